What follows belongs to an exercise in optimizing a design on an open flow for a short achievable clock period and few clock cycles; a production flow would make more cautious choices. At most, simulation tests tie the RTL to the original design; equivalence was not proved. Runs are listed by start time; runs that overlapped did not see each other's results, and the first one shown may already differ from the original design. Not every run is shown, and edits may drop behaviour that the tests do not exercise. Function not checked in runs 4 to 6, 8, 9, 12 to 15, 17 to 20, 24 and 25: the RTL went through the layout flow alone.

### flow/config.mk
export PLATFORM = sky130hd
export DESIGN_NAME = overture
export DESIGN_NICKNAME = overture
export VERILOG_FILES = /design/flow/design.v
export SDC_FILE = /design/flow/constraint.sdc
export NUM_CORES = 4
export LEC_CHECK = 0
export CAP_MARGIN = 20
export CORE_MARGIN = 2
export CORE_UTILIZATION = 40
export SLEW_MARGIN = 20
### flow/constraint.sdc
create_clock -name core_clock -period 7.2 [get_ports {clk_i}]
set_input_delay 1.4400 -clock core_clock [delete_from_list [all_inputs] [get_ports {clk_i}]]
set_output_delay 1.4400 -clock core_clock [all_outputs]
set_load 0.01 [all_outputs]
### flow/design.v
module fetch (
    input  wire       clk_i,
    input  wire       reset_i,
    input  wire       perform_jump_i,
    input  wire [7:0] jump_address_i,
    input  wire       halt_i,
    input  wire [7:0] memory_data_i,
    output wire [7:0] memory_address_o,
    output wire [7:0] fetched_instruction_o
);
    reg [7:0] program_counter_reg;
    always @(posedge clk_i) begin
        if (reset_i)
            program_counter_reg <= 8'd0;
        else if (halt_i)
            program_counter_reg <= program_counter_reg;
        else if (perform_jump_i)
            program_counter_reg <= jump_address_i;
        else
            program_counter_reg <= program_counter_reg + 8'd1;
    end
    assign memory_address_o      = program_counter_reg;
    assign fetched_instruction_o = memory_data_i;
endmodule
module decode (
    input  wire [7:0] fetched_instruction_i,
    output wire [1:0] instruction_type_o,
    output reg  [2:0] alu_op_o,
    output reg  [2:0] jump_condition_o,
    output reg  [2:0] src_reg_o,
    output reg  [2:0] dst_reg_o,
    output reg  [5:0] immediate_value_o,
    output reg        halt_o
);
    assign instruction_type_o = fetched_instruction_i[7:6];
    always @(*) begin
        src_reg_o         = 3'b000;
        dst_reg_o         = 3'b000;
        alu_op_o          = 3'b000;
        jump_condition_o  = 3'b000;
        immediate_value_o = 6'b000000;
        halt_o            = 1'b0;
        case (fetched_instruction_i[7:6])
            2'b00: begin  
                dst_reg_o         = 3'd0;
                immediate_value_o = fetched_instruction_i[5:0];
            end
            2'b01: begin  
                if (fetched_instruction_i[5:3] != 3'b000) begin
                    halt_o = 1'b1;
                end else begin
                    src_reg_o = 3'd2;
                    dst_reg_o = 3'd3;
                    alu_op_o  = fetched_instruction_i[2:0];
                end
            end
            2'b10: begin  
                src_reg_o = fetched_instruction_i[5:3];
                dst_reg_o = fetched_instruction_i[2:0];
            end
            default: begin  
                if (fetched_instruction_i[5:3] != 3'b000) begin
                    halt_o = 1'b1;
                end else begin
                    src_reg_o        = 3'd3;
                    jump_condition_o = fetched_instruction_i[2:0];
                end
            end
        endcase
    end
endmodule
module alu (
    input  wire [2:0] alu_op_i,
    input  wire [7:0] operand_a_i,
    input  wire [7:0] operand_b_i,
    output reg  [7:0] result_o
);
    always @(*) begin
        case (alu_op_i)
            3'b000:  result_o = operand_a_i | operand_b_i;
            3'b001:  result_o = ~(operand_a_i & operand_b_i);
            3'b010:  result_o = ~(operand_a_i | operand_b_i);
            3'b011:  result_o = operand_a_i & operand_b_i;
            3'b100:  result_o = operand_a_i + operand_b_i;
            3'b101:  result_o = operand_a_i - operand_b_i;
            3'b110:  result_o = operand_a_i ^ operand_b_i;
            default: result_o = 8'h00;
        endcase
    end
endmodule
module barrel_shifter (
    input  wire [7:0] input_vector_i,
    input  wire [3:0] shift_amount_i,
    output wire [7:0] output_vector_o
);
    wire       shift_direction_left = ~shift_amount_i[3];
    wire [3:0] shift_amount_abs     = shift_amount_i[3] ? (4'd0 - shift_amount_i) : shift_amount_i;
    wire [7:0] input_vector_reversed;
    wire [7:0] output_vector_reversed;
    wire [7:0] stage0;
    wire [7:0] stage1;
    wire [7:0] stage2;
    wire [7:0] stage3;
    genvar i;
    generate
        for (i = 0; i < 8; i = i + 1) begin : g_reverse
            assign input_vector_reversed[7 - i]  = input_vector_i[i];
            assign output_vector_reversed[7 - i] = stage3[i];
        end
    endgenerate
    assign stage0 = shift_direction_left ? input_vector_reversed : input_vector_i;
    assign stage1 = shift_amount_abs[0] ? {1'b0, stage0[7:1]}    : stage0;
    assign stage2 = shift_amount_abs[1] ? {2'b00, stage1[7:2]}   : stage1;
    assign stage3 = shift_amount_abs[2] ? {4'b0000, stage2[7:4]} : stage2;
    assign output_vector_o = shift_direction_left ? output_vector_reversed : stage3;
endmodule
module condition (
    input  wire [2:0] condition_op_i,
    input  wire [7:0] operand_i,
    output reg        result_o
);
    wire is_zero     = (operand_i == 8'd0);
    wire is_negative = operand_i[7];
    always @(*) begin
        case (condition_op_i)
            3'b000:  result_o = 1'b0;
            3'b001:  result_o = is_zero;
            3'b010:  result_o = is_negative;
            3'b011:  result_o = is_negative | is_zero;
            3'b100:  result_o = 1'b1;
            3'b101:  result_o = ~is_zero;
            3'b110:  result_o = ~is_negative;
            default: result_o = ~is_negative & ~is_zero;
        endcase
    end
endmodule
module execute (
    input  wire [1:0] instruction_type_i,
    input  wire [2:0] alu_op_i,
    input  wire [2:0] jump_condition_i,
    input  wire [2:0] dst_reg_i,
    input  wire [7:0] alu_operand_a_i,
    input  wire [7:0] source_register_i,
    input  wire [5:0] immediate_value_i,
    output wire [1:0] instruction_type_o,
    output wire [2:0] dst_reg_o,
    output reg  [7:0] result_data_o,
    output wire       condition_result_o
);
    wire [7:0] logic_alu_result;
    wire [7:0] barrel_shift_result;
    wire [7:0] alu_result;
    assign dst_reg_o          = dst_reg_i;
    assign instruction_type_o = instruction_type_i;
    assign alu_result = (alu_op_i != 3'b111) ? logic_alu_result : barrel_shift_result;
    always @(*) begin
        case (instruction_type_i)
            2'b00:   result_data_o = {2'b00, immediate_value_i};
            2'b01:   result_data_o = alu_result;
            default: result_data_o = source_register_i;
        endcase
    end
    alu ALU_INST (
        .alu_op_i    (alu_op_i),
        .operand_a_i (alu_operand_a_i),
        .operand_b_i (source_register_i),
        .result_o    (logic_alu_result)
    );
    barrel_shifter BARREL_SHIFTER_INST (
        .input_vector_i  (alu_operand_a_i),
        .shift_amount_i  (source_register_i[3:0]),
        .output_vector_o (barrel_shift_result)
    );
    condition JMP_CONDITION_CHECK_INST (
        .condition_op_i (jump_condition_i),
        .operand_i      (source_register_i),
        .result_o       (condition_result_o)
    );
endmodule
module registers (
    input  wire       clk_i,
    input  wire       reset_i,
    input  wire [2:0] write_address_i,
    input  wire [7:0] write_data_i,
    input  wire       write_enable_i,
    input  wire [2:0] read_address_i,
    output wire [7:0] read_data_o,
    output wire [7:0] jump_address_o,
    output wire [7:0] alu_operand_a_o,
    output wire [7:0] io_address_o
);
    reg [7:0] register_file [0:6];
    assign read_data_o     = (read_address_i == 3'b111) ? 8'h00 : register_file[read_address_i];
    assign jump_address_o  = register_file[0];
    assign alu_operand_a_o = register_file[1];
    assign io_address_o    = register_file[6];
    integer k;
    always @(posedge clk_i) begin
        if (reset_i) begin
            for (k = 0; k < 7; k = k + 1)
                register_file[k] <= 8'h00;
        end else if (write_enable_i && write_address_i < 3'd7) begin
            register_file[write_address_i] <= write_data_i;
        end
    end
endmodule
module write_back (
    input  wire [1:0] instruction_type_i,
    input  wire [2:0] dst_reg_i,
    input  wire [7:0] result_data_i,
    output wire [7:0] register_data_o,
    output reg        registers_write_enable_o,
    output wire [2:0] registers_write_address_o,
    output wire [7:0] io_data_o,
    output reg        io_data_write_enable_o
);
    assign register_data_o           = result_data_i;
    assign registers_write_address_o = dst_reg_i;
    assign io_data_o                 = result_data_i;
    always @(*) begin
        registers_write_enable_o = 1'b0;
        io_data_write_enable_o   = 1'b0;
        case (instruction_type_i)
            2'b00, 2'b01: registers_write_enable_o = 1'b1;
            2'b10: begin
                if (dst_reg_i == 3'b111)
                    io_data_write_enable_o = 1'b1;
                else
                    registers_write_enable_o = 1'b1;
            end
            default: ;
        endcase
    end
endmodule
module overture (
    input  wire       clk_i,
    input  wire       reset_i,
    input  wire [7:0] memory_data_i,
    output wire [7:0] memory_address_o,
    output wire [7:0] io_address_o,
    input  wire [7:0] io_data_read_i,
    output wire [7:0] io_data_write_o,
    output wire       io_data_write_enable_o,
    output wire       io_data_read_enable_o,
    output wire       cpu_halted_o
);
    wire       perform_jump_EX_FE;
    wire [7:0] jump_address_RF_FE;
    wire       cpu_halt_DE_FE;
    wire [7:0] fetched_instruction_FE_DE;
    wire [1:0] instruction_type_DE_EX;
    wire [1:0] instruction_type_EX_WB;
    wire [5:0] immediate_value_DE_EX;
    wire [2:0] alu_op_DE_EX;
    wire [2:0] jump_condition_DE_EX;
    wire [2:0] src_reg_addr_DE_RF;
    wire [2:0] dst_reg_addr_DE_EX;
    wire [2:0] dst_reg_addr_EX_WB;
    wire [7:0] result_data_EX_WB;
    wire [7:0] alu_operand_a_RF_EX;
    wire [7:0] source_register_EX;
    wire [7:0] read_register_RF_EX;
    wire       register_write_enable_WB_RF;
    wire [2:0] write_address_WB_RF;
    wire [7:0] write_data_WB_RF;
    reg cpu_halted_reg;
    assign cpu_halted_o = cpu_halted_reg;
    always @(posedge clk_i) begin
        if (reset_i)
            cpu_halted_reg <= 1'b0;
        else
            cpu_halted_reg <= cpu_halt_DE_FE;
    end
    fetch FETCH_UNIT (
        .clk_i                 (clk_i),
        .reset_i               (reset_i),
        .perform_jump_i        (perform_jump_EX_FE),
        .jump_address_i        (jump_address_RF_FE),
        .halt_i                (cpu_halt_DE_FE),
        .memory_data_i         (memory_data_i),
        .memory_address_o      (memory_address_o),
        .fetched_instruction_o (fetched_instruction_FE_DE)
    );
    decode DECODE_UNIT (
        .fetched_instruction_i (fetched_instruction_FE_DE),
        .instruction_type_o    (instruction_type_DE_EX),
        .alu_op_o              (alu_op_DE_EX),
        .jump_condition_o      (jump_condition_DE_EX),
        .src_reg_o             (src_reg_addr_DE_RF),
        .dst_reg_o             (dst_reg_addr_DE_EX),
        .immediate_value_o     (immediate_value_DE_EX),
        .halt_o                (cpu_halt_DE_FE)
    );
    assign source_register_EX    = (src_reg_addr_DE_RF == 3'b111) ? io_data_read_i : read_register_RF_EX;
    assign io_data_read_enable_o = (src_reg_addr_DE_RF == 3'b111);
    execute EXECUTE_UNIT (
        .instruction_type_i (instruction_type_DE_EX),
        .alu_op_i           (alu_op_DE_EX),
        .jump_condition_i   (jump_condition_DE_EX),
        .dst_reg_i          (dst_reg_addr_DE_EX),
        .alu_operand_a_i    (alu_operand_a_RF_EX),
        .source_register_i  (source_register_EX),
        .immediate_value_i  (immediate_value_DE_EX),
        .instruction_type_o (instruction_type_EX_WB),
        .dst_reg_o          (dst_reg_addr_EX_WB),
        .result_data_o      (result_data_EX_WB),
        .condition_result_o (perform_jump_EX_FE)
    );
    registers REGISTER_FILE (
        .clk_i           (clk_i),
        .reset_i         (reset_i),
        .write_address_i (write_address_WB_RF),
        .write_data_i    (write_data_WB_RF),
        .write_enable_i  (register_write_enable_WB_RF),
        .read_address_i  (src_reg_addr_DE_RF),
        .read_data_o     (read_register_RF_EX),
        .jump_address_o  (jump_address_RF_FE),
        .alu_operand_a_o (alu_operand_a_RF_EX),
        .io_address_o    (io_address_o)
    );
    write_back WRITE_BACK_UNIT (
        .instruction_type_i        (instruction_type_EX_WB),
        .dst_reg_i                 (dst_reg_addr_EX_WB),
        .result_data_i             (result_data_EX_WB),
        .register_data_o           (write_data_WB_RF),
        .registers_write_enable_o  (register_write_enable_WB_RF),
        .registers_write_address_o (write_address_WB_RF),
        .io_data_o                 (io_data_write_o),
        .io_data_write_enable_o    (io_data_write_enable_o)
    );
endmodule
### flow/run.sh
#!/bin/bash
# synth_recipe.tcl (not shown) runs the flow's synth.tcl, then flattens the netlist and writes it again
# the make line also repeats each setting of config.mk as NAME=value (left out here)
make -C /OpenROAD-flow-scripts/flow DESIGN_CONFIG=/design/flow/config.mk WORK_HOME=/design/flow/orfs CLKGATE_MAP_FILE= SYNTH_SCRIPT=/design/flow/synth_recipe.tcl finish
==> results of run 1 <==
per-stage QoR:
| stage | TNS [ns] | utilization | hold WS, ns |
|---|---|---|---|
| 4_1_cts | -0.0446 | 0.533 | 0.517 |
| 5_1_grt | -0.0346 | 0.547 | 0.564 |
| 6_report | 0 | 0.547 | 0.518 |
| 2_1_floorplan | 0 | - | 0.503 |
| 3_3_place_gp | -2.95 | 0.507 | 0.495 |
| 3_5_place_dp | -3.44 | 0.507 | 0.508 |
worst max-delay path: cells and delay by family:
family,cells,cell delay (ns)
multiplexers,2,0.38
adder cells (fa/ha/maj),3,0.79
buffers and inverters,6,0.74
AND/OR/NAND/NOR,5,0.66
AO/OA/AOI/OAI,6,1.26
XOR/XNOR,2,0.34
layout make-up:
type | count | share of cell area
Timing Repair Buffer | 187 | 0.192
Tap cell | 184 | 0.0291
Sequential cell | 65 | 0.225
Clock buffer | 9 | 0.0284
Multi-Input combinational cell | 531 | 0.500
Clock inverter | 7 | 0.00901
Inverter | 34 | 0.0161
layer usage:
metal	global-route usage	wire [microns]	vias to the layer above
met5	0	0	-
li1	-	-	2875
met1	0.385	9670	3063
met4	0.118	975	0
met3	0.0351	1420	67
met2	0.486	11100	296
worst max path at each step:
stage                      from            endpoint  cells after the start
2_1_floorplan  memory_data_i[6]  io_data_write_o[6]                     25
3_3_place_gp   memory_data_i[7]  io_data_write_o[6]                     21
3_5_place_dp   memory_data_i[7]  io_data_write_o[7]                     21
4_1_cts        memory_data_i[5]  io_data_write_o[7]                     22
5_1_grt        memory_data_i[6]  io_data_write_o[7]                     24
6_report       memory_data_i[6]  io_data_write_o[7]                     24
synth_stat cells (4+ instances only):
cell / count / area, sq um
a211oi_1: 7 / 52.6
a21boi_0: 11 / 82.6
a21boi_1: 5 / 37.5
a21oi_1: 40 / 200
a22oi_1: 9 / 67.6
a31oi_1: 9 / 56.3
and2_1: 7 / 43.8
and3_1: 11 / 68.8
buf_1: 6 / 22.5
buf_2: 16 / 80.1
clkbuf_1: 19 / 71.3
dfxtp_1: 17 / 340
edfxtp_1: 48 / 1440
ha_1: 30 / 375
inv_1: 33 / 124
mux2_2: 6 / 67.6
mux2i_1: 27 / 270
nand2_1: 56 / 210
nand2b_1: 14 / 87.6
nand3_1: 15 / 75.1
nand4_1: 5 / 31.3
nor2_1: 64 / 240
nor2b_1: 5 / 31.3
nor3_1: 28 / 140
o2111ai_1: 4 / 35.0
o211ai_1: 11 / 82.6
o21a_1: 4 / 30.0
o21ai_0: 18 / 90.1
o221ai_1: 10 / 87.6
o22a_1: 4 / 35.0
o22ai_1: 16 / 100
o32ai_1: 6 / 52.6
or3_1: 8 / 50.1
xnor2_1: 11 / 96.3
cells by family after synthesis:
family,count (synthesis),synth area share
multiplexers,34,0.0596
AND/OR/NAND/NOR,232,0.198
AO/OA/AOI/OAI,219,0.290
XOR/XNOR,15,0.0246
adder cells (fa/ha/maj),31,0.0671
flip-flops,65,0.302
buffers and inverters,80,0.0588
timing repair:
action	in CTS	in global routing
gates cloned	0	0
setup endpoints to repair	8	8
pin swaps	12	19
hold buffers	0	0
setup buffers	2	10
gates resized for setup	27	43
==> results.json, run 1 <==
{
  "placed_area_sq_um": 7340,
  "cp_data_required_time_ns": 5.76,
  "crit_fanout": 6,
  "syn_avg_cell_area_sq_um": 8.72,
  "dp_slack_ns": -0.757,
  "whs_endpoint": "FETCH_UNIT.program_counter_reg[0]$_SDFFE_PP0N_",
  "remaining_drc_errors": 0,
  "die-area_sq_um": 15700,
  "first_iter_violations": 741,
  "io_buffers": 44,
  "period_minus_slack_ns": 7.07,
  "r2r_slack_ns": 2.67,
  "hold_class": "reg -> reg",
  "ctsRootBufferMaster": "clkbuf_16",
  "cts_sinks": 65,
  "largest_reg_flops": 56,
  "vias": 6301,
  "layout.nets": 877,
  "cts_tree": "yes",
  "die_height_microns": 125,
  "clk_latency_ns": 0.33,
  "crit_chain": "clkbuf_2 > inv_2 > ha_4 > clkbuf_4 > and2_2 > buf_4 > mux2i_4 > mux2i_4 > a21oi_4 > ha_4 > nor2_2 > a21oi_2 > inv_1 > ha_1 > nor2b_2 > o2111ai_2 > nand3_2 > o41a_1 > xnor3_1 > xnor2_1 > o221ai_1 > o211ai_2 > nand2_1 > buf_2",
  "cp-start-kind": "input port",
  "setup_slack_ns": 0.128,
  "min-delay-start": "FETCH_UNIT.program_counter_reg[0]$_SDFFE_PP0N_",
  "final-setup-viol-count": 0,
  "slew_headroom": 0.361,
  "clk_pin_slew_worst_paths_ns": 0.06,
  "layout_commonest_cell": "buf_4",
  "nFillCells": 1342,
  "wl_per_cell_microns": 22.8,
  "dp_hpwl_microns": 17900,
  "ys_async_sr_fraction": 0,
  "worstMarginPinSlew_ns": 0.951,
  "antenna_found_initial": 0,
  "io_pins": 45,
  "layout.cells.non_filler": 1017,
  "cts-htree-levels": 3,
  "netlist_area_sq_um": 5900,
  "drv_slew": 0,
  "fin_area_sq_um": 7920,
  "finalHoldViolCount": 0,
  "first_pass_iters": 5,
  "mostFrequentLayoutCells": "buf_4 (137), nor2_1 (60), nand2_1 (54), edfxtp_1 (48), a21oi_1 (38)",
  "ys_ff_latch": 65,
  "area_growth_pct": 34.3,
  "syn_nets": 725,
  "core_area_sq_um": 14500,
  "cts-buffers-inserted": 9,
  "r2r_end": "REGISTER_FILE.register_file[0][7]$_SDFFCE_PN0P_",
  "syn_inst": 676,
  "critPathSlowestCell": "o41a_1",
  "drive_gt1_frac": 0.281,
  "clockBufferDepth": 2,
  "n_antenna_cell": 0,
  "place_inst": 989,
  "sequential_cell_area_sq_um": 1780,
  "ys.flop_type": "edfxtp_1",
  "r2r-start": "REGISTER_FILE.register_file[1][1]$_SDFFCE_PN0P_",
  "cap_viol_max_count": 0,
  "yosys.cell_types.count": 94,
  "multi_input_area_sq_um": 3960,
  "wirelength_microns": 23200,
  "cpPeakStageDelay_ns": 0.39,
  "reg2reg_depth": 19,
  "synth-edff-count": 48,
  "yosysSeqAreaShare": 0.302,
  "viasPerCell": 6.20,
  "fp.dieW_microns": 125,
  "worstSetupEndpointType": "output pin",
  "postRouteAntennaNets": 0,
  "grt_max_degree": 27,
  "critPathKind": "in -> out",
  "start_util": 0.407,
  "track_usage": 0.291,
  "max_clock_freq_mhz": 141,
  "hold-path-cell-count": 2,
  "grt_pass1_vias": 6099,
  "overflow": 0,
  "place_congestion": 0.946,
  "grt_pass1_wl_microns": 35500,
  "finalCritPeriodShare": 0.982,
  "rows": 44,
  "status": "timing/DRC/antenna clean",
  "arrival_ns": 5.63,
  "yosys_warnings": 8,
  "fin_skew_ns": 0.00471
}
Testbench counts, summed over its fixed seeds: cycles 58,323.
Power of run 1 is not shown: the default activity estimate is doubtful for this run.
==> run 2: changes to the inputs <==
==> flow/design.v (replaced) <==
module overture (
    input  wire       clk_i,
    input  wire       reset_i,
    input  wire [7:0] memory_data_i,
    output wire [7:0] memory_address_o,
    output wire [7:0] io_address_o,
    input  wire [7:0] io_data_read_i,
    output wire [7:0] io_data_write_o,
    output wire       io_data_write_enable_o,
    output wire       io_data_read_enable_o,
    output wire       cpu_halted_o
);
    reg [7:0] pc;
    reg [7:0] r0, r1, r2, r3, r4, r5, r6;
    reg       halted;
    reg [6:0] e_wen;       
    reg       e_alu;       
    reg       e_sel_imm;   
    reg       e_sel_io;    
    reg [2:0] e_op;
    reg [5:0] e_imm;
    reg [7:0] op_a;        
    reg [7:0] op_b;        
    reg       re_q;
    reg       we_q;
    reg       bf_phase;    
    reg [7:0] alu_out;
    wire [3:0] sh_amt = op_b[3:0];
    wire [2:0] sh_right = 3'd0 - sh_amt[2:0];
    always @(*) begin
        case (e_op)
            3'b000:  alu_out = op_a | op_b;
            3'b001:  alu_out = ~(op_a & op_b);
            3'b010:  alu_out = ~(op_a | op_b);
            3'b011:  alu_out = op_a & op_b;
            3'b100:  alu_out = op_a + op_b;
            3'b101:  alu_out = op_a - op_b;
            3'b110:  alu_out = op_a ^ op_b;
            default: alu_out = sh_amt[3] ? (op_a >> sh_right) : (op_a << sh_amt[2:0]);
        endcase
    end
    wire [7:0] e_val_fast = e_sel_imm ? {2'b00, e_imm} :
                            e_sel_io  ? io_data_read_i : op_b;
    wire [7:0] e_val      = e_alu ? alu_out : e_val_fast;
    wire [7:0] n0 = e_wen[0] ? e_val : r0;
    wire [7:0] n1 = e_wen[1] ? e_val : r1;
    wire [7:0] n2 = e_wen[2] ? e_val : r2;
    wire [7:0] n3 = e_wen[3] ? e_val : r3;
    wire [7:0] n4 = e_wen[4] ? e_val : r4;
    wire [7:0] n5 = e_wen[5] ? e_val : r5;
    wire [7:0] n6 = e_wen[6] ? e_val : r6;
    wire [7:0] n0_fast = e_wen[0] ? e_val_fast : r0;
    wire [7:0] n3_fast = e_wen[3] ? e_val_fast : r3;
    wire [7:0] ins    = memory_data_i;
    wire [1:0] ty     = ins[7:6];
    wire [2:0] src    = ins[5:3];
    wire [2:0] dst    = ins[2:0];
    wire       bad    = (ty[0] == 1'b1) && (src != 3'b000);
    wire       is_ldi = (ty == 2'b00);
    wire       is_alu = (ty == 2'b01) && !bad;
    wire       is_cp  = (ty == 2'b10);
    wire       is_jmp = (ty == 2'b11) && !bad;
    wire       is_rd  = is_cp && (src == 3'b111);
    wire       is_wr  = is_cp && (dst == 3'b111);
    wire       is_bf  = is_rd && is_wr;
    wire       zero = (n3_fast == 8'd0);
    wire       neg  = n3_fast[7];
    reg        cond;
    always @(*) begin
        case (dst)
            3'b000:  cond = 1'b0;
            3'b001:  cond = zero;
            3'b010:  cond = neg;
            3'b011:  cond = neg | zero;
            3'b100:  cond = 1'b1;
            3'b101:  cond = ~zero;
            3'b110:  cond = ~neg;
            default: cond = ~neg & ~zero;
        endcase
    end
    wire jstall  = is_jmp && e_alu && (dst[1:0] != 2'b00);
    wire issue   = !halted && !bad && !jstall;
    wire bf_rd   = is_bf && !bf_phase;
    wire advance = issue && !bf_rd;
    reg [7:0] src_val;
    always @(*) begin
        case (is_alu ? 3'd2 : src)
            3'd0:    src_val = n0;
            3'd1:    src_val = n1;
            3'd2:    src_val = n2;
            3'd3:    src_val = n3;
            3'd4:    src_val = n4;
            3'd5:    src_val = n5;
            3'd6:    src_val = n6;
            default: src_val = io_data_read_i;    
        endcase
    end
    reg [6:0] wen;
    always @(*) begin
        wen = 7'd0;
        if (is_ldi) wen[0] = 1'b1;
        if (is_alu) wen[3] = 1'b1;
        if (is_cp && dst != 3'b111) wen[dst] = 1'b1;
    end
    always @(posedge clk_i) begin
        if (reset_i) begin
            pc        <= 8'd0;
            halted    <= 1'b0;
            r0 <= 8'd0; r1 <= 8'd0; r2 <= 8'd0; r3 <= 8'd0;
            r4 <= 8'd0; r5 <= 8'd0; r6 <= 8'd0;
            e_wen     <= 7'd0;
            e_alu     <= 1'b0;
            e_sel_imm <= 1'b0;
            e_sel_io  <= 1'b0;
            e_op      <= 3'd0;
            e_imm     <= 6'd0;
            op_a      <= 8'd0;
            op_b      <= 8'd0;
            re_q      <= 1'b0;
            we_q      <= 1'b0;
            bf_phase  <= 1'b0;
        end else begin
            r0 <= n0; r1 <= n1; r2 <= n2; r3 <= n3;
            r4 <= n4; r5 <= n5; r6 <= n6;
            if (!halted && bad)
                halted <= 1'b1;
            if (advance)
                pc <= (is_jmp && cond) ? n0_fast : pc + 8'd1;
            e_wen     <= issue ? wen : 7'd0;
            e_alu     <= issue && is_alu;
            e_sel_imm <= is_ldi;
            e_sel_io  <= is_rd;
            e_op      <= dst;
            e_imm     <= ins[5:0];
            op_a      <= n1;
            op_b      <= src_val;
            re_q      <= issue && is_rd && !(is_bf && bf_phase);
            we_q      <= issue && is_wr && !bf_rd;
            bf_phase  <= issue && bf_rd;
        end
    end
    assign memory_address_o       = pc;
    assign io_address_o           = r6;
    assign io_data_write_o        = op_b;
    assign io_data_write_enable_o = we_q;
    assign io_data_read_enable_o  = re_q;
    assign cpu_halted_o           = halted;
endmodule
==> results.json, run 2 <==
{
  "status": "timing/DRC/antenna clean",
  "cp-start-kind": "flop",
  "viasPerCell": 6.23,
  "finalHoldViolCount": 0,
  "hold_class": "reg -> reg",
  "track_usage": 0.249,
  "ys_async_sr_fraction": 0,
  "ctsRootBufferMaster": "clkbuf_16",
  "clockBufferDepth": 2,
  "yosys.cell_types.count": 78,
  "syn_inst": 767,
  "first_iter_violations": 641,
  "grt_max_degree": 83,
  "fp.dieW_microns": 130,
  "whs_ns": 0.455,
  "setup-tns-final_ns": 0,
  "nFillCells": 1550,
  "first_pass_iters": 8,
  "cts_resized": 0,
  "critPathKind": "reg -> reg",
  "grt_pass1_wl_microns": 32100,
  "r2r-start": "e_imm[2]$_SDFF_PP0_",
  "cts_sinks": 92,
  "syn_avg_cell_area_sq_um": 8.25,
  "layout_commonest_cell": "nor2_1",
  "antenna_found_initial": 0,
  "finalCritPeriodShare": 0.636,
  "die-area_sq_um": 16800,
  "mostFrequentLayoutCells": "nor2_1 (106), dfxtp_1 (91), a211oi_1 (59), nand2_1 (44), clkdlybuf4s50_1 (43)",
  "syn_nets": 819,
  "drive_gt1_frac": 0.0736,
  "postCtsHoldBufs": 0,
  "vias": 6137,
  "startpoint": "e_imm[2]$_SDFF_PP0_",
  "postCtsSetupBuffers": 0,
  "max_clock_freq_mhz": 218,
  "cts-buffers-inserted": 9,
  "placed_area_sq_um": 6820,
  "slew_headroom": 0.299,
  "grt_setup_unrepaired": "false",
  "io_pins": 45,
  "yosysMostFrequentCell": "nor2_1",
  "ys.flop_type": "dfxtp_1",
  "period_minus_slack_ns": 4.58,
  "clk_latency_ns": 0.35,
  "overflow": 0,
  "wirelength_microns": 20900,
  "core_area_sq_um": 15300,
  "wl_per_cell_microns": 21.2,
  "final-setup-viol-count": 0,
  "synth_commonest_cells": "nor2_1 (106), dfxtp_1 (92), a211oi_1 (59)",
  "die_height_microns": 130,
  "synth.area.top_cells": "dfxtp_1 (29%), a211oi_1 (7.0%), ha_1 (6.5%)",
  "drv_slew": 0,
  "yosysSeqAreaShare": 0.291,
  "crit_fanout": 20,
  "rows": 45,
  "start_util": 0.413,
  "min-delay-start": "bf_phase$_SDFF_PP0_",
  "yosys_warnings": 1,
  "cts_tree": "yes",
  "grt_pass1_vias": 5649,
  "place_congestion": 0.915,
  "netlist_area_sq_um": 6330,
  "n_antenna_cell": 0,
  "fin_area_sq_um": 7150,
  "layout.nets": 821,
  "fin_skew_ns": 0.00737,
  "cp_data_required_time_ns": 7.39,
  "remaining_drc_errors": 0,
  "yosysTopAreaCell": "dfxtp_1",
  "synth-edff-count": 0,
  "postRouteAntennaNets": 0,
  "cap_viol_max_count": 0,
  "worstSetupEndpointType": "flop",
  "cts-htree-levels": 3,
  "clk_pin_slew_worst_paths_ns": 0.06,
  "dp_hpwl_microns": 14800,
  "ys_ff_latch": 92,
  "worstMarginPinSlew_ns": 1.05,
  "yosys.area.top_type_share": 0.291,
  "io_buffers": 44,
  "arrival_ns": 4.77,
  "area_growth_pct": 13.0
}
run 2: cell types whose count changed after synthesis, sizes merged, moves of 17 or more:
cell / delta
dfxtp: +75
edfxtp: -48
clkbuf: +17
a211oi: +52
nor2: +41
run 2: kinds of logic after synthesis:
logic type / count (synthesis) / synth area share
and+or+nand+nor: 267 / 0.208
AOI/OAI and AO/OA: 221 / 0.251
buffers and inverters: 93 / 0.0625
DFF: 92 / 0.291
muxes: 47 / 0.0980
adders and majority gates: 34 / 0.0684
xor gates and xnor gates: 13 / 0.0210
run 2: metal layers:
metal  track usage  part of all wire  up-vias
li1              -                 -     2860
met1         0.360              0.47     2929
met4        0.0955             0.038        0
met2         0.366              0.42      295
met3        0.0463             0.076       53
met5             0                 0        -
run 2: worst paths after layout:
kind / depth (start not counted) / to / slack, ns
worst max-delay path: 14 / op_b[5]$_SDFF_PP0_ / 2.62
worst min-delay path: 1 / bf_phase$_SDFF_PP0_ / 0.46
worst max register to register: 14 / op_b[5]$_SDFF_PP0_ / 2.62
worst min register to register: 1 / bf_phase$_SDFF_PP0_ / 0.46
run 2: area by class of cell:
| class | count | area (sq um) | area share |
|---|---|---|---|
| tap | 211 | 264 | 0.0369 |
| multi-input combinational | 582 | 4100 | 0.573 |
| inverter | 33 | 124 | 0.0173 |
| clock buffer | 11 | 253 | 0.0353 |
| timing repair buffer | 51 | 488 | 0.0682 |
| sequential | 92 | 1840 | 0.258 |
| clock inverter | 5 | 83.8 | 0.0117 |
run 2: through the flow:
step                 util  cells  setup slack [ns]
finish              0.467    985              2.62
global route        0.467    985              2.25
CTS                 0.467    985              2.68
detailed placement  0.445    969              2.56
global placement    0.445    969              2.77
floorplan               -    767              3.30
run 2: critical path, stage by stage, from the launching register on:
cell	delay [ns]
dfxtp_1	0.72
nor2b_1	0.69
nand2_1	0.24
nor2_1	0.14
a21o_1	0.15
inv_1	0.06
ha_1	0.27
nor2b_4	0.13
o2111a_1	0.26
or4_1	0.49
a31o_1	0.27
a31oi_4	0.32
a211oi_1	0.13
a2111oi_1	0.39
a311oi_1	0.14
Testbench counts for the RTL of run 2, summed over its fixed seeds: cycles 58,570.
Power of run 2 is not shown: the default activity estimate is doubtful for this run.
==> run 3: changes to the inputs <==
--- a/flow/config.mk
+++ b/flow/config.mk
@@ -5,7 +5,9 @@
 export SDC_FILE = /design/flow/constraint.sdc
 export NUM_CORES = 4
 export LEC_CHECK = 0
+export ABC_CLOCK_PERIOD_IN_PS = 2000
 export CAP_MARGIN = 20
 export CORE_MARGIN = 2
 export CORE_UTILIZATION = 40
+export SETUP_SLACK_MARGIN = 5
 export SLEW_MARGIN = 20
==> results.json, run 3 <==
{
  "layout_commonest_cell": "nor2_1",
  "postRouteAntennaNets": 0,
  "die-area_sq_um": 16800,
  "slew_headroom": 0.266,
  "fin_skew_ns": 0.00809,
  "ys_async_sr_fraction": 0,
  "hold_class": "reg -> reg",
  "route.met3.wl_microns": 2230,
  "critPathKind": "reg -> reg",
  "mostFrequentLayoutCells": "nor2_1 (96), buf_4 (79), dfxtp_1 (63), buf_6 (54), nand2_1 (40)",
  "first_iter_violations": 770,
  "wl_met1_microns": 10200,
  "synth-edff-count": 0,
  "synth_commonest_cells": "nor2_1 (106), dfxtp_1 (92), a211oi_1 (59)",
  "crit_fanout": 7,
  "grt_pass1_vias": 6421,
  "io_pins": 45,
  "worstSetupEndpointType": "flop",
  "vias": 6812,
  "ys.flop_type": "dfxtp_1",
  "clk_latency_ns": 0.35,
  "cp_data_required_time_ns": 7.41,
  "cts_tree": "yes",
  "syn_inst": 767,
  "overflow": 0,
  "grt_max_degree": 84,
  "ctsRootBufferMaster": "clkbuf_16",
  "io_buffers": 44,
  "cpPeakStageDelay_ns": 0.40,
  "max_clock_freq_mhz": 304,
  "yosys_warnings": 1,
  "layout.nets": 934,
  "finalCritPeriodShare": 0.457,
  "first_pass_iters": 6,
  "cp-start-kind": "flop",
  "grt_pass1_wl_microns": 37100,
  "clk_pin_slew_worst_paths_ns": 0.07,
  "path_buf_inv": 3,
  "status": "timing/DRC/antenna clean",
  "crit_chain": "clkinvlp_4 > ha_4 > a21o_1 > inv_2 > ha_4 > nor2b_4 > o2111a_1 > or4_1 > a31o_1 > a31oi_4 > buf_6 > a21oi_4 > o21bai_1 > a311oi_1",
  "die_height_microns": 130,
  "area_growth_pct": 44.7,
  "whs_ns": 0.445,
  "cap_viol_max_count": 0,
  "top_layer_used": "met4",
  "place_congestion": 0.913,
  "worstMarginPinSlew_ns": 1.10,
  "yosys.cell_types.count": 78,
  "wl_met2_microns": 11000,
  "synth.area.top_cells": "dfxtp_1 (29%), a211oi_1 (7.0%), ha_1 (6.5%)",
  "dp_hpwl_microns": 15000,
  "cp_top_family": "compound AO/OA/AOI/OAI gates",
  "netlist_area_sq_um": 6330,
  "fp.dieW_microns": 130,
  "wl_per_cell_microns": 22.3,
  "period_minus_slack_ns": 3.29,
  "viasPerCell": 6.20,
  "remaining_drc_errors": 0,
  "cts_sinks": 92,
  "yosysSeqAreaShare": 0.291,
  "wirelength_microns": 24400,
  "clockBufferDepth": 2,
  "cts-htree-levels": 3,
  "final-setup-viol-count": 0,
  "arrival_ns": 3.50,
  "drive_gt1_frac": 0.404,
  "finalHoldViolCount": 0,
  "start_util": 0.413,
  "drv_slew": 0,
  "syn_nets": 819,
  "yosys.area.top_type_share": 0.291,
  "setup-tns-final_ns": 0,
  "ys_ff_latch": 92,
  "antenna_found_initial": 0,
  "grt_setup_unrepaired": "true",
  "yosysMostFrequentCell": "nor2_1",
  "core_area_sq_um": 15300,
  "cts-buffers-inserted": 9,
  "critPathSlowestCell": "or4_1",
  "yosysTopAreaCell": "dfxtp_1",
  "cpMostUsedCell": "ha_4",
  "track_usage": 0.288,
  "syn_avg_cell_area_sq_um": 8.25,
  "rows": 45
}
-- run 3: layer usage --
metal,GRT usage,vias to the layer above
met5,0,-
met4,0.130,0
met3,0.0668,76
met2,0.434,378
met1,0.393,3280
li1,-,3078
-- run 3: timing repair --
action	CTS	global route
endpoints found under the setup margin	117	110
setup buffers	90	19
pin swaps	58	39
cloned	3	1
hold buffers	0	0
resized for setup	358	56
-- run 3: area by class of cell --
cell class / count / area, sq um
Clock inverter: 4 / 28.8
Multi-Input combinational cell: 583 / 4970
Tap cell: 211 / 264
Inverter: 33 / 139
Clock buffer: 11 / 233
Timing Repair Buffer: 162 / 1600
Fill cell: 1343 / 6160
Sequential cell: 92 / 1920
Antenna cell: 1 / 2.50
Timing Repair inverter: 1 / 7.51
-- run 3: final timing paths --
kind	from	to	slack [ns]	depth (start not counted)
worst min register to register	bf_phase$_SDFF_PP0_	bf_phase$_SDFF_PP0_	0.44	1
worst min-delay path	bf_phase$_SDFF_PP0_	bf_phase$_SDFF_PP0_	0.44	1
worst max-delay path	op_b[1]$_SDFF_PP0_	op_b[5]$_SDFF_PP0_	3.91	14
worst max register to register	op_b[1]$_SDFF_PP0_	op_b[5]$_SDFF_PP0_	3.91	14
-- run 3: through the flow --
stage          instances  worst slack [ns]  utilization  cell area, sq um
3_3_place_gp         969              2.76        0.459              7030
4_1_cts             1077              3.90        0.570              8730
6_report            1098              3.91        0.598              9160
5_1_grt             1097              3.81        0.598              9160
3_5_place_dp         969              2.61        0.459              7030
2_1_floorplan        767              3.70            -              6670
-- run 3: cell families (layout without fill, tap and decap cells) --
logic type	count (synthesis)	after routing	synth area share
adder cells (fa/ha/maj)	34	34	0.0684
XOR/XNOR	13	13	0.0210
flip-flops	92	92	0.291
other	0	1	0
buffers and inverters	93	211	0.0625
AND/OR/NAND/NOR	267	267	0.208
multiplexers	47	47	0.0980
AO/OA/AOI/OAI	221	222	0.251
Power of run 3 is not shown: the default activity estimate is doubtful for this run.
==> run 4: changes to the inputs <==
--- a/flow/design.v
+++ b/flow/design.v
@@ -24,6 +24,8 @@
     reg       re_q;
     reg       we_q;
     reg       bf_phase;    
+    reg [7:0] io_addr_q;   
+    reg [7:0] io_wdata_q;  
     reg [7:0] alu_out;
     wire [3:0] sh_amt = op_b[3:0];
     wire [2:0] sh_right = 3'd0 - sh_amt[2:0];
@@ -41,15 +43,14 @@
     end
     wire [7:0] e_val_fast = e_sel_imm ? {2'b00, e_imm} :
                             e_sel_io  ? io_data_read_i : op_b;
-    wire [7:0] e_val      = e_alu ? alu_out : e_val_fast;
-    wire [7:0] n0 = e_wen[0] ? e_val : r0;
-    wire [7:0] n1 = e_wen[1] ? e_val : r1;
-    wire [7:0] n2 = e_wen[2] ? e_val : r2;
-    wire [7:0] n3 = e_wen[3] ? e_val : r3;
-    wire [7:0] n4 = e_wen[4] ? e_val : r4;
-    wire [7:0] n5 = e_wen[5] ? e_val : r5;
-    wire [7:0] n6 = e_wen[6] ? e_val : r6;
-    wire [7:0] n0_fast = e_wen[0] ? e_val_fast : r0;
+    wire [7:0] n0 = e_wen[0] ? e_val_fast : r0;
+    wire [7:0] n1 = e_wen[1] ? e_val_fast : r1;
+    wire [7:0] n2 = e_wen[2] ? e_val_fast : r2;
+    wire [7:0] n3 = e_alu ? alu_out : e_wen[3] ? e_val_fast : r3;
+    wire [7:0] n4 = e_wen[4] ? e_val_fast : r4;
+    wire [7:0] n5 = e_wen[5] ? e_val_fast : r5;
+    wire [7:0] n6 = e_wen[6] ? e_val_fast : r6;
+    wire [7:0] n0_fast = n0;
     wire [7:0] n3_fast = e_wen[3] ? e_val_fast : r3;
     wire [7:0] ins    = memory_data_i;
     wire [1:0] ty     = ins[7:6];
@@ -82,19 +83,21 @@
     wire issue   = !halted && !bad && !jstall;
     wire bf_rd   = is_bf && !bf_phase;
     wire advance = issue && !bf_rd;
-    reg [7:0] src_val;
+    wire [2:0] sel = is_alu ? 3'd2 : src;
+    reg  [7:0] src_fast;
     always @(*) begin
-        case (is_alu ? 3'd2 : src)
-            3'd0:    src_val = n0;
-            3'd1:    src_val = n1;
-            3'd2:    src_val = n2;
-            3'd3:    src_val = n3;
-            3'd4:    src_val = n4;
-            3'd5:    src_val = n5;
-            3'd6:    src_val = n6;
-            default: src_val = io_data_read_i;    
+        case (sel)
+            3'd0:    src_fast = n0_fast;
+            3'd1:    src_fast = n1;
+            3'd2:    src_fast = n2;
+            3'd3:    src_fast = n3_fast;
+            3'd4:    src_fast = n4;
+            3'd5:    src_fast = n5;
+            3'd6:    src_fast = n6;
+            default: src_fast = io_data_read_i;    
         endcase
     end
+    wire [7:0] src_val = (e_alu && sel == 3'd3) ? alu_out : src_fast;
     reg [6:0] wen;
     always @(*) begin
         wen = 7'd0;
@@ -119,6 +122,8 @@
             re_q      <= 1'b0;
             we_q      <= 1'b0;
             bf_phase  <= 1'b0;
+            io_addr_q <= 8'd0;
+            io_wdata_q <= 8'd0;
         end else begin
             r0 <= n0; r1 <= n1; r2 <= n2; r3 <= n3;
             r4 <= n4; r5 <= n5; r6 <= n6;
@@ -137,11 +142,15 @@
             re_q      <= issue && is_rd && !(is_bf && bf_phase);
             we_q      <= issue && is_wr && !bf_rd;
             bf_phase  <= issue && bf_rd;
+            if (is_rd || is_wr)
+                io_addr_q <= n6;
+            if (is_wr)
+                io_wdata_q <= src_val;
         end
     end
     assign memory_address_o       = pc;
-    assign io_address_o           = r6;
-    assign io_data_write_o        = op_b;
+    assign io_address_o           = io_addr_q;
+    assign io_data_write_o        = io_wdata_q;
     assign io_data_write_enable_o = we_q;
     assign io_data_read_enable_o  = re_q;
     assign cpu_halted_o           = halted;
==> results.json, run 4 <==
{
  "status": "timing/DRC/antenna clean",
  "worstSetupEndpointType": "flop",
  "grt_pass1_wl_microns": 35100,
  "yosys.cell_types.count": 75,
  "clockBufferDepth": 2,
  "ys_ff_latch": 108,
  "fp.dieW_microns": 132,
  "netlist_area_sq_um": 6590,
  "io_pins": 45,
  "placed_area_sq_um": 7310,
  "crit_fanout": 6,
  "grt_max_degree": 61,
  "antenna_found_initial": 0,
  "n_antenna_cell": 0,
  "drive_gt1_frac": 0.396,
  "ys_async_sr_fraction": 0,
  "wirelength_microns": 24000,
  "cp-start-kind": "input port",
  "top_layer_used": "met4",
  "vias": 6732,
  "yosysTopAreaCell": "dfxtp_1",
  "layout_commonest_cell": "nor2_1",
  "ys.flop_type": "dfxtp_1",
  "final-setup-viol-count": 0,
  "first_pass_iters": 5,
  "synth-edff-count": 0,
  "cts_tree": "yes",
  "finalHoldViolCount": 0,
  "die-area_sq_um": 17500,
  "syn_inst": 782,
  "clk_pin_slew_worst_paths_ns": 0.07,
  "finalCritPeriodShare": 0.441,
  "slew_headroom": 0.407,
  "syn_nets": 834,
  "dp_hpwl_microns": 14300,
  "rows": 46,
  "worstMarginPinSlew_ns": 0.888,
  "arrival_ns": 3.42,
  "synth.area.top_cells": "dfxtp_1 (33%), mux2i_1 (13%), nor2_1 (6.4%)",
  "yosys.area.top_type_share": 0.328,
  "max_clock_freq_mhz": 315,
  "hold_class": "reg -> reg",
  "cts-htree-levels": 3,
  "ctsRootBufferMaster": "clkbuf_16",
  "cap_viol_max_count": 0,
  "track_usage": 0.256,
  "postRouteAntennaNets": 0,
  "first_iter_violations": 556,
  "yosysSeqAreaShare": 0.328,
  "fin_area_sq_um": 9620,
  "wl_met2_microns": 11500,
  "cts_sinks": 108,
  "start_util": 0.412,
  "viasPerCell": 6.05,
  "yosysMostFrequentCell": "nor2_1",
  "die_height_microns": 132,
  "clk_latency_ns": 0.36,
  "synth_commonest_cells": "nor2_1 (112), dfxtp_1 (108), mux2i_1 (83)",
  "syn_avg_cell_area_sq_um": 8.43,
  "layout.nets": 944,
  "yosys_warnings": 1,
  "place_congestion": 0.894,
  "core_area_sq_um": 16000,
  "wl_met1_microns": 9870,
  "route.met3.wl_microns": 1610,
  "grt_pass1_vias": 6203,
  "remaining_drc_errors": 0,
  "cts-buffers-inserted": 9,
  "fin_skew_ns": 0.0114,
  "wl_per_cell_microns": 21.6,
  "mostFrequentLayoutCells": "nor2_1 (104), dfxtp_1 (74), buf_4 (72), mux2i_1 (53), buf_6 (48)",
  "period_minus_slack_ns": 3.18,
  "setup-tns-final_ns": 0,
  "overflow": 0,
  "drv_slew": 0,
  "cp_data_required_time_ns": 7.44,
  "grt_setup_unrepaired": "true",
  "critPathKind": "in -> reg",
  "io_buffers": 44,
  "area_growth_pct": 46.0
}
==> run 4: cell type report <==
type | instances | area, sq um
timing repair buffer | 150 | 1610
inverter | 33 | 158
fill | 1345 | 6380
multi-input combinational | 590 | 5090
clock buffer | 12 | 236
tap | 216 | 270
sequential | 108 | 2230
clock inverter | 4 | 26.3
==> run 4: worst paths after layout <==
path	from	to	slack, ns	cells past startpoint
max	io_data_read_i[5]	pc[1]$_SDFFE_PP0P_	4.02	10
min	io_wdata_q[6]$_SDFFE_PP0P_	io_wdata_q[6]$_SDFFE_PP0P_	0.48	2
max reg2reg	e_imm[2]$_SDFF_PP0_	io_wdata_q[5]$_SDFFE_PP0P_	4.32	15
min reg2reg	io_wdata_q[6]$_SDFFE_PP0P_	io_wdata_q[6]$_SDFFE_PP0P_	0.48	2
==> run 4: cells by family (layout without fill, tap and decap cells) <==
logic type               after synthesis  count (layout)  share of synthesized area
AND/OR/NAND/NOR                      261             262                      0.189
flip-flops                           108             108                      0.328
adder cells (fa/ha/maj)               34              34                     0.0657
AO/OA/AOI/OAI                        189             191                      0.195
buffers and inverters                 87             199                     0.0558
multiplexers                          94              94                      0.155
XOR/XNOR                               9               9                     0.0120
==> run 4: what timing repair did <==
action                                  in CTS  in global routing
gates resized for setup                    363                127
buffers inserted                            56                 40
pin swaps                                   40                 50
hold buffers                                 0                  0
cloned                                       5                  2
endpoints found under the setup margin     135                123
==> run 4: critical path, stage by stage <==
cell and delay, ns:
buf_8 0.10, mux2i_4 0.16, o21ai_4 0.10, nor4_2 0.33, nand2_2 0.11, o311ai_4 0.30, buf_12 0.17, o211ai_4 0.14
and4bb_1 0.25, a311o_1 0.30
==> run 4: routing by layer <==
layer / up-vias / GRT usage
li1: 3086 / -
met1: 3263 / 0.335
met2: 307 / 0.425
met3: 76 / 0.0323
met4: 0 / 0.108
met5: - / 0
==> run 4: through the flow <==
stage	instances	hold slack [ns]	util	worst slack [ns]
floorplan	782	0.427	-	4.03
global placement	994	0.466	0.457	2.78
detailed placement	994	0.475	0.457	2.59
CTS	1071	0.487	0.544	4.00
global route	1113	0.503	0.601	3.97
finish	1113	0.480	0.601	4.02
Power of run 4 is not shown: the default activity estimate is doubtful for this run.
==> run 5: changes to the inputs <==
==> flow/design.v (replaced) <==
module overture (
    input  wire       clk_i,
    input  wire       reset_i,
    input  wire [7:0] memory_data_i,
    output wire [7:0] memory_address_o,
    output wire [7:0] io_address_o,
    input  wire [7:0] io_data_read_i,
    output wire [7:0] io_data_write_o,
    output wire       io_data_write_enable_o,
    output wire       io_data_read_enable_o,
    output wire       cpu_halted_o
);
    reg [7:0] pc;
    reg [7:0] r0, r1, r2, r3, r4, r5, r6;
    reg       halted;
    reg [6:0] e_wen;       
    reg       e_alu;       
    reg       e_io;        
    reg [7:0] e_val;       
    reg       e_add;       
    reg       e_sub;
    reg       e_shl;
    reg       e_shr;
    reg       e_log;
    reg [2:0] e_op;
    reg [7:0] op_a;        
    reg [7:0] op_b;        
    reg [2:0] sh_n;        
    reg       re_q;
    reg       we_q;
    reg       bf_phase;    
    reg [7:0] io_addr_q;   
    reg [7:0] io_wdata_q;  
    reg [7:0] log_out;
    always @(*) begin
        case (e_op[2:0])
            3'b000:  log_out = op_a | op_b;
            3'b001:  log_out = ~(op_a & op_b);
            3'b010:  log_out = ~(op_a | op_b);
            3'b011:  log_out = op_a & op_b;
            default: log_out = op_a ^ op_b;
        endcase
    end
    wire [7:0] sum     = op_a + (op_b ^ {8{e_sub}}) + {7'd0, e_sub};
    wire [7:0] shl_out = op_a << sh_n;
    wire [7:0] shr_out = op_a >> sh_n;
    wire [7:0] alu_out = ({8{e_add | e_sub}} & sum) |
                         ({8{e_shl}} & shl_out) |
                         ({8{e_shr}} & shr_out) |
                         ({8{e_log}} & log_out);
    wire [7:0] e_wval = e_io ? io_data_read_i : e_val;
    wire [7:0] n0 = e_wen[0] ? e_wval : r0;
    wire [7:0] n1 = e_wen[1] ? e_wval : r1;
    wire [7:0] n2 = e_wen[2] ? e_wval : r2;
    wire [7:0] n3 = e_alu ? alu_out : e_wen[3] ? e_wval : r3;
    wire [7:0] n4 = e_wen[4] ? e_wval : r4;
    wire [7:0] n5 = e_wen[5] ? e_wval : r5;
    wire [7:0] n6 = e_wen[6] ? e_wval : r6;
    wire [7:0] m0 = e_wen[0] ? e_val : r0;
    wire [7:0] m1 = e_wen[1] ? e_val : r1;
    wire [7:0] m2 = e_wen[2] ? e_val : r2;
    wire [7:0] m3 = e_wen[3] ? e_val : r3;
    wire [7:0] m4 = e_wen[4] ? e_val : r4;
    wire [7:0] m5 = e_wen[5] ? e_val : r5;
    wire [7:0] m6 = e_wen[6] ? e_val : r6;
    wire [7:0] ins    = memory_data_i;
    wire [1:0] ty     = ins[7:6];
    wire [2:0] src    = ins[5:3];
    wire [2:0] dst    = ins[2:0];
    wire       bad    = (ty[0] == 1'b1) && (src != 3'b000);
    wire       is_ldi = (ty == 2'b00);
    wire       is_alu = (ty == 2'b01);             
    wire       is_cp  = (ty == 2'b10);
    wire       is_jmp = (ty == 2'b11);             
    wire       is_rd  = is_cp && (src == 3'b111);
    wire       is_wr  = is_cp && (dst == 3'b111);
    wire       is_bf  = is_rd && is_wr;
    wire       zero = (m3 == 8'd0);
    wire       neg  = m3[7];
    reg        cond;
    always @(*) begin
        case (dst)
            3'b000:  cond = 1'b0;
            3'b001:  cond = zero;
            3'b010:  cond = neg;
            3'b011:  cond = neg | zero;
            3'b100:  cond = 1'b1;
            3'b101:  cond = ~zero;
            3'b110:  cond = ~neg;
            default: cond = ~neg & ~zero;
        endcase
    end
    wire e_r3_late = e_alu | (e_io & e_wen[3]);
    wire jstall  = is_jmp && e_r3_late && (dst[1:0] != 2'b00);
    wire bf_rd   = is_bf && !bf_phase;
    wire issue   = !halted && !bad && !jstall;
    wire hold    = halted || bad || jstall || bf_rd;
    wire [2:0] sel = is_alu ? 3'd2 : src;
    reg  [7:0] src_m;
    reg        src_e;    
    always @(*) begin
        case (sel)
            3'd0:    begin src_m = m0; src_e = e_wen[0]; end
            3'd1:    begin src_m = m1; src_e = e_wen[1]; end
            3'd2:    begin src_m = m2; src_e = e_wen[2]; end
            3'd3:    begin src_m = m3; src_e = e_wen[3]; end
            3'd4:    begin src_m = m4; src_e = e_wen[4]; end
            3'd5:    begin src_m = m5; src_e = e_wen[5]; end
            3'd6:    begin src_m = m6; src_e = e_wen[6]; end
            default: begin src_m = m0; src_e = 1'b1;     end  
        endcase
    end
    wire fwd_io  = e_io && src_e;
    wire fwd_alu = e_alu && (sel == 3'd3);
    wire [7:0] src_val = fwd_io ? io_data_read_i : fwd_alu ? alu_out : src_m;
    reg [6:0] wen;
    always @(*) begin
        wen = 7'd0;
        if (is_ldi) wen[0] = 1'b1;
        if (is_alu) wen[3] = 1'b1;
        if (is_cp && dst != 3'b111) wen[dst] = 1'b1;
    end
    wire [3:0] amt = n2[3:0];
    wire [2:0] amt_neg = 3'd0 - amt[2:0];
    always @(posedge clk_i) begin
        if (reset_i) begin
            pc        <= 8'd0;
            halted    <= 1'b0;
            r0 <= 8'd0; r1 <= 8'd0; r2 <= 8'd0; r3 <= 8'd0;
            r4 <= 8'd0; r5 <= 8'd0; r6 <= 8'd0;
            e_wen     <= 7'd0;
            e_alu     <= 1'b0;
            e_io      <= 1'b0;
            re_q      <= 1'b0;
            we_q      <= 1'b0;
            bf_phase  <= 1'b0;
        end else begin
            r0 <= n0; r1 <= n1; r2 <= n2; r3 <= n3;
            r4 <= n4; r5 <= n5; r6 <= n6;
            if (bad)
                halted <= 1'b1;
            if (!hold)
                pc <= (is_jmp && cond) ? n0 : pc + 8'd1;
            e_wen     <= issue ? wen : 7'd0;
            e_alu     <= issue && is_alu;
            e_io      <= issue && is_rd;
            re_q      <= issue && is_rd && !(is_bf && bf_phase);
            we_q      <= issue && is_wr && !bf_rd;
            bf_phase  <= issue && bf_rd;
        end
        e_val     <= is_ldi ? {2'b00, ins[5:0]} : src_val;
        e_op      <= dst;
        e_add     <= dst == 3'b100;
        e_sub     <= dst == 3'b101;
        e_shl     <= dst == 3'b111 && !amt[3];
        e_shr     <= dst == 3'b111 && amt[3];
        e_log     <= dst[2] == 1'b0 || dst == 3'b110;
        sh_n      <= amt[3] ? amt_neg : amt[2:0];
        op_a      <= n1;
        op_b      <= n2;
        if (is_rd || is_wr)
            io_addr_q <= n6;
        if (is_wr)
            io_wdata_q <= src_val;
    end
    assign memory_address_o       = pc;
    assign io_address_o           = io_addr_q;
    assign io_data_write_o        = io_wdata_q;
    assign io_data_write_enable_o = we_q;
    assign io_data_read_enable_o  = re_q;
    assign cpu_halted_o           = halted;
endmodule
==> results.json, run 5 <==
{
  "status": "timing/DRC/antenna clean",
  "critPathKind": "in -> reg",
  "cts-htree-levels": 4,
  "clockBufferDepth": 2,
  "grt_pass1_vias": 6189,
  "postRouteAntennaNets": 0,
  "sequential_cell_area_sq_um": 2750,
  "io_buffers": 44,
  "clk_pin_slew_worst_paths_ns": 0.06,
  "fin_skew_ns": 0.0129,
  "cap_viol_max_count": 0,
  "critPathSlowestCell": "a222oi_1",
  "area_growth_pct": 38.1,
  "fp.dieW_microns": 137,
  "core_area_sq_um": 17300,
  "first_pass_iters": 6,
  "slew_headroom": 0.422,
  "crit_chain": "buf_8 > and2b_4 > nor4b_4 > buf_4 > buf_6 > a222oi_1 > nand3_1 > o211ai_1 > a31oi_1 > mux2_4",
  "yosys.area.top_type_share": 0.314,
  "vias": 6512,
  "r2r_slack_ns": 4.59,
  "syn_avg_cell_area_sq_um": 9.20,
  "hold_class": "reg -> reg",
  "track_usage": 0.261,
  "multi_input_area_sq_um": 4810,
  "cts_sinks": 127,
  "ys.flop_type": "dfxtp_1",
  "ys_ff_latch": 127,
  "cpPeakStageDelay_ns": 0.42,
  "drv_slew": 0,
  "io_pins": 45,
  "cp_top_family": "compound AO/OA/AOI/OAI gates",
  "reg2reg_depth": 8,
  "start_util": 0.409,
  "drive_gt1_frac": 0.351,
  "wirelength_microns": 24200,
  "place_congestion": 0.925,
  "whs_endpoint": "r5[0]$_SDFFE_PP0P_",
  "finalCritPeriodShare": 0.435,
  "mostFrequentLayoutCells": "nor2_1 (95), dfxtp_1 (92), buf_4 (68), a21oi_1 (50)",
  "synth.area.top_cells": "dfxtp_1 (31%), edfxtp_1 (6.8%), ha_1 (5.8%)",
  "arrival_ns": 3.44,
  "cp_data_required_time_ns": 7.51,
  "setup-tns-final_ns": 0,
  "path_buf_inv": 3,
  "fin_area_sq_um": 9760,
  "die_height_microns": 137,
  "overflow": 0,
  "yosys_warnings": 1,
  "dp_hpwl_microns": 16100,
  "final-setup-viol-count": 0,
  "cts-buffers-inserted": 17,
  "cp-start-kind": "input port",
  "grt_setup_unrepaired": "true",
  "die-area_sq_um": 18700,
  "antenna_found_initial": 1,
  "ctsRootBufferMaster": "clkbuf_16",
  "layout.nets": 927,
  "syn_nets": 820,
  "grt_max_degree": 72,
  "worstMarginPinSlew_ns": 0.866,
  "grt_pass1_wl_microns": 36000,
  "first_iter_violations": 624,
  "period_minus_slack_ns": 3.13,
  "r2r_end": "e_val[1]$_DFF_P_",
  "nFillCells": 1534,
  "rows": 48,
  "synth-edff-count": 16,
  "yosys.cell_types.count": 78,
  "postCtsHoldBufs": 0,
  "crit_fanout": 6,
  "min-delay-start": "r5[0]$_SDFFE_PP0P_",
  "wl_per_cell_microns": 21.7,
  "cts_tree": "yes",
  "yosysMostFrequentCell": "dfxtp_1",
  "hold-path-cell-count": 2,
  "yosysTopAreaCell": "dfxtp_1",
  "max_clock_freq_mhz": 319,
  "ys_async_sr_fraction": 0,
  "synth_commonest_cells": "dfxtp_1 (111), nor2_1 (103), a21oi_1 (57)",
  "clk_latency_ns": 0.43,
  "syn_inst": 768,
  "layout_commonest_cell": "nor2_1",
  "placed_area_sq_um": 7920,
  "finalHoldViolCount": 0,
  "r2r-start": "e_wen[5]$_SDFF_PP0_",
  "whs_ns": 0.484,
  "viasPerCell": 5.85,
  "yosysSeqAreaShare": 0.382,
  "remaining_drc_errors": 0,
  "worstSetupEndpointType": "flop",
  "netlist_area_sq_um": 7070
}
==> run 5: cell types whose count changed in the layout (fill, tap and decap cells not counted), moves of 17 or more <==
cell | previous run | this run
buf_6 | 48 | 24
a21oi_1 | 32 | 50
mux2i_1 | 53 | 23
nor2b_1 | 10 | 27
a211oi_1 | 9 | 30
dfxtp_1 | 74 | 92
==> run 5: kinds of logic (layout without fill, tap and decap cells) <==
logic type	count (synthesis)	in the layout	share of synthesized area
compound gates	195	196	0.192
xor+xnor	23	23	0.0285
fa+ha+maj	34	34	0.0613
buf+inv	77	196	0.0462
flops	127	127	0.382
mux	62	62	0.110
other cells	0	1	0
simple gates	250	250	0.180
==> run 5: worst max-delay path by stage <==
stage | startpoint | endpoint | slack (ns) | depth (start not counted)
4_1_cts | memory_data_i[7] | e_val[1]$_DFF_P_ | 4.13 | 10
3_3_place_gp | memory_data_i[4] | e_val[5]$_DFF_P_ | 2.96 | 8
5_1_grt | memory_data_i[7] | e_val[1]$_DFF_P_ | 4.05 | 10
2_1_floorplan | memory_data_i[7] | io_wdata_q[7]$_DFFE_PP_ | 4.04 | 9
6_report | memory_data_i[7] | e_val[1]$_DFF_P_ | 4.07 | 10
3_5_place_dp | memory_data_i[4] | e_val[6]$_SDFF_PP0_ | 2.89 | 8
==> run 5: area by class of cell <==
cell class	instances	share of cell area
Antenna cell	1	0.000256
Timing Repair Buffer	134	0.124
Sequential cell	127	0.281
Inverter	30	0.0146
Clock buffer	19	0.0444
Clock inverter	13	0.0131
Multi-Input combinational cell	565	0.493
Tap cell	225	0.0288
==> run 5: per-layer routing <==
layer  part of all wire  vias up  global-route usage  wire length [microns]
met5                  0        -                   0                      0
met3              0.076       32              0.0656                   1830
met4              0.020        0              0.0813                    480
li1                   -     3021                   -                      -
met1               0.45     3198               0.362                  10900
met2               0.46      261               0.398                  11000
==> run 5: worst reg2reg max path, cell delays in order (launching register included) <==
cell      delay, ns
dfxtp_1        0.84
nor4b_4        0.13
buf_4          0.19
buf_6          0.11
a222oi_1       0.42
nand3_1        0.24
o211ai_1       0.17
a31oi_1        0.13
mux2_4         0.28
==> run 5: timing repair <==
item,CTS,global route
pin swaps,35,42
setup buffers,58,28
endpoints found under the hold margin,0,0
endpoints found under the setup margin,168,84
cloned,1,0
gates resized for setup,263,68
==> run 5: stage by stage <==
| step | setup slack [ns] | util | std cells |
|---|---|---|---|
| final | 4.07 | 0.564 | 1114 |
| after global routing | 4.05 | 0.564 | 1113 |
| after CTS | 4.13 | 0.535 | 1085 |
| after detailed placement | 2.89 | 0.458 | 994 |
| after global placement | 2.96 | 0.457 | 994 |
| after floorplan | 4.04 | - | 768 |
Power of run 5 is not shown: the default activity estimate is doubtful for this run.
==> run 6: changes to the inputs <==
--- a/flow/config.mk
+++ b/flow/config.mk
@@ -8,6 +8,6 @@
 export ABC_CLOCK_PERIOD_IN_PS = 2000
 export CAP_MARGIN = 20
 export CORE_MARGIN = 2
-export CORE_UTILIZATION = 40
+export CORE_UTILIZATION = 65
 export SETUP_SLACK_MARGIN = 5
 export SLEW_MARGIN = 20
==> results.json, run 6 <==
{
  "status": "timing/DRC/antenna clean",
  "worstMarginPinSlew_ns": 0.951,
  "layout.nets": 952,
  "area_growth_pct": 41.8,
  "cp_data_required_time_ns": 7.64,
  "fp.dieW_microns": 108,
  "antenna_found_initial": 2,
  "vias": 8120,
  "cp-start-kind": "input port",
  "period_minus_slack_ns": 3.32,
  "grt_setup_unrepaired": "true",
  "max_clock_freq_mhz": 301,
  "core_area_sq_um": 10700,
  "io_pins": 45,
  "netlist_area_sq_um": 7070,
  "grt_max_degree": 72,
  "ys.flop_type": "dfxtp_1",
  "track_usage": 0.422,
  "grt_pass1_wl_microns": 36700,
  "worstSetupEndpointType": "flop",
  "ctsRootBufferMaster": "clkbuf_8",
  "syn_inst": 768,
  "ys_async_sr_fraction": 0,
  "crit_fanout": 6,
  "io_buffers": 44,
  "yosysTopAreaCell": "dfxtp_1",
  "die-area_sq_um": 11700,
  "critPathSlowestCell": "a222oi_1",
  "arrival_ns": 3.77,
  "ys_ff_latch": 127,
  "viasPerCell": 7.71,
  "clk_latency_ns": 0.57,
  "rows": 38,
  "fin_area_sq_um": 10000,
  "syn_avg_cell_area_sq_um": 9.20,
  "synth_commonest_cells": "dfxtp_1 (111), nor2_1 (103), a21oi_1 (57)",
  "yosys.cell_types.count": 78,
  "final-setup-viol-count": 0,
  "cap_viol_max_count": 0,
  "critPathKind": "in -> reg",
  "clockBufferDepth": 2,
  "placed_area_sq_um": 7800,
  "drive_gt1_frac": 0.372,
  "finalCritPeriodShare": 0.462,
  "wirelength_microns": 33000,
  "clk_pin_slew_worst_paths_ns": 0.06,
  "start_util": 0.658,
  "die_height_microns": 108,
  "cpPeakStageDelay_ns": 0.50,
  "cts-htree-levels": 4,
  "cts-buffers-inserted": 17,
  "cts_sinks": 127,
  "yosys.area.top_type_share": 0.314,
  "crit_chain": "buf_12 > and2b_4 > buf_6 > nor4b_4 > buf_4 > a222oi_1 > nand3_1 > o211ai_1 > a31oi_1 > mux2_4",
  "n_antenna_cell": 0,
  "drv_slew": 0,
  "cts_tree": "yes",
  "finalHoldViolCount": 0,
  "synth-edff-count": 16,
  "wl_per_cell_microns": 31.3,
  "first_iter_violations": 1674,
  "setup-tns-final_ns": 0,
  "mostFrequentLayoutCells": "nor2_1 (95), dfxtp_1 (92), buf_4 (92), a21oi_1 (47), nand2_1 (30)",
  "synth.area.top_cells": "dfxtp_1 (31%), edfxtp_1 (6.8%), ha_1 (5.8%)",
  "overflow": 0,
  "grt_pass1_vias": 6616,
  "fin_skew_ns": 0.0285,
  "layout_commonest_cell": "nor2_1",
  "first_pass_iters": 20,
  "syn_nets": 820,
  "yosysMostFrequentCell": "dfxtp_1",
  "path_buf_inv": 3,
  "postRouteAntennaNets": 0,
  "remaining_drc_errors": 0,
  "yosysSeqAreaShare": 0.382,
  "hold_class": "reg -> reg",
  "cp_top_family": "compound AO/OA/AOI/OAI gates",
  "place_congestion": 0.997,
  "slew_headroom": 0.365,
  "yosys_warnings": 1,
  "dp_hpwl_microns": 14700
}
run 6: cell counts after synthesis:
No cell type changed its count.
run 6: final timing paths:
path,end,from,depth (start not counted),slack (ns)
max reg2reg,e_val[0]$_DFF_P_,e_wen[6]$_SDFF_PP0_,7,4.26
min,r5[2]$_SDFFE_PP0P_,r5[2]$_SDFFE_PP0P_,2,0.51
min reg2reg,r5[2]$_SDFFE_PP0P_,r5[2]$_SDFFE_PP0P_,2,0.51
max,e_val[4]$_DFF_P_,memory_data_i[7],10,3.88
run 6: layout make-up:
cell class / instances / area (sq um)
clock inverter: 8 / 124
inverter: 30 / 143
timing repair buffer: 157 / 1410
tap: 140 / 175
multi-input combinational: 567 / 4930
fill: 320 / 719
sequential: 127 / 2740
clock buffer: 24 / 502
run 6: cell families (layout without fill, tap and decap cells):
| group | count (synthesis) | in the layout | synth area share |
|---|---|---|---|
| xor+xnor | 23 | 23 | 0.0285 |
| simple gates | 250 | 251 | 0.180 |
| flops | 127 | 127 | 0.382 |
| fa+ha+maj | 34 | 34 | 0.0613 |
| buf+inv | 77 | 219 | 0.0462 |
| compound gates | 195 | 197 | 0.192 |
| mux | 62 | 62 | 0.110 |
run 6: what timing repair did:
| action | 4_1_cts | 5_1_grt |
|---|---|---|
| gates cloned | 3 | 0 |
| setup buffers | 59 | 51 |
| pin swaps | 41 | 55 |
| setup endpoints to repair | 157 | 69 |
| hold buffers | 0 | 0 |
| resized for setup | 256 | 87 |
run 6: per-layer routing:
metal	global-route usage	vias up	share of wire
li1	-	3068	-
met1	0.520	3682	0.32
met2	0.655	961	0.41
met3	0.147	405	0.16
met4	0.220	4	0.10
met5	0	-	0.00058
run 6: metrics by stage:
step	cells	setup slack (ns)	hold WS (ns)	utilization
CTS	1002	4.31	0.492	0.855
finish	1053	3.88	0.506	0.933
global route	1053	3.88	0.521	0.933
floorplan	768	4.04	0.450	-
global placement	907	3.01	0.474	0.725
detailed placement	908	2.91	0.482	0.726
run 6: worst register-to-register path, cell delays in order, from the launching register on:
cell,delay [ns]
dfxtp_1,0.80
nand4bb_1,0.36
nor2_4,0.11
a222oi_1,0.61
nand3_1,0.29
o211ai_1,0.21
a31oi_2,0.14
mux2_4,0.29
Power of run 6 is not shown: the default activity estimate is doubtful for this run.
==> run 7: changes to the inputs <==
--- a/flow/design.v
+++ b/flow/design.v
@@ -17,6 +17,8 @@
     reg       e_alu;       
     reg       e_io;        
     reg [7:0] e_val;       
+    reg       e_ldi;       
+    reg [5:0] e_imm;
     reg       e_add;       
     reg       e_sub;
     reg       e_shl;
@@ -48,7 +50,8 @@
                          ({8{e_shl}} & shl_out) |
                          ({8{e_shr}} & shr_out) |
                          ({8{e_log}} & log_out);
-    wire [7:0] e_wval = e_io ? io_data_read_i : e_val;
+    wire [7:0] e_fval = e_ldi ? {2'b00, e_imm} : e_val;
+    wire [7:0] e_wval = e_io ? io_data_read_i : e_fval;
     wire [7:0] n0 = e_wen[0] ? e_wval : r0;
     wire [7:0] n1 = e_wen[1] ? e_wval : r1;
     wire [7:0] n2 = e_wen[2] ? e_wval : r2;
@@ -56,13 +59,13 @@
     wire [7:0] n4 = e_wen[4] ? e_wval : r4;
     wire [7:0] n5 = e_wen[5] ? e_wval : r5;
     wire [7:0] n6 = e_wen[6] ? e_wval : r6;
-    wire [7:0] m0 = e_wen[0] ? e_val : r0;
-    wire [7:0] m1 = e_wen[1] ? e_val : r1;
-    wire [7:0] m2 = e_wen[2] ? e_val : r2;
-    wire [7:0] m3 = e_wen[3] ? e_val : r3;
-    wire [7:0] m4 = e_wen[4] ? e_val : r4;
-    wire [7:0] m5 = e_wen[5] ? e_val : r5;
-    wire [7:0] m6 = e_wen[6] ? e_val : r6;
+    wire [7:0] m0 = e_wen[0] ? e_fval : r0;
+    wire [7:0] m1 = e_wen[1] ? e_fval : r1;
+    wire [7:0] m2 = e_wen[2] ? e_fval : r2;
+    wire [7:0] m3 = e_wen[3] ? e_fval : r3;
+    wire [7:0] m4 = e_wen[4] ? e_fval : r4;
+    wire [7:0] m5 = e_wen[5] ? e_fval : r5;
+    wire [7:0] m6 = e_wen[6] ? e_fval : r6;
     wire [7:0] ins    = memory_data_i;
     wire [1:0] ty     = ins[7:6];
     wire [2:0] src    = ins[5:3];
@@ -95,7 +98,7 @@
     wire bf_rd   = is_bf && !bf_phase;
     wire issue   = !halted && !bad && !jstall;
     wire hold    = halted || bad || jstall || bf_rd;
-    wire [2:0] sel = is_alu ? 3'd2 : src;
+    wire [2:0] sel = src;
     reg  [7:0] src_m;
     reg        src_e;    
     always @(*) begin
@@ -148,7 +151,9 @@
             we_q      <= issue && is_wr && !bf_rd;
             bf_phase  <= issue && bf_rd;
         end
-        e_val     <= is_ldi ? {2'b00, ins[5:0]} : src_val;
+        e_val     <= src_val;
+        e_ldi     <= is_ldi;
+        e_imm     <= ins[5:0];
         e_op      <= dst;
         e_add     <= dst == 3'b100;
         e_sub     <= dst == 3'b101;
@@ -158,10 +163,8 @@
         sh_n      <= amt[3] ? amt_neg : amt[2:0];
         op_a      <= n1;
         op_b      <= n2;
-        if (is_rd || is_wr)
-            io_addr_q <= n6;
-        if (is_wr)
-            io_wdata_q <= src_val;
+        io_addr_q <= n6;
+        io_wdata_q <= src_val;
     end
     assign memory_address_o       = pc;
     assign io_address_o           = io_addr_q;
--- a/flow/config.mk
+++ b/flow/config.mk
@@ -8,6 +8,6 @@
 export ABC_CLOCK_PERIOD_IN_PS = 2000
 export CAP_MARGIN = 20
 export CORE_MARGIN = 2
-export CORE_UTILIZATION = 65
+export CORE_UTILIZATION = 40
 export SETUP_SLACK_MARGIN = 5
 export SLEW_MARGIN = 20
==> results.json, run 7 <==
{
  "viasPerCell": 5.98,
  "vias": 7066,
  "cts-htree-levels": 4,
  "yosysSeqAreaShare": 0.356,
  "fin_skew_ns": 0.00538,
  "syn_nets": 850,
  "synth_commonest_cells": "dfxtp_1 (123), nor2_1 (85), nand2_1 (51)",
  "first_iter_violations": 688,
  "place_congestion": 0.944,
  "cts-buffers-inserted": 17,
  "syn_avg_cell_area_sq_um": 8.66,
  "max_clock_freq_mhz": 326,
  "layout.nets": 995,
  "crit_fanout": 4,
  "dp_hpwl_microns": 15600,
  "die-area_sq_um": 18400,
  "mostFrequentLayoutCells": "dfxtp_1 (92), buf_4 (84), nor2_1 (75), nor2b_1 (46), nand2_1 (44)",
  "top_layer_used": "met4",
  "yosys_warnings": 1,
  "period_minus_slack_ns": 3.06,
  "synth-edff-count": 0,
  "overflow": 0,
  "status": "timing/DRC/antenna clean",
  "worstMarginPinSlew_ns": 0.872,
  "rows": 48,
  "layout_commonest_cell": "dfxtp_1",
  "ys_ff_latch": 123,
  "ys.flop_type": "dfxtp_1",
  "hold-path-cell-count": 2,
  "slew_headroom": 0.418,
  "yosys.area.top_type_share": 0.356,
  "finalHoldViolCount": 0,
  "worstSetupEndpointType": "flop",
  "area_growth_pct": 49.8,
  "yosys.cell_types.count": 66,
  "wl_met2_microns": 12700,
  "netlist_area_sq_um": 6920,
  "wirelength_microns": 26800,
  "critPathKind": "in -> reg",
  "hold_class": "reg -> reg",
  "grt_pass1_vias": 6733,
  "yosysMostFrequentCell": "dfxtp_1",
  "first_pass_iters": 6,
  "cts_tree": "yes",
  "start_util": 0.404,
  "track_usage": 0.287,
  "drive_gt1_frac": 0.393,
  "clockBufferDepth": 2,
  "nFillCells": 1358,
  "clk_latency_ns": 0.42,
  "final-setup-viol-count": 0,
  "arrival_ns": 3.40,
  "clk_pin_slew_worst_paths_ns": 0.06,
  "ys_async_sr_fraction": 0,
  "drv_slew": 0,
  "postRouteAntennaNets": 0,
  "grt_setup_unrepaired": "true",
  "grt_max_degree": 36,
  "io_pins": 45,
  "reg2reg_depth": 7,
  "cp-start-kind": "input port",
  "core_area_sq_um": 17100,
  "cp_data_required_time_ns": 7.54,
  "io_buffers": 44,
  "multi_input_area_sq_um": 4970,
  "ctsRootBufferMaster": "clkbuf_16",
  "die_height_microns": 136,
  "finalCritPeriodShare": 0.425,
  "syn_inst": 799,
  "synth.area.top_cells": "dfxtp_1 (36%), ha_1 (5.8%), mux2i_1 (5.2%)",
  "antenna_found_initial": 0,
  "setup-tns-final_ns": 0,
  "n_antenna_cell": 0,
  "sequential_cell_area_sq_um": 2530,
  "cts_sinks": 123,
  "fp.dieW_microns": 136,
  "grt_pass1_wl_microns": 39200,
  "route.met3.wl_microns": 1630,
  "yosysTopAreaCell": "dfxtp_1",
  "wl_per_cell_microns": 22.6,
  "wl_met1_microns": 10700,
  "remaining_drc_errors": 0,
  "cap_viol_max_count": 0
}
run 7: changes by cell type after synthesis, sizes merged, moves of 6 or more:
cell	delta
edfxtp	-16
dfxtp	+12
o21ai	+9
nand4	-6
inv	+13
clkbuf	+6
a21oi	-14
nor2b	+19
nor2	-18
a211oi	-13
nand2	+17
run 7: layout make-up:
class / instances / area share
multi-input cells: 587 / 0.479
flip-flops and latches: 123 / 0.244
repair buffers: 172 / 0.177
clock buffers: 22 / 0.0457
well taps: 225 / 0.0272
inverters: 43 / 0.0182
clock inverters: 10 / 0.00893
run 7: cells by family after synthesis:
group           synth area share
compound gates             0.182
xor+xnor                  0.0266
fa+ha+maj                 0.0608
buf+inv                   0.0504
flops                      0.356
mux                        0.123
simple gates               0.202
run 7: through the flow:
| stage | cells | hold slack (ns) | area (sq um) | util | worst slack (ns) |
|---|---|---|---|---|---|
| 3_3_place_gp | 1028 | 0.465 | 7780 | 0.455 | 3.11 |
| 2_1_floorplan | 799 | 0.425 | 7300 | - | 3.99 |
| 4_1_cts | 1150 | 0.483 | 9810 | 0.573 | 4.19 |
| 3_5_place_dp | 1028 | 0.473 | 7780 | 0.455 | 2.95 |
| 5_1_grt | 1182 | 0.492 | 10400 | 0.606 | 4.12 |
| 6_report | 1182 | 0.487 | 10400 | 0.606 | 4.14 |
run 7: final timing paths:
path                 startpoint                  to  slack (ns)
max reg2reg       e_ldi$_DFF_P_  pc[4]$_SDFFE_PP0N_        4.46
min          r5[6]$_SDFFE_PP0P_  r5[6]$_SDFFE_PP0P_        0.49
min reg2reg  r5[6]$_SDFFE_PP0P_  r5[6]$_SDFFE_PP0P_        0.49
max            memory_data_i[1]  pc[5]$_SDFFE_PP0N_        4.14
run 7: layer usage:
metal / GRT usage / vias to the layer above
li1: - / 3148
met3: 0.0494 / 124
met2: 0.491 / 393
met5: 0 / -
met1: 0.346 / 3401
met4: 0.147 / 0
run 7: repair_timing:
action,4_1_cts,5_1_grt
cloned,12,0
setup endpoints to repair,128,57
setup buffers,78,32
resized for setup,322,80
endpoints found under the hold margin,0,0
pin swaps,60,52
hold buffers,0,0
run 7: worst max-delay path, cell delays in order:
cell	delay, ns
buf_12	0.11
inv_12	0.03
ha_4	0.17
ha_4	0.16
nor3_4	0.17
buf_6	0.15
nand3_4	0.08
a211oi_4	0.43
nor3_4	0.09
or3_1	0.38
a31oi_1	0.17
Testbench counts for the RTL of run 7, summed over its fixed seeds: cycles 58,708.
Power of run 7 is not shown: the default activity estimate is doubtful for this run.
==> run 8: changes to the inputs <==
==> flow/design.v (replaced) <==
module overture (
    input  wire       clk_i,
    input  wire       reset_i,
    input  wire [7:0] memory_data_i,
    output wire [7:0] memory_address_o,
    output wire [7:0] io_address_o,
    input  wire [7:0] io_data_read_i,
    output wire [7:0] io_data_write_o,
    output wire       io_data_write_enable_o,
    output wire       io_data_read_enable_o,
    output wire       cpu_halted_o
);
    reg         halted;
    reg [7:0]   r0, r1, r2, r3, r4, r5, r6;
    reg [7:0]   s0, s1;        
    reg [1:0]   s_n;           
    reg [7:0]   q;             
    reg [255:0] qh;            
    reg [7:0]   m;             
    reg [8:0]   h;             
    reg         bf_phase;      
    reg [255:0] cv;            
    reg [2047:0] cd;           
    reg [6:0]   e_w0;          
    reg [6:0]   e_w1;          
    reg [6:0]   e_wio;         
    reg [6:0]   e_walu;        
    reg [7:0]   ev0, ev1;
    reg [2:0]   e_op;
    reg [7:0]   op_a, op_b;
    reg         re_q, we_q;
    reg [7:0]   io_addr_q, io_wdata_q;
    wire [2:0] sh_r = 3'd0 - op_b[2:0];
    reg  [7:0] alu_out;
    always @(*) begin
        case (e_op)
            3'b000:  alu_out = op_a | op_b;
            3'b001:  alu_out = ~(op_a & op_b);
            3'b010:  alu_out = ~(op_a | op_b);
            3'b011:  alu_out = op_a & op_b;
            3'b100:  alu_out = op_a + op_b;
            3'b101:  alu_out = op_a - op_b;
            3'b110:  alu_out = op_a ^ op_b;
            default: alu_out = op_b[3] ? (op_a >> sh_r) : (op_a << op_b[2:0]);
        endcase
    end
    wire [7:0] rr [0:6];
    assign rr[0] = r0; assign rr[1] = r1; assign rr[2] = r2; assign rr[3] = r3;
    assign rr[4] = r4; assign rr[5] = r5; assign rr[6] = r6;
    wire [7:0] mm [0:7];
    wire [7:0] nn [0:6];
    wire [7:0] late;
    genvar g;
    generate
        for (g = 0; g < 7; g = g + 1) begin : g_next
            assign mm[g] = e_w1[g] ? ev1 : e_w0[g] ? ev0 : rr[g];
            assign nn[g] = e_walu[g] ? alu_out : e_wio[g] ? io_data_read_i : mm[g];
            assign late[g] = e_walu[g] | e_wio[g];
        end
    endgenerate
    assign mm[7] = 8'd0;
    assign late[7] = 1'b0;
    function [7:0] val;
        input [2:0] x;
        begin
            if (x != 3'd7 && e_walu[x])     val = alu_out;
            else if (x != 3'd7 && e_wio[x]) val = io_data_read_i;
            else                            val = mm[x];
        end
    endfunction
    function cond;
        input [2:0] cc;
        input [7:0] v;
        reg z, n;
        begin
            z = (v == 8'd0);
            n = v[7];
            case (cc)
                3'b000:  cond = 1'b0;
                3'b001:  cond = z;
                3'b010:  cond = n;
                3'b011:  cond = n | z;
                3'b100:  cond = 1'b1;
                3'b101:  cond = ~z;
                3'b110:  cond = ~n;
                default: cond = ~n & ~z;
            endcase
        end
    endfunction
    wire [1:0] ty0 = s0[7:6], ty1 = s1[7:6];
    wire [2:0] sr0 = s0[5:3], sr1 = s1[5:3];
    wire [2:0] ds0 = s0[2:0], ds1 = s1[2:0];
    wire bad0 = ty0[0] && sr0 != 3'd0;
    wire bad1 = ty1[0] && sr1 != 3'd0;
    wire ldi0 = ty0 == 2'b00, ldi1 = ty1 == 2'b00;
    wire alu0 = ty0 == 2'b01 && !bad0, alu1 = ty1 == 2'b01 && !bad1;
    wire cp0  = ty0 == 2'b10, cp1 = ty1 == 2'b10;
    wire jmp0 = ty0 == 2'b11 && !bad0, jmp1 = ty1 == 2'b11 && !bad1;
    wire rd0  = cp0 && sr0 == 3'd7, rd1 = cp1 && sr1 == 3'd7;
    wire wr0  = cp0 && ds0 == 3'd7, wr1 = cp1 && ds1 == 3'd7;
    wire io0  = rd0 || wr0, io1 = rd1 || wr1;
    wire bf0  = rd0 && wr0, bf1 = rd1 && wr1;
    wire cj0  = jmp0 && ds0 != 3'd0;     
    wire cj1  = jmp1 && ds1 != 3'd0;
    reg [6:0] w0, w1, rdm1;
    always @(*) begin
        w0 = 7'd0; w1 = 7'd0; rdm1 = 7'd0;
        if (ldi0) w0[0] = 1'b1;
        if (alu0) w0[3] = 1'b1;
        if (cp0 && ds0 != 3'd7) w0[ds0] = 1'b1;
        if (ldi1) w1[0] = 1'b1;
        if (alu1) w1[3] = 1'b1;
        if (cp1 && ds1 != 3'd7) w1[ds1] = 1'b1;
        if (alu1) begin rdm1[1] = 1'b1; rdm1[2] = 1'b1; end
        if (cp1 && sr1 != 3'd7) rdm1[sr1] = 1'b1;
        if (io1) rdm1[6] = 1'b1;
        if (cj1) begin rdm1[0] = 1'b1; rdm1[3] = 1'b1; end
    end
    wire [7:0] v0   = ldi0 ? {2'b00, s0[5:0]} : val(sr0);
    wire [7:0] v0e  = ldi0 ? {2'b00, s0[5:0]} : mm[sr0];    
    wire       v0_late = !ldi0 && late[sr0];
    function [7:0] val1;       
        input [2:0] x;
        begin
            if (x != 3'd7 && w0[x]) val1 = v0;
            else                    val1 = val(x);
        end
    endfunction
    wire [7:0] v1 = ldi1 ? {2'b00, s1[5:0]} : val1(sr1);
    wire head   = (s_n != 2'd0) && !halted;
    wire stall0 = cj0 && (late[3] || late[0]);
    wire go0    = head && !bad0 && !stall0;           
    wire bf_rd  = bf0 && !bf_phase;                    
    wire k0     = go0 && !bf_rd;                       
    wire tk0    = k0 && jmp0 && cond(ds0, mm[3]);
    wire [7:0] r3a = w0[3] ? v0e : mm[3];
    wire [7:0] r0a = w0[0] ? v0e : mm[0];
    wire r3a_late = w0[3] ? (alu0 || rd0 || v0_late) : late[3];
    wire r0a_late = w0[0] ? (rd0 || v0_late) : late[0];
    wire pair_ok = (s_n == 2'd2) && !tk0 && !bad1 && !bf0 && !bf1 &&
                   !(io0 && io1) &&
                   !(rd0 && (rdm1[ds0] && ds0 != 3'd7)) &&
                   !(alu0 && rdm1[3] && !(cp1 && !wr1)) &&
                   !(cj1 && (r3a_late || r0a_late));
    wire k1     = k0 && pair_ok;
    wire tk1    = k1 && jmp1 && cond(ds1, r3a);
    wire taken  = tk0 || tk1;
    wire [7:0] tgt = tk0 ? mm[0] : r0a;
    wire [1:0] k = {1'b0, k0} + {1'b0, k1};
    reg [6:0] nw0, nw1, nwio, nwalu;
    always @(*) begin
        nw0 = 7'd0; nw1 = 7'd0; nwio = 7'd0; nwalu = 7'd0;
        if (k0) begin
            if (ldi0) nw0[0] = 1'b1;
            if (alu0) nwalu[3] = 1'b1;
            if (cp0 && ds0 != 3'd7) begin
                if (rd0) nwio[ds0] = 1'b1;
                else     nw0[ds0]  = 1'b1;
            end
        end
        if (k1) begin
            nw0 = nw0 & ~w1; nwio = nwio & ~w1; nwalu = nwalu & ~w1;
            if (ldi1) nw1[0] = 1'b1;
            if (alu1) nwalu[3] = 1'b1;
            if (cp1 && ds1 != 3'd7) begin
                if (rd1)                    nwio[ds1]  = 1'b1;
                else if (alu0 && sr1 == 3'd3) nwalu[ds1] = 1'b1;
                else                        nw1[ds1]   = 1'b1;
            end
        end
    end
    wire alu_sel1 = k1 && alu1;
    reg [7:0] c0, c1;
    reg       cv0, cv1, cv2;
    integer i;
    always @(*) begin
        c0 = 8'd0; c1 = 8'd0; cv0 = 1'b0; cv1 = 1'b0; cv2 = 1'b0;
        for (i = 0; i < 256; i = i + 1) begin
            c0  = c0  | ({8{qh[i]}} & cd[8*i +: 8]);
            c1  = c1  | ({8{qh[i]}} & cd[8*((i+1)%256) +: 8]);
            cv0 = cv0 | (qh[i] & cv[i]);
            cv1 = cv1 | (qh[i] & cv[(i+1)%256]);
            cv2 = cv2 | (qh[i] & cv[(i+2)%256]);
        end
    end
    wire [7:0] q1 = q + 8'd1;
    wire [7:0] q2 = q + 8'd2;
    wire av0 = cv0 || (m == q);
    wire av1 = cv1 || (m == q1);
    wire [7:0] b0 = cv0 ? c0 : memory_data_i;
    wire [7:0] b1 = cv1 ? c1 : memory_data_i;
    wire nav0 = cv0 || (m == q);
    wire nav1 = cv1 || (m == q1);
    wire nav2 = cv2 || (m == q2);
    wire [1:0] rem = s_n - k;
    reg  [1:0] fill;
    reg  [7:0] ns0, ns1;
    always @(*) begin
        ns0 = s0; ns1 = s1; fill = 2'd0;
        case (rem)
            2'd0: begin
                if (av0) begin
                    ns0 = b0; fill = 2'd1;
                    if (av1) begin ns1 = b1; fill = 2'd2; end
                end
            end
            2'd1: begin
                if (s_n == 2'd2) ns0 = s1;
                if (av0) begin ns1 = b0; fill = 2'd1; end
            end
            default: ;
        endcase
    end
    wire [7:0] qn  = taken ? tgt : q + {6'd0, fill};
    wire       qn_av = (fill == 2'd0) ? nav0 : (fill == 2'd1) ? nav1 : nav2;
    wire [8:0] hp  = h;
    reg  [7:0] mn;
    always @(*) begin
        if (taken)
            mn = ({1'b0, tgt} >= h || h[8]) ? tgt : h[7:0];
        else if (!qn_av)
            mn = qn;
        else
            mn = h[8] ? m : h[7:0];
    end
    wire [8:0] hn = ({1'b0, mn} >= h) ? {1'b0, mn} + 9'd1 : h;
    reg [255:0] qhn;
    always @(*) begin
        if (taken)
            qhn = 256'd1 << tgt;
        else case (fill)
            2'd1:    qhn = {qh[254:0], qh[255]};
            2'd2:    qhn = {qh[253:0], qh[255:254]};
            default: qhn = qh;
        endcase
    end
    always @(posedge clk_i) begin
        if (reset_i) begin
            halted   <= 1'b0;
            r0 <= 8'd0; r1 <= 8'd0; r2 <= 8'd0; r3 <= 8'd0;
            r4 <= 8'd0; r5 <= 8'd0; r6 <= 8'd0;
            s_n      <= 2'd0;
            q        <= 8'd0;
            qh       <= 256'd1;
            m        <= 8'd0;
            h        <= 9'd1;
            bf_phase <= 1'b0;
            cv       <= 256'd0;
            e_w0     <= 7'd0;
            e_w1     <= 7'd0;
            e_wio    <= 7'd0;
            e_walu   <= 7'd0;
            re_q     <= 1'b0;
            we_q     <= 1'b0;
        end else begin
            r0 <= nn[0]; r1 <= nn[1]; r2 <= nn[2]; r3 <= nn[3];
            r4 <= nn[4]; r5 <= nn[5]; r6 <= nn[6];
            if (head && bad0)
                halted <= 1'b1;
            s_n      <= taken ? 2'd0 : rem + fill;
            q        <= qn;
            qh       <= qhn;
            m        <= mn;
            h        <= hn;
            bf_phase <= go0 && bf_rd;
            cv[m]    <= 1'b1;
            e_w0     <= nw0;
            e_w1     <= nw1;
            e_wio    <= nwio;
            e_walu   <= nwalu;
            re_q     <= (go0 && rd0 && !(bf0 && bf_phase)) || (k1 && rd1);
            we_q     <= (go0 && wr0 && !bf_rd) || (k1 && wr1);
        end
        s0 <= ns0;
        s1 <= ns1;
        cd[8*m +: 8] <= memory_data_i;
        ev0 <= v0;
        ev1 <= v1;
        e_op <= alu_sel1 ? ds1 : ds0;
        op_a <= alu_sel1 ? val1(3'd1) : val(3'd1);
        op_b <= alu_sel1 ? val1(3'd2) : val(3'd2);
        io_addr_q <= (k1 && io1) ? val1(3'd6) : val(3'd6);
        io_wdata_q <= (bf0 && bf_phase) ? io_data_read_i : (k1 && io1) ? v1 : v0;
    end
    assign memory_address_o       = m;
    assign io_address_o           = io_addr_q;
    assign io_data_write_o        = io_wdata_q;
    assign io_data_write_enable_o = we_q;
    assign io_data_read_enable_o  = re_q;
    assign cpu_halted_o           = halted;
endmodule
==> results.json, run 8 <==
{
  "yosys.area.top_type_share": 0.421,
  "synth.area.top_cells": "dfxtp_1 (42%), mux2_2 (16%), a22o_1 (6.1%)",
  "syn_inst": 13200,
  "overflow": 4897,
  "grt_pass1_wl_microns": 2140000,
  "haltStage": "global routing",
  "yosys.cell_types.count": 95,
  "io_pins": 45,
  "synth-edff-count": 16,
  "status": "aborted with a tool error",
  "error_line": "[ERROR GRT-0116] Global routing finished with congestion. Check the congestion regions in the DRC Viewer.",
  "ctsRootBufferMaster": "clkbuf_16",
  "rows": 209,
  "place_congestion": 1.37,
  "fp.dieW_microns": 574,
  "cts-htree-levels": 5,
  "syn_avg_cell_area_sq_um": 9.80,
  "grt_pass1_vias": 177000,
  "place_inst": 17600,
  "yosysMostFrequentCell": "dfxtp_1",
  "clockBufferDepth": 4,
  "ys_async_sr_fraction": 0,
  "cts_sinks": 2742,
  "start_util": 0.401,
  "die_height_microns": 574,
  "yosys_warnings": 1,
  "track_usage": 0.945,
  "yosysTopAreaCell": "dfxtp_1",
  "ys_ff_latch": 2742,
  "syn_nets": 13300,
  "postCtsHoldBufs": 0,
  "netlist_area_sq_um": 130000,
  "grt_max_degree": 163,
  "ys.flop_type": "dfxtp_1",
  "cts-buffers-inserted": 319,
  "synth_commonest_cells": "dfxtp_1 (2726), mux2_2 (1877), clkbuf_1 (986)",
  "dp_hpwl_microns": 1020000,
  "yosysSeqAreaShare": 0.424,
  "io_buffers": 44
}
## run 8: cell count changes after synthesis, sizes merged, moves of 753 or more
cell / delta
nor2: +834
mux2: +1860
a221oi: +882
a22o: +906
nand2: +753
dfxtp: +2603
clkbuf: +951
## run 8: cells by family after synthesis
kind of cell,share of synthesized area
AO/OA/AOI/OAI,0.242
AND/OR/NAND/NOR,0.101
flip-flops,0.424
multiplexers,0.182
buffers and inverters,0.0395
adder cells (fa/ha/maj),0.00754
XOR/XNOR,0.00391
## run 8: how the worst max path moves through the flow
| stage | from | depth (start not counted) | slack [ns] | endpoint |
|---|---|---|---|---|
| after floorplan | s0[1]$_DFFE_PP_ | 40 | 0.37 | h[1]$_SDFFE_PP0P_ |
| after global placement | e_w0[3]$_SDFF_PP0_ | 36 | -1.22 | h[7]$_SDFFE_PP0P_ |
| after detailed placement | e_w0[3]$_SDFF_PP0_ | 34 | -0.60 | h[7]$_SDFFE_PP0P_ |
| after CTS | e_w0[3]$_SDFF_PP0_ | 37 | -0.44 | h[1]$_SDFFE_PP0P_ |
## run 8: routing by layer
metal	global-route usage	overflow
met1	0.945	793
met2	0.994	1870
met3	0.913	875
met4	0.927	1247
met5	0.791	112
## run 8: metrics by stage
step	setup slack [ns]	area [sq um]
after floorplan	0.373	132000
after global placement	-1.22	143000
after detailed placement	-0.599	144000
after CTS	-0.445	157000
## run 8: timing repair
| item | 4_1_cts |
|---|---|
| buffers inserted | 83 |
| pin swaps | 45 |
| gates cloned | 55 |
| endpoints found under the setup margin | 2783 |
| gates resized for setup | 155 |
==> run 9: changes to the inputs <==
==> flow/design.v (replaced) <==
module overture (
    input  wire       clk_i,
    input  wire       reset_i,
    input  wire [7:0] memory_data_i,
    output wire [7:0] memory_address_o,
    output wire [7:0] io_address_o,
    input  wire [7:0] io_data_read_i,
    output wire [7:0] io_data_write_o,
    output wire       io_data_write_enable_o,
    output wire       io_data_read_enable_o,
    output wire       cpu_halted_o
);
    reg         halted;
    reg [7:0]   r0, r1, r2, r3, r4, r5, r6;
    reg [7:0]   s0, s1;        
    reg [23:0]  s0d, s1d;      
    reg [1:0]   s_n;           
    reg [7:0]   q;             
    reg [63:0]  x0h, x1h;      
    reg [7:0]   m;             
    reg [8:0]   h;             
    reg         bf_phase;      
    reg [63:0]  cv0b, cv1b;    
    reg [63:0]  ct0b, ct1b;    
    reg [511:0] cd0b, cd1b;    
    reg [6:0]   e_w0;          
    reg [6:0]   e_w1;          
    reg [6:0]   e_wio;         
    reg [6:0]   e_walu;        
    reg [7:0]   ev0, ev1;
    reg [2:0]   e_op;
    reg [7:0]   op_a, op_b;
    reg         re_q, we_q;
    reg [7:0]   io_addr_q, io_wdata_q;
    wire [2:0] sh_r = 3'd0 - op_b[2:0];
    reg  [7:0] alu_out;
    always @(*) begin
        case (e_op)
            3'b000:  alu_out = op_a | op_b;
            3'b001:  alu_out = ~(op_a & op_b);
            3'b010:  alu_out = ~(op_a | op_b);
            3'b011:  alu_out = op_a & op_b;
            3'b100:  alu_out = op_a + op_b;
            3'b101:  alu_out = op_a - op_b;
            3'b110:  alu_out = op_a ^ op_b;
            default: alu_out = op_b[3] ? (op_a >> sh_r) : (op_a << op_b[2:0]);
        endcase
    end
    wire [7:0] rr [0:6];
    assign rr[0] = r0; assign rr[1] = r1; assign rr[2] = r2; assign rr[3] = r3;
    assign rr[4] = r4; assign rr[5] = r5; assign rr[6] = r6;
    wire [7:0] mm [0:7];
    wire [7:0] nn [0:6];
    wire [7:0] late;
    genvar g;
    generate
        for (g = 0; g < 7; g = g + 1) begin : g_next
            assign mm[g] = e_w1[g] ? ev1 : e_w0[g] ? ev0 : rr[g];
            assign nn[g] = e_walu[g] ? alu_out : e_wio[g] ? io_data_read_i : mm[g];
            assign late[g] = e_walu[g] | e_wio[g];
        end
    endgenerate
    assign mm[7] = 8'd0;
    assign late[7] = 1'b0;
    function [7:0] val;
        input [2:0] x;
        begin
            if (x != 3'd7 && e_walu[x])     val = alu_out;
            else if (x != 3'd7 && e_wio[x]) val = io_data_read_i;
            else                            val = mm[x];
        end
    endfunction
    function condf;
        input [2:0] cc;
        input z, n;
        begin
            case (cc)
                3'b000:  condf = 1'b0;
                3'b001:  condf = z;
                3'b010:  condf = n;
                3'b011:  condf = n | z;
                3'b100:  condf = 1'b1;
                3'b101:  condf = ~z;
                3'b110:  condf = ~n;
                default: condf = ~n & ~z;
            endcase
        end
    endfunction
    function [23:0] dec;
        input [7:0] b;
        reg [1:0] ty;
        reg [2:0] sr, ds;
        reg bad, ldi, alu, cp, jmp, rd, wr, cj;
        reg [6:0] w, r;
        begin
            ty = b[7:6]; sr = b[5:3]; ds = b[2:0];
            bad = ty[0] && sr != 3'd0;
            ldi = ty == 2'b00;
            alu = ty == 2'b01 && !bad;
            cp  = ty == 2'b10;
            jmp = ty == 2'b11 && !bad;
            rd  = cp && sr == 3'd7;
            wr  = cp && ds == 3'd7;
            cj  = jmp && ds != 3'd0;
            w = 7'd0; r = 7'd0;
            if (ldi) w[0] = 1'b1;
            if (alu) w[3] = 1'b1;
            if (cp && ds != 3'd7) w[ds] = 1'b1;
            if (alu) begin r[1] = 1'b1; r[2] = 1'b1; end
            if (cp && sr != 3'd7) r[sr] = 1'b1;
            if (rd || wr) r[6] = 1'b1;
            if (cj) begin r[0] = 1'b1; r[3] = 1'b1; end
            dec = {r, w, cj, rd && wr, rd || wr, wr, rd, jmp, cp, alu, ldi, bad};
        end
    endfunction
    wire [1:0] ty0 = s0[7:6], ty1 = s1[7:6];
    wire [2:0] sr0 = s0[5:3], sr1 = s1[5:3];
    wire [2:0] ds0 = s0[2:0], ds1 = s1[2:0];
    wire bad0 = s0d[0],  bad1 = s1d[0];
    wire ldi0 = s0d[1],  ldi1 = s1d[1];
    wire alu0 = s0d[2],  alu1 = s1d[2];
    wire cp0  = s0d[3],  cp1  = s1d[3];
    wire jmp0 = s0d[4],  jmp1 = s1d[4];
    wire rd0  = s0d[5],  rd1  = s1d[5];
    wire wr0  = s0d[6],  wr1  = s1d[6];
    wire io0  = s0d[7],  io1  = s1d[7];
    wire bf0  = s0d[8],  bf1  = s1d[8];
    wire cj0  = s0d[9],  cj1  = s1d[9];       
    wire [6:0] w0   = s0d[16:10];               
    wire [6:0] w1   = s1d[16:10];
    wire [6:0] rdm1 = s1d[23:17];               
    wire [7:0] v0   = ldi0 ? {2'b00, s0[5:0]} : val(sr0);
    wire [7:0] v0e  = ldi0 ? {2'b00, s0[5:0]} : mm[sr0];    
    wire       v0_late = !ldi0 && late[sr0];
    function [7:0] val1;       
        input [2:0] x;
        begin
            if (x != 3'd7 && w0[x]) val1 = v0;
            else                    val1 = val(x);
        end
    endfunction
    wire [7:0] v1 = ldi1 ? {2'b00, s1[5:0]} : val1(sr1);
    wire head   = (s_n != 2'd0) && !halted;
    wire stall0 = cj0 && (late[3] || late[0]);
    wire go0    = head && !bad0 && !stall0;           
    wire bf_rd  = bf0 && !bf_phase;                    
    wire k0     = go0 && !bf_rd;                       
    wire zev0 = ev0 == 8'd0, zev1 = ev1 == 8'd0;
    wire [7:0] mz;
    generate
        for (g = 0; g < 7; g = g + 1) begin : g_zero
            assign mz[g] = e_w1[g] ? zev1 : e_w0[g] ? zev0 : (rr[g] == 8'd0);
        end
    endgenerate
    assign mz[7] = 1'b1;
    wire tk0    = k0 && jmp0 && condf(ds0, mz[3], mm[3][7]);
    wire r3z = w0[3] ? mz[sr0] : mz[3];
    wire r3n = w0[3] ? mm[sr0][7] : mm[3][7];
    wire r3a_late = w0[3] ? (alu0 || rd0 || v0_late) : late[3];
    wire r0a_late = w0[0] ? !ldi0 : late[0];
    wire pair_ok = (s_n == 2'd2) && !tk0 && !bad1 && !bf0 && !bf1 &&
                   !(io0 && io1) &&
                   !(rd0 && (rdm1[ds0] && ds0 != 3'd7)) &&
                   !(alu0 && rdm1[3] && !(cp1 && !wr1)) &&
                   !(cj1 && (r3a_late || r0a_late));
    wire k1     = k0 && pair_ok;
    wire tk1    = k1 && jmp1 && condf(ds1, r3z, r3n);
    wire taken  = tk0 || tk1;
    wire [7:0] tgt = w0[0] ? {2'b00, s0[5:0]} : mm[0];
    reg [6:0] nw0, nw1, nwio, nwalu;
    always @(*) begin
        nw0 = 7'd0; nw1 = 7'd0; nwio = 7'd0; nwalu = 7'd0;
        if (k0) begin
            if (ldi0) nw0[0] = 1'b1;
            if (alu0) nwalu[3] = 1'b1;
            if (cp0 && ds0 != 3'd7) begin
                if (rd0) nwio[ds0] = 1'b1;
                else     nw0[ds0]  = 1'b1;
            end
        end
        if (k1) begin
            nw0 = nw0 & ~w1; nwio = nwio & ~w1; nwalu = nwalu & ~w1;
            if (ldi1) nw1[0] = 1'b1;
            if (alu1) nwalu[3] = 1'b1;
            if (cp1 && ds1 != 3'd7) begin
                if (rd1)                    nwio[ds1]  = 1'b1;
                else if (alu0 && sr1 == 3'd3) nwalu[ds1] = 1'b1;
                else                        nw1[ds1]   = 1'b1;
            end
        end
    end
    wire alu_sel1 = k1 && alu1;
    reg [7:0] d0r, d1r;
    reg       v0r, v1r, t0r, t1r;
    integer i;
    always @(*) begin
        d0r = 8'd0; d1r = 8'd0; v0r = 1'b0; v1r = 1'b0; t0r = 1'b0; t1r = 1'b0;
        for (i = 0; i < 64; i = i + 1) begin
            d0r = d0r | ({8{x0h[i]}} & cd0b[8*i +: 8]);
            d1r = d1r | ({8{x1h[i]}} & cd1b[8*i +: 8]);
            v0r = v0r | (x0h[i] & cv0b[i]);
            v1r = v1r | (x1h[i] & cv1b[i]);
            t0r = t0r | (x0h[i] & ct0b[i]);
            t1r = t1r | (x1h[i] & ct1b[i]);
        end
    end
    wire [7:0] q1 = q + 8'd1;
    wire [7:0] q2 = q + 8'd2;
    wire h0 = v0r && (t0r == (q[0] ? q1[7] : q[7]));
    wire h1 = v1r && (t1r == q[7]);
    wire cv0 = q[0] ? h1 : h0;
    wire cv1 = q[0] ? h0 : h1;
    wire [7:0] c0 = q[0] ? d1r : d0r;
    wire [7:0] c1 = q[0] ? d0r : d1r;
    wire av0 = cv0 || (m == q);
    wire av1 = cv1 || (m == q1);
    wire [7:0] b0 = cv0 ? c0 : memory_data_i;
    wire [7:0] b1 = cv1 ? c1 : memory_data_i;
    wire [23:0] md = dec(memory_data_i);
    wire [23:0] bd0 = cv0 ? dec(c0) : md;
    wire [23:0] bd1 = cv1 ? dec(c1) : md;
    wire left2 = (s_n == 2'd2) && !k0;
    wire left1 = ((s_n == 2'd1) && !k0) || ((s_n == 2'd2) && k0 && !k1);
    wire left0 = !left2 && !left1;
    wire f1 = av0 && !left2;            
    wire f2 = av0 && av1 && left0;      
    wire [1:0] fill = {f2, f1 && !f2};
    reg  [7:0] ns0, ns1;
    reg  [23:0] nsd0, nsd1;
    reg  [1:0] nsn;
    always @(*) begin
        ns0 = s0; ns1 = s1; nsd0 = s0d; nsd1 = s1d;
        if (left0) begin
            ns0 = b0; ns1 = b1; nsd0 = bd0; nsd1 = bd1;
            nsn = {f2, f1 && !f2};
        end else if (left1) begin
            if (s_n == 2'd2) begin ns0 = s1; nsd0 = s1d; end
            ns1 = b0; nsd1 = bd0;
            nsn = f1 ? 2'd2 : 2'd1;
        end else
            nsn = 2'd2;
        if (taken) nsn = 2'd0;
    end
    wire [7:0] qn = taken ? tgt : f2 ? q2 : f1 ? q1 : q;
    wire       m_ge = !h[8] && m >= h[7:0];
    wire [8:0] he = m_ge ? {1'b0, m} + 9'd1 : h;
    wire [8:0] he1 = he + 9'd1;
    wire       pf = !taken && av0 && av1 && !he[8];
    wire [7:0] mn = taken ? tgt : !av0 ? q : !av1 ? q1 : he[8] ? m : he[7:0];
    wire [8:0] hn = pf ? he1 : he;
    reg [63:0] x0n, x1n;
    always @(*) begin
        if (taken) begin
            x1n = 64'd1 << tgt[6:1];
            x0n = tgt[0] ? {x1n[62:0], x1n[63]} : x1n;
        end else begin
            x0n = x0h; x1n = x1h;
            if (f2 || (f1 && !q[0])) x0n = {x0h[62:0], x0h[63]};
            if (f2 || (f1 &&  q[0])) x1n = {x1h[62:0], x1h[63]};
        end
    end
    always @(posedge clk_i) begin
        if (reset_i) begin
            halted   <= 1'b0;
            r0 <= 8'd0; r1 <= 8'd0; r2 <= 8'd0; r3 <= 8'd0;
            r4 <= 8'd0; r5 <= 8'd0; r6 <= 8'd0;
            s_n      <= 2'd0;
            q        <= 8'd0;
            x0h      <= 64'd1;
            x1h      <= 64'd1;
            m        <= 8'd0;
            h        <= 9'd1;
            bf_phase <= 1'b0;
            cv0b     <= 64'd0;
            cv1b     <= 64'd0;
            e_w0     <= 7'd0;
            e_w1     <= 7'd0;
            e_wio    <= 7'd0;
            e_walu   <= 7'd0;
            re_q     <= 1'b0;
            we_q     <= 1'b0;
        end else begin
            r0 <= nn[0]; r1 <= nn[1]; r2 <= nn[2]; r3 <= nn[3];
            r4 <= nn[4]; r5 <= nn[5]; r6 <= nn[6];
            if (head && bad0)
                halted <= 1'b1;
            s_n      <= nsn;
            q        <= qn;
            x0h      <= x0n;
            x1h      <= x1n;
            m        <= mn;
            h        <= hn;
            bf_phase <= go0 && bf_rd;
            if (m[0]) cv1b[m[6:1]] <= 1'b1;
            else      cv0b[m[6:1]] <= 1'b1;
            e_w0     <= nw0;
            e_w1     <= nw1;
            e_wio    <= nwio;
            e_walu   <= nwalu;
            re_q     <= (go0 && rd0 && !(bf0 && bf_phase)) || (k1 && rd1);
            we_q     <= (go0 && wr0 && !bf_rd) || (k1 && wr1);
        end
        s0 <= ns0;
        s1 <= ns1;
        s0d <= nsd0;
        s1d <= nsd1;
        if (m[0]) begin
            cd1b[8*m[6:1] +: 8] <= memory_data_i;
            ct1b[m[6:1]] <= m[7];
        end else begin
            cd0b[8*m[6:1] +: 8] <= memory_data_i;
            ct0b[m[6:1]] <= m[7];
        end
        ev0 <= v0;
        ev1 <= v1;
        e_op <= alu_sel1 ? ds1 : ds0;
        op_a <= alu_sel1 ? val1(3'd1) : val(3'd1);
        op_b <= alu_sel1 ? val1(3'd2) : val(3'd2);
        io_addr_q <= (k1 && io1) ? val1(3'd6) : val(3'd6);
        io_wdata_q <= (bf0 && bf_phase) ? io_data_read_i : (k1 && io1) ? v1 : v0;
    end
    assign memory_address_o       = m;
    assign io_address_o           = io_addr_q;
    assign io_data_write_o        = io_wdata_q;
    assign io_data_write_enable_o = we_q;
    assign io_data_read_enable_o  = re_q;
    assign cpu_halted_o           = halted;
endmodule
--- a/flow/config.mk
+++ b/flow/config.mk
@@ -8,6 +8,6 @@
 export ABC_CLOCK_PERIOD_IN_PS = 2000
 export CAP_MARGIN = 20
 export CORE_MARGIN = 2
-export CORE_UTILIZATION = 40
+export CORE_UTILIZATION = 50
 export SETUP_SLACK_MARGIN = 5
 export SLEW_MARGIN = 20
==> results.json, run 9 <==
{
  "placed_area_sq_um": 87000,
  "syn_nets": 7858,
  "status": "aborted with a tool error",
  "ys.flop_type": "edfxtp_1",
  "fp.dieW_microns": 413,
  "grt_max_degree": 105,
  "die_height_microns": 413,
  "netlist_area_sq_um": 83600,
  "cts-buffers-inserted": 182,
  "cts_sinks": 1627,
  "clockBufferDepth": 3,
  "yosysSeqAreaShare": 0.534,
  "syn_inst": 7757,
  "place_inst": 9699,
  "io_pins": 45,
  "synth_commonest_cells": "nand2_1 (1498), edfxtp_1 (1205), mux2_2 (665)",
  "ys_ff_latch": 1627,
  "synth.area.top_cells": "edfxtp_1 (43%), dfxtp_1 (10%), mux2_2 (9.0%)",
  "yosysMostFrequentCell": "nand2_1",
  "ctsRootBufferMaster": "clkbuf_16",
  "haltStage": "global routing",
  "syn_avg_cell_area_sq_um": 10.8,
  "overflow": 10,
  "cts-htree-levels": 4,
  "io_buffers": 44,
  "yosys.area.top_type_share": 0.433,
  "ys_async_sr_fraction": 0,
  "track_usage": 0.661,
  "dp_hpwl_microns": 303000,
  "yosys_warnings": 1,
  "postCtsHoldBufs": 0,
  "error_line": "[ERROR GRT-0232] Routing congestion too high. Check the congestion heatmap in the GUI.",
  "yosysTopAreaCell": "edfxtp_1",
  "yosys.cell_types.count": 101,
  "rows": 150,
  "start_util": 0.502,
  "place_congestion": 1.12,
  "synth-edff-count": 1205
}
==> run 9: kinds of logic after synthesis <==
group | share of synthesized area
adders and majority gates | 0.0125
and+or+nand+nor | 0.126
buffers and inverters | 0.0367
xor gates and xnor gates | 0.00459
muxes | 0.127
AOI/OAI and AO/OA | 0.160
DFF | 0.534
==> run 9: what timing repair did <==
action                                  4_1_cts
gates resized for setup                    2950
setup buffers                               767
endpoints found under the setup margin     2461
cloned                                      110
pin swaps                                   655
==> run 9: worst max path at each step <==
stage / endpoint / slack, ns / from
floorplan: h[5]$_SDFF_PP0_ / -1.22 / m[0]$_SDFFE_PP0P_
global placement: io_wdata_q[4]$_DFF_P_ / 1.62 / e_op[2]$_DFF_P_
detailed placement: io_wdata_q[6]$_DFF_P_ / 1.96 / e_op[2]$_DFF_P_
CTS: s1d[7]$_DFFE_PP_ / 3.41 / x1h[62]$_SDFFE_PP0P_
==> run 9: stage by stage <==
stage               TNS (ns)  hold slack [ns]  worst slack, ns   util
CTS                        0            0.471             3.41  0.679
detailed placement         0            0.454             1.96  0.522
global placement           0            0.448             1.62  0.522
floorplan             -17.66            0.437            -1.22      -
==> run 9: layer usage <==
layer | GRT usage | GRT overflow
met1 | 0.722 | 0
met2 | 0.811 | 5
met3 | 0.496 | 0
met4 | 0.543 | 5
met5 | 0.263 | 0
==> run 10: changes to the inputs <==
==> flow/design.v (replaced) <==
module overture (
    input  wire       clk_i,
    input  wire       reset_i,
    input  wire [7:0] memory_data_i,
    output wire [7:0] memory_address_o,
    output wire [7:0] io_address_o,
    input  wire [7:0] io_data_read_i,
    output wire [7:0] io_data_write_o,
    output wire       io_data_write_enable_o,
    output wire       io_data_read_enable_o,
    output wire       cpu_halted_o
);
    reg [7:0] pc;
    reg [7:0] r0, r1, r2, r3, r4, r5, r6;
    reg       halted;
    reg [7:0] ir;          
    reg       ir_v;
    reg [6:0] e_wen;       
    reg       e_alu;       
    reg       e_io;        
    reg [7:0] e_val;       
    reg       e_ldi;       
    reg [5:0] e_imm;
    reg       e_add;       
    reg       e_sub;
    reg       e_shl;
    reg       e_shr;
    reg       e_log;
    reg [2:0] e_op;
    reg [7:0] op_a;        
    reg [7:0] op_b;        
    reg [2:0] sh_n;        
    reg       re_q;
    reg       we_q;
    reg       bf_phase;    
    reg [7:0] io_addr_q;   
    reg [7:0] io_wdata_q;  
    reg [7:0] log_out;
    always @(*) begin
        case (e_op[2:0])
            3'b000:  log_out = op_a | op_b;
            3'b001:  log_out = ~(op_a & op_b);
            3'b010:  log_out = ~(op_a | op_b);
            3'b011:  log_out = op_a & op_b;
            default: log_out = op_a ^ op_b;
        endcase
    end
    wire [7:0] sum     = op_a + (op_b ^ {8{e_sub}}) + {7'd0, e_sub};
    wire [7:0] shl_out = op_a << sh_n;
    wire [7:0] shr_out = op_a >> sh_n;
    wire [7:0] alu_out = ({8{e_add | e_sub}} & sum) |
                         ({8{e_shl}} & shl_out) |
                         ({8{e_shr}} & shr_out) |
                         ({8{e_log}} & log_out);
    wire [7:0] e_fval = e_ldi ? {2'b00, e_imm} : e_val;
    wire [7:0] e_wval = e_io ? io_data_read_i : e_fval;
    wire [7:0] n0 = e_wen[0] ? e_wval : r0;
    wire [7:0] n1 = e_wen[1] ? e_wval : r1;
    wire [7:0] n2 = e_wen[2] ? e_wval : r2;
    wire [7:0] n3 = e_alu ? alu_out : e_wen[3] ? e_wval : r3;
    wire [7:0] n4 = e_wen[4] ? e_wval : r4;
    wire [7:0] n5 = e_wen[5] ? e_wval : r5;
    wire [7:0] n6 = e_wen[6] ? e_wval : r6;
    wire [7:0] m0 = e_wen[0] ? e_fval : r0;
    wire [7:0] m1 = e_wen[1] ? e_fval : r1;
    wire [7:0] m2 = e_wen[2] ? e_fval : r2;
    wire [7:0] m3 = e_wen[3] ? e_fval : r3;
    wire [7:0] m4 = e_wen[4] ? e_fval : r4;
    wire [7:0] m5 = e_wen[5] ? e_fval : r5;
    wire [7:0] m6 = e_wen[6] ? e_fval : r6;
    wire [7:0] ins    = ir;
    wire [1:0] ty     = ins[7:6];
    wire [2:0] src    = ins[5:3];
    wire [2:0] dst    = ins[2:0];
    wire       bad    = ir_v && (ty[0] == 1'b1) && (src != 3'b000);
    wire       is_ldi = (ty == 2'b00);
    wire       is_alu = (ty == 2'b01);             
    wire       is_cp  = (ty == 2'b10);
    wire       is_jmp = (ty == 2'b11);             
    wire       is_rd  = is_cp && (src == 3'b111);
    wire       is_wr  = is_cp && (dst == 3'b111);
    wire       is_bf  = is_rd && is_wr;
    wire       zero = (m3 == 8'd0);
    wire       neg  = m3[7];
    reg        cond;
    always @(*) begin
        case (dst)
            3'b000:  cond = 1'b0;
            3'b001:  cond = zero;
            3'b010:  cond = neg;
            3'b011:  cond = neg | zero;
            3'b100:  cond = 1'b1;
            3'b101:  cond = ~zero;
            3'b110:  cond = ~neg;
            default: cond = ~neg & ~zero;
        endcase
    end
    wire e_r3_late = e_alu | (e_io & e_wen[3]);
    wire jstall  = is_jmp && e_r3_late && (dst[1:0] != 2'b00);
    wire bf_rd   = is_bf && !bf_phase;
    wire issue   = ir_v && !halted && !bad && !jstall;
    wire hold    = halted || bad || (ir_v && (jstall || bf_rd));
    wire [2:0] sel = src;
    reg  [7:0] src_m;
    reg        src_e;    
    always @(*) begin
        case (sel)
            3'd0:    begin src_m = m0; src_e = e_wen[0]; end
            3'd1:    begin src_m = m1; src_e = e_wen[1]; end
            3'd2:    begin src_m = m2; src_e = e_wen[2]; end
            3'd3:    begin src_m = m3; src_e = e_wen[3]; end
            3'd4:    begin src_m = m4; src_e = e_wen[4]; end
            3'd5:    begin src_m = m5; src_e = e_wen[5]; end
            3'd6:    begin src_m = m6; src_e = e_wen[6]; end
            default: begin src_m = m0; src_e = 1'b1;     end  
        endcase
    end
    wire fwd_io  = e_io && src_e;
    wire fwd_alu = e_alu && (sel == 3'd3);
    wire [7:0] src_val = fwd_io ? io_data_read_i : fwd_alu ? alu_out : src_m;
    reg [6:0] wen;
    always @(*) begin
        wen = 7'd0;
        if (is_ldi) wen[0] = 1'b1;
        if (is_alu) wen[3] = 1'b1;
        if (is_cp && dst != 3'b111) wen[dst] = 1'b1;
    end
    wire [3:0] amt = n2[3:0];
    wire [2:0] amt_neg = 3'd0 - amt[2:0];
    always @(posedge clk_i) begin
        if (reset_i) begin
            pc        <= 8'd0;
            halted    <= 1'b0;
            ir_v      <= 1'b0;
            r0 <= 8'd0; r1 <= 8'd0; r2 <= 8'd0; r3 <= 8'd0;
            r4 <= 8'd0; r5 <= 8'd0; r6 <= 8'd0;
            e_wen     <= 7'd0;
            e_alu     <= 1'b0;
            e_io      <= 1'b0;
            re_q      <= 1'b0;
            we_q      <= 1'b0;
            bf_phase  <= 1'b0;
        end else begin
            r0 <= n0; r1 <= n1; r2 <= n2; r3 <= n3;
            r4 <= n4; r5 <= n5; r6 <= n6;
            if (bad)
                halted <= 1'b1;
            if (!hold) begin
                if (ir_v && is_jmp && cond) begin
                    pc   <= n0;
                    ir_v <= 1'b0;      
                end else begin
                    pc   <= pc + 8'd1;
                    ir   <= memory_data_i;
                    ir_v <= 1'b1;
                end
            end
            e_wen     <= issue ? wen : 7'd0;
            e_alu     <= issue && is_alu;
            e_io      <= issue && is_rd;
            re_q      <= issue && is_rd && !(is_bf && bf_phase);
            we_q      <= issue && is_wr && !bf_rd;
            bf_phase  <= issue && bf_rd;
        end
        e_val     <= src_val;
        e_ldi     <= is_ldi;
        e_imm     <= ins[5:0];
        e_op      <= dst;
        e_add     <= dst == 3'b100;
        e_sub     <= dst == 3'b101;
        e_shl     <= dst == 3'b111 && !amt[3];
        e_shr     <= dst == 3'b111 && amt[3];
        e_log     <= dst[2] == 1'b0 || dst == 3'b110;
        sh_n      <= amt[3] ? amt_neg : amt[2:0];
        op_a      <= n1;
        op_b      <= n2;
        io_addr_q <= n6;
        io_wdata_q <= src_val;
    end
    assign memory_address_o       = pc;
    assign io_address_o           = io_addr_q;
    assign io_data_write_o        = io_wdata_q;
    assign io_data_write_enable_o = we_q;
    assign io_data_read_enable_o  = re_q;
    assign cpu_halted_o           = halted;
endmodule
--- a/flow/config.mk
+++ b/flow/config.mk
@@ -8,6 +8,6 @@
 export ABC_CLOCK_PERIOD_IN_PS = 2000
 export CAP_MARGIN = 20
 export CORE_MARGIN = 2
-export CORE_UTILIZATION = 50
+export CORE_UTILIZATION = 40
 export SETUP_SLACK_MARGIN = 5
 export SLEW_MARGIN = 20
==> results.json, run 10 <==
{
  "layout.nets": 978,
  "vias": 6637,
  "layout.cells.non_filler": 1169,
  "yosys.area.top_type_share": 0.342,
  "hold_class": "reg -> reg",
  "synthXorXnorAreaFrac": 0.0241,
  "yosysTopAreaCell": "dfxtp_1",
  "syn_nets": 857,
  "wl_per_cell_microns": 19.9,
  "io_pins": 45,
  "min-delay-start": "r4[6]$_SDFFE_PP0P_",
  "r2r-start": "ir[1]$_DFFE_PP_",
  "synth-edff-count": 8,
  "cp_data_required_time_ns": 7.50,
  "grt_setup_unrepaired": "true",
  "yosysSeqAreaShare": 0.375,
  "final-setup-viol-count": 0,
  "clk_pin_slew_worst_paths_ns": 0.06,
  "postRouteAntennaNets": 0,
  "core_area_sq_um": 17900,
  "finalCritPeriodShare": 0.349,
  "syn_inst": 807,
  "synth_commonest_cells": "dfxtp_1 (124), nor2_1 (75), nand2_1 (49)",
  "critPathKind": "reg -> reg",
  "cts-htree-levels": 4,
  "reg2reg_depth": 10,
  "place_inst": 1038,
  "grt_pass1_wl_microns": 35200,
  "area_growth_pct": 37.2,
  "viasPerCell": 5.68,
  "postCtsHoldBufs": 0,
  "dp_hpwl_microns": 14700,
  "setup-tns-final_ns": 0,
  "top_layer_used": "met4",
  "ys_ff_latch": 132,
  "remaining_drc_errors": 0,
  "first_pass_iters": 8,
  "clk_latency_ns": 0.43,
  "place_congestion": 0.909,
  "synth_top_family_by_area": "simple AND/OR/NAND/NOR gates",
  "track_usage": 0.233,
  "wirelength_microns": 23300,
  "clockBufferDepth": 2,
  "critPathSlowestCell": "edfxtp_1",
  "grt_max_degree": 29,
  "muxShareOfSynthArea": 0.118,
  "overflow": 0,
  "cpPeakStageDelay_ns": 0.45,
  "r2r_slack_ns": 4.69,
  "wl_met2_microns": 11100,
  "syn_avg_cell_area_sq_um": 9.01,
  "worstMarginPinSlew_ns": 0.552,
  "synth_compound_area_frac": 0.178,
  "first_iter_violations": 613,
  "drive_gt1_frac": 0.359,
  "die-area_sq_um": 19300,
  "status": "timing/DRC/antenna clean",
  "layout_commonest_cell": "dfxtp_1",
  "mostFrequentLayoutCells": "dfxtp_1 (84), buf_4 (81), nor2_1 (68), nand2_1 (46)",
  "crit_chain": "buf_4 > ha_4 > o21bai_1 > a22oi_1 > a311oi_2 > o32a_1 > and2_4 > buf_6 > mux2i_1 > a311o_1",
  "worstSetupEndpointType": "flop",
  "crit_fanout": 5,
  "cp-start-kind": "flop",
  "yosysMostFrequentCell": "dfxtp_1",
  "final_util": 0.557,
  "synthAdderAreaFrac": 0.0561,
  "cap_viol_max_count": 0,
  "ctsRootBufferMaster": "clkbuf_16",
  "route.met3.wl_microns": 1560,
  "rows": 49,
  "wl_met1_microns": 9940,
  "cts_sinks": 132,
  "ys_async_sr_fraction": 0,
  "netlist_area_sq_um": 7270,
  "r2r_end": "pc[6]$_SDFFE_PP0N_",
  "die_height_microns": 139,
  "drv_slew": 0,
  "arrival_ns": 2.81,
  "synth_simple_gate_area_frac": 0.195,
  "antenna_found_initial": 0,
  "yosys_warnings": 1,
  "slew_headroom": 0.632,
  "whs_endpoint": "r4[6]$_SDFFE_PP0P_",
  "start_util": 0.406,
  "fp.dieW_microns": 139,
  "period_minus_slack_ns": 2.51,
  "cts-buffers-inserted": 17,
  "finalHoldViolCount": 0,
  "max_clock_freq_mhz": 398,
  "grt_pass1_vias": 6109,
  "n_antenna_cell": 0,
  "synth.area.top_cells": "dfxtp_1 (34%), ha_1 (5.3%), mux2_2 (5.1%)",
  "cts_tree": "yes",
  "ys.flop_type": "dfxtp_1",
  "io_buffers": 44,
  "yosys.cell_types.count": 78,
  "hold-path-cell-count": 2,
  "fin_skew_ns": 0.0146
}
==> run 10: what timing repair did <==
action | in CTS | in global routing
buffers inserted | 68 | 27
pin swaps | 38 | 38
endpoints found under the setup margin | 123 | 64
cloned | 2 | 3
resized for setup | 255 | 68
==> run 10: how the worst max path moves through the flow <==
stage                      start                 end  slack (ns)  cells past startpoint
3_3_place_gp             reset_i  pc[3]$_SDFFE_PP0N_        4.02                      6
6_report         ir[1]$_DFFE_PP_  pc[6]$_SDFFE_PP0N_        4.69                     10
3_5_place_dp             reset_i  pc[3]$_SDFFE_PP0N_        4.04                      6
2_1_floorplan  io_data_read_i[0]     sh_n[1]$_DFF_P_        4.80                      5
4_1_cts          sh_n[0]$_DFF_P_    e_val[6]$_DFF_P_        4.79                     10
5_1_grt            e_sub$_DFF_P_    e_val[6]$_DFF_P_        4.54                     10
==> run 10: logic make-up after synthesis <==
| group | Yosys count |
|---|---|
| and+or+nand+nor | 269 |
| AOI/OAI and AO/OA | 190 |
| DFF | 132 |
| buffers and inverters | 91 |
| muxes | 73 |
| adders and majority gates | 32 |
| xor gates and xnor gates | 20 |
==> run 10: final cells by class <==
class	instances	area, sq um
Fill cell	1599	7930
Multi-Input combinational cell	587	4780
Sequential cell	132	2810
Timing Repair Buffer	147	1380
Clock buffer	26	499
Tap cell	229	287
Inverter	43	176
Clock inverter	5	50.0
==> run 10: critical path: cells and delay by family, from the launching register on <==
family          cells  cell delay [ns]
simple gates        1             0.22
mux                 1             0.07
flops               1             0.45
fa+ha+maj           1             0.17
compound gates      5             1.17
buf+inv             2             0.31
==> run 10: through the flow <==
stage	hold WS (ns)	worst slack, ns	cell area (sq um)
finish	0.481	4.69	9970
global route	0.489	4.54	9970
CTS	0.482	4.79	9420
detailed placement	0.460	4.04	7920
global placement	0.465	4.02	7920
floorplan	0.365	4.80	7440
==> run 10: metal layers <==
metal  GRT usage  vias to the layer above
li1            -                     3156
met1       0.311                     3156
met2       0.377                      277
met3      0.0439                       48
met4      0.0872                        0
met5           0                        -
Testbench counts for the RTL of run 10, summed over its fixed seeds: cycles 60,843.
Power of run 10 is not shown: the default activity estimate is doubtful for this run.
==> run 11: changes to the inputs <==
--- a/flow/design.v
+++ b/flow/design.v
@@ -26,32 +26,22 @@
     reg       e_shl;
     reg       e_shr;
     reg       e_log;
-    reg [2:0] e_op;
     reg [7:0] op_a;        
-    reg [7:0] op_b;        
+    reg [7:0] op_bx;       
+    reg [7:0] log_q;       
     reg [2:0] sh_n;        
     reg       re_q;
     reg       we_q;
     reg       bf_phase;    
     reg [7:0] io_addr_q;   
     reg [7:0] io_wdata_q;  
-    reg [7:0] log_out;
-    always @(*) begin
-        case (e_op[2:0])
-            3'b000:  log_out = op_a | op_b;
-            3'b001:  log_out = ~(op_a & op_b);
-            3'b010:  log_out = ~(op_a | op_b);
-            3'b011:  log_out = op_a & op_b;
-            default: log_out = op_a ^ op_b;
-        endcase
-    end
-    wire [7:0] sum     = op_a + (op_b ^ {8{e_sub}}) + {7'd0, e_sub};
+    wire [7:0] sum     = op_a + op_bx + {7'd0, e_sub};
     wire [7:0] shl_out = op_a << sh_n;
     wire [7:0] shr_out = op_a >> sh_n;
     wire [7:0] alu_out = ({8{e_add | e_sub}} & sum) |
                          ({8{e_shl}} & shl_out) |
                          ({8{e_shr}} & shr_out) |
-                         ({8{e_log}} & log_out);
+                         ({8{e_log}} & log_q);
     wire [7:0] e_fval = e_ldi ? {2'b00, e_imm} : e_val;
     wire [7:0] e_wval = e_io ? io_data_read_i : e_fval;
     wire [7:0] n0 = e_wen[0] ? e_wval : r0;
@@ -165,7 +155,6 @@
         e_val     <= src_val;
         e_ldi     <= is_ldi;
         e_imm     <= ins[5:0];
-        e_op      <= dst;
         e_add     <= dst == 3'b100;
         e_sub     <= dst == 3'b101;
         e_shl     <= dst == 3'b111 && !amt[3];
@@ -173,7 +162,14 @@
         e_log     <= dst[2] == 1'b0 || dst == 3'b110;
         sh_n      <= amt[3] ? amt_neg : amt[2:0];
         op_a      <= n1;
-        op_b      <= n2;
+        op_bx     <= n2 ^ {8{dst == 3'b101}};
+        case (dst)
+            3'b000:  log_q <= n1 | n2;
+            3'b001:  log_q <= ~(n1 & n2);
+            3'b010:  log_q <= ~(n1 | n2);
+            3'b011:  log_q <= n1 & n2;
+            default: log_q <= n1 ^ n2;
+        endcase
         io_addr_q <= n6;
         io_wdata_q <= src_val;
     end
==> results.json, run 11 <==
{
  "period_minus_slack_ns": 2.41,
  "start_util": 0.409,
  "grt_setup_unrepaired": "true",
  "critPathKind": "reg -> reg",
  "clk_pin_slew_worst_paths_ns": 0.06,
  "core_area_sq_um": 18000,
  "die_height_microns": 139,
  "r2r_slack_ns": 4.79,
  "grt_pass1_vias": 6458,
  "cp-start-kind": "flop",
  "postRouteAntennaNets": 0,
  "viasPerCell": 5.78,
  "layout.nets": 1000,
  "yosysMostFrequentCell": "dfxtp_1",
  "fin_skew_ns": 0.0102,
  "hold_class": "reg -> reg",
  "place_congestion": 0.928,
  "yosys.cell_types.count": 77,
  "cap_viol_max_count": 0,
  "syn_inst": 825,
  "postCtsHoldBufs": 0,
  "clockBufferDepth": 2,
  "yosys_warnings": 1,
  "finalHoldViolCount": 0,
  "dp_slack_ns": 3.98,
  "synth-edff-count": 8,
  "syn_nets": 875,
  "arrival_ns": 2.76,
  "cp_data_required_time_ns": 7.54,
  "netlist_area_sq_um": 7340,
  "wl_per_cell_microns": 20.6,
  "nFillCells": 1541,
  "ys_ff_latch": 141,
  "remaining_drc_errors": 0,
  "synth_commonest_cells": "dfxtp_1 (133), nor2_1 (91), a21oi_1 (53)",
  "setup_slack_ns": 4.79,
  "first_iter_violations": 607,
  "synth.area.top_cells": "dfxtp_1 (36%), mux2i_1 (5.7%), ha_1 (5.1%)",
  "rows": 49,
  "cts-buffers-inserted": 17,
  "first_pass_iters": 5,
  "place_inst": 1057,
  "yosysSeqAreaShare": 0.395,
  "fp.dieW_microns": 139,
  "wirelength_microns": 24500,
  "drv_slew": 0,
  "track_usage": 0.246,
  "ctsRootBufferMaster": "clkbuf_16",
  "cts_tree": "yes",
  "dp_hpwl_microns": 15600,
  "final_util": 0.577,
  "layout.cells.non_filler": 1193,
  "yosys.area.top_type_share": 0.363,
  "multi_input_area_sq_um": 4770,
  "status": "timing/DRC/antenna clean",
  "syn_avg_cell_area_sq_um": 8.90,
  "cts-htree-levels": 4,
  "clk_latency_ns": 0.43,
  "slew_headroom": 0.460,
  "worstMarginPinSlew_ns": 0.808,
  "io_pins": 45,
  "yosysTopAreaCell": "dfxtp_1",
  "antenna_found_initial": 1,
  "vias": 6897,
  "cts_sinks": 141,
  "area_growth_pct": 41.1,
  "max_clock_freq_mhz": 415,
  "overflow": 0,
  "mostFrequentLayoutCells": "dfxtp_1 (98), nor2_1 (83), buf_4 (79), nand2_1 (45), buf_6 (43)",
  "final-setup-viol-count": 0,
  "finalCritPeriodShare": 0.335,
  "grt_max_degree": 33,
  "die-area_sq_um": 19500,
  "crit_fanout": 6,
  "drive_gt1_frac": 0.371,
  "worstSetupEndpointType": "flop",
  "ys_async_sr_fraction": 0,
  "layout_commonest_cell": "dfxtp_1",
  "ys.flop_type": "dfxtp_1",
  "setup-tns-final_ns": 0,
  "grt_pass1_wl_microns": 36800,
  "sequential_cell_area_sq_um": 2980,
  "io_buffers": 44
}
## run 11: changes by cell type in the layout (fill, tap and decap cells not counted), sizes merged, moves of 6 or more
cell,change
mux2,-9
buf,+11
o21a,+10
nor3,-11
nor2,+16
dfxtp,+9
and2,-18
mux2i,+9
a221oi,-6
## run 11: kinds of logic (layout without fill, tap and decap cells)
kind of cell / Yosys count / count (layout) / synth area share
flops: 141 / 141 / 0.395
compound gates: 212 / 212 / 0.195
other cells: 0 / 1 / 0
buf+inv: 88 / 226 / 0.0491
xor+xnor: 15 / 15 / 0.0179
fa+ha+maj: 32 / 32 / 0.0566
mux: 68 / 68 / 0.100
simple gates: 269 / 269 / 0.186
## run 11: cell type report
class | count | area share
Antenna cell | 1 | 0.000241
Clock buffer | 22 | 0.0468
Clock inverter | 10 | 0.0109
Inverter | 41 | 0.0155
Multi-Input combinational cell | 596 | 0.460
Sequential cell | 141 | 0.287
Tap cell | 229 | 0.0277
Timing Repair Buffer | 153 | 0.151
## run 11: metal layers
| metal | global-route usage | part of all wire | routed length [microns] |
|---|---|---|---|
| met2 | 0.367 | 0.44 | 10800 |
| met3 | 0.0743 | 0.097 | 2370 |
| met4 | 0.0665 | 0.018 | 451 |
| met1 | 0.345 | 0.44 | 10900 |
| met5 | 0 | 0 | 0 |
## run 11: worst max-delay path, cell delays in order, from the launching register on
cell and delay (ns):
edfxtp_1 0.48, ha_4 0.23, nor2b_4 0.12, or4_4 0.53, o2111a_2 0.16, o21ai_4 0.21, nand2_4 0.12, or3_1 0.32
a31oi_1 0.14
## run 11: path summary, 6_finish.rpt
kind                                         start            endpoint  cells after the start
worst min-delay path            r5[6]$_SDFFE_PP0P_  r5[6]$_SDFFE_PP0P_                      2
worst max-delay path               ir[0]$_DFFE_PP_  pc[0]$_SDFFE_PP0N_                      8
worst min register to register  r5[6]$_SDFFE_PP0P_  r5[6]$_SDFFE_PP0P_                      2
worst max register to register     ir[0]$_DFFE_PP_  pc[0]$_SDFFE_PP0N_                      8
## run 11: what timing repair did
action	CTS	global route
endpoints found under the setup margin	123	78
pin swaps	41	51
gates cloned	3	1
resized for setup	283	69
buffers inserted	71	28
## run 11: through the flow
step	hold WS, ns	cell area (sq um)
3_3_place_gp	0.461	8170
4_1_cts	0.487	9850
5_1_grt	0.507	10400
6_report	0.489	10400
3_5_place_dp	0.468	8170
2_1_floorplan	0.343	7650
Testbench counts for the RTL of run 11, summed over its fixed seeds: cycles 60,843.
Power of run 11 is not shown: the default activity estimate is doubtful for this run.
==> run 12: changes to the inputs <==
--- a/flow/design.v
+++ b/flow/design.v
@@ -19,6 +19,8 @@
     reg       e_alu;       
     reg       e_io;        
     reg [7:0] e_val;       
+    reg       e_valz;      
+    reg       e_valz_ok;   
     reg       e_ldi;       
     reg [5:0] e_imm;
     reg       e_add;       
@@ -70,7 +72,7 @@
     wire       is_rd  = is_cp && (src == 3'b111);
     wire       is_wr  = is_cp && (dst == 3'b111);
     wire       is_bf  = is_rd && is_wr;
-    wire       zero = (m3 == 8'd0);
+    wire       zero = e_wen[3] ? (e_ldi ? (e_imm == 6'd0) : e_valz) : (r3 == 8'd0);
     wire       neg  = m3[7];
     reg        cond;
     always @(*) begin
@@ -85,7 +87,7 @@
             default: cond = ~neg & ~zero;
         endcase
     end
-    wire e_r3_late = e_alu | (e_io & e_wen[3]);
+    wire e_r3_late = e_alu | (e_wen[3] & (e_io | (!e_ldi & !e_valz_ok)));
     wire jstall  = is_jmp && e_r3_late && (dst[1:0] != 2'b00);
     wire bf_rd   = is_bf && !bf_phase;
     wire issue   = ir_v && !halted && !bad && !jstall;
@@ -153,6 +155,8 @@
             bf_phase  <= issue && bf_rd;
         end
         e_val     <= src_val;
+        e_valz    <= fwd_io ? (io_data_read_i == 8'd0) : (src_m == 8'd0);
+        e_valz_ok <= !fwd_alu;
         e_ldi     <= is_ldi;
         e_imm     <= ins[5:0];
         e_add     <= dst == 3'b100;
==> results.json, run 12 <==
{
  "core_area_sq_um": 18800,
  "final_util": 0.582,
  "ctsRootBufferMaster": "clkbuf_16",
  "r2r_end": "e_val[5]$_DFF_P_",
  "critical_path.endpoint": "e_val[5]$_DFF_P_",
  "ys.flop_type": "dfxtp_1",
  "worstSetupEndpointType": "flop",
  "syn_avg_cell_area_sq_um": 9.29,
  "drv_slew": 0,
  "place_congestion": 0.907,
  "grt_pass1_vias": 6798,
  "layout.nets": 1022,
  "status": "timing/DRC/antenna clean",
  "ys_async_sr_fraction": 0,
  "hold-path-cell-count": 2,
  "clk_latency_ns": 0.43,
  "synth_compound_area_frac": 0.205,
  "muxShareOfSynthArea": 0.0988,
  "cts-htree-levels": 4,
  "placed_area_sq_um": 8410,
  "die-area_sq_um": 20300,
  "cts_tree": "yes",
  "track_usage": 0.255,
  "wirelength_microns": 25500,
  "synthXorXnorAreaFrac": 0.0183,
  "postCtsHoldBufs": 0,
  "netlist_area_sq_um": 7660,
  "first_pass_iters": 5,
  "synth_simple_gate_area_frac": 0.183,
  "start_util": 0.408,
  "slew_headroom": 0.478,
  "yosysSeqAreaShare": 0.384,
  "yosys_warnings": 1,
  "crit_fanout": 4,
  "syn_inst": 825,
  "r2r-start": "ir[4]$_DFFE_PP_",
  "arrival_ns": 2.82,
  "synth_top_family_by_area": "compound AO/OA/AOI/OAI gates",
  "final-setup-viol-count": 0,
  "max_clock_freq_mhz": 405,
  "critPathKind": "reg -> reg",
  "yosysTopAreaCell": "dfxtp_1",
  "fin_area_sq_um": 10900,
  "first_iter_violations": 505,
  "startpoint": "ir[4]$_DFFE_PP_",
  "postRouteAntennaNets": 0,
  "io_pins": 45,
  "syn_nets": 875,
  "setup-tns-final_ns": 0,
  "wl_per_cell_microns": 21.0,
  "layout_commonest_cell": "dfxtp_1",
  "ys_ff_latch": 143,
  "io_buffers": 44,
  "mostFrequentLayoutCells": "dfxtp_1 (108), buf_4 (105), nor2_1 (76), nand2_1 (44), buf_6 (40)",
  "grt_pass1_wl_microns": 38900,
  "drive_gt1_frac": 0.412,
  "finalCritPeriodShare": 0.343,
  "finalHoldViolCount": 0,
  "rows": 50,
  "cap_viol_max_count": 0,
  "remaining_drc_errors": 0,
  "yosys.cell_types.count": 93,
  "period_minus_slack_ns": 2.47,
  "grt_max_degree": 40,
  "clk_pin_slew_worst_paths_ns": 0.06,
  "dp_hpwl_microns": 15100,
  "synth-edff-count": 8,
  "synth_commonest_cells": "dfxtp_1 (135), nor2_1 (89), nand2_1 (51)",
  "hold_class": "reg -> reg",
  "yosys.area.top_type_share": 0.353,
  "synth.area.top_cells": "dfxtp_1 (35%), mux2i_1 (5.1%), ha_1 (4.9%)",
  "r2r_slack_ns": 4.73,
  "vias": 7076,
  "clockBufferDepth": 2,
  "cts_sinks": 143,
  "cts-buffers-inserted": 17,
  "die_height_microns": 142,
  "n_antenna_cell": 0,
  "grt_setup_unrepaired": "true",
  "fp.dieW_microns": 142,
  "overflow": 0,
  "reg2reg_depth": 11,
  "viasPerCell": 5.81,
  "fin_skew_ns": 0.00808,
  "worstMarginPinSlew_ns": 0.782,
  "yosysMostFrequentCell": "dfxtp_1",
  "cp-start-kind": "flop",
  "antenna_found_initial": 0,
  "cp_data_required_time_ns": 7.55,
  "synthAdderAreaFrac": 0.0542,
  "area_growth_pct": 42.6
}
## run 12: area by class of cell
| class | count | area (sq um) |
|---|---|---|
| multi-input cells | 593 | 5160 |
| inverters | 38 | 150 |
| clock buffers | 19 | 443 |
| clock inverters | 12 | 143 |
| repair buffers | 179 | 1730 |
| fillers | 1550 | 7840 |
| flip-flops and latches | 143 | 3010 |
| well taps | 234 | 293 |
## run 12: how the worst min path moves through the flow
| stage | to | slack (ns) | start |
|---|---|---|---|
| final | r5[6]$_SDFFE_PP0P_ | 0.49 | r5[6]$_SDFFE_PP0P_ |
| after global routing | re_q$_SDFF_PP0_ | 0.50 | bf_phase$_SDFF_PP0_ |
| after CTS | re_q$_SDFF_PP0_ | 0.49 | bf_phase$_SDFF_PP0_ |
| after detailed placement | e_imm[1]$_DFF_P_ | 0.46 | ir[1]$_DFFE_PP_ |
| after global placement | e_imm[1]$_DFF_P_ | 0.46 | ir[1]$_DFFE_PP_ |
| after floorplan | e_imm[5]$_DFF_P_ | 0.35 | ir[5]$_DFFE_PP_ |
## run 12: critical path, stage by stage (launching register included)
cell	delay (ns)
edfxtp_1	0.44
buf_6	0.18
buf_12	0.13
buf_16	0.12
nand2b_4	0.15
o221ai_4	0.21
a22oi_2	0.09
buf_4	0.15
nor3b_2	0.14
or3_1	0.34
mux2_2	0.31
o21ai_2	0.14
## run 12: kinds of logic (layout without fill, tap and decap cells)
kind of cell,count (synthesis),in the layout
simple gates,267,267
compound gates,210,213
flops,143,143
buf+inv,92,248
mux,65,65
fa+ha+maj,32,32
xor+xnor,16,16
## run 12: per-layer routing
layer | vias up | global-route usage | share of wire
met1 | 3401 | 0.338 | 0.43
met4 | 0 | 0.0995 | 0.037
li1 | 3299 | - | -
met5 | - | 0 | 0
met3 | 78 | 0.0562 | 0.069
met2 | 298 | 0.406 | 0.46
## run 12: timing repair
| action | CTS | global route |
|---|---|---|
| gates cloned | 11 | 0 |
| pin swaps | 70 | 38 |
| setup endpoints to repair | 140 | 75 |
| buffers inserted | 94 | 25 |
| resized for setup | 341 | 34 |
## run 12: stage by stage
stage          setup slack (ns)  hold slack (ns)  cells
2_1_floorplan              4.56            0.349    825
3_3_place_gp               3.86            0.457   1057
3_5_place_dp               3.81            0.459   1057
4_1_cts                    4.79            0.489   1193
5_1_grt                    4.68            0.496   1218
6_report                   4.73            0.490   1218
Power of run 12 is not shown: the default activity estimate is doubtful for this run.
==> run 13: changes to the inputs <==
--- a/flow/config.mk
+++ b/flow/config.mk
@@ -9,5 +9,7 @@
 export CAP_MARGIN = 20
 export CORE_MARGIN = 2
 export CORE_UTILIZATION = 40
+export CTS_CLUSTER_DIAMETER = 300
+export CTS_CLUSTER_SIZE = 100
 export SETUP_SLACK_MARGIN = 5
 export SLEW_MARGIN = 20
==> results.json, run 13 <==
{
  "status": "timing/DRC/antenna clean",
  "layout.nets": 1022,
  "finalCritPeriodShare": 0.343,
  "crit_fanout": 4,
  "grt_pass1_wl_microns": 38900,
  "clockBufferDepth": 2,
  "clk_latency_ns": 0.43,
  "cpPeakStageDelay_ns": 0.44,
  "max_clock_freq_mhz": 405,
  "ys.flop_type": "dfxtp_1",
  "track_usage": 0.255,
  "synth_simple_gate_area_frac": 0.183,
  "syn_nets": 875,
  "vias": 7076,
  "layout_commonest_cell": "dfxtp_1",
  "slew_headroom": 0.478,
  "cts-htree-levels": 4,
  "fin_skew_ns": 0.00808,
  "first_pass_iters": 5,
  "yosysTopAreaCell": "dfxtp_1",
  "worstMarginPinSlew_ns": 0.782,
  "cp_top_family": "simple AND/OR/NAND/NOR gates",
  "viasPerCell": 5.81,
  "cp-start-kind": "flop",
  "nFillCells": 1550,
  "ys_async_sr_fraction": 0,
  "yosys_warnings": 1,
  "layout.cells.non_filler": 1218,
  "first_iter_violations": 505,
  "cts-buffers-inserted": 17,
  "hold_class": "reg -> reg",
  "yosys.area.top_type_share": 0.353,
  "antenna_found_initial": 0,
  "finalHoldViolCount": 0,
  "grt-busiest-layer": "met2",
  "place_inst": 1057,
  "clk_pin_slew_worst_paths_ns": 0.06,
  "synth-edff-count": 8,
  "yosysSeqAreaShare": 0.384,
  "whs_endpoint": "r5[6]$_SDFFE_PP0P_",
  "syn_inst": 825,
  "ctsRootBufferMaster": "clkbuf_16",
  "setup-tns-final_ns": 0,
  "syn_avg_cell_area_sq_um": 9.29,
  "synthXorXnorAreaFrac": 0.0183,
  "drive_gt1_frac": 0.412,
  "grt_max_degree": 40,
  "met1_usage": 0.338,
  "synthAdderAreaFrac": 0.0542,
  "area_growth_pct": 42.6,
  "postCtsHoldBufs": 0,
  "die_height_microns": 142,
  "critPathSlowestCell": "edfxtp_1",
  "cp_data_required_time_ns": 7.55,
  "wirelength_microns": 25500,
  "cts_sinks": 143,
  "drv_slew": 0,
  "period_minus_slack_ns": 2.47,
  "netlist_area_sq_um": 7660,
  "mostFrequentLayoutCells": "dfxtp_1 (108), buf_4 (105), nor2_1 (76), nand2_1 (44), buf_6 (40)",
  "n_antenna_cell": 0,
  "remaining_drc_errors": 0,
  "core_area_sq_um": 18800,
  "grt_setup_unrepaired": "true",
  "reg2reg_depth": 11,
  "wl_per_cell_microns": 21.0,
  "synth.area.top_cells": "dfxtp_1 (35%), mux2i_1 (5.1%), ha_1 (4.9%)",
  "grtUsageMet2": 0.406,
  "hold-path-cell-count": 2,
  "cap_viol_max_count": 0,
  "final-setup-viol-count": 0,
  "synth_commonest_cells": "dfxtp_1 (135), nor2_1 (89), nand2_1 (51)",
  "critPathKind": "reg -> reg",
  "min-delay-start": "r5[6]$_SDFFE_PP0P_",
  "io_buffers": 44,
  "crit_chain": "buf_6 > buf_12 > buf_16 > nand2b_4 > o221ai_4 > a22oi_2 > buf_4 > nor3b_2 > or3_1 > mux2_2 > o21ai_2",
  "io_pins": 45,
  "yosysMostFrequentCell": "dfxtp_1",
  "grt_pass1_vias": 6798,
  "r2r-start": "ir[4]$_DFFE_PP_",
  "arrival_ns": 2.82,
  "fp.dieW_microns": 142,
  "worstSetupEndpointType": "flop",
  "place_congestion": 0.907,
  "muxShareOfSynthArea": 0.0988,
  "overflow": 0,
  "synth_compound_area_frac": 0.205,
  "grt.met3_usage": 0.0562,
  "dp_hpwl_microns": 15100,
  "path_buf_inv": 4,
  "start_util": 0.408,
  "die-area_sq_um": 20300,
  "cts_tree": "yes",
  "postRouteAntennaNets": 0,
  "r2r_slack_ns": 4.73,
  "r2r_end": "e_val[5]$_DFF_P_",
  "rows": 50,
  "synth_top_family_by_area": "compound AO/OA/AOI/OAI gates",
  "ys_ff_latch": 143,
  "yosys.cell_types.count": 93
}
[run 13: cell counts in the layout (fill, tap and decap cells not counted)]
No cell type changed its count.
[run 13: worst register-to-register path, cell delays in order (launching register included)]
cell and delay, ns:
edfxtp_1 0.44, buf_6 0.18, buf_12 0.13, buf_16 0.12, nand2b_4 0.15, o221ai_4 0.21
a22oi_2 0.09, buf_4 0.15, nor3b_2 0.14, or3_1 0.34, mux2_2 0.31, o21ai_2 0.14
[run 13: kinds of logic (layout without fill, tap and decap cells)]
logic type | count (synthesis) | count (layout)
simple gates | 267 | 267
compound gates | 210 | 213
flops | 143 | 143
buf+inv | 92 | 248
mux | 65 | 65
fa+ha+maj | 32 | 32
xor+xnor | 16 | 16
[run 13: cell type report]
| type | instances | area, sq um | share of cell area |
|---|---|---|---|
| inverters | 38 | 150 | 0.0137 |
| clock buffers | 19 | 443 | 0.0405 |
| flip-flops and latches | 143 | 3010 | 0.275 |
| clock inverters | 12 | 143 | 0.0131 |
| repair buffers | 179 | 1730 | 0.158 |
| multi-input cells | 593 | 5160 | 0.472 |
| well taps | 234 | 293 | 0.0268 |
[run 13: layer usage]
layer  part of all wire  vias up
met4              0.037        0
met5                  0        -
met2               0.46      298
met3              0.069       78
met1               0.43     3401
li1                   -     3299
[run 13: what timing repair did]
action                     4_1_cts  5_1_grt
gates resized for setup        341       34
cloned                          11        0
pin swaps                       70       38
setup buffers                   94       25
setup endpoints to repair      140       75
[run 13: how the worst max path moves through the flow]
stage          slack [ns]              start          endpoint  cells past startpoint
5_1_grt              4.68      e_sub$_DFF_P_  e_val[7]$_DFF_P_                      9
2_1_floorplan        4.56  io_data_read_i[3]  log_q[3]$_DFF_P_                      6
3_5_place_dp         3.81  io_data_read_i[4]  log_q[4]$_DFF_P_                      7
6_report             4.73    ir[4]$_DFFE_PP_  e_val[5]$_DFF_P_                     11
4_1_cts              4.79      e_sub$_DFF_P_  e_val[7]$_DFF_P_                      9
3_3_place_gp         3.86  io_data_read_i[4]  log_q[4]$_DFF_P_                      7
[run 13: per-stage QoR]
stage	setup WS, ns	hold WS (ns)	cell area, sq um	utilization
global route	4.68	0.496	10900	0.582
detailed placement	3.81	0.459	8410	0.448
finish	4.73	0.490	10900	0.582
CTS	4.79	0.489	10600	0.563
floorplan	4.56	0.349	7990	-
global placement	3.86	0.457	8410	0.448
Power of run 13 is not shown: the default activity estimate is doubtful for this run.
==> run 14: changes to the inputs <==
--- a/flow/design.v
+++ b/flow/design.v
@@ -15,6 +15,8 @@
     reg       halted;
     reg [7:0] ir;          
     reg       ir_v;
+    reg       ir_pred;     
+    reg [7:0] ir_pc1;      
     reg [6:0] e_wen;       
     reg       e_alu;       
     reg       e_io;        
@@ -91,6 +93,9 @@
     wire jstall  = is_jmp && e_r3_late && (dst[1:0] != 2'b00);
     wire bf_rd   = is_bf && !bf_phase;
     wire issue   = ir_v && !halted && !bad && !jstall;
+    wire pred     = memory_data_i[7:2] == 6'b110001 && !(ir_v && is_cp && dst == 3'd0);
+    wire [7:0] pred_tgt = (ir_v && is_ldi) ? {2'b00, ir[5:0]} : n0;
+    wire mispredict = ir_v && is_jmp && (cond != ir_pred);
     wire hold    = halted || bad || (ir_v && (jstall || bf_rd));
     wire [2:0] sel = src;
     reg  [7:0] src_m;
@@ -138,13 +143,15 @@
             if (bad)
                 halted <= 1'b1;
             if (!hold) begin
-                if (ir_v && is_jmp && cond) begin
-                    pc   <= n0;
+                if (mispredict) begin
+                    pc   <= cond ? n0 : ir_pc1;
                     ir_v <= 1'b0;      
                 end else begin
-                    pc   <= pc + 8'd1;
-                    ir   <= memory_data_i;
-                    ir_v <= 1'b1;
+                    pc      <= pred ? pred_tgt : pc + 8'd1;
+                    ir      <= memory_data_i;
+                    ir_v    <= 1'b1;
+                    ir_pred <= pred;
+                    ir_pc1  <= pc + 8'd1;
                 end
             end
             e_wen     <= issue ? wen : 7'd0;
--- a/flow/config.mk
+++ b/flow/config.mk
@@ -9,7 +9,5 @@
 export CAP_MARGIN = 20
 export CORE_MARGIN = 2
 export CORE_UTILIZATION = 40
-export CTS_CLUSTER_DIAMETER = 300
-export CTS_CLUSTER_SIZE = 100
 export SETUP_SLACK_MARGIN = 5
 export SLEW_MARGIN = 20
==> results.json, run 14 <==
{
  "cp_data_required_time_ns": 7.58,
  "cts-htree-levels": 4,
  "period_minus_slack_ns": 2.94,
  "cp-start-kind": "input port",
  "yosys_warnings": 1,
  "cts_tree": "yes",
  "synth-edff-count": 17,
  "clockBufferDepth": 2,
  "fin_skew_ns": 0.0121,
  "syn_nets": 935,
  "first_pass_iters": 7,
  "layout_commonest_cell": "dfxtp_1",
  "grt_pass1_wl_microns": 40700,
  "yosysMostFrequentCell": "dfxtp_1",
  "netlist_area_sq_um": 8050,
  "finalHoldViolCount": 0,
  "cpPeakStageDelay_ns": 0.52,
  "n_antenna_cell": 0,
  "overflow": 0,
  "setup_slack_ns": 4.26,
  "ys.flop_type": "dfxtp_1",
  "io_buffers": 44,
  "yosysTopAreaCell": "dfxtp_1",
  "finalCritPeriodShare": 0.408,
  "grt_setup_unrepaired": "true",
  "wirelength_microns": 27100,
  "postRouteAntennaNets": 0,
  "yosys.cell_types.count": 82,
  "yosys.area.top_type_share": 0.336,
  "io_pins": 45,
  "wl_per_cell_microns": 21.0,
  "start_util": 0.411,
  "critPathSlowestCell": "or4b_4",
  "cts-buffers-inserted": 17,
  "place_congestion": 0.908,
  "rows": 51,
  "core_area_sq_um": 19600,
  "ys_async_sr_fraction": 0,
  "syn_avg_cell_area_sq_um": 9.09,
  "track_usage": 0.246,
  "worstMarginPinSlew_ns": 0.772,
  "fp.dieW_microns": 146,
  "crit_fanout": 3,
  "grt_max_degree": 33,
  "syn_inst": 885,
  "setup-tns-final_ns": 0,
  "synth_commonest_cells": "dfxtp_1 (135), nor2_1 (97), a21oi_1 (60)",
  "die-area_sq_um": 21300,
  "synth.area.top_cells": "dfxtp_1 (34%), edfxtp_1 (6.3%), mux2i_1 (6.1%)",
  "slew_headroom": 0.485,
  "drv_slew": 0,
  "area_growth_pct": 42.8,
  "drive_gt1_frac": 0.396,
  "worstSetupEndpointType": "flop",
  "clk_latency_ns": 0.43,
  "clk_pin_slew_worst_paths_ns": 0.07,
  "yosysSeqAreaShare": 0.399,
  "mostFrequentLayoutCells": "dfxtp_1 (107), nor2_1 (91), buf_4 (91), nand2_1 (44), buf_6 (42)",
  "cts_sinks": 152,
  "ctsRootBufferMaster": "clkbuf_16",
  "arrival_ns": 3.32,
  "dp_slack_ns": 3.29,
  "hold_class": "reg -> reg",
  "remaining_drc_errors": 0,
  "antenna_found_initial": 0,
  "first_iter_violations": 651,
  "final-setup-viol-count": 0,
  "die_height_microns": 146,
  "grt_pass1_vias": 7176,
  "vias": 7452,
  "ys_ff_latch": 152,
  "cap_viol_max_count": 0,
  "max_clock_freq_mhz": 340,
  "critPathKind": "in -> reg",
  "dp_hpwl_microns": 16800,
  "crit_chain": "buf_6 > or4b_4 > a311o_2 > a211oi_2 > a21oi_4 > mux2_4 > a22oi_2 > a22o_1",
  "viasPerCell": 5.78,
  "layout.nets": 1062,
  "status": "timing/DRC/antenna clean"
}
## run 14: cell types whose count changed after synthesis, moves of 9 or more
cell      before  now
a21oi_1       46   60
clkbuf_1      26   40
a211oi_1      19   30
and2_1         1   12
mux2i_1       39   49
edfxtp_1       8   17
## run 14: layout make-up
type | count | area (sq um)
Clock buffer | 21 | 460
Clock inverter | 10 | 143
Fill cell | 1653 | 8100
Inverter | 43 | 214
Multi-Input combinational cell | 634 | 5490
Sequential cell | 152 | 3270
Tap cell | 265 | 332
Timing Repair Buffer | 164 | 1580
## run 14: per-stage QoR
| stage | hold slack [ns] | cells | utilization | area [sq um] |
|---|---|---|---|---|
| after floorplan | 0.393 | 885 | - | 8330 |
| after global placement | 0.458 | 1147 | 0.456 | 8920 |
| after detailed placement | 0.463 | 1147 | 0.456 | 8920 |
| after CTS | 0.476 | 1259 | 0.553 | 10800 |
| after global routing | 0.510 | 1289 | 0.586 | 11500 |
| final | 0.477 | 1289 | 0.586 | 11500 |
## run 14: worst paths after layout
| check | startpoint | end | slack [ns] | depth (start not counted) |
|---|---|---|---|---|
| max | memory_data_i[4] | pc[5]$_SDFFE_PP0N_ | 4.26 | 8 |
| min | bf_phase$_SDFF_PP0_ | bf_phase$_SDFF_PP0_ | 0.48 | 1 |
| max reg2reg | ir[1]$_DFFE_PP_ | pc[2]$_SDFFE_PP0N_ | 4.29 | 11 |
| min reg2reg | bf_phase$_SDFF_PP0_ | bf_phase$_SDFF_PP0_ | 0.48 | 1 |
## run 14: critical path: cells and delay by family
kind / cells / cell delay, ns
multiplexers: 1 / 0.27
AO/OA/AOI/OAI: 5 / 1.00
AND/OR/NAND/NOR: 1 / 0.52
buffers and inverters: 1 / 0.09
## run 14: cells by family (layout without fill, tap and decap cells)
kind of cell,count (synthesis),in the layout,synth area share
AO/OA/AOI/OAI,228,228,0.199
XOR/XNOR,20,20,0.0227
adder cells (fa/ha/maj),32,32,0.0516
buffers and inverters,100,238,0.0491
flip-flops,152,152,0.399
multiplexers,71,71,0.0973
AND/OR/NAND/NOR,282,283,0.181
## run 14: what timing repair did
item,4_1_cts,5_1_grt
setup endpoints to repair,152,85
hold buffers,0,0
pin swaps,70,65
gates cloned,4,0
setup buffers,77,30
resized for setup,348,84
## run 14: layer usage
layer / up-vias / routed length [microns] / track usage
li1: 3484 / - / -
met2: 302 / 12700 / 0.387
met4: 0 / 717 / 0.0936
met5: - / 0 / 0
met1: 3614 / 11600 / 0.324
met3: 52 / 2010 / 0.0643
Power of run 14 is not shown: the default activity estimate is doubtful for this run.
==> run 15: changes to the inputs <==
--- a/flow/design.v
+++ b/flow/design.v
@@ -17,6 +17,7 @@
     reg       ir_v;
     reg       ir_pred;     
     reg [7:0] ir_pc1;      
+    reg [7:0] ir_srch;     
     reg [6:0] e_wen;       
     reg       e_alu;       
     reg       e_io;        
@@ -97,23 +98,13 @@
     wire [7:0] pred_tgt = (ir_v && is_ldi) ? {2'b00, ir[5:0]} : n0;
     wire mispredict = ir_v && is_jmp && (cond != ir_pred);
     wire hold    = halted || bad || (ir_v && (jstall || bf_rd));
-    wire [2:0] sel = src;
-    reg  [7:0] src_m;
-    reg        src_e;    
-    always @(*) begin
-        case (sel)
-            3'd0:    begin src_m = m0; src_e = e_wen[0]; end
-            3'd1:    begin src_m = m1; src_e = e_wen[1]; end
-            3'd2:    begin src_m = m2; src_e = e_wen[2]; end
-            3'd3:    begin src_m = m3; src_e = e_wen[3]; end
-            3'd4:    begin src_m = m4; src_e = e_wen[4]; end
-            3'd5:    begin src_m = m5; src_e = e_wen[5]; end
-            3'd6:    begin src_m = m6; src_e = e_wen[6]; end
-            default: begin src_m = m0; src_e = 1'b1;     end  
-        endcase
-    end
+    wire [7:0] src_m = ({8{ir_srch[0]}} & m0) | ({8{ir_srch[1]}} & m1) |
+                       ({8{ir_srch[2]}} & m2) | ({8{ir_srch[3]}} & m3) |
+                       ({8{ir_srch[4]}} & m4) | ({8{ir_srch[5]}} & m5) |
+                       ({8{ir_srch[6]}} & m6);
+    wire       src_e = |(ir_srch & {1'b1, e_wen});   
     wire fwd_io  = e_io && src_e;
-    wire fwd_alu = e_alu && (sel == 3'd3);
+    wire fwd_alu = e_alu && ir_srch[3];
     wire [7:0] src_val = fwd_io ? io_data_read_i : fwd_alu ? alu_out : src_m;
     reg [6:0] wen;
     always @(*) begin
@@ -149,6 +140,7 @@
                 end else begin
                     pc      <= pred ? pred_tgt : pc + 8'd1;
                     ir      <= memory_data_i;
+                    ir_srch <= 8'd1 << memory_data_i[5:3];
                     ir_v    <= 1'b1;
                     ir_pred <= pred;
                     ir_pc1  <= pc + 8'd1;
==> results.json, run 15 <==
{
  "antenna_found_initial": 0,
  "min-delay-start": "r5[7]$_SDFFE_PP0P_",
  "cp_data_required_time_ns": 7.36,
  "wirelength_microns": 26300,
  "yosys.cell_types.count": 68,
  "ys.flop_type": "dfxtp_1",
  "viasPerCell": 5.66,
  "r2r_end": "ir_srch[3]$_SDFFCE_PP0P_",
  "period_minus_slack_ns": 2.65,
  "synthAdderAreaFrac": 0.0537,
  "yosysMostFrequentCell": "dfxtp_1",
  "yosysSeqAreaShare": 0.433,
  "cts_tree": "yes",
  "io_pins": 45,
  "clockBufferDepth": 2,
  "vias": 7149,
  "die-area_sq_um": 21100,
  "clk_pin_slew_worst_paths_ns": 0.07,
  "syn_nets": 886,
  "cpMostUsedCell": "buf_6",
  "postRouteAntennaNets": 0,
  "cp-start-kind": "flop",
  "ys_async_sr_fraction": 0,
  "io_buffers": 44,
  "reg2reg_depth": 10,
  "synthXorXnorAreaFrac": 0.0220,
  "wl_met2_microns": 12300,
  "crit_chain": "buf_6 > ha_4 > or3_4 > a21oi_4 > a2111oi_4 > a32o_2 > a211oi_4 > buf_6 > buf_4 > and2_4",
  "synth_top_family_by_area": "compound AO/OA/AOI/OAI gates",
  "synth.area.top_cells": "dfxtp_1 (34%), edfxtp_1 (9.4%), ha_1 (4.9%)",
  "critPathSlowestCell": "edfxtp_1",
  "arrival_ns": 2.80,
  "dp_hpwl_microns": 16500,
  "area_growth_pct": 41.3,
  "drive_gt1_frac": 0.403,
  "wl_per_cell_microns": 20.8,
  "syn_inst": 835,
  "core_area_sq_um": 19500,
  "top_layer_used": "met4",
  "synth_compound_area_frac": 0.183,
  "r2r_slack_ns": 4.55,
  "route.met3.wl_microns": 1420,
  "postCtsHoldBufs": 0,
  "setup_slack_ns": 4.55,
  "r2r-start": "ir[0]$_DFFE_PP_",
  "fin_skew_ns": 0.0207,
  "clk_latency_ns": 0.44,
  "yosysTopAreaCell": "dfxtp_1",
  "dp_slack_ns": 3.37,
  "final-setup-viol-count": 0,
  "cts-htree-levels": 4,
  "slew_headroom": 0.496,
  "muxShareOfSynthArea": 0.0981,
  "first_pass_iters": 5,
  "wl_met1_microns": 11700,
  "ctsRootBufferMaster": "clkbuf_16",
  "cts-buffers-inserted": 17,
  "drv_slew": 0,
  "synth_simple_gate_area_frac": 0.165,
  "layout.nets": 1035,
  "overflow": 0,
  "remaining_drc_errors": 0,
  "grt_max_degree": 31,
  "critPathKind": "reg -> reg",
  "start_util": 0.408,
  "grt_setup_unrepaired": "true",
  "n_antenna_cell": 0,
  "crit_fanout": 6,
  "cpPeakStageDelay_ns": 0.45,
  "first_iter_violations": 602,
  "synth_commonest_cells": "dfxtp_1 (135), nor2_1 (87), a21oi_1 (62), nor2b_1 (62), nand2_1 (41)",
  "synth-edff-count": 25,
  "rows": 51,
  "grt_pass1_vias": 6827,
  "mostFrequentLayoutCells": "buf_4 (107), dfxtp_1 (105), nor2_1 (78), nor2b_1 (56), nand2_1 (40)",
  "cap_viol_max_count": 0,
  "grt_pass1_wl_microns": 40100,
  "place_congestion": 0.878,
  "whs_endpoint": "r5[7]$_SDFFE_PP0P_",
  "fp.dieW_microns": 145,
  "worstMarginPinSlew_ns": 0.752,
  "finalHoldViolCount": 0,
  "finalCritPeriodShare": 0.368,
  "ys_ff_latch": 160,
  "die_height_microns": 145,
  "syn_avg_cell_area_sq_um": 9.55,
  "hold_class": "reg -> reg",
  "yosys.area.top_type_share": 0.339,
  "layout_commonest_cell": "buf_4",
  "worstSetupEndpointType": "flop",
  "status": "timing/DRC/antenna clean",
  "setup-tns-final_ns": 0,
  "max_clock_freq_mhz": 378,
  "cts_sinks": 160,
  "netlist_area_sq_um": 7970,
  "track_usage": 0.249,
  "yosys_warnings": 1,
  "hold-path-cell-count": 2
}
## run 15: changes by cell type after synthesis, sizes merged, moves of 8 or more
cell | before | now
o2111ai | 10 | 1
nand2 | 50 | 41
o21a | 18 | 0
nor2b | 29 | 62
a22oi | 4 | 17
buf | 17 | 8
mux2i | 49 | 32
a211oi | 30 | 21
nor2 | 97 | 87
edfxtp | 17 | 25
nor3b | 15 | 5
## run 15: logic make-up (layout without fill, tap and decap cells)
logic type	count (synthesis)	after routing
AO/OA/AOI/OAI	208	209
XOR/XNOR	20	20
adder cells (fa/ha/maj)	33	33
AND/OR/NAND/NOR	262	265
multiplexers	63	63
flip-flops	160	160
buffers and inverters	89	247
## run 15: routing by layer
layer	global-route usage	vias to the layer above
met5	0	-
met4	0.103	0
met3	0.0487	53
met2	0.390	256
met1	0.338	3491
li1	-	3349
## run 15: stage by stage
step / utilization / hold WS [ns] / instance area (sq um) / instances
floorplan: - / 0.375 / 8350 / 835
global placement: 0.457 / 0.469 / 8920 / 1100
detailed placement: 0.457 / 0.470 / 8920 / 1100
CTS: 0.554 / 0.487 / 10800 / 1239
global route: 0.577 / 0.517 / 11300 / 1262
finish: 0.577 / 0.487 / 11300 / 1262
## run 15: worst max-delay path by stage
stage,from,to,slack [ns]
floorplan,ir[0]$_DFFE_PP_,ir[0]$_DFFE_PP_,4.58
global placement,ir[0]$_DFFE_PP_,ir_srch[1]$_SDFFCE_PP0P_,3.46
detailed placement,ir[0]$_DFFE_PP_,ir_srch[4]$_SDFFCE_PN0P_,3.37
CTS,ir[0]$_DFFE_PP_,pc[7]$_SDFFE_PP0N_,4.56
global route,ir[0]$_DFFE_PP_,pc[1]$_SDFFE_PP0N_,4.47
finish,ir[0]$_DFFE_PP_,ir_srch[3]$_SDFFCE_PP0P_,4.55
## run 15: cell type report
| class | instances | area [sq um] |
|---|---|---|
| clock buffers | 17 | 425 |
| flip-flops and latches | 160 | 3520 |
| repair buffers | 173 | 1570 |
| multi-input cells | 590 | 5090 |
| inverters | 42 | 158 |
| fillers | 1706 | 8260 |
| well taps | 265 | 332 |
| clock inverters | 15 | 169 |
## run 15: critical path: cells and delay by family (launching register included)
| family | cells | cell delay [ns] |
|---|---|---|
| AOI/OAI and AO/OA | 4 | 0.74 |
| adders and majority gates | 1 | 0.15 |
| buffers and inverters | 3 | 0.44 |
| DFF | 1 | 0.45 |
| and+or+nand+nor | 2 | 0.57 |
## run 15: what timing repair did
| action | 4_1_cts | 5_1_grt |
|---|---|---|
| gates cloned | 6 | 1 |
| resized for setup | 317 | 72 |
| pin swaps | 54 | 61 |
| buffers inserted | 101 | 22 |
| setup endpoints to repair | 161 | 88 |
Power of run 15 is not shown: the default activity estimate is doubtful for this run.
==> run 16: changes to the inputs <==
--- a/flow/design.v
+++ b/flow/design.v
@@ -18,6 +18,10 @@
     reg       ir_pred;     
     reg [7:0] ir_pc1;      
     reg [7:0] ir_srch;     
+    reg       ir_bad;      
+    reg       ir_r3;       
+    reg [2:0] ir_jt;       
+    reg [2:0] ir_jm;       
     reg [6:0] e_wen;       
     reg       e_alu;       
     reg       e_io;        
@@ -67,7 +71,7 @@
     wire [1:0] ty     = ins[7:6];
     wire [2:0] src    = ins[5:3];
     wire [2:0] dst    = ins[2:0];
-    wire       bad    = ir_v && (ty[0] == 1'b1) && (src != 3'b000);
+    wire       bad    = ir_v && ir_bad;
     wire       is_ldi = (ty == 2'b00);
     wire       is_alu = (ty == 2'b01);             
     wire       is_cp  = (ty == 2'b10);
@@ -77,26 +81,21 @@
     wire       is_bf  = is_rd && is_wr;
     wire       zero = e_wen[3] ? (e_ldi ? (e_imm == 6'd0) : e_valz) : (r3 == 8'd0);
     wire       neg  = m3[7];
-    reg        cond;
-    always @(*) begin
-        case (dst)
-            3'b000:  cond = 1'b0;
-            3'b001:  cond = zero;
-            3'b010:  cond = neg;
-            3'b011:  cond = neg | zero;
-            3'b100:  cond = 1'b1;
-            3'b101:  cond = ~zero;
-            3'b110:  cond = ~neg;
-            default: cond = ~neg & ~zero;
-        endcase
-    end
+    wire cond = zero ? ir_jt[0] : neg ? ir_jt[1] : ir_jt[2];
     wire e_r3_late = e_alu | (e_wen[3] & (e_io | (!e_ldi & !e_valz_ok)));
-    wire jstall  = is_jmp && e_r3_late && (dst[1:0] != 2'b00);
+    wire jstall  = ir_r3 && e_r3_late;
     wire bf_rd   = is_bf && !bf_phase;
     wire issue   = ir_v && !halted && !bad && !jstall;
     wire pred     = memory_data_i[7:2] == 6'b110001 && !(ir_v && is_cp && dst == 3'd0);
     wire [7:0] pred_tgt = (ir_v && is_ldi) ? {2'b00, ir[5:0]} : n0;
-    wire mispredict = ir_v && is_jmp && (cond != ir_pred);
+    wire       f_bad = memory_data_i[6] && memory_data_i[5:3] != 3'd0;
+    wire       f_jmp = memory_data_i[7:3] == 5'b11000;
+    wire [2:0] f_cc  = memory_data_i[2:0];
+    wire [2:0] f_jt  = {3{f_jmp}} & {
+        f_cc == 3'b100 || f_cc == 3'b101 || f_cc == 3'b110 || f_cc == 3'b111,    
+        f_cc == 3'b010 || f_cc == 3'b011 || f_cc == 3'b100 || f_cc == 3'b101,    
+        f_cc == 3'b001 || f_cc == 3'b011 || f_cc == 3'b100 || f_cc == 3'b110};   
+    wire mispredict = ir_v && (zero ? ir_jm[0] : neg ? ir_jm[1] : ir_jm[2]);
     wire hold    = halted || bad || (ir_v && (jstall || bf_rd));
     wire [7:0] src_m = ({8{ir_srch[0]}} & m0) | ({8{ir_srch[1]}} & m1) |
                        ({8{ir_srch[2]}} & m2) | ({8{ir_srch[3]}} & m3) |
@@ -141,6 +140,10 @@
                     pc      <= pred ? pred_tgt : pc + 8'd1;
                     ir      <= memory_data_i;
                     ir_srch <= 8'd1 << memory_data_i[5:3];
+                    ir_bad  <= f_bad;
+                    ir_r3   <= f_jmp && memory_data_i[1:0] != 2'b00;
+                    ir_jt   <= f_jt;
+                    ir_jm   <= f_jt ^ {3{pred}};
                     ir_v    <= 1'b1;
                     ir_pred <= pred;
                     ir_pc1  <= pc + 8'd1;
==> results.json, run 16 <==
{
  "clk_pin_slew_worst_paths_ns": 0.08,
  "yosys_warnings": 1,
  "clockBufferDepth": 2,
  "yosysMostFrequentCell": "dfxtp_1",
  "grt.met3_usage": 0.0531,
  "grt_setup_unrepaired": "true",
  "ctsRootBufferMaster": "clkbuf_16",
  "hold_class": "reg -> reg",
  "ys_ff_latch": 167,
  "netlist_area_sq_um": 8230,
  "wirelength_microns": 27200,
  "mostFrequentLayoutCells": "buf_4 (110), dfxtp_1 (100), nor2_1 (78), nand2_1 (55), nor2b_1 (54)",
  "place_inst": 1146,
  "syn_avg_cell_area_sq_um": 9.45,
  "reg2reg_depth": 6,
  "finalHoldViolCount": 0,
  "wl_per_cell_microns": 20.7,
  "layout.cells.non_filler": 1311,
  "place_congestion": 0.916,
  "grt_max_degree": 32,
  "dp_hpwl_microns": 17000,
  "die-area_sq_um": 21700,
  "critical_path.endpoint": "e_valz$_DFF_P_",
  "layout_commonest_cell": "buf_4",
  "io_buffers": 44,
  "arrival_ns": 2.82,
  "layout.nets": 1079,
  "vias": 7563,
  "track_usage": 0.245,
  "final-setup-viol-count": 0,
  "syn_nets": 922,
  "startpoint": "ir_srch[1]$_SDFFCE_PP0P_",
  "drive_gt1_frac": 0.382,
  "ys_async_sr_fraction": 0,
  "worstMarginPinSlew_ns": 0.743,
  "yosys.cell_types.count": 62,
  "overflow": 0,
  "grt_pass1_wl_microns": 40800,
  "syn_inst": 871,
  "fp.dieW_microns": 147,
  "synth.area.top_cells": "dfxtp_1 (33%), edfxtp_1 (12%), ha_1 (4.7%)",
  "max_clock_freq_mhz": 407,
  "setup-tns-final_ns": 0,
  "critPathKind": "reg -> reg",
  "crit_fanout": 8,
  "worstSetupEndpointType": "flop",
  "drv_slew": 0,
  "grtUsageMet2": 0.396,
  "cp-start-kind": "flop",
  "remaining_drc_errors": 0,
  "r2r_slack_ns": 4.74,
  "die_height_microns": 147,
  "cts_sinks": 167,
  "yosys.area.top_type_share": 0.329,
  "slew_headroom": 0.504,
  "postCtsHoldBufs": 0,
  "cts-buffers-inserted": 17,
  "viasPerCell": 5.77,
  "finalCritPeriodShare": 0.341,
  "synth_commonest_cells": "dfxtp_1 (135), nor2_1 (86), nand2_1 (60)",
  "period_minus_slack_ns": 2.46,
  "first_pass_iters": 5,
  "fin_skew_ns": 0.0182,
  "status": "timing/DRC/antenna clean",
  "cp_data_required_time_ns": 7.56,
  "r2r_end": "e_valz$_DFF_P_",
  "ys.flop_type": "dfxtp_1",
  "io_pins": 45,
  "area_growth_pct": 41.9,
  "n_antenna_cell": 0,
  "start_util": 0.407,
  "cap_viol_max_count": 0,
  "cts-htree-levels": 4,
  "yosysSeqAreaShare": 0.445,
  "grt-busiest-layer": "met2",
  "synth-edff-count": 32,
  "clk_latency_ns": 0.44,
  "postRouteAntennaNets": 0,
  "grt_pass1_vias": 7146,
  "yosysTopAreaCell": "dfxtp_1",
  "r2r-start": "ir_srch[1]$_SDFFCE_PP0P_",
  "antenna_found_initial": 0,
  "core_area_sq_um": 20200,
  "first_iter_violations": 732,
  "cts_tree": "yes",
  "met1_usage": 0.323,
  "rows": 52
}
run 16: changes by cell type in the layout (fill, tap and decap cells not counted), moves of 6 or more:
| cell | change |
|---|---|
| mux2_2 | -7 |
| buf_12 | +8 |
| a211o_1 | +8 |
| a22o_1 | -7 |
| a21oi_2 | -6 |
| nand3_1 | +6 |
| nand2_1 | +15 |
| edfxtp_1 | +7 |
run 16: how the worst min path moves through the flow:
stage                     from                to  slack (ns)  depth (start not counted)
5_1_grt        ir[4]$_DFFE_PP_  e_imm[4]$_DFF_P_        0.45                          0
2_1_floorplan  ir[5]$_DFFE_PP_  e_imm[5]$_DFF_P_        0.36                          0
3_3_place_gp   ir[4]$_DFFE_PP_  e_imm[4]$_DFF_P_        0.39                          0
6_report       ir[4]$_DFFE_PP_  e_imm[4]$_DFF_P_        0.44                          0
3_5_place_dp   ir[4]$_DFFE_PP_  e_imm[4]$_DFF_P_        0.40                          0
4_1_cts        ir[4]$_DFFE_PP_  e_imm[4]$_DFF_P_        0.41                          0
run 16: area by class of cell:
type | instances | area (sq um)
clock buffer | 17 | 425
clock inverter | 15 | 165
fill | 1694 | 8560
inverter | 41 | 166
multi-input combinational | 622 | 5140
sequential | 167 | 3740
tap | 270 | 338
timing repair buffer | 179 | 1700
run 16: critical path: stages (launching register included):
cell	delay, ns
edfxtp_1	0.60
nor2b_1	0.25
a22oi_1	0.15
o2111ai_1	0.17
a2111o_1	0.44
or4_4	0.53
o31ai_4	0.23
run 16: metrics by stage:
stage	hold slack (ns)	setup WS, ns	area, sq um	utilization
2_1_floorplan	0.364	4.45	8620	-
3_3_place_gp	0.392	3.76	9220	0.456
3_5_place_dp	0.396	3.81	9220	0.456
4_1_cts	0.412	4.77	11100	0.549
5_1_grt	0.450	4.67	11700	0.577
6_report	0.442	4.74	11700	0.577
run 16: metal layers:
layer  share of wire  vias to the layer above
met1            0.42                     3636
met4           0.038                        0
met5               0                        -
li1                -                     3505
met2            0.46                      351
met3           0.076                       71
run 16: cell families after synthesis:
| family | count (synthesis) | synth area share |
|---|---|---|
| xor+xnor | 20 | 0.0213 |
| mux | 55 | 0.0760 |
| flops | 167 | 0.445 |
| compound gates | 222 | 0.189 |
| simple gates | 289 | 0.178 |
| buf+inv | 85 | 0.0389 |
| fa+ha+maj | 33 | 0.0520 |
run 16: repair_timing:
item / 4_1_cts / 5_1_grt
gates cloned: 6 / 0
endpoints found under the setup margin: 166 / 88
resized for setup: 325 / 83
hold endpoints to repair: 0 / 0
setup buffers: 97 / 30
pin swaps: 53 / 64
Testbench counts for the RTL of run 16, summed over its fixed seeds: cycles 59,732.
Power of run 16 is not shown: the default activity estimate is doubtful for this run.
==> run 17: changes to the inputs <==
--- a/flow/design.v
+++ b/flow/design.v
@@ -67,6 +67,11 @@
     wire [7:0] m4 = e_wen[4] ? e_fval : r4;
     wire [7:0] m5 = e_wen[5] ? e_fval : r5;
     wire [7:0] m6 = e_wen[6] ? e_fval : r6;
+    wire       zf = e_fval == 8'd0;
+    wire [6:0] mzv = {e_wen[6] ? zf : r6 == 8'd0, e_wen[5] ? zf : r5 == 8'd0,
+                      e_wen[4] ? zf : r4 == 8'd0, e_wen[3] ? zf : r3 == 8'd0,
+                      e_wen[2] ? zf : r2 == 8'd0, e_wen[1] ? zf : r1 == 8'd0,
+                      e_wen[0] ? zf : r0 == 8'd0};
     wire [7:0] ins    = ir;
     wire [1:0] ty     = ins[7:6];
     wire [2:0] src    = ins[5:3];
@@ -97,6 +102,8 @@
         f_cc == 3'b001 || f_cc == 3'b011 || f_cc == 3'b100 || f_cc == 3'b110};   
     wire mispredict = ir_v && (zero ? ir_jm[0] : neg ? ir_jm[1] : ir_jm[2]);
     wire hold    = halted || bad || (ir_v && (jstall || bf_rd));
+    wire [7:0] pc_seq  = hold ? pc : mispredict ? (cond ? n0 : ir_pc1) : pc + 8'd1;
+    wire [7:0] pc_next = (pred && !hold && !mispredict) ? pred_tgt : pc_seq;
     wire [7:0] src_m = ({8{ir_srch[0]}} & m0) | ({8{ir_srch[1]}} & m1) |
                        ({8{ir_srch[2]}} & m2) | ({8{ir_srch[3]}} & m3) |
                        ({8{ir_srch[4]}} & m4) | ({8{ir_srch[5]}} & m5) |
@@ -132,12 +139,11 @@
             r4 <= n4; r5 <= n5; r6 <= n6;
             if (bad)
                 halted <= 1'b1;
+            pc <= pc_next;
             if (!hold) begin
                 if (mispredict) begin
-                    pc   <= cond ? n0 : ir_pc1;
                     ir_v <= 1'b0;      
                 end else begin
-                    pc      <= pred ? pred_tgt : pc + 8'd1;
                     ir      <= memory_data_i;
                     ir_srch <= 8'd1 << memory_data_i[5:3];
                     ir_bad  <= f_bad;
@@ -157,7 +163,7 @@
             bf_phase  <= issue && bf_rd;
         end
         e_val     <= src_val;
-        e_valz    <= fwd_io ? (io_data_read_i == 8'd0) : (src_m == 8'd0);
+        e_valz    <= fwd_io ? (io_data_read_i == 8'd0) : (ir_srch[6:0] & mzv) != 7'd0;
         e_valz_ok <= !fwd_alu;
         e_ldi     <= is_ldi;
         e_imm     <= ins[5:0];
==> results.json, run 17 <==
{
  "yosys.area.top_type_share": 0.321,
  "place_congestion": 0.944,
  "status": "timing/DRC/antenna clean",
  "clockBufferDepth": 2,
  "worstMarginPinSlew_ns": 0.842,
  "worstSetupEndpointType": "flop",
  "arrival_ns": 2.88,
  "multi_input_area_sq_um": 5140,
  "cts-htree-levels": 4,
  "synth.area.top_cells": "dfxtp_1 (32%), edfxtp_1 (11%), mux2i_1 (8.8%)",
  "synth-edff-count": 32,
  "placed_area_sq_um": 9200,
  "ys.flop_type": "dfxtp_1",
  "period_minus_slack_ns": 2.57,
  "yosysMostFrequentCell": "dfxtp_1",
  "layout.nets": 1041,
  "cap_viol_max_count": 0,
  "wl_per_cell_microns": 21.1,
  "core_area_sq_um": 20800,
  "slew_headroom": 0.434,
  "whs_endpoint": "e_imm[3]$_DFF_P_",
  "fin_skew_ns": 0.00876,
  "syn_avg_cell_area_sq_um": 9.68,
  "mostFrequentLayoutCells": "nor2_1 (102), dfxtp_1 (100), buf_4 (87), mux2i_1 (54), nand2_1 (35)",
  "wirelength_microns": 27000,
  "cts_sinks": 167,
  "r2r-start": "e_sub$_DFF_P_",
  "path_buf_inv": 1,
  "setup-tns-final_ns": 0,
  "yosysSeqAreaShare": 0.435,
  "ctsRootBufferMaster": "clkbuf_16",
  "min-delay-start": "ir[3]$_DFFE_PP_",
  "cp_top_family": "simple AND/OR/NAND/NOR gates",
  "nFillCells": 1810,
  "crit_fanout": 6,
  "fin_area_sq_um": 11500,
  "cts-buffers-inserted": 17,
  "antenna_found_initial": 0,
  "area_growth_pct": 36.3,
  "syn_nets": 922,
  "finalCritPeriodShare": 0.357,
  "io_pins": 45,
  "first_pass_iters": 7,
  "critPathKind": "in -> reg",
  "ys_async_sr_fraction": 0,
  "cp-start-kind": "input port",
  "max_clock_freq_mhz": 389,
  "syn_inst": 871,
  "hold_class": "reg -> reg",
  "netlist_area_sq_um": 8430,
  "dp_hpwl_microns": 17800,
  "grt_max_degree": 38,
  "yosys_warnings": 1,
  "fp.dieW_microns": 149,
  "clk_latency_ns": 0.43,
  "critPathSlowestCell": "or3_4",
  "n_antenna_cell": 0,
  "viasPerCell": 5.75,
  "reg2reg_depth": 9,
  "start_util": 0.405,
  "grt_pass1_wl_microns": 40400,
  "hold-path-cell-count": 0,
  "sequential_cell_area_sq_um": 3750,
  "remaining_drc_errors": 0,
  "die-area_sq_um": 22300,
  "grt_setup_unrepaired": "true",
  "ys_ff_latch": 167,
  "overflow": 0,
  "rows": 53,
  "r2r_end": "e_val[6]$_DFF_P_",
  "cp_data_required_time_ns": 7.51,
  "r2r_slack_ns": 4.79,
  "final-setup-viol-count": 0,
  "crit_chain": "buf_8 > nor3_4 > nand3_4 > or3_4 > mux2_4 > o221a_1",
  "finalHoldViolCount": 0,
  "cts_tree": "yes",
  "yosys.cell_types.count": 77,
  "track_usage": 0.241,
  "vias": 7345,
  "synth_commonest_cells": "dfxtp_1 (135), nor2_1 (110), mux2i_1 (74)",
  "layout_commonest_cell": "nor2_1",
  "drv_slew": 0,
  "drive_gt1_frac": 0.360,
  "yosysTopAreaCell": "dfxtp_1",
  "die_height_microns": 149,
  "cpPeakStageDelay_ns": 0.44,
  "postRouteAntennaNets": 0,
  "grt_pass1_vias": 6990,
  "io_buffers": 44,
  "clk_pin_slew_worst_paths_ns": 0.06,
  "first_iter_violations": 768
}
[run 17: per-layer routing]
metal | wire length, microns | global-route usage | vias to the layer above
li1 | - | - | 3418
met1 | 11800 | 0.329 | 3535
met2 | 12400 | 0.384 | 331
met3 | 1970 | 0.0483 | 61
met4 | 790 | 0.0790 | 0
met5 | 0 | 0 | -
[run 17: worst max path at each step]
stage	endpoint	cells past startpoint	from	slack, ns
5_1_grt	pc[1]$_SDFFE_PP0P_	6	memory_data_i[3]	4.62
3_3_place_gp	pc[1]$_SDFFE_PP0P_	6	memory_data_i[5]	3.43
3_5_place_dp	pc[1]$_SDFFE_PP0P_	6	memory_data_i[5]	3.37
2_1_floorplan	pc[1]$_SDFFE_PP0P_	6	memory_data_i[5]	4.30
6_report	pc[1]$_SDFFE_PP0P_	6	memory_data_i[3]	4.63
4_1_cts	log_q[3]$_DFF_P_	9	io_data_read_i[3]	4.63
[run 17: area by class of cell]
type	count	share of cell area
Timing Repair Buffer	149	0.127
Clock inverter	11	0.0147
Inverter	37	0.0147
Multi-Input combinational cell	618	0.447
Sequential cell	167	0.326
Tap cell	275	0.0300
Clock buffer	21	0.0402
[run 17: through the flow]
| step | util | hold slack [ns] | setup WS, ns | std cells |
|---|---|---|---|---|
| CTS | 0.526 | 0.439 | 4.63 | 1254 |
| global placement | 0.442 | 0.403 | 3.43 | 1141 |
| finish | 0.552 | 0.442 | 4.63 | 1278 |
| global route | 0.552 | 0.474 | 4.62 | 1278 |
| detailed placement | 0.442 | 0.417 | 3.37 | 1141 |
| floorplan | - | 0.370 | 4.30 | 871 |
[run 17: repair_timing]
item | in CTS | in global routing
setup endpoints to repair | 184 | 99
buffers inserted | 77 | 24
cloned | 4 | 0
hold endpoints to repair | 0 | 0
pin swaps | 28 | 38
resized for setup | 301 | 101
hold buffers | 0 | 0
[run 17: cells by family after synthesis]
kind of cell,count (synthesis),share of synthesized area
muxes,93,0.114
xor gates and xnor gates,21,0.0218
AOI/OAI and AO/OA,187,0.161
adders and majority gates,33,0.0508
and+or+nand+nor,282,0.168
DFF,167,0.435
buffers and inverters,88,0.0496
Power of run 17 is not shown: the default activity estimate is doubtful for this run.
==> run 18: changes to the inputs <==
--- a/flow/config.mk
+++ b/flow/config.mk
@@ -8,6 +8,6 @@
 export ABC_CLOCK_PERIOD_IN_PS = 2000
 export CAP_MARGIN = 20
 export CORE_MARGIN = 2
-export CORE_UTILIZATION = 40
+export CORE_UTILIZATION = 55
 export SETUP_SLACK_MARGIN = 5
 export SLEW_MARGIN = 20
==> results.json, run 18 <==
{
  "core_area_sq_um": 15100,
  "muxShareOfSynthArea": 0.114,
  "yosys.cell_types.count": 77,
  "yosys_warnings": 1,
  "period_minus_slack_ns": 2.64,
  "clk_pin_slew_worst_paths_ns": 0.07,
  "synthAdderAreaFrac": 0.0508,
  "dp_hpwl_microns": 18400,
  "cts_tree": "yes",
  "cts_sinks": 167,
  "ys_ff_latch": 167,
  "hold_class": "reg -> reg",
  "final_util": 0.737,
  "ctsRootBufferMaster": "clkbuf_16",
  "yosys.area.top_type_share": 0.321,
  "synth_commonest_cells": "dfxtp_1 (135), nor2_1 (110), mux2i_1 (74)",
  "viasPerCell": 6.52,
  "area_growth_pct": 31.9,
  "ys_async_sr_fraction": 0,
  "wl_per_cell_microns": 23.6,
  "grt_setup_unrepaired": "true",
  "synth.area.top_cells": "dfxtp_1 (32%), edfxtp_1 (11%), mux2i_1 (8.8%)",
  "postCtsHoldBufs": 0,
  "drive_gt1_frac": 0.336,
  "cts-buffers-inserted": 17,
  "layout.nets": 1030,
  "finalHoldViolCount": 0,
  "final-setup-viol-count": 0,
  "synth-edff-count": 32,
  "crit_fanout": 7,
  "clockBufferDepth": 2,
  "cap_viol_max_count": 0,
  "worstMarginPinSlew_ns": 0.737,
  "track_usage": 0.341,
  "fp.dieW_microns": 128,
  "vias": 7691,
  "nFillCells": 1083,
  "ys.flop_type": "dfxtp_1",
  "first_iter_violations": 846,
  "overflow": 0,
  "die-area_sq_um": 16300,
  "netlist_area_sq_um": 8430,
  "fin_skew_ns": 0.0156,
  "mostFrequentLayoutCells": "nor2_1 (102), dfxtp_1 (100), buf_4 (81), mux2i_1 (56), nand2_1 (37)",
  "critPathKind": "in -> reg",
  "syn_inst": 871,
  "grt_pass1_wl_microns": 41900,
  "grt_max_degree": 38,
  "cp_data_required_time_ns": 7.57,
  "remaining_drc_errors": 0,
  "synth_top_family_by_area": "simple AND/OR/NAND/NOR gates",
  "place_inst": 1055,
  "grt_pass1_vias": 7218,
  "die_height_microns": 128,
  "status": "timing/DRC/antenna clean",
  "cts-htree-levels": 4,
  "synth_compound_area_frac": 0.161,
  "postRouteAntennaNets": 0,
  "n_antenna_cell": 0,
  "setup-tns-final_ns": 0,
  "syn_avg_cell_area_sq_um": 9.68,
  "finalCritPeriodShare": 0.367,
  "first_pass_iters": 7,
  "yosysMostFrequentCell": "dfxtp_1",
  "synth_simple_gate_area_frac": 0.168,
  "max_clock_freq_mhz": 378,
  "slew_headroom": 0.507,
  "io_buffers": 44,
  "place_congestion": 0.953,
  "layout.cells.non_filler": 1180,
  "cp-start-kind": "input port",
  "io_pins": 45,
  "yosysSeqAreaShare": 0.435,
  "yosysTopAreaCell": "dfxtp_1",
  "syn_nets": 922,
  "rows": 45,
  "arrival_ns": 3.01,
  "start_util": 0.559,
  "synthXorXnorAreaFrac": 0.0218,
  "drv_slew": 0,
  "layout_commonest_cell": "nor2_1",
  "wirelength_microns": 27900,
  "clk_latency_ns": 0.44,
  "worstSetupEndpointType": "flop",
  "antenna_found_initial": 0
}
[run 18: cell types whose count changed in the layout (fill, tap and decap cells not counted), moves of 4 or more]
cell / before / now
bufinv_16: 4 / 0
nor4_2: 4 / 0
buf_4: 87 / 81
ha_2: 7 / 11
[run 18: logic make-up after synthesis]
| family | count (synthesis) |
|---|---|
| xor+xnor | 21 |
| flops | 167 |
| compound gates | 187 |
| fa+ha+maj | 33 |
| simple gates | 282 |
| mux | 93 |
| buf+inv | 88 |
[run 18: layer usage]
| layer | global-route usage | part of all wire | vias to the layer above |
|---|---|---|---|
| met1 | 0.426 | 0.40 | 3697 |
| met3 | 0.0689 | 0.074 | 125 |
| met4 | 0.166 | 0.054 | 0 |
| li1 | - | - | 3405 |
| met2 | 0.566 | 0.47 | 464 |
| met5 | 0 | 0 | - |
[run 18: final cells by class]
type	instances	area [sq um]	share of cell area
Clock buffer	22	508	0.0457
Clock inverter	10	77.6	0.00698
Inverter	37	173	0.0155
Multi-Input combinational cell	618	5020	0.451
Sequential cell	167	3750	0.337
Tap cell	188	235	0.0212
Timing Repair Buffer	138	1360	0.122
[run 18: worst paths after layout]
check / from / end / slack [ns] / depth (start not counted)
max: memory_data_i[2] / pc[2]$_SDFFE_PP0P_ / 4.56 / 7
min: ir[3]$_DFFE_PP_ / e_imm[3]$_DFF_P_ / 0.41 / 0
max reg2reg: ir[2]$_DFFE_PP_ / pc[2]$_SDFFE_PP0P_ / 4.63 / 9
min reg2reg: ir[3]$_DFFE_PP_ / e_imm[3]$_DFF_P_ / 0.41 / 0
[run 18: timing repair]
action                     CTS  global route
gates cloned                 4             0
resized for setup          320            61
setup endpoints to repair  187            94
buffers inserted            67            22
pin swaps                   30            23
[run 18: critical path, stage by stage]
cell and delay [ns]:
dlygate4sd2_1 0.32, inv_2 0.13, or3_4 0.48, buf_4 0.17, a211oi_2 0.16, a211o_1 0.14, o211a_1 0.16
[run 18: through the flow]
step                hold slack, ns  area [sq um]  setup WS, ns
floorplan                    0.370          8730          4.30
global placement             0.395          9100          3.38
finish                       0.408         11100          4.56
CTS                          0.406         10700          4.58
global route                 0.422         11100          4.51
detailed placement           0.393          9100          3.31
Power of run 18 is not shown: the default activity estimate is doubtful for this run.
==> run 19: changes to the inputs <==
--- a/flow/config.mk
+++ b/flow/config.mk
@@ -8,6 +8,6 @@
 export ABC_CLOCK_PERIOD_IN_PS = 2000
 export CAP_MARGIN = 20
 export CORE_MARGIN = 2
-export CORE_UTILIZATION = 55
+export CORE_UTILIZATION = 30
 export SETUP_SLACK_MARGIN = 5
 export SLEW_MARGIN = 20
==> results.json, run 19 <==
{
  "syn_avg_cell_area_sq_um": 9.68,
  "fp.dieW_microns": 172,
  "synth-edff-count": 32,
  "yosysTopAreaCell": "dfxtp_1",
  "critPathKind": "in -> reg",
  "mostFrequentLayoutCells": "nor2_1 (101), dfxtp_1 (98), buf_4 (88), mux2i_1 (56), nand2_1 (34)",
  "n_antenna_cell": 0,
  "yosys.cell_types.count": 77,
  "final-setup-viol-count": 0,
  "max_clock_freq_mhz": 391,
  "syn_nets": 922,
  "dp_slack_ns": 3.37,
  "cts-buffers-inserted": 17,
  "period_minus_slack_ns": 2.56,
  "vias": 7320,
  "setup-tns-final_ns": 0,
  "yosysSeqAreaShare": 0.435,
  "synth_commonest_cells": "dfxtp_1 (135), nor2_1 (110), mux2i_1 (74)",
  "ys.flop_type": "dfxtp_1",
  "antenna_found_initial": 0,
  "yosysMostFrequentCell": "dfxtp_1",
  "grt_max_degree": 38,
  "synth_compound_area_frac": 0.161,
  "yosys_warnings": 1,
  "rows": 61,
  "postCtsHoldBufs": 0,
  "wirelength_microns": 27600,
  "start_util": 0.304,
  "grt-busiest-layer": "met2",
  "first_pass_iters": 9,
  "crit_fanout": 7,
  "grt_pass1_wl_microns": 41500,
  "worstMarginPinSlew_ns": 0.782,
  "finalCritPeriodShare": 0.355,
  "finalHoldViolCount": 0,
  "clockBufferDepth": 2,
  "drv_slew": 0,
  "setup_slack_ns": 4.64,
  "clk_latency_ns": 0.44,
  "remaining_drc_errors": 0,
  "netlist_area_sq_um": 8430,
  "die_height_microns": 172,
  "core_area_sq_um": 27700,
  "syn_inst": 871,
  "cap_viol_max_count": 0,
  "place_inst": 1243,
  "cts-htree-levels": 4,
  "overflow": 0,
  "yosys.area.top_type_share": 0.321,
  "synth.area.top_cells": "dfxtp_1 (32%), edfxtp_1 (11%), mux2i_1 (8.8%)",
  "dp_hpwl_microns": 18500,
  "status": "timing/DRC/antenna clean",
  "layout.nets": 1034,
  "grtUsageMet2": 0.297,
  "hold_class": "reg -> reg",
  "place_congestion": 0.926,
  "synthXorXnorAreaFrac": 0.0218,
  "grt_pass1_vias": 6894,
  "worstSetupEndpointType": "flop",
  "grt.met3_usage": 0.0416,
  "arrival_ns": 2.89,
  "clk_pin_slew_worst_paths_ns": 0.07,
  "io_pins": 45,
  "ys_async_sr_fraction": 0,
  "synthAdderAreaFrac": 0.0508,
  "die-area_sq_um": 29500,
  "grt_setup_unrepaired": "true",
  "first_iter_violations": 777,
  "final_util": 0.414,
  "muxShareOfSynthArea": 0.114,
  "cp-start-kind": "input port",
  "fin_skew_ns": 0.00937,
  "postRouteAntennaNets": 0,
  "met1_usage": 0.256,
  "area_growth_pct": 36.2,
  "cts_tree": "yes",
  "cp_data_required_time_ns": 7.53,
  "ys_ff_latch": 167,
  "layout_commonest_cell": "nor2_1",
  "synth_top_family_by_area": "simple AND/OR/NAND/NOR gates",
  "synth_simple_gate_area_frac": 0.168,
  "io_buffers": 44,
  "layout.cells.non_filler": 1374,
  "viasPerCell": 5.33,
  "ctsRootBufferMaster": "clkbuf_16",
  "track_usage": 0.188,
  "slew_headroom": 0.478,
  "cts_sinks": 167,
  "wl_per_cell_microns": 20.1,
  "drive_gt1_frac": 0.360
}
[run 19: worst max-delay path, cell delays in order]
cell and delay [ns]:
buf_12 0.10, nor3_4 0.23, nand3_4 0.11, or3_4 0.44, mux2_4 0.32, o221a_1 0.25
[run 19: cell families (layout without fill, tap and decap cells)]
| group | Yosys count | count (layout) |
|---|---|---|
| compound gates | 187 | 187 |
| xor+xnor | 21 | 21 |
| fa+ha+maj | 33 | 33 |
| buf+inv | 88 | 211 |
| flops | 167 | 167 |
| mux | 93 | 93 |
| simple gates | 282 | 284 |
[run 19: layout make-up]
| class | count | area, sq um |
|---|---|---|
| Clock buffer | 19 | 464 |
| Clock inverter | 13 | 109 |
| Fill cell | 2630 | 16200 |
| Inverter | 37 | 169 |
| Multi-Input combinational cell | 618 | 5130 |
| Sequential cell | 167 | 3750 |
| Tap cell | 378 | 473 |
| Timing Repair Buffer | 142 | 1380 |
[run 19: repair_timing]
item	CTS	global route
cloned	4	0
buffers inserted	71	24
gates resized for setup	337	71
endpoints found under the setup margin	187	97
pin swaps	35	31
[run 19: path summary, 6_finish.rpt]
check                                      start                  to  slack [ns]  cells after the start
worst max-delay path            memory_data_i[3]  pc[1]$_SDFFE_PP0P_        4.64                      6
worst min-delay path             ir[3]$_DFFE_PP_    e_imm[3]$_DFF_P_        0.44                      0
worst min register to register   ir[3]$_DFFE_PP_    e_imm[3]$_DFF_P_        0.44                      0
worst max register to register   ir[2]$_DFFE_PP_  pc[1]$_SDFFE_PP0P_        4.84                      7
[run 19: per-stage QoR]
stage          cell area [sq um]  hold WS (ns)
3_5_place_dp                9320         0.420
3_3_place_gp                9320         0.408
4_1_cts                    11000         0.436
2_1_floorplan               8730         0.370
6_report                   11500         0.438
5_1_grt                    11500         0.466
[run 19: layer usage]
metal | vias to the layer above | wire length [microns]
met5 | - | 0
met3 | 61 | 2020
li1 | 3410 | -
met4 | 0 | 731
met1 | 3549 | 11900
met2 | 300 | 12900
Power of run 19 is not shown: the default activity estimate is doubtful for this run.
==> run 20: changes to the inputs <==
--- a/flow/config.mk
+++ b/flow/config.mk
@@ -5,9 +5,9 @@
 export SDC_FILE = /design/flow/constraint.sdc
 export NUM_CORES = 4
 export LEC_CHECK = 0
-export ABC_CLOCK_PERIOD_IN_PS = 2000
+export ABC_CLOCK_PERIOD_IN_PS = 1200
 export CAP_MARGIN = 20
 export CORE_MARGIN = 2
-export CORE_UTILIZATION = 30
+export CORE_UTILIZATION = 40
 export SETUP_SLACK_MARGIN = 5
 export SLEW_MARGIN = 20
==> results.json, run 20 <==
{
  "antenna_found_initial": 0,
  "yosysSeqAreaShare": 0.435,
  "synth_commonest_cells": "dfxtp_1 (135), nor2_1 (110), mux2i_1 (74)",
  "io_pins": 45,
  "layout.nets": 1041,
  "remaining_drc_errors": 0,
  "clk_pin_slew_worst_paths_ns": 0.06,
  "mostFrequentLayoutCells": "nor2_1 (102), dfxtp_1 (100), buf_4 (87), mux2i_1 (54), nand2_1 (35)",
  "place_congestion": 0.944,
  "min-delay-start": "ir[3]$_DFFE_PP_",
  "grt_pass1_vias": 6990,
  "fin_area_sq_um": 11500,
  "critPathSlowestCell": "or3_4",
  "postRouteAntennaNets": 0,
  "track_usage": 0.241,
  "worstSetupEndpointType": "flop",
  "arrival_ns": 2.88,
  "r2r_end": "e_val[6]$_DFF_P_",
  "grt_max_degree": 38,
  "rows": 53,
  "drv_slew": 0,
  "syn_inst": 871,
  "setup-tns-final_ns": 0,
  "wirelength_microns": 27000,
  "syn_nets": 922,
  "max_clock_freq_mhz": 389,
  "grt_setup_unrepaired": "true",
  "placed_area_sq_um": 9200,
  "synth-edff-count": 32,
  "cp_data_required_time_ns": 7.51,
  "yosys.cell_types.count": 77,
  "nFillCells": 1810,
  "syn_avg_cell_area_sq_um": 9.68,
  "status": "timing/DRC/antenna clean",
  "clockBufferDepth": 2,
  "vias": 7345,
  "grt_pass1_wl_microns": 40400,
  "netlist_area_sq_um": 8430,
  "layout_commonest_cell": "nor2_1",
  "slew_headroom": 0.434,
  "ys_async_sr_fraction": 0,
  "dp_hpwl_microns": 17800,
  "path_buf_inv": 1,
  "worstMarginPinSlew_ns": 0.842,
  "crit_chain": "buf_8 > nor3_4 > nand3_4 > or3_4 > mux2_4 > o221a_1",
  "cp_num_cells": 6,
  "finalCritPeriodShare": 0.357,
  "cap_viol_max_count": 0,
  "yosysTopAreaCell": "dfxtp_1",
  "die_height_microns": 149,
  "cts_sinks": 167,
  "drive_gt1_frac": 0.360,
  "cts_tree": "yes",
  "clk_latency_ns": 0.43,
  "io_buffers": 44,
  "final-setup-viol-count": 0,
  "cp-start-kind": "input port",
  "start_util": 0.405,
  "layout.cells.non_filler": 1278,
  "yosys_warnings": 1,
  "period_minus_slack_ns": 2.57,
  "cts-buffers-inserted": 17,
  "die-area_sq_um": 22300,
  "cp_top_family": "simple AND/OR/NAND/NOR gates",
  "yosysMostFrequentCell": "dfxtp_1",
  "ys_ff_latch": 167,
  "cts-htree-levels": 4,
  "fin_skew_ns": 0.00876,
  "first_iter_violations": 768,
  "place_inst": 1141,
  "ctsRootBufferMaster": "clkbuf_16",
  "ys.flop_type": "dfxtp_1",
  "whs_endpoint": "e_imm[3]$_DFF_P_",
  "wl_per_cell_microns": 21.1,
  "hold-path-cell-count": 0,
  "core_area_sq_um": 20800,
  "fp.dieW_microns": 149,
  "area_growth_pct": 36.3,
  "finalHoldViolCount": 0,
  "n_antenna_cell": 0,
  "yosys.area.top_type_share": 0.321,
  "viasPerCell": 5.75,
  "r2r-start": "e_sub$_DFF_P_",
  "critPathKind": "in -> reg",
  "crit_fanout": 6,
  "first_pass_iters": 7,
  "overflow": 0,
  "hold_class": "reg -> reg",
  "synth.area.top_cells": "dfxtp_1 (32%), edfxtp_1 (11%), mux2i_1 (8.8%)",
  "reg2reg_depth": 9,
  "final_util": 0.552,
  "cpPeakStageDelay_ns": 0.44,
  "r2r_slack_ns": 4.79
}
## run 20: logic make-up (layout without fill, tap and decap cells)
family / after synthesis / after routing / share of synthesized area
simple gates: 282 / 284 / 0.168
compound gates: 187 / 187 / 0.161
flops: 167 / 167 / 0.435
mux: 93 / 93 / 0.114
buf+inv: 88 / 218 / 0.0496
fa+ha+maj: 33 / 33 / 0.0508
xor+xnor: 21 / 21 / 0.0218
## run 20: final cells by class
cell class,count,area (sq um),area share
Multi-Input combinational cell,618,5140,0.447
Sequential cell,167,3750,0.326
Timing Repair Buffer,149,1460,0.127
Clock buffer,21,462,0.0402
Tap cell,275,344,0.0300
Clock inverter,11,169,0.0147
Inverter,37,169,0.0147
## run 20: how the worst max path moves through the flow
stage	startpoint	endpoint	slack (ns)
3_5_place_dp	memory_data_i[5]	pc[1]$_SDFFE_PP0P_	3.37
3_3_place_gp	memory_data_i[5]	pc[1]$_SDFFE_PP0P_	3.43
6_report	memory_data_i[3]	pc[1]$_SDFFE_PP0P_	4.63
5_1_grt	memory_data_i[3]	pc[1]$_SDFFE_PP0P_	4.62
4_1_cts	io_data_read_i[3]	log_q[3]$_DFF_P_	4.63
2_1_floorplan	memory_data_i[5]	pc[1]$_SDFFE_PP0P_	4.30
## run 20: layer usage
metal,vias up,global-route usage,part of all wire
li1,3418,-,-
met1,3535,0.329,0.44
met2,331,0.384,0.46
met3,61,0.0483,0.073
met4,0,0.0790,0.029
met5,-,0,0
## run 20: repair_timing
action	4_1_cts	5_1_grt
endpoints found under the setup margin	184	99
hold buffers	0	0
endpoints found under the hold margin	0	0
gates cloned	4	0
buffers inserted	77	24
resized for setup	301	101
pin swaps	28	38
## run 20: per-stage QoR
step	hold WS [ns]	worst slack, ns
after global routing	0.474	4.62
after CTS	0.439	4.63
after floorplan	0.370	4.30
final	0.442	4.63
after global placement	0.403	3.43
after detailed placement	0.417	3.37
## run 20: worst reg2reg max path, cell delays in order, from the launching register on
cell,delay [ns]
dfxtp_2,0.33
fa_2,0.40
inv_2,0.07
fa_2,0.20
nand2b_4,0.15
a21oi_2,0.07
or4_4,0.42
and3_4,0.21
a2111oi_4,0.29
o21ai_2,0.15
Power of run 20 is not shown: the default activity estimate is doubtful for this run.
==> run 21: changes to the inputs <==
==> flow/design.v: back to that of run 11 <==
--- a/flow/config.mk
+++ b/flow/config.mk
@@ -5,9 +5,9 @@
 export SDC_FILE = /design/flow/constraint.sdc
 export NUM_CORES = 4
 export LEC_CHECK = 0
-export ABC_CLOCK_PERIOD_IN_PS = 1200
+export ABC_CLOCK_PERIOD_IN_PS = 2000
 export CAP_MARGIN = 20
 export CORE_MARGIN = 2
-export CORE_UTILIZATION = 40
+export CORE_UTILIZATION = 55
 export SETUP_SLACK_MARGIN = 5
 export SLEW_MARGIN = 20
==> results.json, run 21 <==
{
  "crit_fanout": 4,
  "viasPerCell": 6.32,
  "synth_top_family_by_area": "compound AO/OA/AOI/OAI gates",
  "synthXorXnorAreaFrac": 0.0179,
  "min-delay-start": "r5[7]$_SDFFE_PP0P_",
  "vias": 7179,
  "cts-buffers-inserted": 17,
  "max_clock_freq_mhz": 401,
  "die_height_microns": 120,
  "ys_ff_latch": 141,
  "dp_slack_ns": 3.75,
  "wl_per_cell_microns": 21.7,
  "final-setup-viol-count": 0,
  "grt_pass1_wl_microns": 37300,
  "cts_sinks": 141,
  "io_pins": 45,
  "syn_inst": 825,
  "layout_commonest_cell": "dfxtp_1",
  "cap_viol_max_count": 0,
  "worstMarginPinSlew_ns": 0.843,
  "r2r_slack_ns": 4.71,
  "grt_pass1_vias": 6806,
  "r2r_end": "pc[0]$_SDFFE_PP0N_",
  "cpMostUsedCell": "ha_4",
  "cp_top_family": "simple AND/OR/NAND/NOR gates",
  "synth_compound_area_frac": 0.195,
  "postCtsHoldBufs": 0,
  "whs_endpoint": "r5[7]$_SDFFE_PP0P_",
  "antenna_found_initial": 0,
  "ctsRootBufferMaster": "clkbuf_16",
  "overflow": 0,
  "hold_class": "reg -> reg",
  "syn_avg_cell_area_sq_um": 8.90,
  "setup-tns-final_ns": 0,
  "path_buf_inv": 1,
  "synth.area.top_cells": "dfxtp_1 (36%), mux2i_1 (5.7%), ha_1 (5.1%)",
  "critPathSlowestCell": "or4_4",
  "yosysMostFrequentCell": "dfxtp_1",
  "period_minus_slack_ns": 2.49,
  "netlist_area_sq_um": 7340,
  "remaining_drc_errors": 0,
  "drv_slew": 0,
  "worstSetupEndpointType": "flop",
  "ys.flop_type": "dfxtp_1",
  "synth_commonest_cells": "dfxtp_1 (133), nor2_1 (91), a21oi_1 (53)",
  "yosysTopAreaCell": "dfxtp_1",
  "synth_simple_gate_area_frac": 0.186,
  "synthAdderAreaFrac": 0.0566,
  "cp_num_cells": 9,
  "mostFrequentLayoutCells": "dfxtp_1 (98), nor2_1 (81), buf_4 (74), buf_6 (54), nand2_1 (43)",
  "sequential_cell_area_sq_um": 2970,
  "fin_skew_ns": 0.00848,
  "drive_gt1_frac": 0.383,
  "cts_tree": "yes",
  "setup_slack_ns": 4.71,
  "grt_setup_unrepaired": "true",
  "ys_async_sr_fraction": 0,
  "start_util": 0.559,
  "cp-start-kind": "flop",
  "status": "timing/DRC/antenna clean",
  "die-area_sq_um": 14300,
  "track_usage": 0.341,
  "arrival_ns": 2.83,
  "hold-path-cell-count": 2,
  "dp_hpwl_microns": 15100,
  "reg2reg_depth": 9,
  "yosysSeqAreaShare": 0.395,
  "syn_nets": 875,
  "clockBufferDepth": 2,
  "nFillCells": 835,
  "layout.nets": 997,
  "postRouteAntennaNets": 0,
  "area_growth_pct": 40.0,
  "finalHoldViolCount": 0,
  "yosys.area.top_type_share": 0.363,
  "crit_chain": "inv_2 > ha_4 > ha_4 > or4_4 > o2111a_2 > o21ai_4 > nand2_4 > or3_1 > a31oi_1",
  "multi_input_area_sq_um": 4880,
  "yosys_warnings": 1,
  "clk_latency_ns": 0.43,
  "core_area_sq_um": 13100,
  "synth-edff-count": 8,
  "cts-htree-levels": 4,
  "fp.dieW_microns": 120,
  "n_antenna_cell": 0,
  "muxShareOfSynthArea": 0.100,
  "rows": 42,
  "cpPeakStageDelay_ns": 0.55,
  "clk_pin_slew_worst_paths_ns": 0.06,
  "critPathKind": "reg -> reg",
  "grt_max_degree": 33,
  "yosys.cell_types.count": 77,
  "place_congestion": 0.965,
  "io_buffers": 44,
  "finalCritPeriodShare": 0.346,
  "cp_data_required_time_ns": 7.54,
  "first_iter_violations": 740,
  "r2r-start": "ir[0]$_DFFE_PP_",
  "first_pass_iters": 6,
  "slew_headroom": 0.437,
  "wirelength_microns": 24700
}
run 21: worst max path at each step:
| stage | slack (ns) | end | startpoint |
|---|---|---|---|
| floorplan | 4.59 | ir[0]$_DFFE_PP_ | ir[2]$_DFFE_PP_ |
| global placement | 3.79 | pc[6]$_SDFFE_PP0N_ | reset_i |
| detailed placement | 3.75 | pc[6]$_SDFFE_PP0N_ | reset_i |
| CTS | 4.76 | ir[5]$_DFFE_PP_ | ir[1]$_DFFE_PP_ |
| global route | 4.63 | ir[5]$_DFFE_PP_ | ir[0]$_DFFE_PP_ |
| finish | 4.71 | pc[0]$_SDFFE_PP0N_ | ir[0]$_DFFE_PP_ |
run 21: area by class of cell:
class / count / share of cell area
multi-input combinational: 596 / 0.474
clock inverter: 9 / 0.0107
timing repair buffer: 150 / 0.141
sequential: 141 / 0.289
clock buffer: 23 / 0.0476
tap: 176 / 0.0214
inverter: 41 / 0.0159
run 21: cells by family (layout without fill, tap and decap cells):
group | Yosys count | in the layout
AO/OA/AOI/OAI | 212 | 212
XOR/XNOR | 15 | 15
adder cells (fa/ha/maj) | 32 | 32
buffers and inverters | 88 | 223
flip-flops | 141 | 141
multiplexers | 68 | 68
AND/OR/NAND/NOR | 269 | 269
run 21: what timing repair did:
item / CTS / global route
gates resized for setup: 286 / 95
endpoints found under the setup margin: 129 / 84
pin swaps: 40 / 44
buffers inserted: 86 / 13
gates cloned: 2 / 0
run 21: per-layer routing:
layer | part of all wire | wire length [microns] | vias up | track usage
met1 | 0.40 | 9850 | 3438 | 0.441
li1 | - | - | 3228 | -
met4 | 0.041 | 1020 | 0 | 0.142
met3 | 0.096 | 2360 | 95 | 0.0879
met5 | 0 | 0 | - | 0
met2 | 0.46 | 11400 | 418 | 0.544
run 21: tightest hold or removal path, delay by kind of cell (launching register included):
family           cells  cell delay, ns
flip-flops           1            0.31
AO/OA/AOI/OAI        1            0.05
AND/OR/NAND/NOR      1            0.09
run 21: metrics by stage:
step           cell area [sq um]  hold WS [ns]  cells  utilization
2_1_floorplan               7650         0.343    825            -
3_3_place_gp                8100         0.435   1003        0.616
3_5_place_dp                8100         0.456   1003        0.616
4_1_cts                     9840         0.491   1123        0.749
5_1_grt                    10300         0.513   1136        0.783
6_report                   10300         0.498   1136        0.783
Testbench counts for the RTL of run 21, summed over its fixed seeds: cycles 60,843.
Power of run 21 is not shown: the default activity estimate is doubtful for this run.
==> run 22: changes to the inputs <==
==> flow/design.v: back to that of run 16 <==
--- a/flow/config.mk
+++ b/flow/config.mk
@@ -8,6 +8,6 @@
 export ABC_CLOCK_PERIOD_IN_PS = 2000
 export CAP_MARGIN = 20
 export CORE_MARGIN = 2
-export CORE_UTILIZATION = 55
+export CORE_UTILIZATION = 30
 export SETUP_SLACK_MARGIN = 5
 export SLEW_MARGIN = 20
==> results.json, run 22 <==
{
  "status": "timing/DRC/antenna clean",
  "netlist_area_sq_um": 8230,
  "grt_pass1_vias": 7203,
  "clk_latency_ns": 0.43,
  "max_clock_freq_mhz": 398,
  "fp.dieW_microns": 170,
  "n_antenna_cell": 0,
  "hold-path-cell-count": 0,
  "ys_ff_latch": 167,
  "postRouteAntennaNets": 0,
  "area_growth_pct": 44.7,
  "nFillCells": 2483,
  "cts_tree": "yes",
  "io_pins": 45,
  "wl_per_cell_microns": 20.6,
  "cts_sinks": 167,
  "worstSetupEndpointType": "flop",
  "cts-htree-levels": 4,
  "postCtsHoldBufs": 0,
  "vias": 7580,
  "whs_ns": 0.435,
  "place_congestion": 0.882,
  "overflow": 0,
  "cts-buffers-inserted": 17,
  "r2r_end": "e_valz$_DFF_P_",
  "period_minus_slack_ns": 2.51,
  "antenna_found_initial": 0,
  "track_usage": 0.193,
  "start_util": 0.305,
  "finalHoldViolCount": 0,
  "synth_commonest_cells": "dfxtp_1 (135), nor2_1 (86), nand2_1 (60)",
  "worstMarginPinSlew_ns": 0.767,
  "core_area_sq_um": 27000,
  "min-delay-start": "ir[4]$_DFFE_PP_",
  "r2r-start": "e_wen[4]$_SDFF_PP0_",
  "die_height_microns": 170,
  "syn_nets": 922,
  "yosysTopAreaCell": "dfxtp_1",
  "layout_commonest_cell": "buf_4",
  "yosysMostFrequentCell": "dfxtp_1",
  "place_inst": 1217,
  "die-area_sq_um": 28800,
  "slew_headroom": 0.487,
  "met1_usage": 0.256,
  "crit_fanout": 8,
  "yosysSeqAreaShare": 0.445,
  "arrival_ns": 2.88,
  "io_buffers": 44,
  "setup-tns-final_ns": 0,
  "layout.nets": 1079,
  "wirelength_microns": 28500,
  "layout.cells.non_filler": 1382,
  "synth-edff-count": 32,
  "r2r_slack_ns": 4.75,
  "grtUsageMet2": 0.289,
  "clk_pin_slew_worst_paths_ns": 0.07,
  "first_iter_violations": 724,
  "mostFrequentLayoutCells": "buf_4 (109), dfxtp_1 (102), nor2_1 (80), nor2b_1 (54), nand2_1 (52)",
  "drive_gt1_frac": 0.391,
  "grt_max_degree": 32,
  "grt_pass1_wl_microns": 42100,
  "yosys.area.top_type_share": 0.329,
  "cap_viol_max_count": 0,
  "ys.flop_type": "dfxtp_1",
  "hold_class": "reg -> reg",
  "finalCritPeriodShare": 0.349,
  "multi_input_area_sq_um": 5190,
  "ctsRootBufferMaster": "clkbuf_16",
  "critPathKind": "in -> reg",
  "grt-busiest-layer": "met2",
  "drv_slew": 0,
  "dp_hpwl_microns": 17600,
  "remaining_drc_errors": 0,
  "syn_inst": 871,
  "yosys.cell_types.count": 62,
  "first_pass_iters": 7,
  "yosys_warnings": 1,
  "fin_skew_ns": 0.00996,
  "viasPerCell": 5.48,
  "reg2reg_depth": 7,
  "ys_async_sr_fraction": 0,
  "synth.area.top_cells": "dfxtp_1 (33%), edfxtp_1 (12%), ha_1 (4.7%)",
  "cp-start-kind": "input port",
  "sequential_cell_area_sq_um": 3740,
  "grt.met3_usage": 0.0595,
  "syn_avg_cell_area_sq_um": 9.45,
  "cp_data_required_time_ns": 7.57,
  "whs_endpoint": "e_imm[4]$_DFF_P_",
  "final-setup-viol-count": 0,
  "clockBufferDepth": 2,
  "grt_setup_unrepaired": "true",
  "rows": 60
}
[run 22: cell types whose count changed in the layout (fill, tap and decap cells not counted), moves of 7 or more]
cell,before,now
buf_4,74,109
edfxtp_1,8,32
nor2b_1,31,54
buf_6,54,37
mux2i_1,39,23
o21ai_0,22,11
ha_1,10,20
nand2_1,43,52
o21a_1,10,1
buf_12,4,12
ha_2,10,2
a211o_1,1,8
[run 22: metrics by stage]
step           setup slack, ns  instance area (sq um)  utilization
2_1_floorplan             4.45                   8620            -
3_3_place_gp              3.77                   9310        0.345
3_5_place_dp              3.79                   9310        0.345
4_1_cts                   4.76                  11300        0.420
5_1_grt                   4.65                  11900        0.442
6_report                  4.69                  11900        0.442
[run 22: logic make-up after synthesis]
group,share of synthesized area
AOI/OAI and AO/OA,0.189
xor gates and xnor gates,0.0213
adders and majority gates,0.0520
buffers and inverters,0.0389
DFF,0.445
muxes,0.0760
and+or+nand+nor,0.178
[run 22: layer usage]
metal,part of all wire,vias up
met5,0.0025,-
met4,0.041,2
met3,0.082,68
met2,0.45,338
met1,0.42,3667
li1,-,3505
[run 22: timing repair]
| action | 4_1_cts | 5_1_grt |
|---|---|---|
| gates cloned | 6 | 1 |
| gates resized for setup | 350 | 77 |
| setup endpoints to repair | 173 | 92 |
| hold endpoints to repair | 0 | 0 |
| pin swaps | 60 | 63 |
| buffers inserted | 96 | 30 |
[run 22: worst max-delay path, stage by stage]
cell and delay [ns]:
buf_12 0.11, nor3_4 0.31, and3_4 0.34, buf_6 0.12
buf_6 0.09, nand3b_1 0.09, a31oi_1 0.21, a22o_1 0.16
[run 22: how the worst max path moves through the flow]
stage | cells past startpoint | slack [ns] | from | endpoint
floorplan | 4 | 4.45 | reset_i | ir[0]$_DFFE_PP_
global placement | 7 | 3.77 | memory_data_i[3] | pc[2]$_SDFFE_PP0N_
detailed placement | 5 | 3.79 | reset_i | ir_srch[5]$_SDFFCE_PN0P_
CTS | 7 | 4.76 | io_data_read_i[3] | log_q[3]$_DFF_P_
global route | 7 | 4.65 | ir_srch[4]$_SDFFCE_PN0P_ | e_valz$_DFF_P_
finish | 8 | 4.69 | memory_data_i[5] | pc[6]$_SDFFE_PP0N_
[run 22: final cells by class]
cell class | count | area share
Clock inverter | 14 | 0.0131
Timing Repair Buffer | 180 | 0.149
Inverter | 41 | 0.0140
Sequential cell | 167 | 0.314
Clock buffer | 18 | 0.0378
Tap cell | 341 | 0.0358
Multi-Input combinational cell | 621 | 0.436
Testbench counts for the RTL of run 22, summed over its fixed seeds: cycles 59,732.
Power of run 22 is not shown: the default activity estimate is doubtful for this run.
==> run 23: changes to the inputs <==
--- a/flow/config.mk
+++ b/flow/config.mk
@@ -8,6 +8,6 @@
 export ABC_CLOCK_PERIOD_IN_PS = 2000
 export CAP_MARGIN = 20
 export CORE_MARGIN = 2
-export CORE_UTILIZATION = 30
+export CORE_UTILIZATION = 55
 export SETUP_SLACK_MARGIN = 5
 export SLEW_MARGIN = 20
==> results.json, run 23 <==
{
  "drv_slew": 0,
  "viasPerCell": 6.41,
  "yosys.cell_types.count": 62,
  "cts-buffers-inserted": 17,
  "rows": 44,
  "die-area_sq_um": 16000,
  "start_util": 0.564,
  "finalCritPeriodShare": 0.339,
  "reg2reg_depth": 7,
  "grt_setup_unrepaired": "true",
  "grt_pass1_vias": 7675,
  "clk_latency_ns": 0.42,
  "antenna_found_initial": 0,
  "mostFrequentLayoutCells": "buf_4 (104), dfxtp_1 (103), nor2_1 (81), nor2b_1 (53), nand2_1 (53)",
  "period_minus_slack_ns": 2.44,
  "hold-path-cell-count": 0,
  "clk_pin_slew_worst_paths_ns": 0.07,
  "vias": 7805,
  "yosysSeqAreaShare": 0.445,
  "netlist_area_sq_um": 8230,
  "fp.dieW_microns": 126,
  "ctsRootBufferMaster": "clkbuf_16",
  "drive_gt1_frac": 0.383,
  "place_congestion": 0.964,
  "area_growth_pct": 40.6,
  "io_buffers": 44,
  "r2r_slack_ns": 4.81,
  "syn_nets": 922,
  "final-setup-viol-count": 0,
  "yosys.area.top_type_share": 0.329,
  "whs_endpoint": "e_imm[5]$_DFF_P_",
  "critPathKind": "in -> reg",
  "finalHoldViolCount": 0,
  "grt_pass1_wl_microns": 41600,
  "worstSetupEndpointType": "flop",
  "layout.nets": 1071,
  "fin_skew_ns": 0.0119,
  "n_antenna_cell": 0,
  "yosysMostFrequentCell": "dfxtp_1",
  "max_clock_freq_mhz": 410,
  "core_area_sq_um": 14600,
  "synth-edff-count": 32,
  "setup-tns-final_ns": 0,
  "first_iter_violations": 798,
  "ys.flop_type": "dfxtp_1",
  "cts_tree": "yes",
  "slew_headroom": 0.439,
  "r2r-start": "e_wen[2]$_SDFF_PP0_",
  "cts-htree-levels": 4,
  "dp_hpwl_microns": 17200,
  "clockBufferDepth": 2,
  "min-delay-start": "ir[5]$_DFFE_PP_",
  "track_usage": 0.335,
  "wirelength_microns": 28000,
  "cp-start-kind": "input port",
  "cp_data_required_time_ns": 7.48,
  "synth_commonest_cells": "dfxtp_1 (135), nor2_1 (86), nand2_1 (60)",
  "r2r_end": "e_valz$_DFF_P_",
  "hold_class": "reg -> reg",
  "postRouteAntennaNets": 0,
  "grt_max_degree": 63,
  "worstMarginPinSlew_ns": 0.840,
  "overflow": 0,
  "arrival_ns": 2.72,
  "cap_viol_max_count": 0,
  "io_pins": 45,
  "first_pass_iters": 6,
  "yosysTopAreaCell": "dfxtp_1",
  "ys_ff_latch": 167,
  "syn_avg_cell_area_sq_um": 9.45,
  "status": "timing/DRC/antenna clean",
  "die_height_microns": 126,
  "ys_async_sr_fraction": 0,
  "yosys_warnings": 1,
  "remaining_drc_errors": 0,
  "cts_sinks": 167,
  "crit_fanout": 4,
  "syn_inst": 871,
  "layout_commonest_cell": "buf_4",
  "wl_per_cell_microns": 23.0,
  "synth.area.top_cells": "dfxtp_1 (33%), edfxtp_1 (12%), ha_1 (4.7%)"
}
-- run 23: cell types whose count changed in the layout (fill, tap and decap cells not counted), moves of 3 or more --
cell	before	now
buf_4	109	104
buf_12	12	8
a22oi_2	4	1
bufbuf_16	3	0
a22oi_1	8	11
-- run 23: cell families (layout without fill, tap and decap cells) --
| logic type | after synthesis | count (layout) | synth area share |
|---|---|---|---|
| AND/OR/NAND/NOR | 289 | 291 | 0.178 |
| AO/OA/AOI/OAI | 222 | 222 | 0.189 |
| XOR/XNOR | 20 | 20 | 0.0213 |
| buffers and inverters | 85 | 245 | 0.0389 |
| multiplexers | 55 | 55 | 0.0760 |
| adder cells (fa/ha/maj) | 33 | 33 | 0.0520 |
| flip-flops | 167 | 167 | 0.445 |
-- run 23: worst max-delay path: stages --
cell	delay [ns]
buf_8	0.10
mux2_4	0.31
a21oi_4	0.20
buf_4	0.14
buf_4	0.12
ha_1	0.23
nand2_1	0.07
o221ai_1	0.11
-- run 23: final cells by class --
type | instances | area, sq um
Multi-Input combinational cell | 621 | 5190
Tap cell | 184 | 230
Sequential cell | 167 | 3740
Inverter | 41 | 166
Timing Repair Buffer | 172 | 1630
Clock inverter | 14 | 169
Fill cell | 885 | 3020
Clock buffer | 18 | 439
-- run 23: metal layers --
metal / routed length [microns] / vias to the layer above / GRT usage
met5: 0 / - / 0
met4: 1520 / 0 / 0.195
met3: 2240 / 104 / 0.0675
met2: 13500 / 445 / 0.547
met1: 10700 / 3775 / 0.413
li1: - / 3481 / -
-- run 23: repair_timing --
action / 4_1_cts / 5_1_grt
endpoints found under the hold margin: 0 / 0
gates cloned: 2 / 3
pin swaps: 57 / 53
setup endpoints to repair: 180 / 98
resized for setup: 346 / 79
hold buffers: 0 / 0
buffers inserted: 92 / 28
-- run 23: stage by stage --
step	util	instances	instance area, sq um	setup slack, ns	hold slack (ns)
final	0.793	1217	11600	4.76	0.443
after global routing	0.793	1217	11600	4.72	0.454
after CTS	0.750	1186	10900	4.78	0.441
after detailed placement	0.625	1060	9110	3.73	0.387
after global placement	0.625	1060	9110	3.75	0.416
after floorplan	-	871	8620	4.45	0.364
-- run 23: worst max path at each step --
stage,from,endpoint,slack [ns]
floorplan,reset_i,ir[0]$_DFFE_PP_,4.45
global placement,memory_data_i[3],pc[1]$_SDFFE_PP0N_,3.75
detailed placement,memory_data_i[3],pc[3]$_SDFFE_PP0N_,3.73
CTS,io_data_read_i[3],log_q[3]$_DFF_P_,4.78
global route,io_data_read_i[5],log_q[5]$_DFF_P_,4.72
finish,io_data_read_i[5],log_q[5]$_DFF_P_,4.76
Power of run 23 is not shown: the default activity estimate is doubtful for this run.
==> run 24: changes to the inputs <==
--- a/flow/design.v
+++ b/flow/design.v
@@ -37,13 +37,24 @@
     reg       e_log;
     reg [7:0] op_a;        
     reg [7:0] op_bx;       
-    reg [7:0] log_q;       
+    reg [7:0] op_b;        
+    reg [2:0] e_op;
     reg [2:0] sh_n;        
     reg       re_q;
     reg       we_q;
     reg       bf_phase;    
     reg [7:0] io_addr_q;   
     reg [7:0] io_wdata_q;  
+    reg [7:0] log_q;
+    always @(*) begin
+        case (e_op)
+            3'b000:  log_q = op_a | op_b;
+            3'b001:  log_q = ~(op_a & op_b);
+            3'b010:  log_q = ~(op_a | op_b);
+            3'b011:  log_q = op_a & op_b;
+            default: log_q = op_a ^ op_b;
+        endcase
+    end
     wire [7:0] sum     = op_a + op_bx + {7'd0, e_sub};
     wire [7:0] shl_out = op_a << sh_n;
     wire [7:0] shr_out = op_a >> sh_n;
@@ -169,13 +180,8 @@
         sh_n      <= amt[3] ? amt_neg : amt[2:0];
         op_a      <= n1;
         op_bx     <= n2 ^ {8{dst == 3'b101}};
-        case (dst)
-            3'b000:  log_q <= n1 | n2;
-            3'b001:  log_q <= ~(n1 & n2);
-            3'b010:  log_q <= ~(n1 | n2);
-            3'b011:  log_q <= n1 & n2;
-            default: log_q <= n1 ^ n2;
-        endcase
+        op_b      <= n2;
+        e_op      <= dst;
         io_addr_q <= n6;
         io_wdata_q <= src_val;
     end
--- a/flow/config.mk
+++ b/flow/config.mk
@@ -8,6 +8,6 @@
 export ABC_CLOCK_PERIOD_IN_PS = 2000
 export CAP_MARGIN = 20
 export CORE_MARGIN = 2
-export CORE_UTILIZATION = 55
+export CORE_UTILIZATION = 40
 export SETUP_SLACK_MARGIN = 5
 export SLEW_MARGIN = 20
==> results.json, run 24 <==
{
  "layout.nets": 1018,
  "cts-buffers-inserted": 17,
  "worstSetupEndpointType": "flop",
  "setup-tns-final_ns": 0,
  "syn_avg_cell_area_sq_um": 9.88,
  "first_pass_iters": 5,
  "drv_slew": 0,
  "overflow": 0,
  "cp-start-kind": "input port",
  "start_util": 0.405,
  "rows": 53,
  "first_iter_violations": 482,
  "io_pins": 45,
  "die_height_microns": 149,
  "whs_ns": 0.479,
  "critPathKind": "in -> reg",
  "grt_pass1_vias": 6639,
  "status": "timing/DRC/antenna clean",
  "postCtsHoldBufs": 0,
  "place_congestion": 0.893,
  "ys_async_sr_fraction": 0,
  "yosys_warnings": 1,
  "postRouteAntennaNets": 0,
  "fin_skew_ns": 0.00897,
  "grt_pass1_wl_microns": 38300,
  "cap_viol_max_count": 0,
  "track_usage": 0.226,
  "ys.flop_type": "dfxtp_1",
  "ys_ff_latch": 166,
  "fp.dieW_microns": 149,
  "die-area_sq_um": 22300,
  "yosysTopAreaCell": "dfxtp_1",
  "yosys.area.top_type_share": 0.317,
  "layout_commonest_cell": "dfxtp_1",
  "finalHoldViolCount": 0,
  "placed_area_sq_um": 9160,
  "dp_slack_ns": 3.21,
  "yosysSeqAreaShare": 0.431,
  "crit_fanout": 3,
  "r2r-start": "ir[0]$_DFFE_PP_",
  "vias": 6941,
  "ctsRootBufferMaster": "clkbuf_16",
  "netlist_area_sq_um": 8460,
  "grt_max_degree": 30,
  "synth.area.top_cells": "dfxtp_1 (32%), edfxtp_1 (11%), ha_1 (4.7%)",
  "setup_slack_ns": 4.74,
  "drive_gt1_frac": 0.334,
  "viasPerCell": 5.54,
  "finalCritPeriodShare": 0.342,
  "cts-htree-levels": 4,
  "cp_data_required_time_ns": 7.55,
  "cts_sinks": 166,
  "clk_pin_slew_worst_paths_ns": 0.06,
  "period_minus_slack_ns": 2.46,
  "mostFrequentLayoutCells": "dfxtp_1 (89), nor2_1 (79), buf_4 (74), nand2_1 (48)",
  "max_clock_freq_mhz": 406,
  "syn_inst": 856,
  "wirelength_microns": 24900,
  "arrival_ns": 2.81,
  "grt_setup_unrepaired": "true",
  "clk_latency_ns": 0.43,
  "io_buffers": 44,
  "slew_headroom": 0.443,
  "hold_class": "reg -> reg",
  "synth-edff-count": 32,
  "fin_area_sq_um": 11000,
  "clockBufferDepth": 2,
  "min-delay-start": "bf_phase$_SDFF_PP0_",
  "startpoint": "reset_i",
  "synth_commonest_cells": "dfxtp_1 (134), nor2_1 (84), a21oi_1 (53)",
  "final-setup-viol-count": 0,
  "yosys.cell_types.count": 92,
  "antenna_found_initial": 0,
  "core_area_sq_um": 20900,
  "worstMarginPinSlew_ns": 0.831,
  "yosysMostFrequentCell": "dfxtp_1",
  "remaining_drc_errors": 0,
  "wl_per_cell_microns": 19.9,
  "area_growth_pct": 29.7,
  "dp_hpwl_microns": 16900,
  "n_antenna_cell": 0,
  "syn_nets": 908,
  "cts_tree": "yes"
}
-- run 24: changes by cell type after synthesis, sizes merged, moves of 10 or more --
cell    previous run  this run
nor2b             55        33
and2               6        22
clkbuf            38        26
a211oi            24        13
buf                6        16
nand2             60        50
-- run 24: layer usage --
layer  GRT usage  share of wire  vias up
met5           0              0        -
met4      0.0838          0.029        0
met3      0.0355          0.058       47
met2       0.377           0.49      258
met1       0.296           0.42     3335
li1            -              -     3301
-- run 24: path summary, 6_finish.rpt --
| kind | cells after the start | end | slack, ns |
|---|---|---|---|
| worst min register to register | 1 | bf_phase$_SDFF_PP0_ | 0.48 |
| worst min-delay path | 1 | bf_phase$_SDFF_PP0_ | 0.48 |
| worst max register to register | 8 | ir_srch[5]$_SDFFCE_PN0P_ | 4.98 |
| worst max-delay path | 7 | e_wen[3]$_SDFF_PP0_ | 4.74 |
-- run 24: final cells by class --
type | instances | area, sq um
Tap cell | 275 | 344
Clock buffer | 24 | 513
Clock inverter | 7 | 43.8
Multi-Input combinational cell | 599 | 4820
Sequential cell | 166 | 3740
Fill cell | 1870 | 9920
Timing Repair Buffer | 133 | 1310
Inverter | 49 | 191
-- run 24: what timing repair did --
item,CTS,global route
setup buffers,49,33
cloned,2,2
setup endpoints to repair,180,95
resized for setup,295,50
pin swaps,32,28
-- run 24: cells by family after synthesis --
family,Yosys count,synth area share
flip-flops,166,0.431
buffers and inverters,91,0.0472
adder cells (fa/ha/maj),34,0.0521
XOR/XNOR,29,0.0300
multiplexers,63,0.0923
AO/OA/AOI/OAI,195,0.172
AND/OR/NAND/NOR,278,0.176
-- run 24: through the flow --
stage / utilization / cells
2_1_floorplan: - / 856
3_3_place_gp: 0.439 / 1136
3_5_place_dp: 0.439 / 1136
4_1_cts: 0.502 / 1218
5_1_grt: 0.525 / 1253
6_report: 0.525 / 1253
-- run 24: worst max-delay path: stages --
cell	delay, ns
buf_8	0.10
buf_12	0.11
or4_4	0.53
nor2_4	0.11
nand4_1	0.18
buf_4	0.21
o21bai_1	0.14
Power of run 24 is not shown: the default activity estimate is doubtful for this run.
==> run 25: changes to the inputs <==
--- a/flow/config.mk
+++ b/flow/config.mk
@@ -8,6 +8,6 @@
 export ABC_CLOCK_PERIOD_IN_PS = 2000
 export CAP_MARGIN = 20
 export CORE_MARGIN = 2
-export CORE_UTILIZATION = 40
+export CORE_UTILIZATION = 55
 export SETUP_SLACK_MARGIN = 5
 export SLEW_MARGIN = 20
==> results.json, run 25 <==
{
  "clk_latency_ns": 0.43,
  "yosysSeqAreaShare": 0.431,
  "arrival_ns": 2.80,
  "r2r-start": "ir[1]$_DFFE_PP_",
  "critPathSlowestCell": "or4_4",
  "drv_slew": 0,
  "area_growth_pct": 28.8,
  "setup-tns-final_ns": 0,
  "crit_chain": "buf_8 > buf_12 > or4_4 > nor2_4 > nand4_1 > buf_4 > nor4_2",
  "io_buffers": 44,
  "layout_commonest_cell": "dfxtp_1",
  "yosys_warnings": 1,
  "remaining_drc_errors": 0,
  "cp_top_family": "simple AND/OR/NAND/NOR gates",
  "cp-start-kind": "input port",
  "worstMarginPinSlew_ns": 0.849,
  "dp_hpwl_microns": 17300,
  "syn_nets": 908,
  "n_antenna_cell": 0,
  "ys_async_sr_fraction": 0,
  "finalHoldViolCount": 0,
  "drive_gt1_frac": 0.331,
  "postRouteAntennaNets": 0,
  "cap_viol_max_count": 0,
  "fin_skew_ns": 0.0101,
  "netlist_area_sq_um": 8460,
  "wirelength_microns": 26100,
  "yosys.area.top_type_share": 0.317,
  "placed_area_sq_um": 9050,
  "final-setup-viol-count": 0,
  "crit_fanout": 3,
  "io_pins": 45,
  "yosysMostFrequentCell": "dfxtp_1",
  "fin_area_sq_um": 10900,
  "slew_headroom": 0.431,
  "period_minus_slack_ns": 2.46,
  "core_area_sq_um": 15100,
  "hold_class": "reg -> reg",
  "die-area_sq_um": 16400,
  "start_util": 0.560,
  "ys.flop_type": "dfxtp_1",
  "synth_top_family_by_area": "simple AND/OR/NAND/NOR gates",
  "cpPeakStageDelay_ns": 0.51,
  "setup_slack_ns": 4.74,
  "rows": 45,
  "place_congestion": 0.944,
  "first_pass_iters": 5,
  "layout.cells.non_filler": 1172,
  "grt_max_degree": 29,
  "grt_pass1_wl_microns": 39500,
  "die_height_microns": 128,
  "yosysTopAreaCell": "dfxtp_1",
  "synth_commonest_cells": "dfxtp_1 (134), nor2_1 (84), a21oi_1 (53)",
  "yosys.cell_types.count": 92,
  "clk_pin_slew_worst_paths_ns": 0.07,
  "cts_tree": "yes",
  "grt_setup_unrepaired": "true",
  "critPathKind": "in -> reg",
  "clockBufferDepth": 2,
  "cts-buffers-inserted": 17,
  "status": "timing/DRC/antenna clean",
  "startpoint": "reset_i",
  "place_inst": 1049,
  "synthAdderAreaFrac": 0.0521,
  "syn_inst": 856,
  "postCtsHoldBufs": 0,
  "synth_simple_gate_area_frac": 0.176,
  "syn_avg_cell_area_sq_um": 9.88,
  "dp_slack_ns": 3.25,
  "cts_sinks": 166,
  "finalCritPeriodShare": 0.342,
  "worstSetupEndpointType": "flop",
  "mostFrequentLayoutCells": "dfxtp_1 (94), buf_4 (78), nor2_1 (77), nand2_1 (48), a21oi_1 (42)",
  "grt_pass1_vias": 6994,
  "overflow": 0,
  "synth_compound_area_frac": 0.172,
  "antenna_found_initial": 0,
  "layout.nets": 1023,
  "ys_ff_latch": 166,
  "synth.area.top_cells": "dfxtp_1 (32%), edfxtp_1 (11%), ha_1 (4.7%)",
  "wl_per_cell_microns": 22.3,
  "fp.dieW_microns": 128,
  "viasPerCell": 6.18,
  "min-delay-start": "bf_phase$_SDFF_PP0_",
  "path_buf_inv": 3,
  "cp_data_required_time_ns": 7.54,
  "synthXorXnorAreaFrac": 0.0300,
  "vias": 7247,
  "synth-edff-count": 32,
  "first_iter_violations": 542,
  "ctsRootBufferMaster": "clkbuf_16",
  "track_usage": 0.321,
  "muxShareOfSynthArea": 0.0923,
  "max_clock_freq_mhz": 406,
  "cts-htree-levels": 4
}
run 25: cells by family after synthesis:
| family | Yosys count |
|---|---|
| flops | 166 |
| xor+xnor | 29 |
| simple gates | 278 |
| fa+ha+maj | 34 |
| mux | 63 |
| compound gates | 195 |
| buf+inv | 91 |
run 25: final timing paths:
| kind | end | slack (ns) | cells past startpoint |
|---|---|---|---|
| max | e_wen[4]$_SDFF_PP0_ | 4.74 | 7 |
| min | bf_phase$_SDFF_PP0_ | 0.47 | 1 |
| max reg2reg | pc[7]$_SDFFE_PP0N_ | 5.00 | 10 |
| min reg2reg | bf_phase$_SDFF_PP0_ | 0.47 | 1 |
run 25: stage by stage:
step | utilization | hold slack, ns
after detailed placement | 0.600 | 0.452
after global routing | 0.722 | 0.488
after floorplan | - | 0.392
after global placement | 0.600 | 0.439
final | 0.722 | 0.466
after CTS | 0.694 | 0.451
run 25: layout make-up:
type | instances | area [sq um]
timing repair buffer | 138 | 1260
clock inverter | 14 | 183
inverter | 49 | 191
sequential | 166 | 3740
clock buffer | 18 | 450
multi-input combinational | 599 | 4830
fill | 1095 | 4200
tap | 188 | 235
run 25: worst reg2reg max path, delay by kind of cell (launching register included):
| kind | cells | cell delay (ns) |
|---|---|---|
| AOI/OAI and AO/OA | 3 | 0.47 |
| DFF | 1 | 0.43 |
| adders and majority gates | 2 | 0.38 |
| and+or+nand+nor | 3 | 0.55 |
| buffers and inverters | 2 | 0.27 |
run 25: repair_timing:
| action | CTS | global route |
|---|---|---|
| pin swaps | 33 | 25 |
| gates resized for setup | 284 | 52 |
| endpoints found under the setup margin | 183 | 96 |
| cloned | 3 | 0 |
| setup buffers | 57 | 31 |
run 25: routing by layer:
layer / up-vias / part of all wire / global-route usage
met3: 72 / 0.066 / 0.0588
met1: 3525 / 0.40 / 0.401
met4: 0 / 0.045 / 0.152
li1: 3324 / - / -
met5: - / 0 / 0
met2: 326 / 0.49 / 0.539
Power of run 25 is not shown: the default activity estimate is doubtful for this run.

-- port drivers added, routing unchanged --
The results above use ideal ports. As a check the final layouts listed here were re-extracted and re-timed, cells and wires unchanged. Step 1 sets driving cells, clkbuf_16 on the clock port and buf_2 on the other inputs (assumed; they add their load-dependent delay and slew). Step 2 adds t to the input delays and takes it off the output delays; t is the mean of the earliest and latest rising clock arrival at the registers after step 1. Input paths then give back, and output paths get back, about the clock's delay inside the block. Slacks: ideal ports / drivers / drivers and shift; pairs: ideal ports / drivers.
run	t (ns)	slack for setup (ns)	slew at the worst register clock pin (ns)	cell pins on the clock port's net
run 1	0.363	0.128 / 0.101 / 0.101	0.06 / 0.06	1
run 2	0.384	2.620 / 2.620 / 2.539	0.07 / 0.07	1
run 3	0.384	3.910 / 3.910 / 3.587	0.07 / 0.07	1
run 4	0.391	4.022 / 3.997 / 3.607	0.08 / 0.08	1
run 5	0.462	4.070 / 4.074 / 3.612	0.06 / 0.06	1
run 6	0.591	3.876 / 3.841 / 3.251	0.07 / 0.07	1
run 7	0.464	4.137 / 4.117 / 3.653	0.06 / 0.06	1
run 10	0.462	4.688 / 4.688 / 4.453	0.06 / 0.06	1
run 11	0.467	4.790 / 4.790 / 4.377	0.06 / 0.06	1
run 12	0.467	4.729 / 4.729 / 4.362	0.06 / 0.06	1
run 13	0.467	4.729 / 4.729 / 4.362	0.06 / 0.06	1
run 14	0.476	4.263 / 4.282 / 3.806	0.07 / 0.07	1
run 15	0.480	4.553 / 4.553 / 4.167	0.07 / 0.07	1
run 16	0.479	4.742 / 4.742 / 4.306	0.08 / 0.08	1
run 17	0.471	4.631 / 4.639 / 4.169	0.07 / 0.07	1
run 18	0.480	4.557 / 4.568 / 4.088	0.07 / 0.07	1
run 19	0.484	4.642 / 4.642 / 4.158	0.07 / 0.07	1
run 20	0.471	4.631 / 4.639 / 4.169	0.07 / 0.07	1
run 21	0.467	4.708 / 4.708 / 4.338	0.06 / 0.06	1
run 22	0.477	4.689 / 4.691 / 4.214	0.07 / 0.07	1
run 23	0.462	4.763 / 4.765 / 4.303	0.07 / 0.07	1
run 24	0.463	4.735 / 4.740 / 4.277	0.07 / 0.07	1
run 25	0.475	4.736 / 4.742 / 4.267	0.07 / 0.07	1
After both steps setup and hold are still met in every run listed. The setup slack of run 6, which loses most, moves by -0.035 ns with the drivers and by -0.625 ns with both steps.
